This is an optimization exercise on Yosys and OpenROAD, whose aim is small area, a short achievable clock period and few clock cycles, not a production implementation.
RTL that was checked went through simulation tests only; none was proved equivalent to the original.
Runs are listed by start time; runs that overlapped did not see each other's results, and the first one shown may already differ from the original design.
Some runs may be left out. An edit can pass the tests and still lose a function that they never use.
Function not checked in runs 7, 9, 10, 14, 17, 18 and 23: the RTL went through the layout flow alone.

**flow/config.mk**
```make
export PLATFORM = sky130hd
export DESIGN_NAME = axi4_lite_slave
export DESIGN_NICKNAME = axi4_lite_slave
export VERILOG_FILES = /design/flow/design.v
export SDC_FILE = /design/flow/constraint.sdc
export NUM_CORES = 4
export LEC_CHECK = 0
export CAP_MARGIN = 20
export CORE_MARGIN = 2
export CORE_UTILIZATION = 40
export SLEW_MARGIN = 20
```
**flow/constraint.sdc**
```tcl
create_clock -name core_clock -period 4.0 [get_ports {aclk}]
set_input_delay 0.8000 -clock core_clock [delete_from_list [all_inputs] [get_ports {aclk}]]
set_output_delay 0.8000 -clock core_clock [all_outputs]
set_load 0.01 [all_outputs]
```
**flow/design.v**
```verilog
module axi4_lite_slave #(
    parameter int unsigned ADDR_WIDTH = 32,
    parameter int unsigned DATA_WIDTH = 32
)(
    input  logic                  aclk,
    input  logic                  aresetn,         
    input  logic [ADDR_WIDTH-1:0] awaddr,
    input  logic                  awvalid,
    output logic                  awready,
    input  logic [DATA_WIDTH-1:0] wdata,
    input  logic [3:0]            wstrb,
    input  logic                  wvalid,
    output logic                  wready,
    output logic [1:0]            bresp,
    output logic                  bvalid,
    input  logic                  bready,
    input  logic [ADDR_WIDTH-1:0] araddr,
    input  logic                  arvalid,
    output logic                  arready,
    output logic [DATA_WIDTH-1:0] rdata,
    output logic [1:0]            rresp,
    output logic                  rvalid,
    input  logic                  rready
);
    localparam int unsigned NUM_REGS  = 16;
    localparam int unsigned REG_BYTES = NUM_REGS * 4;    
    localparam logic [1:0] RESP_OKAY   = 2'b00;
    localparam logic [1:0] RESP_SLVERR = 2'b10;
    logic [DATA_WIDTH-1:0] reg_file [0:NUM_REGS-1];
    function automatic logic addr_ok(input logic [ADDR_WIDTH-1:0] a);
        addr_ok = (a[1:0] == 2'b00) &&
                  (a < ADDR_WIDTH'(REG_BYTES));
    endfunction
    function automatic int unsigned ridx(input logic [ADDR_WIDTH-1:0] a);
        ridx = int'(a[5:2]);
    endfunction
    logic                  aw_done;
    logic                  w_done;
    logic [ADDR_WIDTH-1:0] wr_addr;
    logic [DATA_WIDTH-1:0] wr_data;
    logic [3:0]            wr_strb;
    logic [1:0]            wr_resp;
    logic wr_exec;
    assign wr_exec = aw_done & w_done;
    assign awready = !aw_done;
    assign wready  = !w_done;
    always_ff @(posedge aclk) begin
        if (!aresetn) begin
            aw_done <= 1'b0;
            wr_addr <= '0;
            wr_resp <= RESP_OKAY;
        end else if (awvalid && awready) begin
            aw_done <= 1'b1;
            wr_addr <= awaddr;
            wr_resp <= addr_ok(awaddr) ? RESP_OKAY : RESP_SLVERR;
        end else if (bvalid && bready) begin
            aw_done <= 1'b0;
        end
    end
    always_ff @(posedge aclk) begin
        if (!aresetn) begin
            w_done  <= 1'b0;
            wr_data <= '0;
            wr_strb <= '0;
        end else if (wvalid && wready) begin
            w_done  <= 1'b1;
            wr_data <= wdata;
            wr_strb <= wstrb;
        end else if (bvalid && bready) begin
            w_done <= 1'b0;
        end
    end
    always_ff @(posedge aclk) begin
        if (!aresetn) begin
            bvalid <= 1'b0;
            bresp  <= RESP_OKAY;
        end else if (wr_exec && !bvalid) begin
            bvalid <= 1'b1;
            bresp  <= wr_resp;
        end else if (bvalid && bready) begin
            bvalid <= 1'b0;
        end
    end
    always_ff @(posedge aclk) begin
        if (!aresetn) begin
            for (int i = 0; i < NUM_REGS; i++)
                reg_file[i] <= '0;
        end else if (wr_exec && !bvalid && addr_ok(wr_addr)) begin
            if (wr_strb[0]) reg_file[ridx(wr_addr)][ 7: 0] <= wr_data[ 7: 0];
            if (wr_strb[1]) reg_file[ridx(wr_addr)][15: 8] <= wr_data[15: 8];
            if (wr_strb[2]) reg_file[ridx(wr_addr)][23:16] <= wr_data[23:16];
            if (wr_strb[3]) reg_file[ridx(wr_addr)][31:24] <= wr_data[31:24];
        end
    end
    assign arready = !rvalid;
    always_ff @(posedge aclk) begin
        if (!aresetn) begin
            rvalid <= 1'b0;
            rdata  <= '0;
            rresp  <= RESP_OKAY;
        end else if (arvalid && arready) begin
            rvalid <= 1'b1;
            if (addr_ok(araddr)) begin
                rdata <= reg_file[ridx(araddr)];
                rresp <= RESP_OKAY;
            end else begin
                rdata <= '0;
                rresp <= RESP_SLVERR;
            end
        end else if (rvalid && rready) begin
            rvalid <= 1'b0;
        end
    end
endmodule
```
**flow/run.sh**
```bash
#!/bin/bash
# synth_recipe.tcl (not shown) runs the flow's synth.tcl, then flattens the netlist and writes it again
# the make line also repeats each setting of config.mk as NAME=value (left out here)
make -C /OpenROAD-flow-scripts/flow DESIGN_CONFIG=/design/flow/config.mk WORK_HOME=/design/flow/orfs CLKGATE_MAP_FILE= SYNTH_SCRIPT=/design/flow/synth_recipe.tcl finish
```
==> flow_summary_export.csv, run 1 <==
group,metric,value,unit
global_route,antenna_found_initial,0,
synth,synthDistinctLibCells,34,
synth,synth_ff_type,"edfxtp_1",
critical_path,cp.arrival,3.37,ns
timing,finalCritPeriodShare,77.05,%
timing,finalClockSkew,0.02699,ns
critical_path,crit_family,"simple AND/OR/NAND/NOR gates",
critical_path,r2r_start,"wr_addr[27]$_SDFFE_PN0P_",
cts,numCtsBuffers,66,
die,rows,94,
critical_path,cp_num_cells,6,
cells_and_area,synthToLayoutAreaGrowth,18.50,%
timing,hold_viol,0,
critical_path,slowest_stage,"or4_1",
cts,cts_max_level,3,
cells_and_area,seq_area,0.01752,mm²
critical_path,critPathRequiredTime,4.29,ns
cts,post_cts_resized,0,
global_route,track_usage,21.40,%
synth,syn_avg_cell_area,12.48,µm²
timing,fmax,0.3245,GHz
timing,rsz0062_at_grt,"false",
place,place.gp.congestion,0.8150,
timing,fin_crit,3.082,ns
synth,synth_edf_count,512,
critical_path,setup.worst_path.start,"wr_addr[27]$_SDFFE_PN0P_",
cells_and_area,multi_input_area,0.008093,mm²
critical_path,r2r_cells,6,
detailed_routing,drtAntennaViolNets,0,
detailed_routing,drt_iter0_markers,1817,
detailed_routing,via_count,17310,
global_route,grt_start_max_net_pins,69,
synth,synth_top_area_share,58.44,%
timing,relSlewSlack,34.20,%
critical_path,worst-path-buf-inv,2,
cts,postCtsHoldBufs,0,
cells_and_area,num_antenna_cells,0,
status,status,"timing/DRC/antenna clean",
cts,cts_max_path_buffers,3,
cts,cts.sinks,619,
synth,yosys_register_bits,619,
die,die-area,0.06784,mm²
synth,seq_area_frac_synth,66.58,%
critical_path,crit_chain,"or4_1, nor4_4, buf_4, nand3_1, o21ai_0, buf_4",
hold_path,hold_depth,2,
die,die_x,260.5,µm
cells_and_area,nNetsFinal,2361,
synth,synth_most_common_cell,"nor2_1",
cts,clk_pin_slew,0.06,ns
synth,synth_area,0.02631,mm²
synth,yosysWarningCount,1,
cts,cts_tree,"done",
cts,cts_root_buf,"clkbuf_16",
die,die_y,260.5,µm
detailed_routing,via_per_inst,5.462,
timing,finalMaxSlewViolations,0,
critical_path,crit_path_max_fanout,16,
die,core_area,0.06539,mm²
die,start_util,40.23,%
detailed_routing,wl,72.43,mm
detailed_routing,avgRoutedWirePerCell,22.85,µm
cts,clock_latency,0.60,ns
global_route,grt_overflow,0,
place,hpwl,48.17,mm
critical_path,cp-start-kind,"flop",
global_route,grt_pass1_vias,17240,
critical_path,end_kind,"flop",
hold_path,holdCritStartpoint,"wr_addr[22]$_SDFFE_PN0P_",
timing,setup-tns-final,0,ns
detailed_routing,first_pass_iters,5,
synth,synthArstFlopShare,0,%
timing,setup_viol_count_final,0,
hold_path,hold_class,"flop to flop",
critical_path,critical_path.max_stage_delay,0.58,ns
critical_path,cp_common_cell,"buf_4",
synth,ys_top_cells_by_area,"edfxtp_1 58%, dfxtp_1 8.1%, nor2_1 7.6%",
cells_and_area,drive_gt1_share,12.58,%
cells_and_area,fill_cells,5705,
synth,netlist_instances,2108,
die,io_pins,148,
critical_path,path_class,"flop to flop",
timing,worstMarginPinSlew,0.9846,ns
synth,yosysTopAreaCell,"edfxtp_1",
cells_and_area,post-route-util,47.67,%
timing,holdWs,0.4506,ns
place,io_buffers,145,
run,drv_cap,0,
detailed_routing,drc,0,
cts,post_cts_buffers,0,
synth,yosys-top-cells-count,"532 x nor2_1, 512 x edfxtp_1, 200 x nand2_1",
global_route,grt_pass1_wl,107.8,mm
[through the flow]
step | cell area [µm²] | std cells | worst slack (ns)
3_5_place_dp | 29090 | 3050 | 0.9384
3_3_place_gp | 29090 | 3050 | 0.9262
4_1_cts | 31170 | 3170 | 0.9159
5_1_grt | 31170 | 3170 | 0.8178
6_report | 31170 | 3170 | 0.9180
2_1_floorplan | 26310 | 2109 | 1.219
[per-layer routing]
layer  wire length [µm]  track usage (%)  part of all wire, %
met4               1586            6.286                  2.2
met5                  0                0                    0
met2              35420            35.90                   49
met1              30180            28.34                   42
met3               5240            4.060                  7.2
[path summary, 6_finish.rpt]
check | endpoint | slack, ns
worst min register to register | wr_addr[22]$_SDFFE_PN0P_ | 0.45
worst max-delay path | reg_file[8][23]$_SDFFCE_PN0P_ | 0.92
worst min-delay path | wr_addr[22]$_SDFFE_PN0P_ | 0.45
worst max register to register | reg_file[8][23]$_SDFFCE_PN0P_ | 0.92
[flip-flops by register name, summed over array words and instances, names as in the netlist]
name      count
w_done        1
wr_resp       1
bresp         1
bvalid        1
reg_file    512
rresp         1
rdata        32
rvalid        1
aw_done       1
wr_addr      32
wr_data      32
wr_strb       4
[final cells by class]
| type | instances | area share (%) |
|---|---|---|
| flip-flops and latches | 619 | 56.19 |
| inverters | 4 | 0.04816 |
| clock inverters | 18 | 0.3933 |
| well taps | 864 | 3.468 |
| clock buffers | 102 | 6.289 |
| repair buffers | 261 | 7.650 |
| multi-input cells | 1302 | 25.96 |
[cells in the final DEF (no fill, tap or decap), types with 18 or more instances in the layout]
cell type and n:
nand4_1 24, a21oi_1 67, clkdlybuf4s50_1 140, buf_4 111, mux4_2 66, mux2i_1 159, o21ai_0 68, dfxtp_1 107
a22oi_1 62, nor4_1 18, clkbuf_1 22, edfxtp_1 512, a32o_1 31, clkbuf_16 69, nor2_1 530, nand2_1 200
a21o_1 31
[cell families (layout without fill, tap and decap cells)]
logic type / count (synthesis) / after routing / share of synthesized area, %
other: 1 / 2 / 0.01425
AO/OA/AOI/OAI: 263 / 263 / 6.549
flip-flops: 619 / 619 / 66.58
multiplexers: 225 / 225 / 11.70
buffers and inverters: 188 / 385 / 2.782
AND/OR/NAND/NOR: 812 / 812 / 12.37
[worst reg2reg max path: cells and delay by family (launching register included)]
kind,cells,cell delay (ns)
buffers and inverters,2,0.53
AO/OA/AOI/OAI,1,0.34
AND/OR/NAND/NOR,3,1.60
flip-flops,1,0.30
Testbench counts, summed over its fixed seeds: cycles 9,613.
Power of run 1 is not shown: the default activity estimate is doubtful for this run.
==> run 2: changes to the inputs <==
==> flow/design.v (replaced) <==
module axi4_lite_slave #(
    parameter int unsigned ADDR_WIDTH = 32,
    parameter int unsigned DATA_WIDTH = 32
)(
    input  logic                  aclk,
    input  logic                  aresetn,         
    input  logic [ADDR_WIDTH-1:0] awaddr,
    input  logic                  awvalid,
    output logic                  awready,
    input  logic [DATA_WIDTH-1:0] wdata,
    input  logic [3:0]            wstrb,
    input  logic                  wvalid,
    output logic                  wready,
    output logic [1:0]            bresp,
    output logic                  bvalid,
    input  logic                  bready,
    input  logic [ADDR_WIDTH-1:0] araddr,
    input  logic                  arvalid,
    output logic                  arready,
    output logic [DATA_WIDTH-1:0] rdata,
    output logic [1:0]            rresp,
    output logic                  rvalid,
    input  logic                  rready
);
    localparam int unsigned NUM_REGS = 16;
    function automatic logic addr_ok(input logic [ADDR_WIDTH-1:0] a);
        addr_ok = (a[1:0] == 2'b00) && (a[ADDR_WIDTH-1:6] == '0);
    endfunction
    logic [DATA_WIDTH-1:0] reg_file [0:NUM_REGS-1];
    logic                  aw_v, w_v;
    logic [3:0]            aw_idx;
    logic                  aw_ok;
    logic [DATA_WIDTH-1:0] w_data;
    logic [3:0]            w_strb;
    logic                  awready_r, wready_r;
    logic [1:0]            bcnt;           
    logic                  bq0_err, bq1_err;
    logic                  bvalid_r;
    logic aw_hs, w_hs, pair, aw_v_n, w_v_n, push, push_err, pop;
    logic [1:0] brem, bcnt_n;
    assign aw_hs    = awvalid & awready_r;
    assign w_hs     = wvalid & wready_r;
    assign pair     = aw_v & w_v;              
    assign aw_v_n   = aw_hs | (aw_v & ~pair);
    assign w_v_n    = w_hs  | (w_v  & ~pair);
    assign push     = aw_v_n & w_v_n;          
    assign push_err = aw_hs ? ~addr_ok(awaddr) : ~aw_ok;
    assign pop      = bvalid_r & bready;
    assign brem     = bcnt - {1'b0, pop};
    assign bcnt_n   = brem + {1'b0, push};
    assign awready = awready_r;
    assign wready  = wready_r;
    assign bvalid  = bvalid_r;
    assign bresp   = {bq0_err, 1'b0};
    always_ff @(posedge aclk) begin
        if (aw_hs) begin
            aw_idx <= awaddr[5:2];
            aw_ok  <= addr_ok(awaddr);
        end
        if (w_hs) begin
            w_data <= wdata;
            w_strb <= wstrb;
        end
        if (brem == 2'd0)     bq0_err <= push_err;
        else if (pop)         bq0_err <= bq1_err;
        if (brem == 2'd1)     bq1_err <= push_err;
    end
    always_ff @(posedge aclk) begin
        if (!aresetn) begin
            aw_v      <= 1'b0;
            w_v       <= 1'b0;
            bcnt      <= 2'd0;
            bvalid_r  <= 1'b0;
            awready_r <= 1'b1;
            wready_r  <= 1'b1;
        end else begin
            aw_v      <= aw_v_n;
            w_v       <= w_v_n;
            bcnt      <= bcnt_n;
            bvalid_r  <= (bcnt_n != 2'd0);
            awready_r <= ~(aw_v_n & ~w_v_n) & ~bcnt_n[1];
            wready_r  <= ~(w_v_n & ~aw_v_n) & ~bcnt_n[1];
        end
    end
    logic [DATA_WIDTH-1:0] wr_d;
    assign wr_d = w_data & {DATA_WIDTH{aresetn}};
    always_ff @(posedge aclk) begin
        for (int i = 0; i < NUM_REGS; i++)
            for (int b = 0; b < 4; b++)
                if (!aresetn || (pair && aw_ok && aw_idx == 4'(i) && w_strb[b]))
                    reg_file[i][8*b +: 8] <= wr_d[8*b +: 8];
    end
    logic       arready_r;
    logic [1:0] rcnt;                  
    logic [3:0] rq0_idx, rq1_idx;
    logic       rq0_ok, rq1_ok;
    logic       rvalid_r;
    logic [DATA_WIDTH-1:0] rdata_r;
    logic       rerr_r;
    logic ar_hs, adv;
    logic [1:0] rrem, rcnt_n;
    logic [3:0] ar_idx;
    logic       ar_ok;
    assign ar_hs  = arvalid & arready_r;
    assign ar_idx = araddr[5:2];
    assign ar_ok  = addr_ok(araddr);
    assign adv    = (rcnt != 2'd0) & (~rvalid_r | rready);    
    assign rrem   = rcnt - {1'b0, adv};
    assign rcnt_n = rrem + {1'b0, ar_hs};
    assign arready = arready_r;
    assign rvalid  = rvalid_r;
    assign rdata   = rdata_r;
    assign rresp   = {rerr_r, 1'b0};
    always_ff @(posedge aclk) begin
        if (rrem == 2'd0) begin
            rq0_idx <= ar_idx;
            rq0_ok  <= ar_ok;
        end else if (adv) begin
            rq0_idx <= rq1_idx;
            rq0_ok  <= rq1_ok;
        end
        if (rrem == 2'd1) begin
            rq1_idx <= ar_idx;
            rq1_ok  <= ar_ok;
        end
        if (adv) begin
            rdata_r <= rq0_ok ? reg_file[rq0_idx] : '0;
            rerr_r  <= ~rq0_ok;
        end
    end
    always_ff @(posedge aclk) begin
        if (!aresetn) begin
            rcnt      <= 2'd0;
            rvalid_r  <= 1'b0;
            arready_r <= 1'b1;
        end else begin
            rcnt      <= rcnt_n;
            rvalid_r  <= adv | (rvalid_r & ~rready);
            arready_r <= ~rcnt_n[1];
        end
    end
endmodule
==> run 2 against run 1 <==
Still clean on timing, DRC and antenna. Utilization up 0.56 points. Via count down 14%. Die area down 7.6%. Synthesized area down 7.7%. Clock skew down 0.0063 ns. Synthesized cell count down 29%. Worst setup slack better by 0.092 ns. Critical path depth down 1. Clock-buffer cell count down 17. Routed wire length down 0.59%. Sequential share of layout area up 6.5 points. Largest cell class unchanged. Highest routed layer is now met5.
==> flow_summary_export.csv, run 2 <==
group,metric,value,unit
cts,post_cts_buffers,0,
synth,syn_avg_cell_area,16.17,µm²
synth,synthDistinctLibCells,72,
die,io_pins,148,
synth,yosysTopAreaCell,"edfxtp_1",
detailed_routing,wl,72.00,mm
timing,finalCritPeriodShare,74.74,%
timing,fin_crit,2.990,ns
cts,cts.sinks,609,
detailed_routing,avgRoutedWirePerCell,28.37,µm
synth,ys_top_cells_by_area,"edfxtp_1 74%, mux2i_1 2.7%, o21ai_0 2.3%",
cells_and_area,regMostFlops,"reg_file",
timing,hold_viol,0,
global_route,grt_start_max_net_pins,73,
critical_path,path_class,"flop to flop",
global_route,grt_pass1_wl,102.6,mm
global_route,antenna_found_initial,1,
cts,postCtsHoldBufs,0,
hold_path,hold_class,"flop to flop",
critical_path,crit_path_max_fanout,16,
detailed_routing,drt_iter0_markers,2135,
cells_and_area,synthToLayoutAreaGrowth,19.48,%
status,status,"timing/DRC/antenna clean",
synth,netlist_instances,1501,
global_route,track_usage,22.74,%
cells_and_area,final_common_cell,"edfxtp_1",
cells_and_area,largest_register_ffs,512,
detailed_routing,first_pass_iters,6,
global_route,grt_overflow,0,
cts,cts_max_level,3,
cts,cts_root_buf,"clkbuf_16",
detailed_routing,via_per_inst,5.874,
detailed_routing,via_count,14910,
critical_path,critPathRequiredTime,4.31,ns
synth,synthArstFlopShare,0,%
cts,numCtsBuffers,66,
synth,seq_area_frac_synth,74.88,%
die,core_area,0.06013,mm²
timing,relSlewSlack,24.94,%
cells_and_area,drive_gt1_share,14.41,%
critical_path,cp.arrival,3.30,ns
hold_path,holdCritStartpoint,"bq1_err$_DFFE_PN_",
place,io_buffers,145,
synth,yosys-top-cells-count,"598 x edfxtp_1, 111 x o21ai_0, 65 x mux2i_1",
timing,fmax,0.3345,GHz
cells_and_area,nNetsFinal,1820,
timing,finalMaxSlewViolations,0,
die,die_y,250.3,µm
timing,worstMarginPinSlew,1.118,ns
synth,synth_edf_count,598,
timing,setup-tns-final,0,ns
timing,rsz0062_at_grt,"false",
cts,clock_latency,0.61,ns
synth,yosys_register_bits,609,
critical_path,cp-start-kind,"flop",
critical_path,end_kind,"flop",
timing,finalClockSkew,0.02070,ns
cells_and_area,num_antenna_cells,0,
synth,synth_ff_type,"edfxtp_1",
cells_and_area,layout_common_cells,"598 x edfxtp_1, 144 x clkdlybuf4s50_1, 95 x o21ai_0",
place,place.gp.congestion,0.8587,
synth,synth_top_area_share,73.98,%
die,start_util,40.37,%
cts,cts_tree,"done",
die,die-area,0.06267,mm²
timing,setup_viol_count_final,0,
cts,clk_pin_slew,0.06,ns
global_route,grt_pass1_vias,14930,
critical_path,setup.worst_path.start,"rq0_idx[0]$_DFFE_PP_",
place,hpwl,45.61,mm
synth,synth_most_common_cell,"edfxtp_1",
cts,cts_max_path_buffers,3,
die,rows,90,
run,drv_cap,0,
cts,post_cts_resized,0,
synth,synth_area,0.02427,mm²
detailed_routing,drc,0,
detailed_routing,drtAntennaViolNets,0,
synth,yosysWarningCount,2,
die,die_x,250.3,µm
cells_and_area,largest_registers,"reg_file: 512 flops, rdata_r: 32 flops, w_data: 32 flops",
critical_path,r2r_start,"rq0_idx[0]$_DFFE_PP_",
-- run 2: cell families (layout without fill, tap and decap cells) --
| family | after synthesis | in the layout | synth area share [%] |
|---|---|---|---|
| flip-flops | 609 | 609 | 74.88 |
| AO/OA/AOI/OAI | 371 | 371 | 10.31 |
| AND/OR/NAND/NOR | 286 | 286 | 7.072 |
| buffers and inverters | 123 | 377 | 2.557 |
| multiplexers | 103 | 103 | 4.814 |
| adder cells (fa/ha/maj) | 4 | 4 | 0.2062 |
| XOR/XNOR | 4 | 4 | 0.1443 |
| other | 1 | 2 | 0.01545 |
-- run 2: cell type report --
| cell class | count | area (µm²) |
|---|---|---|
| clock inverter | 30 | 212.7 |
| clock buffer | 85 | 1787 |
| timing repair buffer | 242 | 2273 |
| tap | 782 | 978.4 |
| multi-input combinational | 770 | 5499 |
| fill | 5165 | 31130 |
| inverter | 20 | 75.07 |
| sequential | 609 | 18180 |
-- run 2: final timing paths --
kind / end / slack, ns / depth (start not counted)
worst min register to register: bq0_err$_DFFE_PP_ / 0.53 / 2
worst max-delay path: rdata_r[17]$_SDFFCE_PN0P_ / 1.01 / 5
worst max register to register: rdata_r[17]$_SDFFCE_PN0P_ / 1.01 / 5
worst min-delay path: bq0_err$_DFFE_PP_ / 0.53 / 2
-- run 2: per-stage QoR --
stage	utilization, %	instance area, µm²	worst slack (ns)	instances	hold WS [ns]
CTS	48.21	28990	1.100	2537	0.5385
detailed placement	44.88	26990	1.068	2422	0.5210
global route	48.23	29000	1.040	2538	0.5547
global placement	44.82	26950	1.088	2420	0.5089
finish	48.23	29000	1.010	2538	0.5335
floorplan	-	24280	0.1505	1502	0.4748
-- run 2: worst max-delay path, cell delays in order (launching register included) --
cell	delay, ns
edfxtp_1	0.92
buf_4	0.30
and3b_1	0.46
a32o_1	0.34
a2111oi_0	0.51
a31oi_1	0.16
-- run 2: routing by layer --
| layer | routed length (µm) | vias up | GRT usage (%) |
|---|---|---|---|
| met2 | 34100 | 808 | 37.15 |
| met3 | 6599 | 148 | 5.414 |
| met5 | 27 | - | 0 |
| met4 | 2459 | 4 | 8.109 |
| met1 | 28820 | 7520 | 29.73 |
| li1 | - | 6429 | - |
Testbench counts for the RTL of run 2, summed over its fixed seeds: cycles 3,735.
Power of run 2 is not shown: the default activity estimate is doubtful for this run.
==> run 3: changes to the inputs <==
--- a/flow/design.v
+++ b/flow/design.v
@@ -92,8 +92,10 @@
     end
     logic       arready_r;
     logic [1:0] rcnt;                  
-    logic [3:0] rq0_idx, rq1_idx;
-    logic       rq0_ok, rq1_ok;
+    logic [NUM_REGS-1:0] rq0_sel;      
+    logic       rq0_err;
+    logic [3:0] rq1_idx;
+    logic       rq1_ok;
     logic       rvalid_r;
     logic [DATA_WIDTH-1:0] rdata_r;
     logic       rerr_r;
@@ -101,31 +103,42 @@
     logic [1:0] rrem, rcnt_n;
     logic [3:0] ar_idx;
     logic       ar_ok;
+    logic [NUM_REGS-1:0] ar_sel, rq1_sel;
+    logic [DATA_WIDTH-1:0] rd_mux;
     assign ar_hs  = arvalid & arready_r;
     assign ar_idx = araddr[5:2];
     assign ar_ok  = addr_ok(araddr);
     assign adv    = (rcnt != 2'd0) & (~rvalid_r | rready);    
     assign rrem   = rcnt - {1'b0, adv};
     assign rcnt_n = rrem + {1'b0, ar_hs};
+    always_comb begin
+        for (int i = 0; i < NUM_REGS; i++) begin
+            ar_sel[i]  = ar_ok  && (ar_idx  == 4'(i));
+            rq1_sel[i] = rq1_ok && (rq1_idx == 4'(i));
+        end
+        rd_mux = '0;
+        for (int i = 0; i < NUM_REGS; i++)
+            rd_mux = rd_mux | (reg_file[i] & {DATA_WIDTH{rq0_sel[i]}});
+    end
     assign arready = arready_r;
     assign rvalid  = rvalid_r;
     assign rdata   = rdata_r;
     assign rresp   = {rerr_r, 1'b0};
     always_ff @(posedge aclk) begin
         if (rrem == 2'd0) begin
-            rq0_idx <= ar_idx;
-            rq0_ok  <= ar_ok;
+            rq0_sel <= ar_sel;
+            rq0_err <= ~ar_ok;
         end else if (adv) begin
-            rq0_idx <= rq1_idx;
-            rq0_ok  <= rq1_ok;
+            rq0_sel <= rq1_sel;
+            rq0_err <= ~rq1_ok;
         end
         if (rrem == 2'd1) begin
             rq1_idx <= ar_idx;
             rq1_ok  <= ar_ok;
         end
         if (adv) begin
-            rdata_r <= rq0_ok ? reg_file[rq0_idx] : '0;
-            rerr_r  <= ~rq0_ok;
+            rdata_r <= rd_mux;
+            rerr_r  <= rq0_err;
         end
     end
     always_ff @(posedge aclk) begin
==> run 3 against run 2 <==
First-iteration DRC count decreased by 28%. Still clean. Utilization increased by 0.28 points. Via count decreased by 13%. Highest routed layer is now met4. Critical path type unchanged. Global-route usage decreased by 3.0 points. Largest cell class unchanged.
==> flow_summary_export.csv, run 3 <==
group,metric,value,unit
status,status,"timing/DRC/antenna clean",
cells_and_area,largest_register_ffs,512,
synth,yosys_register_bits,621,
cells_and_area,fill_cells,4692,
global_route,grt_pass1_wl,84.66,mm
critical_path,end_kind,"flop",
global_route,grt_pass1_vias,13030,
synth,yosys-top-cells-count,"610 x edfxtp_1, 128 x a221oi_1, 128 x a22o_1",
detailed_routing,via_per_inst,5.724,
cts,cts_tree,"done",
timing,fin_crit,2.581,ns
global_route,grt_overflow,0,
cells_and_area,final_common_cell,"edfxtp_1",
critical_path,crit_path_max_fanout,8,
die,core_area,0.05628,mm²
cts,post_cts_buffers,0,
synth,yosysTopAreaCell,"edfxtp_1",
global_route,antenna_found_initial,0,
timing,setup-tns-final,0,ns
synth,seq_area_frac_synth,81.55,%
synth,synthAdderAreaFrac,0.2202,%
synth,synth_top_area_share,80.58,%
cells_and_area,nNetsFinal,1573,
die,die-area,0.05876,mm²
critical_path,critPathRequiredTime,4.23,ns
cells_and_area,largest_registers,"reg_file: 512 flops, rdata_r: 32 flops, w_data: 32 flops",
die,io_pins,148,
cts,clk_pin_slew,0.06,ns
place,io_buffers,145,
synth,synth-compound-area-share,12.05,%
cells_and_area,drive_gt1_share,12.27,%
synth,synthArstFlopShare,0,%
timing,relSlewSlack,16.73,%
detailed_routing,avgRoutedWirePerCell,26.11,µm
detailed_routing,wl,59.11,mm
die,start_util,40.39,%
synth,synth_ff_type,"edfxtp_1",
cts,cts_max_path_buffers,3,
synth,synth_most_common_cell,"edfxtp_1",
synth,syn_avg_cell_area,18.30,µm²
synth,synth_top_family_by_area,"compound AO/OA/AOI/OAI gates",
cts,cts_root_buf,"clkbuf_16",
synth,synth_edf_count,610,
detailed_routing,via_count,12960,
die,die_y,242.4,µm
cells_and_area,layout_common_cells,"610 x edfxtp_1, 144 x clkdlybuf4s50_1, 128 x a22o_1, 128 x a221oi_1, 82 x buf_4",
detailed_routing,drc,0,
cells_and_area,num_antenna_cells,0,
timing,finalMaxSlewViolations,0,
cts,clock_latency,0.61,ns
timing,hold_viol,0,
cells_and_area,synthToLayoutAreaGrowth,20.11,%
cts,cts_max_level,2,
synth,synth_xor_area_share,0.1541,%
cts,post_cts_resized,0,
cts,cts.sinks,621,
timing,setup_viol_count_final,0,
synth,ys_top_cells_by_area,"edfxtp_1 81%, a221oi_1 4.9%, a22o_1 4.9%",
cts,numCtsBuffers,60,
timing,rsz0062_at_grt,"false",
critical_path,cp-start-kind,"flop",
synth,yosysWarningCount,2,
global_route,grt_start_max_net_pins,74,
synth,synth_area,0.02273,mm²
cts,postCtsHoldBufs,0,
global_route,track_usage,19.75,%
detailed_routing,drt_iter0_markers,1545,
synth,synthDistinctLibCells,33,
place,place.gp.congestion,0.7948,
die,rows,87,
timing,finalCritPeriodShare,64.53,%
timing,finalClockSkew,0.01275,ns
place,hpwl,32.17,mm
critical_path,path_class,"flop to flop",
hold_path,hold_class,"flop to flop",
timing,worstMarginPinSlew,1.249,ns
cells_and_area,regMostFlops,"reg_file",
detailed_routing,drtAntennaViolNets,0,
run,drv_cap,0,
critical_path,cp.arrival,2.81,ns
synth,yosys.area_share.simple,4.370,%
timing,fmax,0.3874,GHz
synth,synthMuxAreaShare,0.08806,%
synth,netlist_instances,1242,
die,die_x,242.4,µm
detailed_routing,first_pass_iters,5,
## run 3: final timing paths
kind                     startpoint                   endpoint  slack [ns]  cells after the start
setup / recovery     w_v$_SDFF_PN0_  reg_file[4][30]$_DFFE_PP_        1.42                      4
hold / removal    rq0_err$_DFFE_PP_           rerr_r$_DFFE_PP_        0.44                      0
setup reg to reg     w_v$_SDFF_PN0_  reg_file[4][30]$_DFFE_PP_        1.42                      4
hold reg to reg   rq0_err$_DFFE_PP_           rerr_r$_DFFE_PP_        0.44                      0
## run 3: logic make-up after synthesis
| family | Yosys count |
|---|---|
| muxes | 2 |
| adders and majority gates | 4 |
| DFF | 621 |
| and+or+nand+nor | 183 |
| AOI/OAI and AO/OA | 343 |
| xor gates and xnor gates | 4 |
| buffers and inverters | 84 |
| other | 1 |
## run 3: metrics by stage
| step | hold slack [ns] | setup WS [ns] | util, % | cells | area [µm²] |
|---|---|---|---|---|---|
| final | 0.4425 | 1.419 | 48.52 | 2264 | 27300 |
| after global routing | 0.4672 | 1.342 | 48.52 | 2264 | 27300 |
| after CTS | 0.4590 | 1.417 | 48.51 | 2264 | 27300 |
| after detailed placement | 0.4415 | 0.8478 | 45.23 | 2156 | 25450 |
| after global placement | 0.4318 | 0.8689 | 45.22 | 2156 | 25450 |
| after floorplan | 0.4003 | 0.5413 | - | 1243 | 22740 |
## run 3: cell type report
class	count	area, µm²	area share (%)
inverters	15	56.30	0.2062
flip-flops and latches	621	18540	67.89
well taps	756	945.9	3.464
multi-input cells	538	3861	14.14
clock buffers	71	1564	5.728
clock inverters	37	281.5	1.031
repair buffers	226	2057	7.534
## run 3: worst max-delay path, cell delays in order, from the launching register on
cell and delay (ns):
dfxtp_1 0.39, nand3_1 0.19, nor3_1 0.45, nand2_1 0.27, o21ai_1 0.91
## run 3: layer usage
layer	part of all wire, %	global-route usage [%]	vias up
met3	8.8	4.099	92
li1	-	-	5649
met1	41	26.89	6590
met2	47	31.84	629
met5	0	0	-
met4	2.7	6.409	0
Testbench counts for the RTL of run 3, summed over its fixed seeds: cycles 3,735.
Power of run 3 is not shown: the default activity estimate is doubtful for this run.
==> run 4: changes to the inputs <==
--- a/flow/config.mk
+++ b/flow/config.mk
@@ -5,7 +5,9 @@
 export SDC_FILE = /design/flow/constraint.sdc
 export NUM_CORES = 4
 export LEC_CHECK = 0
+export ABC_CLOCK_PERIOD_IN_PS = 1500
 export CAP_MARGIN = 20
 export CORE_MARGIN = 2
 export CORE_UTILIZATION = 40
+export SETUP_SLACK_MARGIN = 2.0
 export SLEW_MARGIN = 20
==> run 4 against run 3 <==
Global-route usage about the same. Fmax up 31%. Synthesized area unchanged. Final cell count up 0.66%. Register-to-register slack better by 0.64 ns. Worst setup slack better by 0.62 ns. Critical path depth down 3. Critical path type is now flop to primary output. Critical endpoint is now rdata[7]. Largest cell class unchanged.
==> flow_summary_export.csv, run 4 <==
group,metric,value,unit
status,status,"timing/DRC/antenna clean",
cells_and_area,layout_common_cells,"610 x edfxtp_1, 128 x a22o_1, 128 x a221oi_1",
global_route,busiest_layer,"met2",
detailed_routing,via_per_inst,5.701,
detailed_routing,via_count,12990,
global_route,track_usage,19.74,%
detailed_routing,drtAntennaViolNets,0,
synth,synth_ff_type,"edfxtp_1",
cts,cts_max_path_buffers,3,
global_route,grt_use_met3,3.866,%
critical_path,worst-path-buf-inv,1,
cts,cts_tree,"done",
timing,rsz0062_at_grt,"true",
critical_path,crit_family,"flip-flops",
synth,synth_top_area_share,80.58,%
cells_and_area,drive_gt1_share,18.84,%
timing,finalClockSkew,0.02779,ns
timing,finalMaxSlewViolations,0,
synth,yosys-top-cells-count,"610 x edfxtp_1, 128 x a221oi_1, 128 x a22o_1",
cts,clock_latency,0.63,ns
critical_path,critical_path.max_stage_delay,0.40,ns
timing,hold_viol,0,
synth,synthArstFlopShare,0,%
critical_path,crit_chain,"buf_2",
die,die-area,0.05876,mm²
critical_path,cp.arrival,1.16,ns
cells_and_area,nNetsFinal,1583,
global_route,grt_overflow,0,
global_route,grt_pass1_vias,12880,
synth,seq_area_frac_synth,81.55,%
global_route,grt_start_max_net_pins,77,
detailed_routing,first_pass_iters,5,
synth,synth_most_common_cell,"edfxtp_1",
place,place.gp.congestion,0.7862,
die,core_area,0.05628,mm²
place,io_buffers,145,
synth,ys_top_cells_by_area,"edfxtp_1 81%, a221oi_1 4.9%, a22o_1 4.9%",
die,die_x,242.4,µm
synth,syn_avg_cell_area,18.30,µm²
timing,setup_viol_count_final,0,
critical_path,slowest_stage,"edfxtp_1",
cells_and_area,final_common_cell,"edfxtp_1",
synth,synthDistinctLibCells,33,
cts,numCtsBuffers,60,
synth,yosys_register_bits,621,
detailed_routing,wl,58.89,mm
global_route,grt_pass1_wl,84.70,mm
die,die_y,242.4,µm
critical_path,cp-start-kind,"flop",
timing,finalCritPeriodShare,49.07,%
cells_and_area,largest_registers,"reg_file: 512 flops, rdata_r: 32 flops, w_data: 32 flops",
timing,worstMarginPinSlew,0.8447,ns
cts,cts.sinks,621,
synth,yosysWarningCount,2,
hold_path,hold_class,"flop to flop",
place,placed_cells,2150,
die,rows,87,
timing,holdWs,0.4503,ns
detailed_routing,drc,0,
global_route,antenna_found_initial,1,
critical_path,crit_path_max_fanout,1,
synth,synth_area,0.02273,mm²
cts,cts_max_level,2,
synth,netlist_instances,1242,
run,drv_cap,0,
cts,postCtsHoldBufs,0,
detailed_routing,drt_iter0_markers,1453,
global_route,grt.met2_usage,32.29,%
critical_path,critPathRequiredTime,3.20,ns
die,io_pins,148,
cells_and_area,synthToLayoutAreaGrowth,21.96,%
synth,synth_edf_count,610,
critical_path,end_kind,"primary output",
timing,setup-tns-final,0,ns
detailed_routing,avgRoutedWirePerCell,25.84,µm
cells_and_area,largest_register_ffs,512,
cells_and_area,instances_no_fill,2279,
global_route,gr-usage-met1,27.17,%
timing,relSlewSlack,43.68,%
timing,fmax,0.5094,GHz
timing,fin_crit,1.963,ns
synth,yosysTopAreaCell,"edfxtp_1",
cells_and_area,num_antenna_cells,0,
critical_path,r2r_slack,2.06,ns
cts,clk_pin_slew,0.06,ns
die,start_util,40.39,%
cts,cts_root_buf,"clkbuf_16",
critical_path,path_class,"flop to primary output",
place,hpwl,31.94,mm
cells_and_area,regMostFlops,"reg_file",
## run 4: cell types whose count changed in the layout (fill, tap and decap cells not counted), moves of 5 or more
cell | before | now
dlymetal6s2s_1 | 0 | 13
nand2_1 | 44 | 39
o21ai_2 | 11 | 16
o21ai_4 | 0 | 5
dlygate4sd2_1 | 0 | 9
o21ai_0 | 62 | 55
clkbuf_8 | 0 | 5
nand2_2 | 0 | 5
buf_2 | 0 | 39
clkdlybuf4s50_1 | 144 | 82
## run 4: stage by stage
step | utilization [%] | area, µm² | setup slack, ns
global route | 49.26 | 27720 | 1.975
finish | 49.26 | 27720 | 2.037
floorplan | - | 22820 | 1.175
detailed placement | 45.27 | 25480 | 0.9336
global placement | 45.27 | 25480 | 0.9497
CTS | 48.95 | 27550 | 1.990
## run 4: path summary, 6_finish.rpt
| check | startpoint | cells after the start | to |
|---|---|---|---|
| setup / recovery | rdata_r[7]$_DFFE_PP_ | 1 | rdata[7] |
| hold / removal | rq0_err$_DFFE_PP_ | 0 | rerr_r$_DFFE_PP_ |
| setup reg to reg | rcnt[1]$_SDFF_PN0_ | 8 | rq0_sel[0]$_DFFE_PP_ |
| hold reg to reg | rq0_err$_DFFE_PP_ | 0 | rerr_r$_DFFE_PP_ |
## run 4: cell type report
type	count	area, µm²
clock inverters	39	395.4
well taps	756	945.9
repair buffers	236	2001
clock buffers	74	1647
inverters	15	56.30
fillers	4635	28550
multi-input cells	538	4136
flip-flops and latches	621	18540
## run 4: per-layer routing
metal / vias to the layer above / share of wire [%]
li1: 5666 / -
met1: 6643 / 42
met2: 608 / 48
met3: 76 / 8.3
met4: 0 / 1.9
met5: - / 0
## run 4: cells by family after synthesis
group / share of synthesized area (%)
fa+ha+maj: 0.2202
buf+inv: 1.558
xor+xnor: 0.1541
other cells: 0.01650
mux: 0.08807
flops: 81.55
simple gates: 4.370
compound gates: 12.05
## run 4: repair_timing
item,in CTS,in global routing
gates cloned,0,0
pin swaps,15,24
setup buffers,10,6
endpoints found under the setup margin,192,659
gates resized for setup,201,36
Power of run 4 is not shown: the default activity estimate is doubtful for this run.
==> run 5: changes to the inputs <==
--- a/flow/config.mk
+++ b/flow/config.mk
@@ -5,7 +5,6 @@
 export SDC_FILE = /design/flow/constraint.sdc
 export NUM_CORES = 4
 export LEC_CHECK = 0
-export ABC_CLOCK_PERIOD_IN_PS = 1500
 export CAP_MARGIN = 20
 export CORE_MARGIN = 2
 export CORE_UTILIZATION = 40
==> run 5 against run 4 <==
Non-clock buffer count unchanged. Critical path depth unchanged. Final cell count unchanged. Register-to-register slack about the same. Synthesized area unchanged. Worst hold slack unchanged. Global-route usage unchanged.
==> flow_summary_export.csv, run 5 <==
group,metric,value,unit
die,die-area,0.05876,mm²
cells_and_area,nNetsFinal,1583,
timing,relSlewSlack,43.68,%
critical_path,worst-path-buf-inv,1,
synth,synth_area,0.02273,mm²
critical_path,r2r_end,"rq0_sel[0]$_DFFE_PP_",
die,io_pins,148,
cts,clk_pin_slew,0.06,ns
synth,synthArstFlopShare,0,%
die,rows,87,
critical_path,cp-start-kind,"flop",
timing,finalCritPeriodShare,49.07,%
cells_and_area,largest_register_ffs,512,
timing,setup_viol_count_final,0,
cts,clock_latency,0.63,ns
synth,yosys-top-cells-count,"610 x edfxtp_1, 128 x a221oi_1, 128 x a22o_1",
cts,cts_max_level,2,
global_route,track_usage,19.74,%
die,die_y,242.4,µm
cells_and_area,largest_registers,"reg_file: 512 flops, rdata_r: 32 flops, w_data: 32 flops",
global_route,antenna_found_initial,1,
die,start_util,40.39,%
synth,synth_ff_type,"edfxtp_1",
synth,yosys_register_bits,621,
cells_and_area,fill_cells,4635,
cells_and_area,synthToLayoutAreaGrowth,21.96,%
synth,synth_most_common_cell,"edfxtp_1",
detailed_routing,wl,58.89,mm
cts,cts_max_path_buffers,3,
cts,numCtsBuffers,60,
status,status,"timing/DRC/antenna clean",
timing,worstMarginPinSlew,0.8447,ns
cells_and_area,final_common_cell,"edfxtp_1",
timing,setup-tns-final,0,ns
global_route,grt_overflow,0,
critical_path,critical_path.max_stage_delay,0.40,ns
run,drv_cap,0,
timing,fmax,0.5094,GHz
detailed_routing,drtAntennaViolNets,0,
synth,syn_avg_cell_area,18.30,µm²
cells_and_area,drive_gt1_share,18.84,%
cells_and_area,layout_common_cells,"610 x edfxtp_1, 128 x a22o_1, 128 x a221oi_1",
timing,rsz0062_at_grt,"true",
die,die_x,242.4,µm
die,core_area,0.05628,mm²
detailed_routing,drt_iter0_markers,1453,
synth,yosysTopAreaCell,"edfxtp_1",
timing,fin_crit,1.963,ns
cts,cts_tree,"done",
critical_path,r2r_start,"rcnt[1]$_SDFF_PN0_",
synth,synthDistinctLibCells,33,
cts,postCtsHoldBufs,0,
critical_path,crit_chain,"buf_2",
hold_path,hold_class,"flop to flop",
cts,cts_root_buf,"clkbuf_16",
critical_path,cp.arrival,1.16,ns
critical_path,crit_path_max_fanout,1,
timing,finalClockSkew,0.02779,ns
cts,cts.sinks,621,
synth,seq_area_frac_synth,81.55,%
global_route,grt_pass1_wl,84.70,mm
synth,ys_top_cells_by_area,"edfxtp_1 81%, a221oi_1 4.9%, a22o_1 4.9%",
critical_path,crit_family,"flip-flops",
synth,netlist_instances,1242,
place,place.gp.congestion,0.7862,
critical_path,r2r_cells,8,
timing,finalMaxSlewViolations,0,
detailed_routing,via_count,12990,
cells_and_area,regMostFlops,"reg_file",
synth,synth_top_area_share,80.58,%
synth,yosysWarningCount,2,
detailed_routing,drc,0,
critical_path,r2r_slack,2.06,ns
critical_path,end_kind,"primary output",
global_route,grt_pass1_vias,12880,
critical_path,slowest_stage,"edfxtp_1",
critical_path,critPathRequiredTime,3.20,ns
synth,synth_edf_count,610,
hold_path,hold_depth,0,
critical_path,path_class,"flop to primary output",
place,io_buffers,145,
place,hpwl,31.94,mm
hold_path,holdCritStartpoint,"rq0_err$_DFFE_PP_",
detailed_routing,first_pass_iters,5,
detailed_routing,avgRoutedWirePerCell,25.84,µm
hold_path,min_to,"rerr_r$_DFFE_PP_",
timing,hold_viol,0,
cells_and_area,num_antenna_cells,0,
detailed_routing,via_per_inst,5.701,
global_route,grt_start_max_net_pins,77,
[run 5: cell counts in the layout (fill, tap and decap cells not counted)]
No cell type changed its count.
[run 5: layout make-up]
| class | instances | area [µm²] | share of cell area, % |
|---|---|---|---|
| repair buffers | 236 | 2001 | 7.216 |
| flip-flops and latches | 621 | 18540 | 66.88 |
| multi-input cells | 538 | 4136 | 14.92 |
| well taps | 756 | 945.9 | 3.412 |
| clock inverters | 39 | 395.4 | 1.426 |
| clock buffers | 74 | 1647 | 5.939 |
| inverters | 15 | 56.30 | 0.2031 |
[run 5: cell families after synthesis]
group / after synthesis / synth area share [%]
mux: 2 / 0.08807
flops: 621 / 81.55
buf+inv: 84 / 1.558
simple gates: 183 / 4.370
xor+xnor: 4 / 0.1541
other cells: 1 / 0.01650
fa+ha+maj: 4 / 0.2202
compound gates: 343 / 12.05
[run 5: repair_timing]
action,4_1_cts,5_1_grt
buffers inserted,10,6
resized for setup,201,36
endpoints found under the setup margin,192,659
pin swaps,15,24
[run 5: per-stage QoR]
step / utilization [%] / cell area (µm²) / std cells / setup WS (ns) / hold WS, ns
5_1_grt: 49.26 / 27720 / 2279 / 1.975 / 0.4528
6_report: 49.26 / 27720 / 2279 / 2.037 / 0.4503
3_3_place_gp: 45.27 / 25480 / 2150 / 0.9497 / 0.4237
3_5_place_dp: 45.27 / 25480 / 2150 / 0.9336 / 0.4497
4_1_cts: 48.95 / 27550 / 2273 / 1.990 / 0.4619
2_1_floorplan: - / 22820 / 1243 / 1.175 / 0.4003
[run 5: routing by layer]
| layer | track usage (%) | wire (µm) | vias up |
|---|---|---|---|
| met5 | 0 | 0 | - |
| met4 | 5.084 | 1095 | 0 |
| met3 | 3.866 | 4908 | 76 |
| met2 | 32.29 | 28370 | 608 |
| met1 | 27.17 | 24510 | 6643 |
| li1 | - | - | 5666 |
[run 5: how the worst max path moves through the flow]
stage | slack, ns | endpoint | from | cells past startpoint
2_1_floorplan | 1.17 | rq0_sel[11]$_DFFE_PP_ | rready | 9
3_3_place_gp | 0.95 | rq0_err$_DFFE_PP_ | rready | 8
3_5_place_dp | 0.93 | rq0_err$_DFFE_PP_ | rready | 8
4_1_cts | 1.99 | rdata[7] | rdata_r[7]$_DFFE_PP_ | 1
5_1_grt | 1.97 | rq0_sel[0]$_DFFE_PP_ | rcnt[1]$_SDFF_PN0_ | 8
6_report | 2.04 | rdata[7] | rdata_r[7]$_DFFE_PP_ | 1
Power of run 5 is not shown: the default activity estimate is doubtful for this run.
==> run 6: changes to the inputs <==
==> flow/design.v (replaced) <==
module axi4_lite_slave #(
    parameter int unsigned ADDR_WIDTH = 32,
    parameter int unsigned DATA_WIDTH = 32
)(
    input  logic                  aclk,
    input  logic                  aresetn,         
    input  logic [ADDR_WIDTH-1:0] awaddr,
    input  logic                  awvalid,
    output logic                  awready,
    input  logic [DATA_WIDTH-1:0] wdata,
    input  logic [3:0]            wstrb,
    input  logic                  wvalid,
    output logic                  wready,
    output logic [1:0]            bresp,
    output logic                  bvalid,
    input  logic                  bready,
    input  logic [ADDR_WIDTH-1:0] araddr,
    input  logic                  arvalid,
    output logic                  arready,
    output logic [DATA_WIDTH-1:0] rdata,
    output logic [1:0]            rresp,
    output logic                  rvalid,
    input  logic                  rready
);
    localparam int unsigned NUM_REGS = 16;
    function automatic logic addr_ok(input logic [ADDR_WIDTH-1:0] a);
        addr_ok = (a[1:0] == 2'b00) && (a[ADDR_WIDTH-1:6] == '0);
    endfunction
    logic [DATA_WIDTH-1:0] reg_file [0:NUM_REGS-1];
    logic                  aw_v, w_v;      
    logic                  wr_go;          
    logic [3:0]            aw_idx;
    logic                  aw_ok;
    logic [DATA_WIDTH-1:0] w_data;
    logic [3:0]            w_strb;
    logic                  awready_r, wready_r;
    logic                  b0_v, b1_v;     
    logic                  b0_err, b1_err;
    logic aw_hs, w_hs, pair, aw_v_n, w_v_n, push, push_ok, pop;
    logic b0_v_n, b1_v_n;
    assign aw_hs   = awvalid & awready_r;
    assign w_hs    = wvalid & wready_r;
    assign pair    = aw_v & w_v;               
    assign aw_v_n  = aw_hs | (aw_v & ~pair);
    assign w_v_n   = w_hs  | (w_v  & ~pair);
    assign push    = aw_v_n & w_v_n;           
    assign push_ok = aw_hs ? addr_ok(awaddr) : aw_ok;
    assign pop     = b0_v & bready;
    assign b0_v_n  = b1_v | push | (b0_v & ~pop);
    assign b1_v_n  = ~pop & (b1_v | (b0_v & push));
    assign awready = awready_r;
    assign wready  = wready_r;
    assign bvalid  = b0_v;
    assign bresp   = {b0_err, 1'b0};
    always_ff @(posedge aclk) begin
        if (aw_hs) begin
            aw_idx <= awaddr[5:2];
            aw_ok  <= addr_ok(awaddr);
        end
        if (w_hs) begin
            w_data <= wdata;
            w_strb <= wstrb;
        end
        if (~b0_v | pop) b0_err <= b1_v ? b1_err : ~push_ok;
        if (~b1_v | pop) b1_err <= ~push_ok;
    end
    always_ff @(posedge aclk) begin
        if (!aresetn) begin
            aw_v      <= 1'b0;
            w_v       <= 1'b0;
            wr_go     <= 1'b0;
            b0_v      <= 1'b0;
            b1_v      <= 1'b0;
            awready_r <= 1'b1;
            wready_r  <= 1'b1;
        end else begin
            aw_v      <= aw_v_n;
            w_v       <= w_v_n;
            wr_go     <= push & push_ok;
            b0_v      <= b0_v_n;
            b1_v      <= b1_v_n;
            awready_r <= ~(aw_v_n & ~w_v_n) & ~b1_v_n;
            wready_r  <= ~(w_v_n & ~aw_v_n) & ~b1_v_n;
        end
    end
    logic [DATA_WIDTH-1:0] wr_d;
    assign wr_d = w_data & {DATA_WIDTH{aresetn}};
    always_ff @(posedge aclk) begin
        for (int i = 0; i < NUM_REGS; i++)
            for (int b = 0; b < 4; b++)
                if (!aresetn || (wr_go && aw_idx == 4'(i) && w_strb[b]))
                    reg_file[i][8*b +: 8] <= wr_d[8*b +: 8];
    end
    logic                  arready_r;
    logic                  q0_v, q1_v;      
    logic [NUM_REGS-1:0]   q0_sel;          
    logic                  q0_err;
    logic [3:0]            q1_idx;
    logic                  q1_ok;
    logic                  rvalid_r;
    logic [DATA_WIDTH-1:0] rdata_r;
    logic                  rerr_r;
    logic ar_hs, adv, ar_ok, q1_v_n;
    logic [3:0] ar_idx;
    logic [NUM_REGS-1:0] ar_sel, q1_sel;
    logic [DATA_WIDTH-1:0] rd_mux;
    assign ar_hs  = arvalid & arready_r;
    assign ar_idx = araddr[5:2];
    assign ar_ok  = addr_ok(araddr);
    assign adv    = q0_v & (~rvalid_r | rready);    
    assign q1_v_n = ~adv & (q1_v | (q0_v & ar_hs));
    always_comb begin
        for (int i = 0; i < NUM_REGS; i++) begin
            ar_sel[i] = ar_ok && (ar_idx == 4'(i));
            q1_sel[i] = q1_ok && (q1_idx == 4'(i));
        end
        rd_mux = '0;
        for (int i = 0; i < NUM_REGS; i++)
            rd_mux = rd_mux | (reg_file[i] & {DATA_WIDTH{q0_sel[i]}});
    end
    assign arready = arready_r;
    assign rvalid  = rvalid_r;
    assign rdata   = rdata_r;
    assign rresp   = {rerr_r, 1'b0};
    always_ff @(posedge aclk) begin
        if (~q0_v | adv) begin
            q0_sel <= q1_v ? q1_sel : ar_sel;
            q0_err <= q1_v ? ~q1_ok : ~ar_ok;
        end
        if (~q1_v | adv) begin
            q1_idx <= ar_idx;
            q1_ok  <= ar_ok;
        end
        if (adv) begin
            rdata_r <= rd_mux;
            rerr_r  <= q0_err;
        end
    end
    always_ff @(posedge aclk) begin
        if (!aresetn) begin
            q0_v      <= 1'b0;
            q1_v      <= 1'b0;
            rvalid_r  <= 1'b0;
            arready_r <= 1'b1;
        end else begin
            q0_v      <= q1_v | ar_hs | (q0_v & ~adv);
            q1_v      <= q1_v_n;
            rvalid_r  <= adv | (rvalid_r & ~rready);
            arready_r <= ~q1_v_n;
        end
    end
endmodule
==> run 6 against run 5 <==
Still clean on timing, DRC and antenna. Sequential share of layout area rose by 1.2 points. Synthesized area fell by 0.27%. Clock-buffer cell count rose by 1. First-iteration DRC count rose by 13%. Worst hold slack got worse by 0.025 ns. Critical endpoint is now reg_file[15][4]$_DFFE_PP_. Largest cell class unchanged. Highest routed layer is now met5.
==> flow_summary_export.csv, run 6 <==
group,metric,value,unit
status,status,"timing/DRC/antenna clean",
detailed_routing,top_layer_used,"met5",
synth,yosys_register_bits,621,
cells_and_area,drive_gt1_share,15.87,%
die,die_y,242.1,µm
critical_path,critical_path.max_stage_delay,0.61,ns
synth,synth_top_area_share,80.66,%
timing,hold_viol,0,
synth,ys_top_cells_by_area,"edfxtp_1 81%, a221oi_1 4.9%, a22o_1 4.9%",
detailed_routing,drtAntennaViolNets,0,
die,io_pins,148,
global_route,grt_overflow,0,
cells_and_area,multi_input_area,0.004024,mm²
detailed_routing,via_per_inst,5.777,
cells_and_area,final_common_cell,"edfxtp_1",
timing,finalClockSkew,0.01767,ns
cts,numCtsBuffers,59,
place,dpl_worst_slack,1.244,ns
synth,synthArstFlopShare,0,%
synth,yosys-top-cells-count,"609 x edfxtp_1, 128 x a221oi_1, 128 x a22o_1",
timing,finalCritPeriodShare,52.10,%
timing,setup_ws,1.916,ns
critical_path,path_class,"flop to flop",
cells_and_area,nNetsFinal,1554,
place,place.gp.congestion,0.7916,
synth,yosysWarningCount,2,
detailed_routing,wl_met1,24.72,mm
timing,setup-tns-final,0,ns
detailed_routing,first_pass_iters,5,
synth,synth_ff_type,"edfxtp_1",
timing,finalMaxSlewViolations,0,
timing,fin_crit,2.084,ns
synth,synth_most_common_cell,"edfxtp_1",
detailed_routing,met3_length,5.373,mm
detailed_routing,wl,60.57,mm
cts,clk_pin_slew,0.06,ns
run,drv_cap,0,
cells_and_area,fill_cells,4720,
die,start_util,40.36,%
cells_and_area,num_antenna_cells,0,
critical_path,end_kind,"flop",
detailed_routing,drc,0,
hold_path,hold_class,"flop to flop",
timing,fmax,0.4798,GHz
die,rows,87,
cts,clock_latency,0.61,ns
synth,synthDistinctLibCells,36,
critical_path,cp_common_cell,"nand2_1",
cells_and_area,largest_registers,"reg_file: 512 flops, rdata_r: 32 flops, w_data: 32 flops",
synth,yosysTopAreaCell,"edfxtp_1",
critical_path,slowest_stage,"edfxtp_1",
cts,cts.sinks,621,
global_route,track_usage,20.20,%
global_route,grt_pass1_wl,86.17,mm
cells_and_area,synthToLayoutAreaGrowth,20.12,%
timing,worstMarginPinSlew,0.7365,ns
cts,postCtsHoldBufs,0,
cells_and_area,seq_area,0.01853,mm²
critical_path,crit_path_max_fanout,11,
place,io_buffers,145,
global_route,grt_pass1_vias,12940,
synth,seq_area_frac_synth,81.72,%
global_route,antenna_found_initial,1,
detailed_routing,drt_iter0_markers,1640,
synth,syn_avg_cell_area,18.30,µm²
global_route,grt_start_max_net_pins,70,
cts,cts_root_buf,"clkbuf_16",
timing,relSlewSlack,50.78,%
place,hpwl,32.09,mm
timing,setup_viol_count_final,0,
timing,rsz0062_at_grt,"true",
cells_and_area,largest_register_ffs,512,
cts,cts_max_path_buffers,3,
cts,cts_tree,"done",
die,die_x,242.1,µm
cells_and_area,regMostFlops,"reg_file",
die,die-area,0.05860,mm²
critical_path,cp-start-kind,"flop",
critical_path,cp.arrival,2.33,ns
cells_and_area,layout_common_cells,"609 x edfxtp_1, 128 x a22o_1, 128 x a221oi_1",
detailed_routing,dr_wl_met2,29.37,mm
die,core_area,0.05617,mm²
detailed_routing,via_count,12990,
critical_path,crit_chain,"nand2_1, nor2_1, nand2_1, nand2_1",
critical_path,critPathRequiredTime,4.24,ns
synth,synth_area,0.02267,mm²
cts,cts_max_level,2,
detailed_routing,avgRoutedWirePerCell,26.93,µm
synth,synth_edf_count,609,
synth,netlist_instances,1239,
==> run 6: cell types whose count changed after synthesis, sizes merged, moves of 4 or more <==
cell,before,now
nor2b,12,7
nand3,15,9
nor3b,0,4
and2,41,33
xnor2,4,0
ha,4,0
o31ai,1,14
nand2b,1,8
inv,15,10
o21a,1,5
nand2,44,69
nor2,11,7
o21ai,76,48
==> run 6: cell type report <==
cell class | count | area share, %
Timing Repair Buffer | 218 | 6.832
Inverter | 10 | 0.1516
Tap cell | 756 | 3.473
Multi-Input combinational cell | 537 | 14.78
Clock inverter | 32 | 0.9189
Sequential cell | 621 | 68.05
Clock buffer | 75 | 5.798
==> run 6: timing repair <==
item | in CTS | in global routing
setup buffers | 5 | 4
gates cloned | 0 | 1
gates resized for setup | 175 | 36
endpoints found under the setup margin | 216 | 508
pin swaps | 0 | 6
==> run 6: final timing paths <==
check | startpoint | to | slack [ns] | cells after the start
max reg2reg | aw_idx[3]$_DFFE_PP_ | reg_file[15][4]$_DFFE_PP_ | 1.92 | 4
max | aw_idx[3]$_DFFE_PP_ | reg_file[15][4]$_DFFE_PP_ | 1.92 | 4
min reg2reg | q0_err$_DFFE_PN_ | rerr_r$_DFFE_PP_ | 0.43 | 0
min | q0_err$_DFFE_PN_ | rerr_r$_DFFE_PP_ | 0.43 | 0
==> run 6: per-stage QoR <==
| stage | util, % | std cells | hold slack, ns | instance area (µm²) |
|---|---|---|---|---|
| after floorplan | - | 1240 | 0.4003 | 22680 |
| after global placement | 44.96 | 2132 | 0.4180 | 25250 |
| after detailed placement | 44.96 | 2132 | 0.4177 | 25250 |
| after CTS | 48.17 | 2244 | 0.4252 | 27060 |
| after global routing | 48.48 | 2249 | 0.4378 | 27230 |
| final | 48.48 | 2249 | 0.4253 | 27230 |
==> run 6: logic make-up after synthesis <==
kind of cell | Yosys count | share of synthesized area [%]
flops | 621 | 81.72
compound gates | 334 | 11.94
simple gates | 201 | 4.851
buf+inv | 82 | 1.468
other cells | 1 | 0.01654
==> run 6: metal layers <==
metal | track usage (%) | up-vias
met5 | 0 | -
li1 | - | 5609
met1 | 27.97 | 6652
met3 | 3.301 | 78
met2 | 33.33 | 651
met4 | 5.374 | 2
==> run 6: worst max-delay path, delay by kind of cell, from the launching register on <==
kind             cells  cell delay, ns
DFF                  1            0.61
and+or+nand+nor      4            1.11
Testbench counts for the RTL of run 6, summed over its fixed seeds: cycles 3,735.
Power of run 6 is not shown: the default activity estimate is doubtful for this run.
==> run 7: changes to the inputs <==
--- a/flow/design.v
+++ b/flow/design.v
@@ -61,7 +61,7 @@
             w_data <= wdata;
             w_strb <= wstrb;
         end
-        if (~b0_v | pop) b0_err <= b1_v ? b1_err : ~push_ok;
+        b0_err <= ((~b0_v | pop) & (b1_v ? b1_err : ~push_ok)) | (b0_v & ~pop & b0_err);
         if (~b1_v | pop) b1_err <= ~push_ok;
     end
     always_ff @(posedge aclk) begin
@@ -92,61 +92,96 @@
                     reg_file[i][8*b +: 8] <= wr_d[8*b +: 8];
     end
     logic                  arready_r;
-    logic                  q0_v, q1_v;      
-    logic [NUM_REGS-1:0]   q0_sel;          
-    logic                  q0_err;
-    logic [3:0]            q1_idx;
-    logic                  q1_ok;
-    logic                  rvalid_r;
+    logic                  rvalid_r, v1, v2;
+    logic [3:0]            idx0, idx1, idx2;
+    logic                  ok0, ok1, ok2;
     logic [DATA_WIDTH-1:0] rdata_r;
     logic                  rerr_r;
-    logic ar_hs, adv, ar_ok, q1_v_n;
+    logic ar_hs, take, ar_ok, v2_n, s_ok;
     logic [3:0] ar_idx;
-    logic [NUM_REGS-1:0] ar_sel, q1_sel;
+    logic [NUM_REGS-1:0] s_sel;
     logic [DATA_WIDTH-1:0] rd_mux;
     assign ar_hs  = arvalid & arready_r;
     assign ar_idx = araddr[5:2];
     assign ar_ok  = addr_ok(araddr);
-    assign adv    = q0_v & (~rvalid_r | rready);    
-    assign q1_v_n = ~adv & (q1_v | (q0_v & ar_hs));
+    assign take   = ~rvalid_r | rready;         
+    assign v2_n   = ~take & (v2 | (v1 & ar_hs));
+    assign s_ok   = take ? ok1  : ok0;
+    logic [NUM_REGS*DATA_WIDTH-1:0] rf_flat;
+    logic [NUM_REGS-1:0] sel0, sel1;
     always_comb begin
         for (int i = 0; i < NUM_REGS; i++) begin
-            ar_sel[i] = ar_ok && (ar_idx == 4'(i));
-            q1_sel[i] = q1_ok && (q1_idx == 4'(i));
+            sel0[i] = ok0 && (idx0 == 4'(i));
+            sel1[i] = ok1 && (idx1 == 4'(i));
+            rf_flat[i*DATA_WIDTH +: DATA_WIDTH] = reg_file[i];
         end
-        rd_mux = '0;
-        for (int i = 0; i < NUM_REGS; i++)
-            rd_mux = rd_mux | (reg_file[i] & {DATA_WIDTH{q0_sel[i]}});
     end
+    axi4_lite_slave_selmux #(.N(NUM_REGS)) u_selmux (
+        .s   (take),
+        .a   (sel0),
+        .b   (sel1),
+        .y   (s_sel)
+    );
+    axi4_lite_slave_rdmux #(.N(NUM_REGS), .W(DATA_WIDTH)) u_rdmux (
+        .sel (s_sel),
+        .din (rf_flat),
+        .dout(rd_mux)
+    );
     assign arready = arready_r;
     assign rvalid  = rvalid_r;
     assign rdata   = rdata_r;
     assign rresp   = {rerr_r, 1'b0};
     always_ff @(posedge aclk) begin
-        if (~q0_v | adv) begin
-            q0_sel <= q1_v ? q1_sel : ar_sel;
-            q0_err <= q1_v ? ~q1_ok : ~ar_ok;
+        if (take) begin
+            idx0 <= idx1;
+            ok0  <= ok1;
         end
-        if (~q1_v | adv) begin
-            q1_idx <= ar_idx;
-            q1_ok  <= ar_ok;
+        if (take | ~v1) begin
+            idx1 <= (take & v2) ? idx2 : ar_idx;
+            ok1  <= (take & v2) ? ok2  : ar_ok;
         end
-        if (adv) begin
-            rdata_r <= rd_mux;
-            rerr_r  <= q0_err;
+        if (~v2) begin
+            idx2 <= ar_idx;
+            ok2  <= ar_ok;
         end
+        rdata_r <= rd_mux;
+        rerr_r  <= ~s_ok;
     end
     always_ff @(posedge aclk) begin
         if (!aresetn) begin
-            q0_v      <= 1'b0;
-            q1_v      <= 1'b0;
             rvalid_r  <= 1'b0;
+            v1        <= 1'b0;
+            v2        <= 1'b0;
             arready_r <= 1'b1;
         end else begin
-            q0_v      <= q1_v | ar_hs | (q0_v & ~adv);
-            q1_v      <= q1_v_n;
-            rvalid_r  <= adv | (rvalid_r & ~rready);
-            arready_r <= ~q1_v_n;
+            rvalid_r  <= v1 | ~take;
+            v1        <= (take ? v2 : v1) | ar_hs;
+            v2        <= v2_n;
+            arready_r <= ~v2_n;
         end
     end
 endmodule
+module axi4_lite_slave_rdmux #(
+    parameter int unsigned N = 16,
+    parameter int unsigned W = 32
+)(
+    input  logic [N-1:0] sel,
+    input  logic [N*W-1:0] din,       
+    output logic [W-1:0] dout
+);
+    always_comb begin
+        dout = '0;
+        for (int i = 0; i < N; i++)
+            dout = dout | (din[i*W +: W] & {W{sel[i]}});
+    end
+endmodule
+module axi4_lite_slave_selmux #(
+    parameter int unsigned N = 16
+)(
+    input  logic         s,
+    input  logic [N-1:0] a,
+    input  logic [N-1:0] b,
+    output logic [N-1:0] y
+);
+    assign y = s ? b : a;
+endmodule
==> flow/flow/run.sh (new file) <==
#!/bin/bash
# Standard ORFS layout, with the I/O port buffers made from a small buffer
# cell (buffer_ports -buffer_cell) instead of the one OpenROAD picks itself.
set -euo pipefail
EXTRA=()
[[ -f flow/extra_args ]] && mapfile -t EXTRA < flow/extra_args
bash standard.sh "BUFFER_PORTS_ARGS=-buffer_cell sky130_fd_sc_hd__buf_1" "${EXTRA[@]}" finish > make_finish.log 2>&1
==> flow/standard.sh (new file) <==
#!/bin/bash
# synth_recipe.tcl (not shown) runs the flow's synth.tcl, then flattens the netlist and writes it again
# the make line also repeats each setting of config.mk as NAME=value (left out here)
make -C /OpenROAD-flow-scripts/flow DESIGN_CONFIG=/design/flow/config.mk WORK_HOME=/design/flow/orfs CLKGATE_MAP_FILE= SYNTH_SCRIPT=/design/flow/synth_recipe.tcl "${@:-finish}"
--- a/flow/config.mk
+++ b/flow/config.mk
@@ -8,5 +8,8 @@
 export CAP_MARGIN = 20
 export CORE_MARGIN = 2
 export CORE_UTILIZATION = 40
+export CTS_CLUSTER_DIAMETER = 80
+export CTS_CLUSTER_SIZE = 25
 export SETUP_SLACK_MARGIN = 2.0
 export SLEW_MARGIN = 20
+export SYNTH_HIERARCHICAL = 1
removed: flow/run.sh
==> run 7 against run 6 <==
Still clean on timing, DRC and antenna. First-iteration DRC count up 5.6%. Global-route usage up 1.5 points. Die area down 0.33%. Critical path type unchanged. Largest cell class unchanged.
==> flow_summary_export.csv, run 7 <==
group,metric,value,unit
status,status,"timing/DRC/antenna clean",
global_route,grt_pass1_wl,92.74,mm
cts,postCtsHoldBufs,0,
cells_and_area,nNetsFinal,1612,
die,rows,87,
global_route,track_usage,21.75,%
synth,synth_ff_type,"edfxtp_1",
synth,synthArstFlopShare,0,%
synth,synthAdderAreaFrac,0,%
cts,cts_max_path_buffers,3,
timing,finalMaxSlewViolations,0,
cells_and_area,drive_gt1_share,28.09,%
detailed_routing,via_per_inst,5.955,
critical_path,r2r_start,"aw_idx[0]$_DFFE_PN_",
timing,finalClockSkew,0.02749,ns
synth,yosys.area_share.simple,5.294,%
critical_path,path_class,"flop to flop",
synth,synth_area,0.02260,mm²
detailed_routing,drt_iter0_markers,1732,
synth,yosysTopAreaCell,"edfxtp_1",
cells_and_area,regMostFlops,"reg_file",
run,drv_cap,0,
global_route,antenna_found_initial,0,
critical_path,cp.arrival,2.46,ns
timing,rsz0062_at_grt,"true",
detailed_routing,wl,68.07,mm
detailed_routing,drc,0,
critical_path,critPathRequiredTime,4.26,ns
synth,synthMuxAreaShare,1.257,%
synth,synth_xor_area_share,0,%
critical_path,cp-start-kind,"flop",
synth,yosysWarningCount,9,
cells_and_area,layout_common_cells,"568 x edfxtp_1, 140 x buf_1, 126 x a22o_1",
cts,cts_tree,"done",
cells_and_area,num_antenna_cells,0,
global_route,grt_overflow,0,
die,core_area,0.05617,mm²
timing,fmax,0.4538,GHz
cells_and_area,fin_area,0.02794,mm²
die,die_x,241.7,µm
place,hpwl,32.88,mm
die,die-area,0.05841,mm²
synth,netlist_instances,1254,
cts,numCtsBuffers,30,
timing,relSlewSlack,34.38,%
cells_and_area,largest_registers,"reg_file: 512 flops, rdata_r: 32 flops, w_data: 32 flops",
cells_and_area,largest_register_ffs,512,
synth,synthDistinctLibCells,44,
hold_path,hold_class,"input pin to flop",
synth,yosys-top-cells-count,"568 x edfxtp_1, 126 x a221oi_1, 126 x a22o_1",
timing,fin_crit,2.204,ns
critical_path,end_kind,"flop",
timing,hold_viol,0,
die,io_pins,148,
synth,synth_most_common_cell,"edfxtp_1",
synth,synth_edf_count,568,
place,io_buffers,145,
timing,worstMarginPinSlew,0.9843,ns
cts,clk_pin_slew,0.10,ns
cells_and_area,fill_cells,4507,
critical_path,crit_path_max_fanout,8,
cts,cts.sinks,614,
cts,cts_root_buf,"clkbuf_16",
global_route,grt_start_max_net_pins,103,
timing,setup_viol_count_final,0,
synth,ys_top_cells_by_area,"edfxtp_1 75%, a221oi_1 4.9%, a22o_1 4.9%",
cells_and_area,synthToLayoutAreaGrowth,23.66,%
synth,syn_avg_cell_area,18.02,µm²
die,die_y,241.7,µm
detailed_routing,drtAntennaViolNets,0,
cells_and_area,final_common_cell,"edfxtp_1",
timing,finalCritPeriodShare,55.10,%
synth,synth_top_area_share,75.49,%
place,place.gp.congestion,0.7592,
synth,synth-compound-area-share,11.39,%
detailed_routing,via_count,13600,
synth,seq_area_frac_synth,79.56,%
hold_path,holdCritStartpoint,"wdata[18]",
global_route,grt_pass1_vias,13060,
timing,setup-tns-final,0,ns
synth,yosys_register_bits,614,
timing,holdWs,0.3440,ns
cts,clock_latency,0.62,ns
synth,synth_top_family_by_area,"compound AO/OA/AOI/OAI gates",
die,start_util,40.23,%
cts,cts_max_level,1,
critical_path,setup.worst_path.start,"aw_idx[0]$_DFFE_PN_",
detailed_routing,avgRoutedWirePerCell,29.82,µm
place,place_area,0.02429,mm²
detailed_routing,first_pass_iters,8,
run 7: cell types whose count changed after synthesis, moves of 6 or more:
cell	previous run	this run
mux2_2	0	11
nand2_1	69	57
nor2_1	7	33
nor3_1	2	8
dfxtp_1	12	46
nor2b_1	7	1
edfxtp_1	609	568
clkbuf_1	64	34
buf_6	1	26
o31ai_1	13	2
mux2_4	0	10
run 7: kinds of logic (layout without fill, tap and decap cells):
kind of cell           count (synthesis)  count (layout)
AO/OA/AOI/OAI                        313             313
buffers and inverters                 85             331
flip-flops                           614             614
multiplexers                          22              48
other                                  1               2
AND/OR/NAND/NOR                      219             219
run 7: routing by layer:
layer	up-vias	global-route usage, %	share of wire (%)
met5	-	0	0
met4	0	8.043	4.2
met3	139	4.140	9.6
met2	730	35.11	47
met1	7022	29.43	40
li1	5705	-	-
run 7: cell type report:
type,count,area [µm²],share of cell area [%]
sequential,614,17980,64.36
multi-input combinational,582,5958,21.32
timing repair buffer,262,2026,7.250
tap,756,945.9,3.385
clock buffer,48,859.6,3.076
clock inverter,6,77.57,0.2776
inverter,13,61.31,0.2194
timing repair inverter,2,28.78,0.1030
run 7: final timing paths:
path         cells past startpoint                         to  slack, ns
min reg2reg                      2         rdata_r[9]$_DFF_P_       0.49
max                              4  reg_file[8][17]$_DFFE_PP_       1.80
min                              1       w_data[18]$_DFFE_PP_       0.34
max reg2reg                      4  reg_file[8][17]$_DFFE_PP_       1.80
run 7: worst max-delay path, stage by stage (launching register included):
cell	delay [ns]
edfxtp_1	0.52
nand2b_1	0.22
nor2_1	0.19
nand2_1	0.31
o21ai_2	0.60
run 7: through the flow:
step	std cells	setup slack [ns]	util, %
2_1_floorplan	1255	1.667	-
3_3_place_gp	2098	1.050	43.24
3_5_place_dp	2098	1.037	43.24
4_1_cts	2238	1.746	48.04
5_1_grt	2283	1.723	49.75
6_report	2283	1.796	49.75
run 7: timing repair:
action | 4_1_cts | 5_1_grt
resized for setup | 144 | 60
endpoints found under the setup margin | 397 | 475
pin swaps | 32 | 61
buffers inserted | 63 | 40
cloned | 23 | 5
Power of run 7 is not shown: the default activity estimate is doubtful for this run.
==> run 8: changes to the inputs <==
--- a/flow/design.v
+++ b/flow/design.v
@@ -98,7 +98,7 @@
     logic [DATA_WIDTH-1:0] rdata_r;
     logic                  rerr_r;
     logic ar_hs, take, ar_ok, v2_n, s_ok;
-    logic [3:0] ar_idx;
+    logic [3:0] ar_idx, s_idx;
     logic [NUM_REGS-1:0] s_sel;
     logic [DATA_WIDTH-1:0] rd_mux;
     assign ar_hs  = arvalid & arready_r;
@@ -106,22 +106,15 @@
     assign ar_ok  = addr_ok(araddr);
     assign take   = ~rvalid_r | rready;         
     assign v2_n   = ~take & (v2 | (v1 & ar_hs));
+    assign s_idx  = take ? idx1 : idx0;
     assign s_ok   = take ? ok1  : ok0;
     logic [NUM_REGS*DATA_WIDTH-1:0] rf_flat;
-    logic [NUM_REGS-1:0] sel0, sel1;
     always_comb begin
         for (int i = 0; i < NUM_REGS; i++) begin
-            sel0[i] = ok0 && (idx0 == 4'(i));
-            sel1[i] = ok1 && (idx1 == 4'(i));
+            s_sel[i] = s_ok && (s_idx == 4'(i));
             rf_flat[i*DATA_WIDTH +: DATA_WIDTH] = reg_file[i];
         end
     end
-    axi4_lite_slave_selmux #(.N(NUM_REGS)) u_selmux (
-        .s   (take),
-        .a   (sel0),
-        .b   (sel1),
-        .y   (s_sel)
-    );
     axi4_lite_slave_rdmux #(.N(NUM_REGS), .W(DATA_WIDTH)) u_rdmux (
         .sel (s_sel),
         .din (rf_flat),
@@ -175,13 +168,3 @@
             dout = dout | (din[i*W +: W] & {W{sel[i]}});
     end
 endmodule
-module axi4_lite_slave_selmux #(
-    parameter int unsigned N = 16
-)(
-    input  logic         s,
-    input  logic [N-1:0] a,
-    input  logic [N-1:0] b,
-    output logic [N-1:0] y
-);
-    assign y = s ? b : a;
-endmodule
==> run 8 against run 7 <==
Still clean on timing, DRC and antenna. Register-to-register slack lost 0.14 ns. Via count shrank 4.7%. Cell area shrank 2.2%. Fmax shrank 5.8%. Utilization shrank 0.13 points.
==> flow_summary_export.csv, run 8 <==
group,metric,value,unit
synth,seq_area_frac_synth,80.57,%
cts,clock_latency,0.61,ns
critical_path,r2r_end,"rdata_r[30]$_DFF_P_",
synth,yosysTopAreaCell,"edfxtp_1",
detailed_routing,drc,0,
cts,postCtsHoldBufs,0,
synth,synth_edf_count,564,
cells_and_area,synthToLayoutAreaGrowth,22.79,%
hold_path,hold_class,"input pin to flop",
synth,synth_most_common_cell,"edfxtp_1",
timing,fin_crit,2.340,ns
hold_path,holdCritStartpoint,"wdata[5]",
global_route,grt_pass1_wl,84.65,mm
timing,finalMaxSlewViolations,0,
timing,worstMarginPinSlew,0.6745,ns
cells_and_area,largest_register_ffs,512,
synth,synth_ff_type,"edfxtp_1",
status,status,"timing/DRC/antenna clean",
global_route,grt_overflow,0,
synth,synth_area,0.02226,mm²
die,die-area,0.05756,mm²
cts,clk_pin_slew,0.10,ns
die,start_util,40.41,%
cells_and_area,layout_common_cells,"564 x edfxtp_1, 139 x buf_1, 125 x a22o_1",
cts,cts_max_level,1,
synth,yosys_register_bits,614,
critical_path,critical_path.max_stage_delay,0.34,ns
cts,cts_tree,"done",
die,core_area,0.05509,mm²
synth,synth_top_area_share,76.07,%
critical_path,end_kind,"flop",
synth,yosys-top-cells-count,"564 x edfxtp_1, 126 x a221oi_1, 126 x a22o_1",
global_route,antenna_found_initial,0,
detailed_routing,drtAntennaViolNets,0,
critical_path,crit_chain,"nor2b_4, buf_12, mux2i_4, inv_4, nand2_8, buf_4, nor2_4, buf_12, buf_4, a221oi_2, nand4_1",
detailed_routing,via_per_inst,5.751,
synth,synthArstFlopShare,0,%
die,die_y,239.9,µm
detailed_routing,first_pass_iters,6,
cells_and_area,largest_registers,"reg_file: 512 flops, rdata_r: 32 flops, w_data: 32 flops",
synth,netlist_instances,1228,
timing,holdWs,0.3498,ns
critical_path,r2r_slack,1.66,ns
detailed_routing,wl,59.42,mm
die,io_pins,148,
synth,synthDistinctLibCells,45,
timing,finalClockSkew,0.02610,ns
critical_path,path_class,"flop to flop",
timing,finalCritPeriodShare,58.49,%
critical_path,cp-start-kind,"flop",
hold_path,hold_depth,1,
place,hpwl,33.44,mm
timing,setup_viol_count_final,0,
timing,rsz0062_at_grt,"true",
critical_path,worst-path-buf-inv,5,
cts,numCtsBuffers,29,
detailed_routing,avgRoutedWirePerCell,26.38,µm
detailed_routing,drt_iter0_markers,1793,
place,io_buffers,145,
critical_path,cp.arrival,2.77,ns
timing,setup-tns-final,0,ns
hold_path,min_to,"w_data[5]$_DFFE_PP_",
synth,yosysWarningCount,9,
cells_and_area,num_antenna_cells,0,
cells_and_area,drive_gt1_share,26.06,%
critical_path,r2r_cells,11,
synth,ys_top_cells_by_area,"edfxtp_1 76%, a221oi_1 5.0%, a22o_1 5.0%",
die,die_x,239.9,µm
cells_and_area,final_common_cell,"edfxtp_1",
critical_path,crit_family,"buffers and inverters",
cts,cts_root_buf,"clkbuf_16",
global_route,grt_pass1_vias,12670,
run,drv_cap,0,
timing,relSlewSlack,54.98,%
cts,cts_max_path_buffers,3,
critical_path,r2r_start,"rvalid_r$_SDFF_PN0_",
timing,fmax,0.4274,GHz
detailed_routing,via_count,12950,
cells_and_area,nNetsFinal,1590,
critical_path,slowest_stage,"dfxtp_2",
critical_path,critPathRequiredTime,4.43,ns
global_route,grt_start_max_net_pins,51,
cells_and_area,regMostFlops,"reg_file",
synth,syn_avg_cell_area,18.13,µm²
timing,hold_viol,0,
place,place.gp.congestion,0.7991,
global_route,track_usage,20.13,%
critical_path,crit_path_max_fanout,13,
die,rows,86,
cts,cts.sinks,614,
run 8: cell types whose count changed after synthesis, sizes merged, moves of 7 or more:
cell and change:
nand2 +7, nor3 -8, mux2 -15, nor2 -8
run 8: how the worst max path moves through the flow:
stage	from	end	slack (ns)	cells after the start
after floorplan	rready	rdata_r[10]$_DFF_P_	1.68	10
after global placement	rready	rdata_r[4]$_DFF_P_	0.50	8
after detailed placement	rready	rdata_r[0]$_DFF_P_	0.42	8
after CTS	aw_idx[0]$_DFFE_PN_	reg_file[14][19]$_DFFE_PP_	1.69	3
after global routing	rvalid_r$_SDFF_PN0_	rdata_r[11]$_DFF_P_	1.59	11
final	rvalid_r$_SDFF_PN0_	rdata_r[30]$_DFF_P_	1.66	11
run 8: repair_timing:
| item | in CTS | in global routing |
|---|---|---|
| gates resized for setup | 213 | 69 |
| hold endpoints to repair | 0 | 0 |
| cloned | 18 | 0 |
| setup buffers | 55 | 27 |
| endpoints found under the setup margin | 419 | 620 |
| pin swaps | 51 | 29 |
run 8: cell type report:
class	instances	area (µm²)
Inverter	15	63.81
Clock buffer	45	807.0
Multi-Input combinational cell	531	5026
Timing Repair Buffer	292	2489
Sequential cell	614	17940
Clock inverter	7	75.07
Fill cell	4469	27760
Tap cell	748	935.9
run 8: logic make-up after synthesis:
group / count (synthesis) / synth area share [%]
other: 1 / 0.01684
AOI/OAI and AO/OA: 314 / 11.58
buffers and inverters: 87 / 2.473
DFF: 614 / 80.57
and+or+nand+nor: 201 / 4.799
muxes: 11 / 0.5620
run 8: metrics by stage:
| step | worst slack [ns] | util, % | instance area (µm²) | instances |
|---|---|---|---|---|
| after global routing | 1.595 | 49.62 | 27340 | 2252 |
| after CTS | 1.695 | 48.48 | 26710 | 2225 |
| after global placement | 0.4987 | 43.06 | 23720 | 2100 |
| after floorplan | 1.681 | - | 22330 | 1229 |
| final | 1.660 | 49.62 | 27340 | 2252 |
| after detailed placement | 0.4188 | 43.06 | 23730 | 2100 |
run 8: layer usage:
| metal | wire [µm] | GRT usage, % | up-vias |
|---|---|---|---|
| li1 | - | - | 5601 |
| met1 | 25100 | 28.86 | 6664 |
| met2 | 28530 | 32.71 | 598 |
| met3 | 4293 | 2.457 | 89 |
| met4 | 1491 | 5.327 | 0 |
| met5 | 0 | 0 | - |
Testbench counts for the RTL of run 8, summed over its fixed seeds: cycles 3,735.
Power of run 8 is not shown: the default activity estimate is doubtful for this run.
==> run 9: changes to the inputs <==
--- a/flow/design.v
+++ b/flow/design.v
@@ -29,7 +29,7 @@
     logic [DATA_WIDTH-1:0] reg_file [0:NUM_REGS-1];
     logic                  aw_v, w_v;      
     logic                  wr_go;          
-    logic [3:0]            aw_idx;
+    logic [NUM_REGS-1:0]   aw_sel;         
     logic                  aw_ok;
     logic [DATA_WIDTH-1:0] w_data;
     logic [3:0]            w_strb;
@@ -54,7 +54,8 @@
     assign bresp   = {b0_err, 1'b0};
     always_ff @(posedge aclk) begin
         if (aw_hs) begin
-            aw_idx <= awaddr[5:2];
+            for (int i = 0; i < NUM_REGS; i++)
+                aw_sel[i] <= addr_ok(awaddr) && (awaddr[5:2] == 4'(i));
             aw_ok  <= addr_ok(awaddr);
         end
         if (w_hs) begin
@@ -76,7 +77,7 @@
         end else begin
             aw_v      <= aw_v_n;
             w_v       <= w_v_n;
-            wr_go     <= push & push_ok;
+            wr_go     <= push;
             b0_v      <= b0_v_n;
             b1_v      <= b1_v_n;
             awready_r <= ~(aw_v_n & ~w_v_n) & ~b1_v_n;
@@ -88,7 +89,7 @@
     always_ff @(posedge aclk) begin
         for (int i = 0; i < NUM_REGS; i++)
             for (int b = 0; b < 4; b++)
-                if (!aresetn || (wr_go && aw_idx == 4'(i) && w_strb[b]))
+                if (!aresetn || (wr_go && aw_sel[i] && w_strb[b]))
                     reg_file[i][8*b +: 8] <= wr_d[8*b +: 8];
     end
     logic                  arready_r;
@@ -98,7 +99,7 @@
     logic [DATA_WIDTH-1:0] rdata_r;
     logic                  rerr_r;
     logic ar_hs, take, ar_ok, v2_n, s_ok;
-    logic [3:0] ar_idx, s_idx;
+    logic [3:0] ar_idx;
     logic [NUM_REGS-1:0] s_sel;
     logic [DATA_WIDTH-1:0] rd_mux;
     assign ar_hs  = arvalid & arready_r;
@@ -106,15 +107,22 @@
     assign ar_ok  = addr_ok(araddr);
     assign take   = ~rvalid_r | rready;         
     assign v2_n   = ~take & (v2 | (v1 & ar_hs));
-    assign s_idx  = take ? idx1 : idx0;
     assign s_ok   = take ? ok1  : ok0;
     logic [NUM_REGS*DATA_WIDTH-1:0] rf_flat;
+    logic [NUM_REGS-1:0] sel0, sel1;
     always_comb begin
         for (int i = 0; i < NUM_REGS; i++) begin
-            s_sel[i] = s_ok && (s_idx == 4'(i));
+            sel0[i] = ok0 && (idx0 == 4'(i));
+            sel1[i] = ok1 && (idx1 == 4'(i));
             rf_flat[i*DATA_WIDTH +: DATA_WIDTH] = reg_file[i];
         end
     end
+    axi4_lite_slave_selmux #(.N(NUM_REGS)) u_selmux (
+        .s   (take),
+        .a   (sel0),
+        .b   (sel1),
+        .y   (s_sel)
+    );
     axi4_lite_slave_rdmux #(.N(NUM_REGS), .W(DATA_WIDTH)) u_rdmux (
         .sel (s_sel),
         .din (rf_flat),
@@ -168,3 +176,13 @@
             dout = dout | (din[i*W +: W] & {W{sel[i]}});
     end
 endmodule
+module axi4_lite_slave_selmux #(
+    parameter int unsigned N = 16
+)(
+    input  logic         s,
+    input  logic [N-1:0] a,
+    input  logic [N-1:0] b,
+    output logic [N-1:0] y
+);
+    assign y = s ? b : a;
+endmodule
--- a/flow/config.mk
+++ b/flow/config.mk
@@ -10,6 +10,6 @@
 export CORE_UTILIZATION = 40
 export CTS_CLUSTER_DIAMETER = 80
 export CTS_CLUSTER_SIZE = 25
-export SETUP_SLACK_MARGIN = 2.0
+export SETUP_SLACK_MARGIN = 2.15
 export SLEW_MARGIN = 20
 export SYNTH_HIERARCHICAL = 1
==> run 9 against run 8 <==
Highest routed layer unchanged. Routed wire length is 0.40% higher. Final cell count hardly changed. Non-clock buffer count is 102 lower. Register-to-register slack better by 0.18 ns. Critical path depth is 3 lower. Via count is 0.21% higher. Cell area is 0.45% lower. Critical endpoint is now rdata_r[28]$_DFF_P_. Utilization is 2.2 points lower. Largest cell class unchanged.
==> flow_summary_export.csv, run 9 <==
group,metric,value,unit
die,io_pins,148,
cts,cts_max_path_buffers,3,
place,io_buffers,145,
detailed_routing,drc,0,
critical_path,crit_chain,"nor2b_4, clkinv_8, mux2_4, buf_12, buf_16, a22o_1, a221oi_2, nand4_1",
cells_and_area,instances_no_fill,2251,
global_route,grt_pass1_vias,12600,
synth,yosys-top-cells-count,"580 x edfxtp_1, 126 x a221oi_1, 126 x a22o_1",
global_route,grt_overflow,0,
cells_and_area,layout_common_cells,"580 x edfxtp_1, 126 x a22o_1, 111 x a221oi_2",
cells_and_area,final_common_cell,"edfxtp_1",
global_route,grt_pass1_wl,82.67,mm
die,die_y,244.3,µm
critical_path,slowest_stage,"mux2_4",
cells_and_area,largest_register_ffs,512,
detailed_routing,via_count,12980,
synth,yosysTopAreaCell,"edfxtp_1",
cts,clock_latency,0.62,ns
critical_path,worst-path-buf-inv,3,
synth,synth_edf_count,580,
critical_path,cp.arrival,2.64,ns
cells_and_area,post-route-util,47.44,%
synth,synthArstFlopShare,0,%
timing,setup_viol_count_final,0,
critical_path,crit_path_max_fanout,16,
cts,cts_max_level,1,
die,rows,88,
cells_and_area,synthToLayoutAreaGrowth,17.82,%
critical_path,end_kind,"flop",
die,die-area,0.05969,mm²
detailed_routing,avgRoutedWirePerCell,26.50,µm
critical_path,r2r_slack,1.84,ns
cts,cts_root_buf,"clkbuf_16",
critical_path,cp_num_cells,8,
synth,synthDistinctLibCells,38,
place,place.gp.congestion,0.8079,
hold_path,hold_class,"input pin to flop",
timing,finalClockSkew,0.02663,ns
global_route,grt_start_max_net_pins,65,
status,status,"timing/DRC/antenna clean",
synth,seq_area_frac_synth,79.38,%
run,drv_cap,0,
critical_path,r2r_end,"rdata_r[28]$_DFF_P_",
cells_and_area,nNetsFinal,1571,
synth,yosysWarningCount,9,
critical_path,critPathRequiredTime,4.47,ns
synth,synth_area,0.02310,mm²
die,die_x,244.3,µm
timing,finalMaxSlewViolations,0,
cells_and_area,num_antenna_cells,0,
critical_path,path_class,"flop to flop",
global_route,antenna_found_initial,0,
synth,synth_top_area_share,75.40,%
cts,cts_tree,"done",
synth,yosys_register_bits,626,
place,hpwl,34.28,mm
detailed_routing,drtAntennaViolNets,0,
cells_and_area,regMostFlops,"reg_file",
timing,finalCritPeriodShare,54.10,%
synth,netlist_instances,1310,
detailed_routing,via_per_inst,5.766,
critical_path,cp-start-kind,"flop",
critical_path,endpoint,"rdata_r[28]$_DFF_P_",
critical_path,setup.worst_path.start,"rvalid_r$_SDFF_PN0_",
critical_path,crit_family,"buffers and inverters",
timing,worstMarginPinSlew,0.7741,ns
synth,synth_ff_type,"edfxtp_1",
cells_and_area,drive_gt1_share,24.63,%
place,placed_cells,2144,
critical_path,r2r_start,"rvalid_r$_SDFF_PN0_",
global_route,track_usage,18.61,%
cts,postCtsHoldBufs,0,
timing,rsz0062_at_grt,"true",
cells_and_area,largest_registers,"reg_file: 512 flops, rdata_r: 32 flops, w_data: 32 flops",
detailed_routing,drt_iter0_markers,1400,
timing,setup-tns-final,0,ns
synth,syn_avg_cell_area,17.63,µm²
die,core_area,0.05737,mm²
timing,relSlewSlack,48.39,%
timing,fin_crit,2.164,ns
critical_path,r2r_cells,8,
synth,synth_most_common_cell,"edfxtp_1",
timing,hold_viol,0,
detailed_routing,first_pass_iters,6,
timing,fmax,0.4621,GHz
cts,numCtsBuffers,31,
die,start_util,40.27,%
detailed_routing,wl,59.65,mm
synth,ys_top_cells_by_area,"edfxtp_1 75%, a221oi_1 4.8%, a22o_1 4.8%",
critical_path,critical_path.max_stage_delay,0.39,ns
cts,cts.sinks,626,
cts,clk_pin_slew,0.10,ns
## run 9: logic make-up (layout without fill, tap and decap cells)
group | count (synthesis) | count (layout) | share of synthesized area (%)
AO/OA/AOI/OAI | 269 | 269 | 10.10
buffers and inverters | 90 | 255 | 2.481
flip-flops | 626 | 626 | 79.38
multiplexers | 22 | 31 | 1.230
other | 1 | 2 | 0.01623
AND/OR/NAND/NOR | 302 | 303 | 6.792
## run 9: metal layers
metal | part of all wire (%) | track usage [%] | vias to the layer above
met5 | 0 | 0 | -
met4 | 2.4 | 3.928 | 0
met3 | 7.9 | 2.678 | 88
met2 | 48 | 30.95 | 568
met1 | 42 | 26.17 | 6639
li1 | - | - | 5684
## run 9: metrics by stage
step	cell area [µm²]	worst slack (ns)	hold slack, ns
after CTS	26740	1.843	0.3138
final	27210	1.836	0.3480
after floorplan	23850	1.661	0.4437
after global placement	24800	1.006	0.4575
after global routing	27210	1.769	0.3282
after detailed placement	24800	0.9800	0.4591
## run 9: what timing repair did
item                       CTS  global route
pin swaps                   25            13
gates cloned                 6             7
gates resized for setup    166            44
setup endpoints to repair  668           409
buffers inserted            24            15
## run 9: worst min-delay path by stage
stage	depth (start not counted)	startpoint	end	slack [ns]
floorplan	2	aw_ok$_DFF_P_	aw_ok$_DFF_P_	0.44
global placement	2	reg_file[12][6]$_DFFE_PP_	rdata_r[6]$_DFF_P_	0.46
detailed placement	2	reg_file[12][3]$_DFFE_PP_	rdata_r[3]$_DFF_P_	0.46
CTS	1	wdata[31]	w_data[31]$_DFFE_PP_	0.31
global route	1	wdata[29]	w_data[29]$_DFFE_PP_	0.33
finish	1	wdata[31]	w_data[31]$_DFFE_PP_	0.35
## run 9: area by class of cell
type / count / area (µm²)
clock buffer: 49 / 863.3
multi-input combinational: 605 / 5473
sequential: 626 / 18390
fill: 4793 / 30150
timing repair buffer: 190 / 1393
tap: 765 / 957.2
inverter: 9 / 50.05
timing repair inverter: 1 / 8.758
clock inverter: 6 / 81.33
Power of run 9 is not shown: the default activity estimate is doubtful for this run.
==> run 10: changes to the inputs <==
--- a/flow/config.mk
+++ b/flow/config.mk
@@ -10,6 +10,6 @@
 export CORE_UTILIZATION = 40
 export CTS_CLUSTER_DIAMETER = 80
 export CTS_CLUSTER_SIZE = 25
-export SETUP_SLACK_MARGIN = 2.15
+export SETUP_SLACK_MARGIN = 2.0
 export SLEW_MARGIN = 20
 export SYNTH_HIERARCHICAL = 1
==> run 10 against run 9 <==
Worst setup slack worse by 0.0089 ns. Synthesized cell count stayed put. First-iteration DRC count is 35% higher. Global-route usage is 3.0 points higher. Critical endpoint is now rdata_r[3]$_DFF_P_. Largest cell class unchanged. Still clean on timing, DRC and antenna.
==> flow_summary_export.csv, run 10 <==
group,metric,value,unit
die,start_util,40.27,%
timing,rsz0062_at_grt,"true",
cts,cts_tree,"done",
detailed_routing,via_count,13660,
cts,clock_latency,0.63,ns
critical_path,critPathRequiredTime,4.48,ns
critical_path,crit_chain,"or3b_4, nor3_4, buf_6, mux2_4, buf_12, a22o_1, a221oi_2, nand4_1",
critical_path,setup.worst_path.start,"ok1$_DFFE_PP_",
critical_path,endpoint,"rdata_r[3]$_DFF_P_",
synth,yosysWarningCount,9,
timing,fmax,0.4602,GHz
status,status,"timing/DRC/antenna clean",
timing,relSlewSlack,51.14,%
die,die_x,244.3,µm
cts,cts_max_level,1,
critical_path,cp.arrival,2.66,ns
synth,seq_area_frac_synth,79.38,%
detailed_routing,drtAntennaViolNets,0,
timing,finalCritPeriodShare,54.33,%
timing,setup_viol_count_final,0,
cells_and_area,largest_registers,"reg_file: 512 flops, rdata_r: 32 flops, w_data: 32 flops",
cts,postCtsHoldBufs,0,
place,place.gp.congestion,0.7784,
detailed_routing,avgRoutedWirePerCell,29.56,µm
cells_and_area,drive_gt1_share,22.05,%
synth,yosys_register_bits,626,
critical_path,r2r_start,"ok1$_DFFE_PP_",
timing,worstMarginPinSlew,0.7329,ns
synth,synth_edf_count,580,
critical_path,r2r_end,"rdata_r[3]$_DFF_P_",
cts,cts_max_path_buffers,3,
timing,holdWs,0.3396,ns
synth,synth_top_area_share,75.40,%
die,io_pins,148,
global_route,track_usage,21.64,%
place,hpwl,34.45,mm
critical_path,path_class,"flop to flop",
cts,cts.sinks,626,
synth,synth_area,0.02310,mm²
die,die_y,244.3,µm
critical_path,end_kind,"flop",
detailed_routing,wl,67.66,mm
critical_path,cp-start-kind,"flop",
critical_path,r2r_slack,1.83,ns
place,io_buffers,145,
synth,ys_top_cells_by_area,"edfxtp_1 75%, a221oi_1 4.8%, a22o_1 4.8%",
die,rows,88,
detailed_routing,via_per_inst,5.969,
cells_and_area,regMostFlops,"reg_file",
detailed_routing,drt_iter0_markers,1890,
timing,finalClockSkew,0.02842,ns
die,die-area,0.05969,mm²
detailed_routing,first_pass_iters,6,
synth,syn_avg_cell_area,17.63,µm²
timing,finalMaxSlewViolations,0,
run,drv_cap,0,
cells_and_area,layout_common_cells,"580 x edfxtp_1, 136 x buf_1, 125 x a22o_1",
synth,yosysTopAreaCell,"edfxtp_1",
cells_and_area,final_common_cell,"edfxtp_1",
timing,fin_crit,2.173,ns
synth,synthDistinctLibCells,38,
cells_and_area,num_antenna_cells,0,
global_route,grt_overflow,0,
critical_path,critical_path.max_stage_delay,0.43,ns
cts,numCtsBuffers,30,
timing,hold_viol,0,
global_route,grt_start_max_net_pins,65,
global_route,grt_pass1_vias,13140,
detailed_routing,drc,0,
critical_path,crit_path_max_fanout,5,
synth,synthArstFlopShare,0,%
critical_path,slowest_stage,"edfxtp_1",
global_route,antenna_found_initial,3,
timing,setup-tns-final,0,ns
die,core_area,0.05737,mm²
cells_and_area,synthToLayoutAreaGrowth,19.74,%
synth,netlist_instances,1310,
cells_and_area,largest_register_ffs,512,
global_route,grt_pass1_wl,93.34,mm
synth,synth_most_common_cell,"edfxtp_1",
cts,clk_pin_slew,0.10,ns
critical_path,r2r_cells,8,
cells_and_area,nNetsFinal,1608,
synth,synth_ff_type,"edfxtp_1",
cts,cts_root_buf,"clkbuf_16",
hold_path,hold_class,"input pin to flop",
synth,yosys-top-cells-count,"580 x edfxtp_1, 126 x a221oi_1, 126 x a22o_1",
[run 10: cells by family (layout without fill, tap and decap cells)]
family / count (synthesis) / count (layout) / share of synthesized area [%]
flip-flops: 626 / 626 / 79.38
AND/OR/NAND/NOR: 302 / 302 / 6.792
AO/OA/AOI/OAI: 269 / 269 / 10.10
buffers and inverters: 90 / 281 / 2.481
multiplexers: 22 / 44 / 1.230
other: 1 / 2 / 0.01623
[run 10: how the worst min path moves through the flow]
stage,from,end,slack (ns),cells after the start
after floorplan,aw_ok$_DFF_P_,aw_ok$_DFF_P_,0.44,2
after global placement,reg_file[12][6]$_DFFE_PP_,rdata_r[6]$_DFF_P_,0.46,2
after detailed placement,reg_file[12][3]$_DFFE_PP_,rdata_r[3]$_DFF_P_,0.46,2
after CTS,wdata[6],w_data[6]$_DFFE_PP_,0.32,1
after global routing,wdata[1],w_data[1]$_DFFE_PP_,0.33,1
final,wdata[6],w_data[6]$_DFFE_PP_,0.34,1
[run 10: repair_timing]
action | CTS | global route
pin swaps | 8 | 25
cloned | 20 | 5
resized for setup | 93 | 45
setup endpoints to repair | 274 | 47
setup buffers | 52 | 13
[run 10: per-stage QoR]
| step | instances | cell area, µm² | setup slack (ns) | util (%) |
|---|---|---|---|---|
| finish | 2289 | 27660 | 1.827 | 48.22 |
| global route | 2289 | 27660 | 1.787 | 48.22 |
| CTS | 2271 | 27160 | 1.862 | 47.35 |
| detailed placement | 2144 | 24710 | 1.019 | 43.07 |
| global placement | 2144 | 24710 | 1.044 | 43.07 |
| floorplan | 1311 | 23750 | 1.661 | - |
[run 10: layout make-up]
cell class,instances,area (µm²)
timing repair buffer,215,1545
clock buffer,48,849.6
sequential,626,18350
inverter,9,53.80
fill,4731,29700
multi-input combinational,617,5763
tap,765,957.2
timing repair inverter,2,31.28
clock inverter,7,112.6
[run 10: worst max-delay path: cells and delay by family (launching register included)]
kind / cells / cell delay, ns
muxes: 1 / 0.31
DFF: 1 / 0.43
buffers and inverters: 2 / 0.29
and+or+nand+nor: 3 / 0.51
AOI/OAI and AO/OA: 2 / 0.49
[run 10: per-layer routing]
metal	global-route usage, %	share of wire, %
met5	0	0.035
met4	6.725	3.2
met3	4.181	9.0
met2	34.94	47
met1	29.72	41
Power of run 10 is not shown: the default activity estimate is doubtful for this run.
==> run 11: changes to the inputs <==
==> flow/design.v: back to that of run 6 <==
--- a/flow/config.mk
+++ b/flow/config.mk
@@ -8,8 +8,5 @@
 export CAP_MARGIN = 20
 export CORE_MARGIN = 2
 export CORE_UTILIZATION = 40
-export CTS_CLUSTER_DIAMETER = 80
-export CTS_CLUSTER_SIZE = 25
 export SETUP_SLACK_MARGIN = 2.0
 export SLEW_MARGIN = 20
-export SYNTH_HIERARCHICAL = 1
==> run 11 against run 10 <==
Highest routed layer is now met4. Still clean on timing, DRC and antenna. Global-route usage shrank 1.6 points. Non-clock buffer count grew 4. Via count shrank 4.0%. Die area shrank 1.8%.
==> flow_summary_export.csv, run 11 <==
group,metric,value,unit
place,io_buffers,145,
place,place.gp.congestion,0.8005,
critical_path,slowest_stage,"edfxtp_1",
cts,cts_max_path_buffers,3,
critical_path,r2r_end,"reg_file[9][26]$_DFFE_PP_",
synth,synth_edf_count,609,
cells_and_area,layout_common_cells,"609 x edfxtp_1, 140 x buf_1, 128 x a22o_1, 128 x a221oi_1, 72 x buf_4",
die,die_x,242.1,µm
synth,yosys.area_share.simple,4.851,%
critical_path,r2r_cells,5,
critical_path,crit_family,"flip-flops",
critical_path,worst-path-buf-inv,1,
cells_and_area,final_common_cell,"edfxtp_1",
cts,cts.sinks,621,
cells_and_area,regMostFlops,"reg_file",
synth,syn_avg_cell_area,18.30,µm²
timing,finalClockSkew,0.02511,ns
synth,ys_top_cells_by_area,"edfxtp_1 81%, a221oi_1 4.9%, a22o_1 4.9%",
critical_path,endpoint,"rdata[14]",
synth,synth_ff_type,"edfxtp_1",
status,status,"timing/DRC/antenna clean",
critical_path,cp_num_cells,1,
detailed_routing,drt_iter0_markers,1541,
synth,synth_most_common_cell,"edfxtp_1",
synth,synth_top_area_share,80.66,%
die,core_area,0.05617,mm²
global_route,grt_use_met3,4.619,%
cells_and_area,nNetsFinal,1556,
cts,cts_tree,"done",
synth,synth_area,0.02267,mm²
hold_path,hold_class,"input pin to flop",
critical_path,crit_chain,"buf_1",
cells_and_area,largest_registers,"reg_file: 512 flops, rdata_r: 32 flops, w_data: 32 flops",
timing,fin_crit,2.032,ns
timing,setup_viol_count_final,0,
cells_and_area,fill_cells,4840,
timing,worstMarginPinSlew,0.7757,ns
critical_path,cp-start-kind,"flop",
critical_path,crit_path_max_fanout,1,
synth,seq_area_frac_synth,81.72,%
global_route,grt_pass1_vias,12950,
synth,synthDistinctLibCells,36,
cells_and_area,synthToLayoutAreaGrowth,16.22,%
cts,clock_latency,0.63,ns
detailed_routing,drc,0,
cells_and_area,num_antenna_cells,0,
cells_and_area,largest_register_ffs,512,
synth,yosysWarningCount,2,
critical_path,r2r_start,"aw_idx[1]$_DFFE_PP_",
timing,finalCritPeriodShare,50.81,%
global_route,busiest_layer,"met2",
die,start_util,40.36,%
timing,finalMaxSlewViolations,0,
global_route,grt_start_max_net_pins,40,
die,die_y,242.1,µm
cts,cts_max_level,2,
synth,netlist_instances,1239,
die,die-area,0.05860,mm²
global_route,grt_pass1_wl,85.41,mm
detailed_routing,via_per_inst,5.826,
synth,yosysTopAreaCell,"edfxtp_1",
cts,postCtsHoldBufs,0,
die,io_pins,148,
timing,relSlewSlack,48.16,%
synth,synthArstFlopShare,0,%
detailed_routing,drtAntennaViolNets,0,
global_route,grt.met2_usage,31.58,%
detailed_routing,avgRoutedWirePerCell,26.54,µm
timing,rsz0062_at_grt,"true",
cts,cts_root_buf,"clkbuf_16",
detailed_routing,wl,59.77,mm
die,rows,87,
critical_path,cp.arrival,1.23,ns
global_route,gr-usage-met1,27.83,%
cells_and_area,drive_gt1_share,12.43,%
synth,synthAdderAreaFrac,0,%
synth,synth_top_family_by_area,"compound AO/OA/AOI/OAI gates",
timing,fmax,0.4921,GHz
critical_path,r2r_slack,2.05,ns
timing,hold_viol,0,
synth,yosys_register_bits,621,
critical_path,critical_path.max_stage_delay,0.44,ns
critical_path,end_kind,"primary output",
synth,synthMuxAreaShare,0,%
detailed_routing,via_count,13120,
global_route,grt_overflow,0,
global_route,track_usage,20.04,%
detailed_routing,first_pass_iters,6,
critical_path,setup.worst_path.start,"rdata_r[14]$_DFFE_PP_",
cts,clk_pin_slew,0.06,ns
place,hpwl,32.02,mm
cts,numCtsBuffers,60,
critical_path,path_class,"flop to primary output",
synth,yosys-top-cells-count,"609 x edfxtp_1, 128 x a221oi_1, 128 x a22o_1",
synth,synth-compound-area-share,11.94,%
run,drv_cap,0,
critical_path,critPathRequiredTime,3.20,ns
synth,synth_xor_area_share,0,%
cells_and_area,seq_area,0.01853,mm²
timing,setup-tns-final,0,ns
cells_and_area,multi_input_area,0.003910,mm²
global_route,antenna_found_initial,0,
hold_path,hold_depth,1,
[run 11: layout make-up]
cell class | count | share of cell area [%]
Clock buffer | 75 | 5.993
Clock inverter | 34 | 0.8690
Inverter | 10 | 0.1567
Multi-Input combinational cell | 537 | 14.84
Sequential cell | 621 | 70.32
Tap cell | 756 | 3.590
Timing Repair Buffer | 219 | 4.236
[run 11: logic make-up (layout without fill, tap and decap cells)]
| family | count (synthesis) | count (layout) |
|---|---|---|
| DFF | 621 | 621 |
| AOI/OAI and AO/OA | 334 | 334 |
| and+or+nand+nor | 201 | 201 |
| buffers and inverters | 82 | 338 |
| other | 1 | 2 |
[run 11: per-stage QoR]
| step | hold slack [ns] | worst slack (ns) | instance area (µm²) | std cells | utilization [%] |
|---|---|---|---|---|---|
| 5_1_grt | 0.3198 | 1.907 | 26350 | 2252 | 46.91 |
| 4_1_cts | 0.3067 | 1.941 | 26260 | 2247 | 46.75 |
| 3_5_place_dp | 0.4148 | 1.376 | 24380 | 2135 | 43.41 |
| 3_3_place_gp | 0.4145 | 1.450 | 24380 | 2135 | 43.41 |
| 2_1_floorplan | 0.4003 | 2.000 | 22680 | 1240 | - |
| 6_report | 0.3385 | 1.968 | 26350 | 2252 | 46.91 |
[run 11: worst min path at each step]
stage | start | endpoint | slack, ns
3_5_place_dp | q0_err$_DFFE_PN_ | rerr_r$_DFFE_PP_ | 0.41
5_1_grt | wdata[17] | w_data[17]$_DFFE_PP_ | 0.32
3_3_place_gp | q0_err$_DFFE_PN_ | rerr_r$_DFFE_PP_ | 0.41
2_1_floorplan | q0_err$_DFFE_PN_ | rerr_r$_DFFE_PP_ | 0.40
6_report | wdata[17] | w_data[17]$_DFFE_PP_ | 0.34
4_1_cts | wdata[17] | w_data[17]$_DFFE_PP_ | 0.31
[run 11: metal layers]
layer	share of wire (%)	vias up
met5	0	-
met4	2.6	0
met3	9.0	127
met2	47	701
met1	42	6668
li1	-	5624
[run 11: timing repair]
item	4_1_cts	5_1_grt
resized for setup	13	24
pin swaps	0	1
buffers inserted	3	5
endpoints found under the setup margin	132	533
Testbench counts for the RTL of run 11, summed over its fixed seeds: cycles 3,735.
Power of run 11 is not shown: the default activity estimate is doubtful for this run.
==> run 12: changes to the inputs <==
--- a/flow/config.mk
+++ b/flow/config.mk
@@ -5,8 +5,10 @@
 export SDC_FILE = /design/flow/constraint.sdc
 export NUM_CORES = 4
 export LEC_CHECK = 0
-export CAP_MARGIN = 20
+export CAP_MARGIN = 0
 export CORE_MARGIN = 2
 export CORE_UTILIZATION = 40
+export CTS_CLUSTER_DIAMETER = 80
+export CTS_CLUSTER_SIZE = 25
 export SETUP_SLACK_MARGIN = 2.0
-export SLEW_MARGIN = 20
+export SLEW_MARGIN = 0
==> run 12 against run 11 <==
Still clean on timing, DRC and antenna. Non-clock buffer count down 2. Clock-buffer cell count is 36 lower. Routed wire length is 1.7% lower. Clock skew shrank 0.012 ns. Critical path depth stayed put. Cell area decreased by 3.6%. Final cell count is 2.8% lower. Synthesized cell count unchanged. Largest cell class unchanged.
==> flow_summary_export.csv, run 12 <==
group,metric,value,unit
global_route,grt_overflow,0,
cts,clk_pin_slew,0.09,ns
synth,synth_most_common_cell,"edfxtp_1",
timing,hold_viol,0,
global_route,grt_start_max_net_pins,40,
synth,synth_top_family_by_area,"compound AO/OA/AOI/OAI gates",
cells_and_area,largest_registers,"reg_file: 512 flops, rdata_r: 32 flops, w_data: 32 flops",
timing,finalClockSkew,0.01287,ns
run,drv_cap,0,
synth,synth_top_area_share,80.66,%
detailed_routing,first_pass_iters,5,
synth,syn_avg_cell_area,18.30,µm²
hold_path,hold_class,"input pin to flop",
timing,finalMaxSlewViolations,0,
cells_and_area,drive_gt1_share,10.19,%
cts,cts.sinks,621,
critical_path,worst-path-buf-inv,1,
cts,cts_root_buf,"clkbuf_16",
synth,ys_top_cells_by_area,"edfxtp_1 81%, a221oi_1 4.9%, a22o_1 4.9%",
place,dpl_worst_slack,1.376,ns
detailed_routing,drt_iter0_markers,1672,
place,place.gp.congestion,0.8005,
timing,rsz0062_at_grt,"true",
detailed_routing,drtAntennaViolNets,0,
die,die_y,242.1,µm
synth,yosysTopAreaCell,"edfxtp_1",
timing,fmax,0.4965,GHz
die,die_x,242.1,µm
critical_path,crit_path_max_fanout,1,
critical_path,end_kind,"primary output",
synth,synth_ff_type,"edfxtp_1",
detailed_routing,avgRoutedWirePerCell,26.83,µm
die,io_pins,148,
cts,cts_max_level,1,
global_route,grt_pass1_vias,12630,
timing,setup_viol_count_final,0,
timing,relSlewSlack,48.47,%
cells_and_area,largest_register_ffs,512,
critical_path,crit_chain,"buf_1",
synth,synth_xor_area_share,0,%
cells_and_area,layout_common_cells,"609 x edfxtp_1, 140 x buf_1, 128 x a22o_1, 128 x a221oi_1, 71 x buf_4",
critical_path,crit_family,"flip-flops",
detailed_routing,wl,58.73,mm
cells_and_area,final_common_cell,"edfxtp_1",
synth,yosys.area_share.simple,4.851,%
place,hpwl,32.02,mm
global_route,antenna_found_initial,0,
critical_path,critPathRequiredTime,3.20,ns
status,status,"timing/DRC/antenna clean",
synth,synth-compound-area-share,11.94,%
critical_path,path_class,"flop to primary output",
cts,numCtsBuffers,30,
place,io_buffers,145,
timing,fin_crit,2.014,ns
global_route,track_usage,19.52,%
cts,cts_tree,"done",
synth,yosysWarningCount,2,
synth,netlist_instances,1239,
die,rows,87,
timing,finalCritPeriodShare,50.35,%
cells_and_area,regMostFlops,"reg_file",
critical_path,cp-start-kind,"flop",
die,start_util,40.36,%
cells_and_area,nNetsFinal,1524,
detailed_routing,drc,0,
cells_and_area,num_antenna_cells,0,
critical_path,slowest_stage,"edfxtp_1",
die,core_area,0.05617,mm²
cts,clock_latency,0.61,ns
die,die-area,0.05860,mm²
synth,yosys_register_bits,621,
critical_path,cp.arrival,1.21,ns
timing,worstMarginPinSlew,0.7711,ns
timing,setup-tns-final,0,ns
cells_and_area,synthToLayoutAreaGrowth,12.04,%
critical_path,critical_path.max_stage_delay,0.45,ns
cts,cts_max_path_buffers,3,
synth,seq_area_frac_synth,81.72,%
synth,synth_edf_count,609,
synth,synthArstFlopShare,0,%
global_route,grt_pass1_wl,84.06,mm
synth,synthMuxAreaShare,0,%
cts,postCtsHoldBufs,0,
synth,yosys-top-cells-count,"609 x edfxtp_1, 128 x a221oi_1, 128 x a22o_1",
detailed_routing,via_per_inst,5.915,
synth,synthAdderAreaFrac,0,%
timing,setup_ws,1.986,ns
synth,synth_area,0.02267,mm²
detailed_routing,via_count,12950,
synth,synthDistinctLibCells,36,
## run 12: changes by cell type in the layout (fill, tap and decap cells not counted), moves of 4 or more
cell / previous run / this run
o21ai_0: 42 / 46
clkinv_2: 7 / 2
clkinv_1: 21 / 1
clkbuf_16: 61 / 31
o21ai_1: 6 / 2
clkbuf_1: 14 / 7
## run 12: kinds of logic after synthesis
kind of cell,after synthesis
AOI/OAI and AO/OA,334
buffers and inverters,82
DFF,621
other,1
and+or+nand+nor,201
## run 12: path summary, 6_finish.rpt
path                            depth (start not counted)             startpoint                        to  slack [ns]
worst max-delay path                                    1  rdata_r[14]$_DFFE_PP_                 rdata[14]        1.99
worst min register to register                          0       q0_err$_DFFE_PN_          rerr_r$_DFFE_PP_        0.45
worst max register to register                          4    aw_idx[0]$_DFFE_PP_  reg_file[1][4]$_DFFE_PP_        2.04
worst min-delay path                                    1              wdata[17]      w_data[17]$_DFFE_PP_        0.35
## run 12: layout make-up
type / count / area [µm²]
fillers: 4912 / 30770
inverters: 10 / 41.29
flip-flops and latches: 621 / 18530
repair buffers: 217 / 1097
well taps: 756 / 945.9
multi-input cells: 537 / 3899
clock buffers: 39 / 815.8
clock inverters: 9 / 75.07
## run 12: worst reg2reg max path: stages, from the launching register on
cell	delay, ns
edfxtp_1	0.50
nand2_1	0.25
nor4_4	0.42
nand2_1	0.10
nand2_1	0.35
## run 12: per-layer routing
layer / global-route usage, % / up-vias / part of all wire (%)
met5: 0 / - / 0
met4: 4.611 / 0 / 2.0
met3: 2.958 / 86 / 8.2
met2: 31.52 / 671 / 47
met1: 28.04 / 6659 / 43
li1: - / 5531 / -
## run 12: stage by stage
step | cell area (µm²) | instances | util [%] | hold WS (ns)
floorplan | 22680 | 1240 | - | 0.4003
global placement | 24380 | 2135 | 43.41 | 0.4145
detailed placement | 24380 | 2135 | 43.41 | 0.4148
CTS | 25300 | 2184 | 45.04 | 0.3209
global route | 25400 | 2189 | 45.22 | 0.3310
finish | 25400 | 2189 | 45.22 | 0.3488
## run 12: timing repair
action | in CTS | in global routing
setup buffers | 1 | 5
resized for setup | 7 | 21
setup endpoints to repair | 130 | 444
Power of run 12 is not shown: the default activity estimate is doubtful for this run.
==> run 13: changes to the inputs <==
--- a/flow/config.mk
+++ b/flow/config.mk
@@ -5,10 +5,10 @@
 export SDC_FILE = /design/flow/constraint.sdc
 export NUM_CORES = 4
 export LEC_CHECK = 0
-export CAP_MARGIN = 0
+export CAP_MARGIN = 20
 export CORE_MARGIN = 2
 export CORE_UTILIZATION = 40
 export CTS_CLUSTER_DIAMETER = 80
 export CTS_CLUSTER_SIZE = 25
 export SETUP_SLACK_MARGIN = 2.0
-export SLEW_MARGIN = 0
+export SLEW_MARGIN = 20
==> run 13 against run 12 <==
Worst setup slack did not move. Via count did not move. Fmax did not move. Register-to-register slack barely moved. Global-route usage did not move. Final cell count did not move. Die area did not move. Clock-buffer cell count did not move. Synthesized area did not move. Sequential cell count did not move. Cell area did not move. Critical endpoint unchanged. Largest cell class unchanged.
==> flow_summary_export.csv, run 13 <==
group,metric,value,unit
cts,cts_max_path_buffers,3,
synth,synthArstFlopShare,0,%
cells_and_area,num_antenna_cells,0,
detailed_routing,via_count,12950,
detailed_routing,wl,58.73,mm
cells_and_area,fill_cells,4912,
timing,worstMarginPinSlew,0.7711,ns
synth,synth_ff_type,"edfxtp_1",
cts,cts_root_buf,"clkbuf_16",
timing,fin_crit,2.014,ns
detailed_routing,via_per_inst,5.915,
timing,rsz0062_at_grt,"true",
synth,synth_area,0.02267,mm²
detailed_routing,first_pass_iters,5,
cts,cts_tree,"done",
critical_path,r2r_slack,2.04,ns
cts,clock_latency,0.61,ns
status,status,"timing/DRC/antenna clean",
place,place.gp.congestion,0.8005,
synth,seq_area_frac_synth,81.72,%
cells_and_area,instances_no_fill,2189,
timing,holdWs,0.3488,ns
critical_path,critical_path.max_stage_delay,0.45,ns
global_route,grt_pass1_wl,84.06,mm
detailed_routing,drc,0,
synth,syn_avg_cell_area,18.30,µm²
critical_path,crit_path_max_fanout,1,
synth,yosysWarningCount,2,
cells_and_area,drive_gt1_share,10.19,%
synth,netlist_instances,1239,
cts,clk_pin_slew,0.09,ns
cells_and_area,layout_common_cells,"609 x edfxtp_1, 140 x buf_1, 128 x a22o_1, 128 x a221oi_1, 71 x buf_4",
timing,fmax,0.4965,GHz
synth,ys_top_cells_by_area,"edfxtp_1 81%, a221oi_1 4.9%, a22o_1 4.9%",
synth,synthDistinctLibCells,36,
die,start_util,40.36,%
synth,synth_edf_count,609,
detailed_routing,avgRoutedWirePerCell,26.83,µm
timing,finalMaxSlewViolations,0,
detailed_routing,drtAntennaViolNets,0,
cells_and_area,largest_registers,"reg_file: 512 flops, rdata_r: 32 flops, w_data: 32 flops",
die,die_y,242.1,µm
die,die_x,242.1,µm
synth,synth_top_area_share,80.66,%
critical_path,crit_family,"flip-flops",
die,io_pins,148,
timing,relSlewSlack,48.47,%
cts,cts_max_level,1,
die,rows,87,
cells_and_area,final_common_cell,"edfxtp_1",
global_route,grt_start_max_net_pins,40,
critical_path,end_kind,"primary output",
cts,cts.sinks,621,
cells_and_area,nNetsFinal,1524,
global_route,antenna_found_initial,0,
place,io_buffers,145,
timing,setup-tns-final,0,ns
critical_path,path_class,"flop to primary output",
timing,setup_viol_count_final,0,
run,drv_cap,0,
place,placed_cells,2135,
global_route,grt_overflow,0,
cells_and_area,largest_register_ffs,512,
critical_path,slowest_stage,"edfxtp_1",
critical_path,cp.arrival,1.21,ns
critical_path,worst-path-buf-inv,1,
synth,yosys-top-cells-count,"609 x edfxtp_1, 128 x a221oi_1, 128 x a22o_1",
synth,yosys_register_bits,621,
global_route,grt_pass1_vias,12630,
synth,yosysTopAreaCell,"edfxtp_1",
cells_and_area,synthToLayoutAreaGrowth,12.04,%
detailed_routing,drt_iter0_markers,1672,
timing,finalClockSkew,0.01287,ns
place,hpwl,32.02,mm
cells_and_area,seq_area,0.01853,mm²
cells_and_area,regMostFlops,"reg_file",
timing,finalCritPeriodShare,50.35,%
critical_path,cp-start-kind,"flop",
die,die-area,0.05860,mm²
critical_path,critPathRequiredTime,3.20,ns
cells_and_area,multi_input_area,0.003899,mm²
hold_path,hold_class,"input pin to flop",
synth,synth_most_common_cell,"edfxtp_1",
critical_path,crit_chain,"buf_1",
die,core_area,0.05617,mm²
global_route,track_usage,19.52,%
cts,numCtsBuffers,30,
timing,hold_viol,0,
[run 13: cell families after synthesis]
kind of cell | synth area share, %
buffers and inverters | 1.468
flip-flops | 81.72
AND/OR/NAND/NOR | 4.851
AO/OA/AOI/OAI | 11.94
other | 0.01654
[run 13: what timing repair did]
action / in CTS / in global routing
resized for setup: 7 / 21
hold buffers: 0 / 0
buffers inserted: 1 / 5
endpoints found under the setup margin: 130 / 444
[run 13: cell type report]
| type | count | share of cell area [%] |
|---|---|---|
| multi-input combinational | 537 | 15.35 |
| tap | 756 | 3.724 |
| inverter | 10 | 0.1625 |
| sequential | 621 | 72.94 |
| clock buffer | 39 | 3.211 |
| clock inverter | 9 | 0.2955 |
| timing repair buffer | 217 | 4.320 |
[run 13: worst paths after layout]
path	startpoint	end	cells past startpoint
setup reg to reg	aw_idx[0]$_DFFE_PP_	reg_file[1][4]$_DFFE_PP_	4
setup / recovery	rdata_r[14]$_DFFE_PP_	rdata[14]	1
hold / removal	wdata[17]	w_data[17]$_DFFE_PP_	1
hold reg to reg	q0_err$_DFFE_PN_	rerr_r$_DFFE_PP_	0
[run 13: per-stage QoR]
step                      utilization [%]  worst slack (ns)  cell area, µm²
final                               45.22             1.986           25400
after global routing                45.22             1.921           25400
after CTS                           45.04             1.843           25300
after detailed placement            43.41             1.376           24380
after global placement              43.41             1.450           24380
after floorplan                         -             2.000           22680
[run 13: per-layer routing]
metal | wire (µm) | vias up | global-route usage (%) | part of all wire, %
met3 | 4814 | 86 | 2.958 | 8.2
li1 | - | 5531 | - | -
met4 | 1173 | 0 | 4.611 | 2.0
met1 | 25130 | 6659 | 28.04 | 43
met2 | 27620 | 671 | 31.52 | 47
met5 | 0 | - | 0 | 0
Power of run 13 is not shown: the default activity estimate is doubtful for this run.
==> run 14: changes to the inputs <==
--- a/flow/design.v
+++ b/flow/design.v
@@ -93,16 +93,15 @@
     end
     logic                  arready_r;
     logic                  q0_v, q1_v;      
-    logic [NUM_REGS-1:0]   q0_sel;          
-    logic                  q0_err;
-    logic [3:0]            q1_idx;
-    logic                  q1_ok;
+    logic [3:0]            q0_idx, q1_idx;
+    logic                  q0_ok, q1_ok;
     logic                  rvalid_r;
     logic [DATA_WIDTH-1:0] rdata_r;
     logic                  rerr_r;
     logic ar_hs, adv, ar_ok, q1_v_n;
     logic [3:0] ar_idx;
-    logic [NUM_REGS-1:0] ar_sel, q1_sel;
+    logic [NUM_REGS-1:0] q0_sel;
+    logic [NUM_REGS*DATA_WIDTH-1:0] rf_flat;
     logic [DATA_WIDTH-1:0] rd_mux;
     assign ar_hs  = arvalid & arready_r;
     assign ar_idx = araddr[5:2];
@@ -111,21 +110,23 @@
     assign q1_v_n = ~adv & (q1_v | (q0_v & ar_hs));
     always_comb begin
         for (int i = 0; i < NUM_REGS; i++) begin
-            ar_sel[i] = ar_ok && (ar_idx == 4'(i));
-            q1_sel[i] = q1_ok && (q1_idx == 4'(i));
+            q0_sel[i] = q0_ok && (q0_idx == 4'(i));
+            rf_flat[i*DATA_WIDTH +: DATA_WIDTH] = reg_file[i];
         end
-        rd_mux = '0;
-        for (int i = 0; i < NUM_REGS; i++)
-            rd_mux = rd_mux | (reg_file[i] & {DATA_WIDTH{q0_sel[i]}});
     end
+    axi4_lite_slave_rdmux #(.N(NUM_REGS), .W(DATA_WIDTH)) u_rdmux (
+        .sel (q0_sel),
+        .din (rf_flat),
+        .dout(rd_mux)
+    );
     assign arready = arready_r;
     assign rvalid  = rvalid_r;
     assign rdata   = rdata_r;
     assign rresp   = {rerr_r, 1'b0};
     always_ff @(posedge aclk) begin
         if (~q0_v | adv) begin
-            q0_sel <= q1_v ? q1_sel : ar_sel;
-            q0_err <= q1_v ? ~q1_ok : ~ar_ok;
+            q0_idx <= q1_v ? q1_idx : ar_idx;
+            q0_ok  <= q1_v ? q1_ok  : ar_ok;
         end
         if (~q1_v | adv) begin
             q1_idx <= ar_idx;
@@ -133,7 +134,7 @@
         end
         if (adv) begin
             rdata_r <= rd_mux;
-            rerr_r  <= q0_err;
+            rerr_r  <= ~q0_ok;
         end
     end
     always_ff @(posedge aclk) begin
@@ -150,3 +151,17 @@
         end
     end
 endmodule
+module axi4_lite_slave_rdmux #(
+    parameter int unsigned N = 16,
+    parameter int unsigned W = 32
+)(
+    input  logic [N-1:0]   sel,
+    input  logic [N*W-1:0] din,       
+    output logic [W-1:0]   dout
+);
+    always_comb begin
+        dout = '0;
+        for (int i = 0; i < N; i++)
+            dout = dout | (din[i*W +: W] & {W{sel[i]}});
+    end
+endmodule
--- a/flow/config.mk
+++ b/flow/config.mk
@@ -12,3 +12,4 @@
 export CTS_CLUSTER_SIZE = 25
 export SETUP_SLACK_MARGIN = 2.0
 export SLEW_MARGIN = 20
+export SYNTH_HIERARCHICAL = 1
==> run 14 against run 13 <==
Fmax shrank 3.4%. Worst setup slack worse by 0.070 ns. First-iteration DRC count fell by 23%. Still clean on timing, DRC and antenna. Via count decreased by 2.1%. Routed wire length hardly changed. Cell area up 4.9%. Worst hold slack improved by 0.016 ns. Synthesized cell count decreased by 2.7%. Critical path type is now flop to flop. Final cell count rose by 0.32%.
==> flow_summary_export.csv, run 14 <==
group,metric,value,unit
timing,fmax,0.4798,GHz
cts,numCtsBuffers,28,
global_route,grt_start_max_net_pins,73,
critical_path,path_class,"flop to flop",
detailed_routing,wl,58.75,mm
hold_path,hold_class,"input pin to flop",
critical_path,end_kind,"flop",
global_route,antenna_found_initial,5,
synth,yosys_register_bits,609,
cts,clk_pin_slew,0.10,ns
cells_and_area,multi_input_area,0.004817,mm²
cells_and_area,regMostFlops,"reg_file",
synth,netlist_instances,1205,
synth,synth_edf_count,598,
global_route,grt_overflow,0,
critical_path,critPathRequiredTime,4.24,ns
global_route,grt_pass1_vias,12520,
cts,cts_max_path_buffers,3,
critical_path,cp-start-kind,"flop",
status,status,"timing/DRC/antenna clean",
cells_and_area,largest_register_ffs,512,
detailed_routing,avgRoutedWirePerCell,26.75,µm
die,rows,86,
place,place.gp.congestion,0.8029,
timing,setup-tns-final,0,ns
detailed_routing,drtAntennaViolNets,0,
die,die_y,240.5,µm
die,io_pins,148,
cells_and_area,nNetsFinal,1533,
die,start_util,40.53,%
detailed_routing,drc,0,
cells_and_area,synthToLayoutAreaGrowth,19.09,%
cts,cts_root_buf,"clkbuf_16",
timing,finalCritPeriodShare,52.11,%
cells_and_area,largest_registers,"reg_file: 512 flops, rdata_r: 32 flops, w_data: 32 flops",
die,die-area,0.05784,mm²
synth,yosys-top-cells-count,"598 x edfxtp_1, 126 x a221oi_1, 126 x a22o_1",
timing,rsz0062_at_grt,"true",
cells_and_area,fill_cells,4504,
synth,ys_top_cells_by_area,"edfxtp_1 80%, a221oi_1 4.9%, a22o_1 4.9%",
synth,seq_area_frac_synth,81.25,%
cells_and_area,seq_area,0.01818,mm²
die,die_x,240.5,µm
cts,cts_max_level,1,
place,io_buffers,145,
critical_path,cp.arrival,2.32,ns
timing,setup_viol_count_final,0,
global_route,track_usage,19.81,%
timing,fin_crit,2.084,ns
detailed_routing,drt_iter0_markers,1281,
timing,holdWs,0.3649,ns
synth,synthArstFlopShare,0,%
critical_path,crit_path_max_fanout,8,
synth,yosysWarningCount,9,
detailed_routing,via_per_inst,5.770,
cells_and_area,drive_gt1_share,22.38,%
timing,worstMarginPinSlew,0.6704,ns
synth,synth_most_common_cell,"edfxtp_1",
cts,cts.sinks,609,
synth,synth_area,0.02237,mm²
synth,synth_ff_type,"edfxtp_1",
synth,yosysTopAreaCell,"edfxtp_1",
place,hpwl,34.24,mm
timing,hold_viol,0,
timing,finalClockSkew,0.01293,ns
cts,clock_latency,0.59,ns
timing,finalMaxSlewViolations,0,
cells_and_area,num_antenna_cells,0,
detailed_routing,via_count,12670,
global_route,grt_pass1_wl,83.90,mm
cts,cts_tree,"done",
cells_and_area,final_common_cell,"edfxtp_1",
synth,synth_top_area_share,80.27,%
timing,relSlewSlack,55.26,%
synth,syn_avg_cell_area,18.57,µm²
die,core_area,0.05520,mm²
synth,synthDistinctLibCells,37,
detailed_routing,first_pass_iters,5,
cells_and_area,layout_common_cells,"598 x edfxtp_1, 137 x buf_1, 124 x a22o_1",
run,drv_cap,0,
run 14: kinds of logic after synthesis:
logic type             after synthesis  synth area share [%]
buffers and inverters               83                 2.310
AND/OR/NAND/NOR                    190                 4.513
other                                1               0.01676
flip-flops                         609                 81.25
multiplexers                         4                0.2013
AO/OA/AOI/OAI                      318                 11.71
run 14: repair_timing:
item	CTS	global route
pin swaps	27	21
cloned	5	3
setup endpoints to repair	330	414
hold buffers	0	0
buffers inserted	39	16
gates resized for setup	135	95
run 14: path summary, 6_finish.rpt:
kind	start	to	slack, ns	cells after the start
worst max register to register	aw_idx[0]$_DFFE_PN_	reg_file[6][22]$_DFFE_PP_	1.92	3
worst max-delay path	aw_idx[0]$_DFFE_PN_	reg_file[6][22]$_DFFE_PP_	1.92	3
worst min-delay path	wdata[27]	w_data[27]$_DFFE_PP_	0.36	1
worst min register to register	b1_err$_DFFE_PP_	b0_err$_DFFE_PN_	0.54	2
run 14: layout make-up:
| class | count | area share (%) |
|---|---|---|
| clock buffers | 50 | 3.057 |
| well taps | 748 | 3.513 |
| flip-flops and latches | 609 | 68.23 |
| inverters | 11 | 0.1691 |
| repair buffers | 261 | 6.885 |
| multi-input cells | 515 | 18.08 |
| clock inverters | 2 | 0.06575 |
run 14: per-layer routing:
metal	share of wire [%]	wire, µm	track usage (%)	up-vias
li1	-	-	-	5467
met1	42	24800	27.64	6584
met2	49	28520	33.16	537
met3	7.3	4293	2.928	76
met4	1.8	1083	4.028	8
met5	0.087	51	0	-
run 14: per-stage QoR:
step	cell area (µm²)	util (%)	setup WS, ns	cells
after global routing	26640	48.26	1.852	2196
after global placement	23860	43.23	1.402	2079
final	26640	48.26	1.916	2196
after CTS	25910	46.94	1.901	2176
after floorplan	22400	-	1.861	1206
after detailed placement	23890	43.28	1.382	2080
run 14: worst max-delay path: stages, from the launching register on:
cell and delay, ns:
edfxtp_1 0.52, nor2b_4 0.22, nand4b_1 0.41, o21ai_2 0.58
Power of run 14 is not shown: the default activity estimate is doubtful for this run.
==> run 15: changes to the inputs <==
==> flow/design.v: back to that of run 6 <==
--- a/flow/config.mk
+++ b/flow/config.mk
@@ -7,9 +7,8 @@
 export LEC_CHECK = 0
 export CAP_MARGIN = 20
 export CORE_MARGIN = 2
-export CORE_UTILIZATION = 40
+export CORE_UTILIZATION = 55
 export CTS_CLUSTER_DIAMETER = 80
 export CTS_CLUSTER_SIZE = 25
 export SETUP_SLACK_MARGIN = 2.0
 export SLEW_MARGIN = 20
-export SYNTH_HIERARCHICAL = 1
==> run 15 against run 14 <==
Clock-buffer cell count shrank 9. Register-to-register slack gained 0.12 ns. Still clean on timing, DRC and antenna. Sequential share of layout area up 5.0 points. Routed wire length decreased by 3.2%. Worst hold slack got worse by 0.016 ns. Synthesized cell count rose by 2.8%. Clock skew increased by 0.011 ns. Via count increased by 0.48%. Fmax rose by 6.0%. Largest cell class unchanged. Highest routed layer is now met4.
==> flow_summary_export.csv, run 15 <==
group,metric,value,unit
timing,finalCritPeriodShare,49.18,%
cells_and_area,layout_common_cells,"609 x edfxtp_1, 144 x buf_1, 128 x a22o_1",
detailed_routing,avgRoutedWirePerCell,28.76,µm
synth,yosys_register_bits,621,
critical_path,setup.worst_path.start,"aw_idx[0]$_DFFE_PP_",
timing,setup_viol_count_final,0,
die,die-area,0.04286,mm²
critical_path,crit_chain,"nand2b_1, nor2_1, nand3_1, o21ai_0, buf_4",
detailed_routing,drc,0,
hold_path,hold_class,"input pin to flop",
timing,hold_viol,0,
critical_path,critical_path.max_stage_delay,0.53,ns
run,drv_cap,0,
cells_and_area,regMostFlops,"reg_file",
cells_and_area,multi_input_area,0.003916,mm²
synth,synthDistinctLibCells,36,
critical_path,worst-path-buf-inv,1,
synth,synth_area,0.02267,mm²
cells_and_area,num_antenna_cells,0,
critical_path,r2r_start,"aw_idx[0]$_DFFE_PP_",
cts,cts_tree,"done",
global_route,antenna_found_initial,0,
synth,synth_ff_type,"edfxtp_1",
detailed_routing,drtAntennaViolNets,0,
critical_path,end_kind,"flop",
detailed_routing,first_pass_iters,5,
synth,synth_most_common_cell,"edfxtp_1",
cells_and_area,instances_no_fill,1978,
place,io_buffers,145,
status,status,"timing/DRC/antenna clean",
cts,clock_latency,0.61,ns
synth,synth_edf_count,609,
timing,worstMarginPinSlew,0.7464,ns
synth,yosysWarningCount,2,
detailed_routing,via_count,12730,
timing,rsz0062_at_grt,"true",
detailed_routing,wl,56.89,mm
global_route,track_usage,26.15,%
place,hpwl,31.26,mm
critical_path,critPathRequiredTime,4.31,ns
timing,fmax,0.5084,GHz
synth,seq_area_frac_synth,81.72,%
timing,setup-tns-final,0,ns
place,place.gp.congestion,0.8323,
cts,postCtsHoldBufs,0,
cells_and_area,fill_cells,2978,
detailed_routing,via_per_inst,6.437,
cells_and_area,largest_register_ffs,512,
synth,synthArstFlopShare,0,%
critical_path,cp-start-kind,"flop",
synth,synth_top_area_share,80.66,%
global_route,grt_pass1_wl,82.08,mm
die,die_x,207.0,µm
synth,yosys-top-cells-count,"609 x edfxtp_1, 128 x a221oi_1, 128 x a22o_1",
hold_path,holdCritStartpoint,"wdata[22]",
cells_and_area,final_common_cell,"edfxtp_1",
critical_path,slowest_stage,"edfxtp_1",
synth,syn_avg_cell_area,18.30,µm²
cts,clk_pin_slew,0.10,ns
timing,finalClockSkew,0.02435,ns
detailed_routing,drt_iter0_markers,1639,
cts,cts.sinks,621,
cts,cts_max_path_buffers,3,
critical_path,crit_family,"simple AND/OR/NAND/NOR gates",
place,placed_cells,1909,
cts,numCtsBuffers,30,
critical_path,path_class,"flop to flop",
cells_and_area,synthToLayoutAreaGrowth,11.61,%
cells_and_area,drive_gt1_share,10.93,%
cts,cts_root_buf,"clkbuf_16",
global_route,grt_overflow,0,
global_route,grt_pass1_vias,12440,
die,core_area,0.04074,mm²
synth,netlist_instances,1239,
synth,ys_top_cells_by_area,"edfxtp_1 81%, a221oi_1 4.9%, a22o_1 4.9%",
cells_and_area,seq_area,0.01853,mm²
die,rows,74,
timing,relSlewSlack,50.12,%
cells_and_area,nNetsFinal,1536,
die,io_pins,148,
timing,finalMaxSlewViolations,0,
cells_and_area,largest_registers,"reg_file: 512 flops, rdata_r: 32 flops, w_data: 32 flops",
die,die_y,207.0,µm
die,start_util,55.65,%
critical_path,crit_path_max_fanout,8,
synth,yosysTopAreaCell,"edfxtp_1",
global_route,grt_start_max_net_pins,78,
timing,fin_crit,1.967,ns
critical_path,cp.arrival,2.27,ns
cts,cts_max_level,1,
[run 15: cell types whose count changed after synthesis, moves of 4 or more]
cell	delta
clkbuf_1	+24
buf_6	-23
nand2_1	+14
edfxtp_1	+11
o31ai_1	+10
nor2_1	-8
nor3_1	-5
mux2_2	-4
[run 15: layout make-up]
type                            instances  area share (%)
Timing Repair inverter                  1         0.02967
Tap cell                              532           2.631
Inverter                               10          0.1632
Multi-Input combinational cell        537           15.48
Timing Repair Buffer                  228           4.816
Clock buffer                           41           3.298
Sequential cell                       621           73.22
Clock inverter                          8          0.3610
[run 15: final timing paths]
check	endpoint	slack, ns	cells after the start
setup / recovery	reg_file[10][30]$_DFFE_PP_	2.03	5
hold reg to reg	rerr_r$_DFFE_PP_	0.44	0
hold / removal	w_data[22]$_DFFE_PP_	0.35	1
setup reg to reg	reg_file[10][30]$_DFFE_PP_	2.03	5
[run 15: worst reg2reg max path, cell delays in order (launching register included)]
cell and delay [ns]:
edfxtp_1 0.53, nand2b_1 0.21, nor2_1 0.15, nand3_1 0.27, o21ai_0 0.25, buf_4 0.26
[run 15: through the flow]
stage / util [%] / cell area, µm² / worst slack (ns) / hold WS (ns)
after floorplan: - / 22680 / 2.000 / 0.4003
after global placement: 59.12 / 24090 / 1.273 / 0.4096
after detailed placement: 59.12 / 24090 / 1.238 / 0.4460
after CTS: 61.77 / 25160 / 1.930 / 0.3240
after global routing: 62.11 / 25300 / 1.959 / 0.3281
final: 62.11 / 25300 / 2.033 / 0.3487
[run 15: cells by family after synthesis]
group                  after synthesis  synth area share [%]
DFF                                621                 81.72
AOI/OAI and AO/OA                  334                 11.94
and+or+nand+nor                    201                 4.851
buffers and inverters               82                 1.468
other                                1               0.01654
[run 15: layer usage]
metal	share of wire, %	wire length [µm]	vias up	track usage, %
met4	1.7	957	0	5.369
met2	48	27480	590	42.47
met5	0	0	-	0
met1	42	23680	6528	38.26
li1	-	-	5549	-
met3	8.4	4769	66	3.942
[run 15: timing repair]
action / 4_1_cts / 5_1_grt
gates resized for setup: 13 / 20
buffers inserted: 8 / 11
setup endpoints to repair: 211 / 338
pin swaps: 0 / 1
cloned: 1 / 0
Testbench counts for the RTL of run 15, summed over its fixed seeds: cycles 3,735.
Power of run 15 is not shown: the default activity estimate is doubtful for this run.
==> run 16: changes to the inputs <==
--- a/flow/config.mk
+++ b/flow/config.mk
@@ -7,8 +7,8 @@
 export LEC_CHECK = 0
 export CAP_MARGIN = 20
 export CORE_MARGIN = 2
-export CORE_UTILIZATION = 55
+export CORE_UTILIZATION = 40
 export CTS_CLUSTER_DIAMETER = 80
 export CTS_CLUSTER_SIZE = 25
-export SETUP_SLACK_MARGIN = 2.0
+export SETUP_SLACK_MARGIN = 1.9
 export SLEW_MARGIN = 20
==> run 16 against run 15 <==
Sequential cell count is the same. Utilization shrank 17 points. Critical path type unchanged. Worst hold slack worse by 0.0081 ns. Still clean on timing, DRC and antenna. Highest routed layer unchanged. First-iteration DRC count down 0.92%. Non-clock buffer count fell by 11. Largest cell class unchanged.
==> flow_summary_export.csv, run 16 <==
group,metric,value,unit
global_route,grt_start_max_net_pins,67,
synth,yosys_register_bits,621,
synth,synth_edf_count,609,
cts,cts_max_level,1,
synth,synth_most_common_cell,"edfxtp_1",
critical_path,worst-path-buf-inv,1,
global_route,grt_pass1_vias,12620,
cells_and_area,nNetsFinal,1523,
timing,finalMaxSlewViolations,0,
cells_and_area,fill_cells,4852,
cells_and_area,synthToLayoutAreaGrowth,11.71,%
run,drv_cap,0,
timing,setup_viol_count_final,0,
cells_and_area,final_common_cell,"edfxtp_1",
hold_path,hold_class,"input pin to flop",
synth,synthDistinctLibCells,36,
timing,finalClockSkew,0.02522,ns
synth,yosysWarningCount,2,
timing,fin_crit,2.126,ns
cts,clock_latency,0.62,ns
cts,clk_pin_slew,0.10,ns
synth,ys_top_cells_by_area,"edfxtp_1 81%, a221oi_1 4.9%, a22o_1 4.9%",
die,die_y,242.1,µm
place,io_buffers,145,
critical_path,slowest_stage,"edfxtp_1",
detailed_routing,drc,0,
cells_and_area,fin_area,0.02533,mm²
global_route,track_usage,19.72,%
place,place_area,0.02438,mm²
die,core_area,0.05617,mm²
synth,yosys-top-cells-count,"609 x edfxtp_1, 128 x a221oi_1, 128 x a22o_1",
synth,netlist_instances,1239,
detailed_routing,drtAntennaViolNets,0,
critical_path,end_kind,"flop",
timing,hold_viol,0,
cells_and_area,largest_registers,"reg_file: 512 flops, rdata_r: 32 flops, w_data: 32 flops",
hold_path,hold_depth,1,
global_route,grt_overflow,0,
cells_and_area,layout_common_cells,"609 x edfxtp_1, 144 x buf_1, 128 x a22o_1, 128 x a221oi_1, 71 x buf_4",
cells_and_area,instances_no_fill,2195,
detailed_routing,via_count,12770,
critical_path,crit_family,"simple AND/OR/NAND/NOR gates",
place,placed_cells,2135,
cts,cts.sinks,621,
timing,fmax,0.4703,GHz
synth,synth_top_area_share,80.66,%
cts,cts_tree,"done",
die,start_util,40.36,%
synth,yosysTopAreaCell,"edfxtp_1",
timing,setup-tns-final,0,ns
cts,numCtsBuffers,29,
critical_path,critPathRequiredTime,4.29,ns
critical_path,critical_path.max_stage_delay,0.51,ns
timing,rsz0062_at_grt,"true",
synth,synthArstFlopShare,0,%
synth,synth_ff_type,"edfxtp_1",
synth,syn_avg_cell_area,18.30,µm²
cts,cts_root_buf,"clkbuf_16",
detailed_routing,first_pass_iters,7,
synth,seq_area_frac_synth,81.72,%
global_route,antenna_found_initial,0,
detailed_routing,wl,58.92,mm
place,dpl_worst_slack,1.364,ns
die,io_pins,148,
global_route,grt_pass1_wl,85.39,mm
critical_path,r2r_cells,5,
die,rows,87,
cells_and_area,drive_gt1_share,9.173,%
die,die-area,0.05860,mm²
critical_path,path_class,"flop to flop",
die,die_x,242.1,µm
timing,setup_ws,1.874,ns
cts,cts_max_path_buffers,3,
detailed_routing,avgRoutedWirePerCell,26.84,µm
synth,synth_area,0.02267,mm²
status,status,"timing/DRC/antenna clean",
cts,postCtsHoldBufs,0,
critical_path,cp_num_cells,5,
critical_path,crit_chain,"nor2b_1, nor3b_1, buf_4, nand2_1, nand2_2",
critical_path,crit_path_max_fanout,8,
detailed_routing,drt_iter0_markers,1624,
cells_and_area,largest_register_ffs,512,
timing,worstMarginPinSlew,1.019,ns
cells_and_area,regMostFlops,"reg_file",
cells_and_area,num_antenna_cells,0,
timing,finalCritPeriodShare,53.15,%
critical_path,cp-start-kind,"flop",
timing,relSlewSlack,32.05,%
critical_path,cp.arrival,2.42,ns
place,hpwl,33.33,mm
place,place.gp.congestion,0.7962,
detailed_routing,via_per_inst,5.820,
## run 16: cell counts after synthesis
Identical to the previous run, type by type.
## run 16: per-layer routing
metal  share of wire [%]  routed length, µm  track usage [%]  vias up
met5                   0                  0                0        -
met4                 1.6                939            3.885        0
met3                 8.9               5255            3.013       74
met2                  47              27750            32.16      664
met1                  42              24980            28.32     6514
li1                    -                  -                -     5522
## run 16: area by class of cell
| cell class | instances | area (µm²) | area share, % |
|---|---|---|---|
| Clock buffer | 49 | 810.8 | 3.201 |
| Clock inverter | 5 | 43.79 | 0.1729 |
| Inverter | 10 | 37.54 | 0.1482 |
| Multi-Input combinational cell | 537 | 3865 | 15.26 |
| Sequential cell | 621 | 18530 | 73.15 |
| Tap cell | 756 | 945.9 | 3.735 |
| Timing Repair Buffer | 217 | 1096 | 4.328 |
## run 16: path summary, 6_finish.rpt
path | startpoint | slack, ns | endpoint
worst max register to register | aw_idx[2]$_DFFE_PP_ | 1.87 | reg_file[5][9]$_DFFE_PP_
worst max-delay path | aw_idx[2]$_DFFE_PP_ | 1.87 | reg_file[5][9]$_DFFE_PP_
worst min-delay path | wdata[14] | 0.34 | w_data[14]$_DFFE_PP_
worst min register to register | q0_err$_DFFE_PN_ | 0.43 | rerr_r$_DFFE_PP_
## run 16: repair_timing
item | 4_1_cts | 5_1_grt
pin swaps | 0 | 2
setup buffers | 1 | 5
gates cloned | 0 | 0
setup endpoints to repair | 62 | 196
resized for setup | 7 | 8
## run 16: logic make-up after synthesis
group	count (synthesis)	synth area share [%]
other cells	1	0.01654
simple gates	201	4.851
buf+inv	82	1.468
compound gates	334	11.94
flops	621	81.72
## run 16: per-stage QoR
stage	utilization, %	hold slack, ns
2_1_floorplan	-	0.4003
3_3_place_gp	43.39	0.4110
5_1_grt	45.09	0.3248
3_5_place_dp	43.41	0.4153
4_1_cts	44.98	0.3278
6_report	45.09	0.3406
## run 16: worst reg2reg max path: cells and delay by family (launching register included)
kind	cells	cell delay, ns
AND/OR/NAND/NOR	4	1.08
buffers and inverters	1	0.19
flip-flops	1	0.51
Power of run 16 is not shown: the default activity estimate is doubtful for this run.
==> run 17: changes to the inputs <==
--- a/flow/design.v
+++ b/flow/design.v
@@ -92,32 +92,46 @@
                     reg_file[i][8*b +: 8] <= wr_d[8*b +: 8];
     end
     logic                  arready_r;
-    logic                  q0_v, q1_v;      
+    logic                  q0_v, q1_v;
     logic [NUM_REGS-1:0]   q0_sel;          
     logic                  q0_err;
     logic [3:0]            q1_idx;
     logic                  q1_ok;
     logic                  rvalid_r;
+    logic [NUM_REGS-1:0]   p_sel;
+    logic                  p_err;
     logic [DATA_WIDTH-1:0] rdata_r;
     logic                  rerr_r;
-    logic ar_hs, adv, ar_ok, q1_v_n;
+    logic ar_hs, take, adv, ar_ok, q1_v_n;
     logic [3:0] ar_idx;
-    logic [NUM_REGS-1:0] ar_sel, q1_sel;
+    logic [NUM_REGS-1:0] ar_sel, q1_sel, s_sel;
+    logic [NUM_REGS*DATA_WIDTH-1:0] rf_flat;
     logic [DATA_WIDTH-1:0] rd_mux;
     assign ar_hs  = arvalid & arready_r;
     assign ar_idx = araddr[5:2];
     assign ar_ok  = addr_ok(araddr);
-    assign adv    = q0_v & (~rvalid_r | rready);    
+    assign take   = ~rvalid_r | rready;         
+    assign adv    = q0_v & take;                
     assign q1_v_n = ~adv & (q1_v | (q0_v & ar_hs));
     always_comb begin
         for (int i = 0; i < NUM_REGS; i++) begin
-            ar_sel[i] = ar_ok && (ar_idx == 4'(i));
+            ar_sel[i] = ar_ok  && (ar_idx == 4'(i));
             q1_sel[i] = q1_ok && (q1_idx == 4'(i));
+            rf_flat[i*DATA_WIDTH +: DATA_WIDTH] = reg_file[i];
         end
-        rd_mux = '0;
-        for (int i = 0; i < NUM_REGS; i++)
-            rd_mux = rd_mux | (reg_file[i] & {DATA_WIDTH{q0_sel[i]}});
     end
+    axi4_lite_slave_nextsel #(.N(NUM_REGS)) u_nextsel (
+        .rready (rready),
+        .rvalid (rvalid_r),
+        .q0_sel (q0_sel),
+        .p_sel  (p_sel),
+        .s_sel  (s_sel)
+    );
+    axi4_lite_slave_rdmux #(.N(NUM_REGS), .W(DATA_WIDTH)) u_rdmux (
+        .sel (s_sel),
+        .din (rf_flat),
+        .dout(rd_mux)
+    );
     assign arready = arready_r;
     assign rvalid  = rvalid_r;
     assign rdata   = rdata_r;
@@ -131,10 +145,12 @@
             q1_idx <= ar_idx;
             q1_ok  <= ar_ok;
         end
-        if (adv) begin
-            rdata_r <= rd_mux;
-            rerr_r  <= q0_err;
+        if (take) begin
+            p_sel <= q0_sel;
+            p_err <= q0_err;
         end
+        rdata_r <= rd_mux;
+        rerr_r  <= rready ? q0_err : (rvalid_r ? p_err : q0_err);
     end
     always_ff @(posedge aclk) begin
         if (!aresetn) begin
@@ -150,3 +166,30 @@
         end
     end
 endmodule
+module axi4_lite_slave_nextsel #(
+    parameter int unsigned N = 16
+)(
+    input  logic         rready,
+    input  logic         rvalid,
+    input  logic [N-1:0] q0_sel,
+    input  logic [N-1:0] p_sel,
+    output logic [N-1:0] s_sel
+);
+    logic [N-1:0] hold_sel;
+    assign hold_sel = rvalid ? p_sel : q0_sel;
+    assign s_sel    = rready ? q0_sel : hold_sel;
+endmodule
+module axi4_lite_slave_rdmux #(
+    parameter int unsigned N = 16,
+    parameter int unsigned W = 32
+)(
+    input  logic [N-1:0]   sel,
+    input  logic [N*W-1:0] din,       
+    output logic [W-1:0]   dout
+);
+    always_comb begin
+        dout = '0;
+        for (int i = 0; i < N; i++)
+            dout = dout | (din[i*W +: W] & {W{sel[i]}});
+    end
+endmodule
--- a/flow/config.mk
+++ b/flow/config.mk
@@ -10,5 +10,6 @@
 export CORE_UTILIZATION = 40
 export CTS_CLUSTER_DIAMETER = 80
 export CTS_CLUSTER_SIZE = 25
-export SETUP_SLACK_MARGIN = 1.9
+export SETUP_SLACK_MARGIN = 2.1
 export SLEW_MARGIN = 20
+export SYNTH_HIERARCHICAL = 1
==> run 17 against run 16 <==
Worst hold slack got worse by 0.0022 ns. Worst setup slack got worse by 0.063 ns. Global-route usage grew 3.2 points. Utilization is 6.0 points higher. Via count increased by 9.7%. Largest cell class unchanged.
==> flow_summary_export.csv, run 17 <==
group,metric,value,unit
cells_and_area,final_common_cell,"edfxtp_1",
die,die-area,0.06013,mm²
detailed_routing,drc,0,
cts,cts_tree,"done",
cts,numCtsBuffers,31,
detailed_routing,drt_iter0_markers,1636,
synth,yosysTopAreaCell,"edfxtp_1",
cts,cts_max_path_buffers,3,
cells_and_area,layout_common_cells,"594 x edfxtp_1, 125 x a22o_1, 105 x buf_1",
cells_and_area,drive_gt1_share,31.67,%
synth,synthArstFlopShare,0,%
cells_and_area,nNetsFinal,1626,
timing,hold_viol,0,
timing,fmax,0.4568,GHz
timing,relSlewSlack,51.75,%
global_route,grt_pass1_vias,13530,
cts,cts_root_buf,"clkbuf_16",
timing,worstMarginPinSlew,0.7220,ns
critical_path,cp.arrival,2.66,ns
critical_path,critPathRequiredTime,4.47,ns
detailed_routing,first_pass_iters,5,
cts,clock_latency,0.64,ns
cells_and_area,largest_registers,"reg_file: 512 flops, rdata_r: 32 flops, w_data: 32 flops",
timing,rsz0062_at_grt,"true",
synth,yosys-top-cells-count,"594 x edfxtp_1, 126 x a221oi_1, 126 x a22o_1",
detailed_routing,via_count,14010,
place,hpwl,34.35,mm
synth,syn_avg_cell_area,18.51,µm²
cts,postCtsHoldBufs,0,
timing,fin_crit,2.189,ns
global_route,grt_pass1_wl,97.68,mm
place,dpl_worst_slack,0.9173,ns
synth,synth_area,0.02327,mm²
cells_and_area,largest_register_ffs,512,
synth,yosys_register_bits,638,
timing,setup_ws,1.811,ns
global_route,track_usage,22.90,%
detailed_routing,via_per_inst,6.076,
synth,synth_edf_count,594,
synth,synth_ff_type,"edfxtp_1",
synth,synthDistinctLibCells,45,
critical_path,path_class,"flop to flop",
cells_and_area,fin_area,0.02943,mm²
cells_and_area,fill_cells,4517,
timing,finalClockSkew,0.03034,ns
timing,finalCritPeriodShare,54.73,%
cells_and_area,multi_input_area,0.006120,mm²
synth,seq_area_frac_synth,80.43,%
critical_path,cp-start-kind,"flop",
status,status,"timing/DRC/antenna clean",
cells_and_area,num_antenna_cells,0,
die,start_util,40.41,%
timing,finalMaxSlewViolations,0,
die,core_area,0.05759,mm²
cts,clk_pin_slew,0.10,ns
synth,netlist_instances,1257,
detailed_routing,drtAntennaViolNets,0,
cells_and_area,regMostFlops,"reg_file",
cells_and_area,instances_no_fill,2306,
global_route,grt_start_max_net_pins,77,
detailed_routing,wl,72.33,mm
cells_and_area,synthToLayoutAreaGrowth,26.48,%
die,rows,88,
place,place_area,0.02491,mm²
global_route,antenna_found_initial,0,
detailed_routing,avgRoutedWirePerCell,31.36,µm
timing,setup_viol_count_final,0,
critical_path,crit_path_max_fanout,16,
place,placed_cells,2117,
synth,yosysWarningCount,9,
timing,setup-tns-final,0,ns
cts,cts_max_level,1,
run,drv_cap,0,
cells_and_area,seq_area,0.01877,mm²
die,io_pins,148,
global_route,grt_overflow,0,
synth,synth_most_common_cell,"edfxtp_1",
place,io_buffers,145,
die,die_x,245.2,µm
place,place.gp.congestion,0.7913,
synth,synth_top_area_share,76.65,%
critical_path,end_kind,"flop",
die,die_y,245.2,µm
hold_path,hold_class,"input pin to flop",
synth,ys_top_cells_by_area,"edfxtp_1 77%, a221oi_1 4.7%, a22o_1 4.7%",
cts,cts.sinks,638,
==> run 17: path summary, 6_finish.rpt <==
kind / startpoint / end / slack [ns] / depth (start not counted)
setup / recovery: rvalid_r$_SDFF_PN0_ / rdata_r[5]$_DFF_P_ / 1.81 / 7
setup reg to reg: rvalid_r$_SDFF_PN0_ / rdata_r[5]$_DFF_P_ / 1.81 / 7
hold reg to reg: q0_err$_DFFE_PN_ / p_err$_DFFE_PN_ / 0.47 / 0
hold / removal: wdata[26] / w_data[26]$_DFFE_PP_ / 0.34 / 1
==> run 17: layer usage <==
layer | wire length [µm] | vias up | track usage [%]
met5 | 0 | - | 0
met4 | 2993 | 0 | 8.124
met3 | 7085 | 176 | 4.166
met2 | 34740 | 847 | 37.63
met1 | 27500 | 7191 | 30.61
li1 | - | 5798 | -
==> run 17: worst max-delay path: stages, from the launching register on <==
cell	delay, ns
dfxtp_2	0.34
nor2b_4	0.20
buf_12	0.13
buf_16	0.12
buf_16	0.15
mux2_4	0.47
a221oi_1	0.42
nand4_1	0.20
==> run 17: logic make-up after synthesis <==
| group | after synthesis | share of synthesized area (%) |
|---|---|---|
| muxes | 16 | 0.9354 |
| DFF | 638 | 80.43 |
| and+or+nand+nor | 170 | 4.156 |
| buffers and inverters | 82 | 2.333 |
| AOI/OAI and AO/OA | 350 | 12.13 |
| other | 1 | 0.01611 |
==> run 17: through the flow <==
step | hold WS (ns) | utilization (%)
floorplan | 0.4081 | -
global placement | 0.4325 | 43.21
detailed placement | 0.4263 | 43.26
CTS | 0.3180 | 49.04
global route | 0.3226 | 51.11
finish | 0.3384 | 51.11
==> run 17: cell type report <==
| cell class | instances | area share [%] |
|---|---|---|
| flip-flops and latches | 638 | 63.78 |
| multi-input cells | 568 | 20.79 |
| clock inverters | 6 | 0.3316 |
| clock buffers | 49 | 2.865 |
| inverters | 11 | 0.2168 |
| repair buffers | 269 | 8.761 |
| well taps | 765 | 3.252 |
==> run 17: what timing repair did <==
action                                  4_1_cts  5_1_grt
endpoints found under the setup margin      810      554
endpoints found under the hold margin         0        0
cloned                                       35        0
gates resized for setup                     280       72
setup buffers                                38       61
pin swaps                                    48       55
Power of run 17 is not shown: the default activity estimate is doubtful for this run.
==> run 18: changes to the inputs <==
==> flow/design.v (replaced) <==
module axi4_lite_slave #(
    parameter int unsigned ADDR_WIDTH = 32,
    parameter int unsigned DATA_WIDTH = 32
)(
    input  logic                  aclk,
    input  logic                  aresetn,         
    input  logic [ADDR_WIDTH-1:0] awaddr,
    input  logic                  awvalid,
    output logic                  awready,
    input  logic [DATA_WIDTH-1:0] wdata,
    input  logic [3:0]            wstrb,
    input  logic                  wvalid,
    output logic                  wready,
    output logic [1:0]            bresp,
    output logic                  bvalid,
    input  logic                  bready,
    input  logic [ADDR_WIDTH-1:0] araddr,
    input  logic                  arvalid,
    output logic                  arready,
    output logic [DATA_WIDTH-1:0] rdata,
    output logic [1:0]            rresp,
    output logic                  rvalid,
    input  logic                  rready
);
    localparam int unsigned NUM_REGS = 16;
    function automatic logic addr_ok(input logic [ADDR_WIDTH-1:0] a);
        addr_ok = (a[1:0] == 2'b00) && (a[ADDR_WIDTH-1:6] == '0);
    endfunction
    logic [DATA_WIDTH-1:0] reg_file [0:NUM_REGS-1];
    logic       aw_v;                  
    logic [3:0] aw_idx;
    logic       aw_ok;
    logic       bvalid_r, berr_r;
    logic bspace, aw_hs, w_hs, wr_ok;
    logic [3:0] wr_idx;
    assign bspace  = ~bvalid_r | bready;       
    assign awready = ~aw_v | (wvalid & bspace);
    assign wready  = bspace & (aw_v | awvalid);
    assign aw_hs   = awvalid & awready;
    assign w_hs    = wvalid & wready;          
    assign wr_idx  = aw_v ? aw_idx : awaddr[5:2];
    assign wr_ok   = aw_v ? aw_ok  : addr_ok(awaddr);
    assign bvalid  = bvalid_r;
    assign bresp   = {berr_r, 1'b0};
    always_ff @(posedge aclk) begin
        if (aw_hs & (aw_v | ~w_hs)) begin
            aw_idx <= awaddr[5:2];
            aw_ok  <= addr_ok(awaddr);
        end
        if (w_hs) berr_r <= ~wr_ok;
    end
    always_ff @(posedge aclk) begin
        if (!aresetn) begin
            aw_v     <= 1'b0;
            bvalid_r <= 1'b0;
        end else begin
            aw_v     <= aw_hs ? (aw_v | ~w_hs) : (aw_v & ~w_hs);
            bvalid_r <= w_hs | (bvalid_r & ~bready);
        end
    end
    logic [DATA_WIDTH-1:0] wr_d;
    assign wr_d = wdata & {DATA_WIDTH{aresetn}};
    logic [NUM_REGS-1:0] wr_sel;            
    axi4_lite_slave_dec #(.N(NUM_REGS)) u_wrdec (
        .en  (w_hs & wr_ok),
        .idx (wr_idx),
        .sel (wr_sel)
    );
    always_ff @(posedge aclk) begin
        for (int i = 0; i < NUM_REGS; i++)
            for (int b = 0; b < 4; b++)
                if (!aresetn || (wr_sel[i] && wstrb[b]))
                    reg_file[i][8*b +: 8] <= wr_d[8*b +: 8];
    end
    logic                  q0_v;
    logic [NUM_REGS-1:0]   q0_sel;          
    logic                  q0_err;
    logic                  rvalid_r;
    logic [DATA_WIDTH-1:0] rdata_r;
    logic                  rerr_r;
    logic ar_hs, take, adv, ar_ok;
    logic [3:0] ar_idx;
    logic [NUM_REGS-1:0] ar_sel;
    logic [DATA_WIDTH-1:0] rd_mux;
    assign take    = ~rvalid_r | rready;       
    assign adv     = q0_v & take;              
    assign arready = ~q0_v | take;
    assign ar_hs   = arvalid & arready;
    assign ar_idx  = araddr[5:2];
    assign ar_ok   = addr_ok(araddr);
    always_comb begin
        for (int i = 0; i < NUM_REGS; i++)
            ar_sel[i] = ar_ok && (ar_idx == 4'(i));
        rd_mux = '0;
        for (int i = 0; i < NUM_REGS; i++)
            rd_mux = rd_mux | (reg_file[i] & {DATA_WIDTH{q0_sel[i]}});
    end
    assign rvalid  = rvalid_r;
    assign rdata   = rdata_r;
    assign rresp   = {rerr_r, 1'b0};
    always_ff @(posedge aclk) begin
        if (~q0_v | adv) begin
            q0_sel <= ar_sel;
            q0_err <= ~ar_ok;
        end
        if (adv) begin
            rdata_r <= rd_mux;
            rerr_r  <= q0_err;
        end
    end
    always_ff @(posedge aclk) begin
        if (!aresetn) begin
            q0_v     <= 1'b0;
            rvalid_r <= 1'b0;
        end else begin
            q0_v     <= ar_hs | (q0_v & ~adv);
            rvalid_r <= adv | (rvalid_r & ~rready);
        end
    end
endmodule
module axi4_lite_slave_dec #(
    parameter int unsigned N = 16
)(
    input  logic         en,
    input  logic [3:0]   idx,
    output logic [N-1:0] sel
);
    always_comb begin
        for (int i = 0; i < N; i++)
            sel[i] = en && (idx == 4'(i));
    end
endmodule
--- a/flow/config.mk
+++ b/flow/config.mk
@@ -10,6 +10,6 @@
 export CORE_UTILIZATION = 40
 export CTS_CLUSTER_DIAMETER = 80
 export CTS_CLUSTER_SIZE = 25
-export SETUP_SLACK_MARGIN = 2.1
+export SETUP_SLACK_MARGIN = 2.0
 export SLEW_MARGIN = 20
 export SYNTH_HIERARCHICAL = 1
==> run 18 against run 17 <==
Cell area is 18% lower. Final cell count decreased by 11%. Synthesized cell count down 5.8%. Global-route usage is 2.8 points lower. Largest cell class unchanged. Via count is 15% lower. Sequential share of layout area up 7.0 points. Worst setup slack got worse by 0.63 ns. Clock skew shrank 0.017 ns. Sequential cell count shrank 66. Worst hold slack improved by 0.089 ns. Non-clock buffer count fell by 73. Highest routed layer is now met5. Register-to-register slack worse by 0.22 ns.
==> flow_summary_export.csv, run 18 <==
group,metric,value,unit
cells_and_area,nNetsFinal,1445,
cells_and_area,layout_common_cells,"568 x edfxtp_1, 140 x buf_1, 128 x a22o_1",
cts,clk_pin_slew,0.09,ns
cells_and_area,multi_input_area,0.004355,mm²
detailed_routing,drc,0,
timing,rsz0062_at_grt,"true",
critical_path,crit_chain,"buf_1, or4_4, o41a_1, nor2_4, or3b_4, nor3_4, buf_6, nand2_4, nand2_8",
die,die_x,233.9,µm
status,status,"timing/DRC/antenna clean",
synth,yosysWarningCount,9,
critical_path,critical_path.max_stage_delay,0.53,ns
global_route,track_usage,20.13,%
place,io_buffers,145,
global_route,antenna_found_initial,2,
die,rows,84,
run,drv_cap,0,
critical_path,slowest_stage,"or4_4",
detailed_routing,met3_length,4.199,mm
die,io_pins,148,
cells_and_area,drive_gt1_share,16.35,%
cts,cts_max_level,1,
timing,worstMarginPinSlew,1.139,ns
synth,ys_top_cells_by_area,"edfxtp_1 81%, a221oi_1 5.3%, a22o_1 5.3%",
place,place.gp.congestion,0.7971,
critical_path,path_class,"input pin to flop",
synth,synth_area,0.02114,mm²
cells_and_area,largest_registers,"reg_file: 512 flops, rdata_r: 32 flops, q0_sel: 16 flops",
timing,finalClockSkew,0.01306,ns
timing,finalCritPeriodShare,70.53,%
critical_path,critPathRequiredTime,4.29,ns
cells_and_area,fill_cells,4389,
detailed_routing,via_per_inst,5.789,
critical_path,crit_family,"simple AND/OR/NAND/NOR gates",
timing,setup_viol_count_final,0,
detailed_routing,wl,55.55,mm
die,core_area,0.05245,mm²
cts,cts_root_buf,"clkbuf_16",
detailed_routing,drtAntennaViolNets,0,
timing,hold_viol,0,
global_route,grt_start_max_net_pins,69,
synth,syn_avg_cell_area,17.86,µm²
timing,relSlewSlack,23.70,%
critical_path,end_kind,"flop",
timing,fin_crit,2.821,ns
cts,clock_latency,0.59,ns
synth,yosysTopAreaCell,"edfxtp_1",
critical_path,cp.arrival,3.11,ns
critical_path,crit_path_max_fanout,8,
timing,finalMaxSlewViolations,0,
synth,synth_ff_type,"edfxtp_1",
timing,setup-tns-final,0,ns
cts,cts.sinks,572,
synth,synth_edf_count,568,
cells_and_area,largest_register_ffs,512,
timing,fmax,0.3545,GHz
cells_and_area,synthToLayoutAreaGrowth,14.60,%
global_route,grt_overflow,0,
detailed_routing,top_layer_used,"met5",
cts,cts_tree,"done",
cells_and_area,seq_area,0.01714,mm²
die,start_util,40.31,%
synth,yosys_register_bits,572,
cells_and_area,regMostFlops,"reg_file",
detailed_routing,via_count,11850,
detailed_routing,wl_met1,23.23,mm
synth,synth_top_area_share,80.68,%
synth,synthDistinctLibCells,37,
hold_path,hold_class,"input pin to flop",
synth,synthArstFlopShare,0,%
cts,cts_max_path_buffers,3,
cells_and_area,final_common_cell,"edfxtp_1",
global_route,grt_pass1_wl,79.67,mm
synth,yosys-top-cells-count,"568 x edfxtp_1, 136 x nand2_1, 128 x a221oi_1, 128 x a22o_1, 67 x clkbuf_1",
detailed_routing,drt_iter0_markers,1168,
global_route,grt_pass1_vias,12040,
synth,seq_area_frac_synth,81.06,%
critical_path,cp-start-kind,"input pin",
place,hpwl,31.95,mm
synth,netlist_instances,1184,
critical_path,worst-path-buf-inv,2,
die,die_y,233.9,µm
detailed_routing,avgRoutedWirePerCell,27.14,µm
detailed_routing,first_pass_iters,6,
detailed_routing,dr_wl_met2,26.83,mm
die,die-area,0.05471,mm²
synth,synth_most_common_cell,"edfxtp_1",
cts,numCtsBuffers,27,
[run 18: cell types whose count changed after synthesis, sizes merged, moves of 7 or more]
cell / change
nand2: +88
o21ai: -61
dfxtp: -40
clkbuf: +30
buf: -28
edfxtp: -26
o31ai: -14
mux2: -12
nor3: +12
nor2: +11
inv: -10
nand3: -7
[run 18: per-stage QoR]
stage	instances	util [%]	area [µm²]	hold WS (ns)	setup slack, ns
after floorplan	1185	-	21360	0.4003	1.021
after global placement	1964	43.14	22620	0.4090	0.5234
final	2047	46.20	24230	0.4273	1.179
after CTS	2039	45.59	23910	0.4121	1.276
after global routing	2047	46.20	24230	0.4367	1.119
after detailed placement	1964	43.14	22620	0.4257	0.4900
[run 18: final timing paths]
| kind | from | slack [ns] | cells after the start | end |
|---|---|---|---|---|
| worst max-delay path | awaddr[23] | 1.18 | 9 | reg_file[0][6]$_DFFE_PP_ |
| worst min-delay path | arvalid | 0.43 | 3 | q0_v$_SDFF_PN0_ |
| worst max register to register | aw_v$_SDFF_PN0_ | 1.59 | 6 | reg_file[5][11]$_DFFE_PP_ |
| worst min register to register | q0_err$_DFFE_PN_ | 0.44 | 0 | rerr_r$_DFFE_PP_ |
[run 18: layout make-up]
| type | count | area share [%] |
|---|---|---|
| Inverter | 1 | 0.01549 |
| Timing Repair Buffer | 196 | 4.266 |
| Tap cell | 688 | 3.553 |
| Sequential cell | 572 | 70.76 |
| Antenna cell | 1 | 0.01033 |
| Multi-Input combinational cell | 540 | 17.98 |
| Clock buffer | 46 | 3.207 |
| Clock inverter | 3 | 0.2169 |
[run 18: kinds of logic after synthesis]
logic type	count (synthesis)	share of synthesized area, %
AOI/OAI and AO/OA	264	10.88
buffers and inverters	74	1.426
DFF	572	81.06
muxes	4	0.2130
other	1	0.01774
and+or+nand+nor	269	6.404
[run 18: timing repair]
action                     4_1_cts  5_1_grt
hold buffers                     0        0
setup endpoints to repair      533      596
pin swaps                       12       14
setup buffers                   26        6
resized for setup               62       62
gates cloned                     0        1
[run 18: per-layer routing]
layer | global-route usage (%) | vias up
met4 | 5.044 | 2
met3 | 3.222 | 74
met2 | 33.45 | 538
met5 | 0 | -
li1 | - | 5199
met1 | 27.82 | 6037
[run 18: worst register-to-register path, stage by stage (launching register included)]
cell and delay, ns:
dfxtp_4 0.39, buf_12 0.11, mux2_2 0.46, nand2b_1 0.37, nor2_2 0.32, nand2_1 0.10, nand2_2 0.33
Power of run 18 is not shown: the default activity estimate is doubtful for this run.
==> run 19: changes to the inputs <==
==> flow/design.v: back to that of run 6 <==
--- a/flow/config.mk
+++ b/flow/config.mk
@@ -10,6 +10,5 @@
 export CORE_UTILIZATION = 40
 export CTS_CLUSTER_DIAMETER = 80
 export CTS_CLUSTER_SIZE = 25
-export SETUP_SLACK_MARGIN = 2.0
+export SETUP_SLACK_MARGIN = 2.05
 export SLEW_MARGIN = 20
-export SYNTH_HIERARCHICAL = 1
==> run 19 against run 18 <==
Global-route usage shrank 0.42 points. Via count grew 9.1%. First-iteration DRC count grew 44%. Fmax grew 41%. Critical path type is now flop to primary output. Worst setup slack gained 0.82 ns. Utilization shrank 0.76 points. Register-to-register slack gained 0.46 ns. Clock skew grew 0.021 ns. Highest routed layer is now met4. Die area grew 7.1%. Critical endpoint is now rdata[14]. Non-clock buffer count grew 28. Routed wire length grew 6.7%. Synthesized cell count grew 4.6%.
==> flow_summary_export.csv, run 19 <==
group,metric,value,unit
cells_and_area,post-route-util,45.44,%
place,place_area,0.02442,mm²
cells_and_area,largest_registers,"reg_file: 512 flops, rdata_r: 32 flops, w_data: 32 flops",
die,die_x,242.1,µm
place,hpwl,32.15,mm
cts,cts_tree,"done",
synth,netlist_instances,1239,
synth,yosysWarningCount,2,
hold_path,hold_class,"input pin to flop",
critical_path,crit_family,"flip-flops",
detailed_routing,via_count,12930,
place,io_buffers,145,
timing,setup_viol_count_final,0,
global_route,grt_overflow,0,
synth,synthArstFlopShare,0,%
cts,cts_root_buf,"clkbuf_16",
cells_and_area,instances_no_fill,2194,
synth,seq_area_frac_synth,81.72,%
place,placed_cells,2137,
global_route,track_usage,19.71,%
synth,synth_ff_type,"edfxtp_1",
critical_path,worst-path-buf-inv,1,
synth,ys_top_cells_by_area,"edfxtp_1 81%, a221oi_1 4.9%, a22o_1 4.9%",
cells_and_area,num_antenna_cells,0,
critical_path,cp.arrival,1.20,ns
synth,synth_edf_count,609,
run,drv_cap,0,
critical_path,critPathRequiredTime,3.20,ns
critical_path,cp_num_cells,1,
synth,yosys-top-cells-count,"609 x edfxtp_1, 128 x a221oi_1, 128 x a22o_1",
detailed_routing,avgRoutedWirePerCell,27.03,µm
detailed_routing,drc,0,
cells_and_area,nNetsFinal,1531,
cells_and_area,fill_cells,4919,
synth,synth_most_common_cell,"edfxtp_1",
cells_and_area,final_common_cell,"edfxtp_1",
timing,hold_viol,0,
timing,finalClockSkew,0.03428,ns
die,io_pins,148,
detailed_routing,drtAntennaViolNets,0,
die,die_y,242.1,µm
global_route,grt_pass1_wl,84.66,mm
cells_and_area,largest_register_ffs,512,
critical_path,crit_path_max_fanout,1,
status,status,"timing/DRC/antenna clean",
cells_and_area,synthToLayoutAreaGrowth,12.58,%
synth,synthDistinctLibCells,36,
critical_path,critical_path.max_stage_delay,0.44,ns
synth,yosysTopAreaCell,"edfxtp_1",
detailed_routing,drt_iter0_markers,1679,
cts,cts.sinks,621,
synth,synth_top_area_share,80.66,%
hold_path,hold_depth,1,
cts,cts_max_level,1,
timing,setup-tns-final,0,ns
timing,relSlewSlack,50.48,%
cts,numCtsBuffers,29,
die,start_util,40.36,%
cells_and_area,drive_gt1_share,12.87,%
cells_and_area,regMostFlops,"reg_file",
detailed_routing,wl,59.30,mm
timing,finalCritPeriodShare,50.08,%
synth,synth_area,0.02267,mm²
critical_path,path_class,"flop to primary output",
synth,yosys_register_bits,621,
detailed_routing,first_pass_iters,5,
cts,clock_latency,0.61,ns
timing,rsz0062_at_grt,"true",
die,die-area,0.05860,mm²
timing,fmax,0.4992,GHz
global_route,gr-usage-met1,28.83,%
global_route,grt_pass1_vias,12390,
critical_path,r2r_cells,5,
die,rows,87,
synth,syn_avg_cell_area,18.30,µm²
critical_path,slowest_stage,"edfxtp_1",
place,place.gp.congestion,0.8070,
timing,fin_crit,2.003,ns
global_route,grt_start_max_net_pins,67,
cts,postCtsHoldBufs,0,
detailed_routing,via_per_inst,5.892,
cts,cts_max_path_buffers,3,
critical_path,cp-start-kind,"flop",
global_route,busiest_layer,"met2",
critical_path,crit_chain,"clkbuf_2",
global_route,grt.met2_usage,31.89,%
cts,clk_pin_slew,0.10,ns
die,core_area,0.05617,mm²
timing,worstMarginPinSlew,0.7409,ns
critical_path,end_kind,"primary output",
cells_and_area,fin_area,0.02552,mm²
timing,finalMaxSlewViolations,0,
global_route,grt_use_met3,2.891,%
cells_and_area,layout_common_cells,"609 x edfxtp_1, 128 x a22o_1, 128 x a221oi_1",
global_route,antenna_found_initial,0,
## run 19: changes by cell type after synthesis, sizes merged, moves of 9 or more
cell / before / now
o31ai: 0 / 14
edfxtp: 568 / 609
inv: 1 / 10
o21ai: 1 / 48
nor3: 14 / 2
nand2: 137 / 69
## run 19: kinds of logic after synthesis
family	after synthesis	synth area share [%]
buf+inv	82	1.468
flops	621	81.72
other cells	1	0.01654
compound gates	334	11.94
simple gates	201	4.851
## run 19: final cells by class
type / count / area, µm² / area share [%]
flip-flops and latches: 621 / 18530 / 72.61
multi-input cells: 537 / 3941 / 15.44
repair buffers: 224 / 1196 / 4.687
well taps: 756 / 945.9 / 3.706
clock buffers: 42 / 807.0 / 3.162
clock inverters: 3 / 52.55 / 0.2059
inverters: 10 / 41.29 / 0.1618
repair inverters: 1 / 7.507 / 0.02941
## run 19: through the flow
step           setup slack (ns)  hold slack [ns]
2_1_floorplan             2.016           0.4003
3_3_place_gp              1.411           0.4065
3_5_place_dp              1.370           0.4180
4_1_cts                   1.947           0.3287
5_1_grt                   1.959           0.3333
6_report                  1.997           0.3509
## run 19: worst paths after layout
path	startpoint	to	slack, ns
worst max-delay path	rdata_r[14]$_DFFE_PP_	rdata[14]	2.00
worst min-delay path	wdata[15]	w_data[15]$_DFFE_PP_	0.35
worst max register to register	aw_idx[0]$_DFFE_PP_	reg_file[0][10]$_DFFE_PP_	2.05
worst min register to register	q0_err$_DFFE_PN_	rerr_r$_DFFE_PP_	0.44
## run 19: metal layers
metal | part of all wire, % | routed length [µm]
met5 | 0 | 0
met4 | 1.7 | 1013
met3 | 8.1 | 4826
met2 | 47 | 28110
met1 | 43 | 25350
## run 19: timing repair
action | 4_1_cts | 5_1_grt
endpoints found under the hold margin | 0 | 0
endpoints found under the setup margin | 167 | 465
cloned | 1 | 0
gates resized for setup | 27 | 46
pin swaps | 0 | 3
buffers inserted | 7 | 4
Testbench counts for the RTL of run 19, summed over its fixed seeds: cycles 3,735.
Power of run 19 is not shown: the default activity estimate is doubtful for this run.
==> run 20: changes to the inputs <==
==> flow/flow/extra_args (new file) <==
CTS_ARGS=-sink_clustering_enable -repair_clock_nets -sink_clustering_size 25 -sink_clustering_max_diameter 80 -dont_use_dummy_load
--- a/flow/config.mk
+++ b/flow/config.mk
@@ -10,5 +10,5 @@
 export CORE_UTILIZATION = 40
 export CTS_CLUSTER_DIAMETER = 80
 export CTS_CLUSTER_SIZE = 25
-export SETUP_SLACK_MARGIN = 2.05
+export SETUP_SLACK_MARGIN = 2.0
 export SLEW_MARGIN = 20
==> run 20 against run 19 <==
Synthesized cell count did not move. Final cell count fell by 1.0%. Clock-buffer cell count fell by 12. Non-clock buffer count fell by 7. First-iteration DRC count fell by 3.4%. Worst hold slack improved by 0.0040 ns. Utilization fell by 0.47 points. Critical path depth did not move. Largest cell class unchanged. Highest routed layer unchanged.
==> flow_summary_export.csv, run 20 <==
group,metric,value,unit
synth,synth_area,0.02267,mm²
timing,setup-tns-final,0,ns
synth,netlist_instances,1239,
detailed_routing,dr_wl_met2,27.40,mm
die,rows,87,
cells_and_area,layout_common_cells,"609 x edfxtp_1, 141 x buf_1, 128 x a22o_1, 128 x a221oi_1, 71 x buf_4",
hold_path,hold_class,"input pin to flop",
timing,holdWs,0.3549,ns
timing,worstMarginPinSlew,0.7649,ns
global_route,antenna_found_initial,0,
die,die-area,0.05860,mm²
critical_path,setup.worst_path.start,"rdata_r[14]$_DFFE_PP_",
synth,yosys_register_bits,621,
critical_path,crit_family,"flip-flops",
global_route,track_usage,19.48,%
synth,synth_top_area_share,80.66,%
detailed_routing,wl,58.47,mm
place,io_buffers,145,
detailed_routing,drc,0,
critical_path,worst-path-buf-inv,1,
global_route,grt_pass1_wl,83.79,mm
timing,rsz0062_at_grt,"true",
synth,synth_ff_type,"edfxtp_1",
run,drv_cap,0,
place,hpwl,32.02,mm
critical_path,slowest_stage,"edfxtp_1",
cells_and_area,num_antenna_cells,0,
detailed_routing,drtAntennaViolNets,0,
global_route,grt_pass1_vias,12570,
die,io_pins,148,
critical_path,cp-start-kind,"flop",
timing,fmax,0.4977,GHz
cells_and_area,multi_input_area,0.003899,mm²
global_route,grt_start_max_net_pins,40,
synth,ys_top_cells_by_area,"edfxtp_1 81%, a221oi_1 4.9%, a22o_1 4.9%",
timing,hold_viol,0,
cts,cts_max_level,1,
detailed_routing,via_per_inst,5.893,
detailed_routing,met3_length,5.019,mm
critical_path,end_kind,"primary output",
critical_path,cp.arrival,1.21,ns
critical_path,crit_chain,"buf_1",
detailed_routing,drt_iter0_markers,1622,
cells_and_area,nNetsFinal,1524,
die,die_x,242.1,µm
synth,yosysTopAreaCell,"edfxtp_1",
critical_path,r2r_cells,5,
global_route,grt_overflow,0,
cts,cts_tree,"done",
cts,postCtsHoldBufs,0,
cts,cts.sinks,621,
synth,synthDistinctLibCells,36,
timing,finalCritPeriodShare,50.23,%
die,die_y,242.1,µm
cells_and_area,fill_cells,4913,
synth,synth_most_common_cell,"edfxtp_1",
critical_path,crit_path_max_fanout,1,
cells_and_area,drive_gt1_share,9.541,%
detailed_routing,via_count,12790,
die,core_area,0.05617,mm²
cells_and_area,final_common_cell,"edfxtp_1",
critical_path,r2r_start,"aw_idx[2]$_DFFE_PP_",
status,status,"timing/DRC/antenna clean",
detailed_routing,first_pass_iters,5,
cells_and_area,regMostFlops,"reg_file",
critical_path,critPathRequiredTime,3.20,ns
timing,relSlewSlack,48.88,%
synth,seq_area_frac_synth,81.72,%
timing,setup_viol_count_final,0,
timing,finalClockSkew,0.02712,ns
critical_path,critical_path.max_stage_delay,0.45,ns
die,start_util,40.36,%
critical_path,endpoint,"rdata[14]",
critical_path,r2r_slack,2.03,ns
detailed_routing,top_layer_used,"met4",
cts,cts_max_path_buffers,3,
cells_and_area,synthToLayoutAreaGrowth,11.42,%
critical_path,cp_num_cells,1,
cts,cts_root_buf,"clkbuf_16",
cts,numCtsBuffers,30,
timing,finalMaxSlewViolations,0,
synth,yosys-top-cells-count,"609 x edfxtp_1, 128 x a221oi_1, 128 x a22o_1",
place,place.gp.congestion,0.8005,
critical_path,r2r_end,"reg_file[9][6]$_DFFE_PP_",
synth,syn_avg_cell_area,18.30,µm²
synth,synthArstFlopShare,0,%
synth,yosysWarningCount,2,
cells_and_area,largest_register_ffs,512,
cells_and_area,largest_registers,"reg_file: 512 flops, rdata_r: 32 flops, w_data: 32 flops",
detailed_routing,avgRoutedWirePerCell,26.93,µm
cts,clk_pin_slew,0.10,ns
timing,fin_crit,2.009,ns
detailed_routing,wl_met1,24.90,mm
cts,clock_latency,0.61,ns
synth,synth_edf_count,609,
cells_and_area,seq_area,0.01853,mm²
critical_path,path_class,"flop to primary output",
run 20: cell counts after synthesis:
No cell type changed its count.
run 20: kinds of logic after synthesis:
family | synth area share, %
compound gates | 11.94
buf+inv | 1.468
flops | 81.72
other cells | 0.01654
simple gates | 4.851
run 20: how the worst min path moves through the flow:
stage                     start              endpoint  slack, ns  cells past startpoint
2_1_floorplan  q0_err$_DFFE_PN_      rerr_r$_DFFE_PP_       0.40                      0
3_3_place_gp   q0_err$_DFFE_PN_      rerr_r$_DFFE_PP_       0.41                      0
3_5_place_dp   q0_err$_DFFE_PN_      rerr_r$_DFFE_PP_       0.41                      0
4_1_cts                wdata[8]   w_data[8]$_DFFE_PP_       0.34                      1
5_1_grt                wdata[9]   w_data[9]$_DFFE_PP_       0.34                      1
6_report              wdata[22]  w_data[22]$_DFFE_PP_       0.35                      1
run 20: metrics by stage:
stage          util, %  instance area, µm²  worst slack (ns)  cells
4_1_cts          44.79               25160             1.840   2166
5_1_grt          44.97               25260             1.903   2171
2_1_floorplan        -               22680             2.000   1240
3_3_place_gp     43.41               24380             1.450   2135
3_5_place_dp     43.41               24380             1.376   2135
6_report         44.97               25260             1.991   2171
run 20: final cells by class:
type,count,area share (%)
Inverter,10,0.1635
Timing Repair Buffer,217,4.339
Tap cell,756,3.745
Sequential cell,621,73.35
Multi-Input combinational cell,537,15.43
Clock buffer,30,2.972
run 20: per-layer routing:
| layer | vias to the layer above | GRT usage, % |
|---|---|---|
| met4 | 0 | 4.448 |
| met3 | 85 | 2.969 |
| met1 | 6525 | 27.91 |
| met5 | - | 0 |
| met2 | 681 | 31.57 |
| li1 | 5503 | - |
run 20: timing repair:
item | CTS | global route
setup buffers | 1 | 5
pin swaps | 0 | 0
endpoints found under the setup margin | 130 | 459
resized for setup | 7 | 20
hold endpoints to repair | 0 | 0
Power of run 20 is not shown: the default activity estimate is doubtful for this run.
==> run 21: changes to the inputs <==
--- a/flow/config.mk
+++ b/flow/config.mk
@@ -10,5 +10,6 @@
 export CORE_UTILIZATION = 40
 export CTS_CLUSTER_DIAMETER = 80
 export CTS_CLUSTER_SIZE = 25
+export GPL_TIMING_DRIVEN = 0
 export SETUP_SLACK_MARGIN = 2.0
 export SLEW_MARGIN = 20
removed: flow/flow/extra_args
==> run 21 against run 20 <==
Via count is 6.6% higher. Non-clock buffer count grew 69. Worst hold slack lost 0.014 ns. Sequential cell count unchanged. Global-route usage grew 3.1 points. Critical path depth is 1 higher. First-iteration DRC count increased by 31%. Worst setup slack worse by 0.076 ns. Critical path type unchanged.
==> flow_summary_export.csv, run 21 <==
group,metric,value,unit
synth,synth_top_area_share,80.66,%
place,place_area,0.02443,mm²
synth,syn_avg_cell_area,18.30,µm²
detailed_routing,first_pass_iters,5,
cells_and_area,synthToLayoutAreaGrowth,17.95,%
synth,synth_most_common_cell,"edfxtp_1",
global_route,track_usage,22.53,%
die,die-area,0.05860,mm²
synth,synth_ff_type,"edfxtp_1",
synth,synth_edf_count,609,
cells_and_area,final_common_cell,"edfxtp_1",
die,io_pins,148,
synth,yosys-top-cells-count,"609 x edfxtp_1, 128 x a221oi_1, 128 x a22o_1",
place,place.gp.congestion,0.9210,
cells_and_area,nNetsFinal,1594,
timing,worstMarginPinSlew,1.210,ns
cts,cts_max_path_buffers,3,
synth,yosysWarningCount,2,
global_route,grt_pass1_vias,12960,
detailed_routing,drt_iter0_markers,2132,
timing,hold_viol,0,
timing,finalMaxSlewViolations,0,
cts,cts.sinks,621,
timing,fmax,0.4794,GHz
die,die_y,242.1,µm
critical_path,worst-path-buf-inv,2,
cts,postCtsHoldBufs,0,
timing,setup-tns-final,0,ns
cells_and_area,layout_common_cells,"609 x edfxtp_1, 140 x buf_1, 128 x a22o_1",
die,core_area,0.05617,mm²
cells_and_area,largest_register_ffs,512,
cells_and_area,fin_area,0.02674,mm²
place,placed_cells,2161,
cells_and_area,largest_registers,"reg_file: 512 flops, rdata_r: 32 flops, w_data: 32 flops",
detailed_routing,wl,68.75,mm
timing,finalClockSkew,0.02448,ns
run,drv_cap,0,
critical_path,critical_path.max_stage_delay,0.42,ns
synth,netlist_instances,1239,
cts,cts_root_buf,"clkbuf_16",
place,hpwl,42.20,mm
cells_and_area,regMostFlops,"reg_file",
cts,cts_tree,"done",
synth,synthArstFlopShare,0,%
critical_path,crit_family,"flip-flops",
critical_path,crit_chain,"buf_6, buf_6",
detailed_routing,via_per_inst,6.039,
global_route,grt_pass1_wl,93.83,mm
die,die_x,242.1,µm
timing,rsz0062_at_grt,"true",
die,start_util,40.36,%
critical_path,slowest_stage,"edfxtp_1",
critical_path,crit_path_max_fanout,1,
detailed_routing,avgRoutedWirePerCell,30.44,µm
synth,ys_top_cells_by_area,"edfxtp_1 81%, a221oi_1 4.9%, a22o_1 4.9%",
hold_path,hold_class,"input pin to flop",
critical_path,r2r_slack,1.96,ns
critical_path,cp.arrival,1.29,ns
global_route,grt_overflow,0,
status,status,"timing/DRC/antenna clean",
detailed_routing,drc,0,
cells_and_area,drive_gt1_share,18.43,%
cts,cts_max_level,1,
timing,finalCritPeriodShare,52.14,%
cells_and_area,num_antenna_cells,0,
critical_path,cp-start-kind,"flop",
timing,setup_viol_count_final,0,
detailed_routing,via_count,13640,
cts,clock_latency,0.62,ns
cts,numCtsBuffers,30,
place,io_buffers,144,
global_route,antenna_found_initial,0,
timing,fin_crit,2.086,ns
critical_path,path_class,"flop to primary output",
synth,yosysTopAreaCell,"edfxtp_1",
cts,clk_pin_slew,0.10,ns
die,rows,87,
cells_and_area,instances_no_fill,2259,
synth,seq_area_frac_synth,81.72,%
synth,synthDistinctLibCells,36,
detailed_routing,drtAntennaViolNets,0,
critical_path,cp_common_cell,"buf_6",
timing,relSlewSlack,19.35,%
critical_path,critPathRequiredTime,3.20,ns
global_route,grt_start_max_net_pins,42,
synth,yosys_register_bits,621,
critical_path,end_kind,"primary output",
synth,synth_area,0.02267,mm²
-- run 21: cell counts after synthesis --
Identical to the previous run, type by type.
-- run 21: worst reg2reg max path, stage by stage, from the launching register on --
cell,delay [ns]
edfxtp_1,0.53
nor2b_2,0.32
nand3_2,0.32
o21ai_4,0.34
buf_4,0.24
-- run 21: area by class of cell --
cell class / count / area (µm²)
Timing Repair Buffer: 214 / 1320
Sequential cell: 621 / 18530
Fill cell: 4731 / 29430
Multi-Input combinational cell: 537 / 4543
Tap cell: 756 / 945.9
Clock buffer: 42 / 817.0
Timing Repair inverter: 1 / 7.507
Clock inverter: 6 / 95.09
Buffer: 72 / 440.4
Inverter: 10 / 41.29
-- run 21: metrics by stage --
step / utilization [%] / setup slack (ns) / hold slack, ns
floorplan: - / 2.000 / 0.4003
global placement: 43.03 / 0.7435 / 0.4374
detailed placement: 43.49 / 1.102 / 0.4184
CTS: 46.40 / 1.817 / 0.3296
global route: 47.61 / 1.887 / 0.3358
finish: 47.61 / 1.914 / 0.3406
-- run 21: cells by family (layout without fill, tap and decap cells) --
| group | Yosys count | in the layout | share of synthesized area (%) |
|---|---|---|---|
| and+or+nand+nor | 201 | 201 | 4.851 |
| other | 1 | 2 | 0.01654 |
| DFF | 621 | 621 | 81.72 |
| AOI/OAI and AO/OA | 334 | 334 | 11.94 |
| buffers and inverters | 82 | 345 | 1.468 |
-- run 21: final timing paths --
path                       start                       end  depth (start not counted)
max             b0_err$_DFFE_PN_                  bresp[1]                          2
min                    wdata[11]      w_data[11]$_DFFE_PP_                          1
max reg2reg  aw_idx[0]$_DFFE_PP_  reg_file[6][3]$_DFFE_PP_                          4
min reg2reg     q0_err$_DFFE_PN_          rerr_r$_DFFE_PP_                          0
-- run 21: layer usage --
layer | global-route usage [%] | wire length [µm]
met5 | 0.3268 | 0
met4 | 8.134 | 2407
met3 | 4.265 | 7139
met2 | 36.20 | 32050
met1 | 30.74 | 27160
-- run 21: timing repair --
action	CTS	global route
resized for setup	151	95
cloned	1	0
endpoints found under the setup margin	559	386
pin swaps	7	21
setup buffers	18	31
hold endpoints to repair	0	0
Power of run 21 is not shown: the default activity estimate is doubtful for this run.
==> run 22: changes to the inputs <==
==> flow/flow/extra_args (new file) <==
MATCH_CELL_FOOTPRINT=0
--- a/flow/config.mk
+++ b/flow/config.mk
@@ -10,6 +10,5 @@
 export CORE_UTILIZATION = 40
 export CTS_CLUSTER_DIAMETER = 80
 export CTS_CLUSTER_SIZE = 25
-export GPL_TIMING_DRIVEN = 0
 export SETUP_SLACK_MARGIN = 2.0
 export SLEW_MARGIN = 20
==> run 22 against run 21 <==
Clock skew down 0.012 ns. Fmax increased by 3.6%. Synthesized area unchanged. Critical path type unchanged. Critical endpoint is now rdata[14].
==> flow_summary_export.csv, run 22 <==
group,metric,value,unit
critical_path,crit_path_max_fanout,1,
cells_and_area,nNetsFinal,1524,
cts,clk_pin_slew,0.09,ns
run,drv_cap,0,
critical_path,r2r_start,"aw_idx[0]$_DFFE_PP_",
cells_and_area,layout_common_cells,"609 x edfxtp_1, 140 x buf_1, 128 x a22o_1, 128 x a221oi_1, 71 x buf_4",
place,io_buffers,145,
timing,relSlewSlack,48.47,%
cts,cts_root_buf,"clkbuf_16",
timing,hold_viol,0,
die,die_y,242.1,µm
synth,yosysTopAreaCell,"edfxtp_1",
global_route,grt_overflow,0,
timing,finalClockSkew,0.01287,ns
synth,seq_area_frac_synth,81.72,%
cts,cts_max_level,1,
global_route,antenna_found_initial,0,
place,dpl_worst_slack,1.376,ns
place,hpwl,32.02,mm
synth,synth_top_area_share,80.66,%
timing,worstMarginPinSlew,0.7711,ns
status,status,"timing/DRC/antenna clean",
cts,cts_tree,"done",
hold_path,holdCritStartpoint,"wdata[17]",
global_route,track_usage,19.52,%
synth,synth_ff_type,"edfxtp_1",
cells_and_area,fill_cells,4912,
critical_path,r2r_slack,2.04,ns
detailed_routing,avgRoutedWirePerCell,26.83,µm
synth,synth_area,0.02267,mm²
global_route,grt_start_max_net_pins,40,
synth,yosys-top-cells-count,"609 x edfxtp_1, 128 x a221oi_1, 128 x a22o_1",
critical_path,critical_path.max_stage_delay,0.45,ns
die,core_area,0.05617,mm²
detailed_routing,via_count,12950,
critical_path,slowest_stage,"edfxtp_1",
synth,yosys_register_bits,621,
hold_path,hold_class,"input pin to flop",
cells_and_area,multi_input_area,0.003899,mm²
critical_path,crit_family,"flip-flops",
detailed_routing,wl,58.73,mm
synth,synthArstFlopShare,0,%
cells_and_area,synthToLayoutAreaGrowth,12.04,%
synth,netlist_instances,1239,
detailed_routing,drt_iter0_markers,1672,
global_route,grt_pass1_vias,12630,
timing,setup_ws,1.986,ns
place,place.gp.congestion,0.8005,
timing,rsz0062_at_grt,"true",
detailed_routing,first_pass_iters,5,
cts,clock_latency,0.61,ns
critical_path,crit_chain,"buf_1",
cells_and_area,regMostFlops,"reg_file",
global_route,grt_pass1_wl,84.06,mm
cells_and_area,final_common_cell,"edfxtp_1",
die,die-area,0.05860,mm²
cells_and_area,largest_registers,"reg_file: 512 flops, rdata_r: 32 flops, w_data: 32 flops",
timing,setup_viol_count_final,0,
timing,finalCritPeriodShare,50.35,%
cells_and_area,drive_gt1_share,10.19,%
hold_path,min_to,"w_data[17]$_DFFE_PP_",
cts,numCtsBuffers,30,
die,die_x,242.1,µm
detailed_routing,via_per_inst,5.915,
critical_path,path_class,"flop to primary output",
cells_and_area,num_antenna_cells,0,
die,rows,87,
synth,synth_most_common_cell,"edfxtp_1",
detailed_routing,drc,0,
detailed_routing,drtAntennaViolNets,0,
critical_path,cp.arrival,1.21,ns
synth,yosysWarningCount,2,
cts,cts.sinks,621,
critical_path,r2r_end,"reg_file[1][4]$_DFFE_PP_",
synth,syn_avg_cell_area,18.30,µm²
timing,finalMaxSlewViolations,0,
timing,setup-tns-final,0,ns
cells_and_area,largest_register_ffs,512,
cells_and_area,seq_area,0.01853,mm²
synth,synth_edf_count,609,
synth,ys_top_cells_by_area,"edfxtp_1 81%, a221oi_1 4.9%, a22o_1 4.9%",
timing,fmax,0.4965,GHz
critical_path,critPathRequiredTime,3.20,ns
critical_path,end_kind,"primary output",
timing,fin_crit,2.014,ns
critical_path,worst-path-buf-inv,1,
synth,synthDistinctLibCells,36,
die,io_pins,148,
die,start_util,40.36,%
critical_path,cp-start-kind,"flop",
critical_path,r2r_cells,4,
hold_path,hold_depth,1,
cts,cts_max_path_buffers,3,
## run 22: cell counts after synthesis
No cell type changed its count.
## run 22: repair_timing
item	in CTS	in global routing
hold buffers	0	0
endpoints found under the setup margin	130	444
gates resized for setup	7	21
gates cloned	0	0
setup buffers	1	5
## run 22: layout make-up
cell class                 instances  area share, %
sequential                       621          72.94
inverter                          10         0.1625
tap                              756          3.724
timing repair buffer             217          4.320
clock inverter                     9         0.2955
clock buffer                      39          3.211
multi-input combinational        537          15.35
## run 22: cell families after synthesis
family	count (synthesis)	share of synthesized area, %
other	1	0.01654
AND/OR/NAND/NOR	201	4.851
AO/OA/AOI/OAI	334	11.94
buffers and inverters	82	1.468
flip-flops	621	81.72
## run 22: layer usage
metal	share of wire (%)	global-route usage [%]
met3	8.2	2.958
met1	43	28.04
met5	0	0
met4	2.0	4.611
met2	47	31.52
## run 22: how the worst max path moves through the flow
stage               cells after the start  slack [ns]                    endpoint                  start
finish                                  1        1.99                   rdata[14]  rdata_r[14]$_DFFE_PP_
global route                            1        1.92                   rdata[14]  rdata_r[14]$_DFFE_PP_
CTS                                     5        1.84    reg_file[5][8]$_DFFE_PP_    aw_idx[2]$_DFFE_PP_
detailed placement                      3        1.38  reg_file[12][12]$_DFFE_PP_                aresetn
global placement                        3        1.45   reg_file[5][12]$_DFFE_PP_                aresetn
floorplan                               3        2.00        rdata_r[0]$_DFFE_PP_                 rready
## run 22: per-stage QoR
step | util [%] | hold WS (ns) | cells | area, µm²
floorplan | - | 0.4003 | 1240 | 22680
global placement | 43.41 | 0.4145 | 2135 | 24380
detailed placement | 43.41 | 0.4148 | 2135 | 24380
CTS | 45.04 | 0.3209 | 2184 | 25300
global route | 45.22 | 0.3310 | 2189 | 25400
finish | 45.22 | 0.3488 | 2189 | 25400
Power of run 22 is not shown: the default activity estimate is doubtful for this run.
==> run 23: changes to the inputs <==
==> flow/design.v (replaced) <==
module axi4_lite_slave #(
    parameter int unsigned ADDR_WIDTH = 32,
    parameter int unsigned DATA_WIDTH = 32
)(
    input  logic                  aclk,
    input  logic                  aresetn,         
    input  logic [ADDR_WIDTH-1:0] awaddr,
    input  logic                  awvalid,
    output logic                  awready,
    input  logic [DATA_WIDTH-1:0] wdata,
    input  logic [3:0]            wstrb,
    input  logic                  wvalid,
    output logic                  wready,
    output logic [1:0]            bresp,
    output logic                  bvalid,
    input  logic                  bready,
    input  logic [ADDR_WIDTH-1:0] araddr,
    input  logic                  arvalid,
    output logic                  arready,
    output logic [DATA_WIDTH-1:0] rdata,
    output logic [1:0]            rresp,
    output logic                  rvalid,
    input  logic                  rready
);
    localparam int unsigned NUM_REGS = 16;
    logic [DATA_WIDTH-1:0] reg_file [0:NUM_REGS-1];
    logic       aw_v;                  
    logic [3:0] aw_idx;
    logic       aw_ok;
    logic       bvalid_r, berr_r;
    logic bspace, aw_hs, w_hs, wr_ok;
    logic [3:0] wr_idx;
    assign bspace  = ~bvalid_r | bready;       
    assign awready = ~aw_v | (wvalid & bspace);
    assign wready  = bspace & (aw_v | awvalid);
    assign aw_hs   = awvalid & awready;
    assign w_hs    = wvalid & wready;          
    logic awaddr_ok;
    axi4_lite_slave_aok #(.AW(ADDR_WIDTH)) u_awok (.a(awaddr), .ok(awaddr_ok));
    assign wr_idx  = aw_v ? aw_idx : awaddr[5:2];
    assign wr_ok   = aw_v ? aw_ok  : awaddr_ok;
    assign bvalid  = bvalid_r;
    assign bresp   = {berr_r, 1'b0};
    always_ff @(posedge aclk) begin
        if (aw_hs & (aw_v | ~w_hs)) begin
            aw_idx <= awaddr[5:2];
            aw_ok  <= awaddr_ok;
        end
        if (w_hs) berr_r <= ~wr_ok;
    end
    always_ff @(posedge aclk) begin
        if (!aresetn) begin
            aw_v     <= 1'b0;
            bvalid_r <= 1'b0;
        end else begin
            aw_v     <= aw_hs ? (aw_v | ~w_hs) : (aw_v & ~w_hs);
            bvalid_r <= w_hs | (bvalid_r & ~bready);
        end
    end
    logic [DATA_WIDTH-1:0] wr_d;
    assign wr_d = wdata & {DATA_WIDTH{aresetn}};
    logic [NUM_REGS-1:0] wr_dec;            
    logic                wr_en;             
    axi4_lite_slave_dec #(.N(NUM_REGS)) u_wrdec (.idx(wr_idx), .sel(wr_dec));
    assign wr_en = w_hs & wr_ok;
    always_ff @(posedge aclk) begin
        for (int i = 0; i < NUM_REGS; i++)
            for (int b = 0; b < 4; b++)
                if (!aresetn || (wr_en && wr_dec[i] && wstrb[b]))
                    reg_file[i][8*b +: 8] <= wr_d[8*b +: 8];
    end
    logic                  q0_v;
    logic [NUM_REGS-1:0]   q0_sel;          
    logic                  q0_err;
    logic                  rvalid_r;
    logic [DATA_WIDTH-1:0] rdata_r;
    logic                  rerr_r;
    logic ar_hs, take, adv, ar_ok;
    logic [3:0] ar_idx;
    logic [NUM_REGS-1:0] ar_sel;
    logic [DATA_WIDTH-1:0] rd_mux;
    assign take    = ~rvalid_r | rready;       
    assign adv     = q0_v & take;              
    assign arready = ~q0_v | take;
    assign ar_hs   = arvalid & arready;
    assign ar_idx  = araddr[5:2];
    axi4_lite_slave_aok #(.AW(ADDR_WIDTH)) u_arok (.a(araddr), .ok(ar_ok));
    always_comb begin
        for (int i = 0; i < NUM_REGS; i++)
            ar_sel[i] = ar_ok && (ar_idx == 4'(i));
        rd_mux = '0;
        for (int i = 0; i < NUM_REGS; i++)
            rd_mux = rd_mux | (reg_file[i] & {DATA_WIDTH{q0_sel[i]}});
    end
    assign rvalid  = rvalid_r;
    assign rdata   = rdata_r;
    assign rresp   = {rerr_r, 1'b0};
    always_ff @(posedge aclk) begin
        if (~q0_v | adv) begin
            q0_sel <= ar_sel;
            q0_err <= ~ar_ok;
        end
        if (adv) begin
            rdata_r <= rd_mux;
            rerr_r  <= q0_err;
        end
    end
    always_ff @(posedge aclk) begin
        if (!aresetn) begin
            q0_v     <= 1'b0;
            rvalid_r <= 1'b0;
        end else begin
            q0_v     <= ar_hs | (q0_v & ~adv);
            rvalid_r <= adv | (rvalid_r & ~rready);
        end
    end
endmodule
module axi4_lite_slave_dec #(
    parameter int unsigned N = 16
)(
    input  logic [3:0]   idx,
    output logic [N-1:0] sel
);
    always_comb begin
        for (int i = 0; i < N; i++)
            sel[i] = (idx == 4'(i));
    end
endmodule
module axi4_lite_slave_aok #(
    parameter int unsigned AW = 32
)(
    input  logic [AW-1:0] a,
    output logic          ok
);
    assign ok = (a[1:0] == 2'b00) && (a[AW-1:6] == '0);
endmodule
--- a/flow/config.mk
+++ b/flow/config.mk
@@ -12,3 +12,4 @@
 export CTS_CLUSTER_SIZE = 25
 export SETUP_SLACK_MARGIN = 2.0
 export SLEW_MARGIN = 20
+export SYNTH_HIERARCHICAL = 1
removed: flow/flow/extra_args
==> run 23 against run 22 <==
Synthesized cell count decreased by 3.5%. Die area decreased by 5.0%. First-iteration DRC count up 16%. Fmax is 13% lower. Register-to-register slack worse by 0.35 ns. Sequential share of layout area down 10 points. Worst setup slack got worse by 0.30 ns. Worst hold slack gained 0.084 ns. Global-route usage rose by 2.5 points. Utilization increased by 5.9 points. Non-clock buffer count up 108. Critical path type is now flop to flop.
==> flow_summary_export.csv, run 23 <==
group,metric,value,unit
status,status,"timing/DRC/antenna clean",
timing,fmax,0.4323,GHz
cells_and_area,largest_registers,"reg_file: 512 flops, rdata_r: 32 flops, q0_sel: 16 flops",
critical_path,cp.arrival,2.63,ns
place,place.gp.congestion,0.7573,
die,io_pins,148,
die,die_x,236.0,µm
critical_path,critPathRequiredTime,4.32,ns
hold_path,hold_class,"input pin to flop",
critical_path,path_class,"flop to flop",
global_route,grt_pass1_vias,13120,
critical_path,crit_chain,"buf_6, mux2_4, nor4b_4, buf_4, nand3_4, o21ai_4, buf_12",
cells_and_area,largest_register_ffs,512,
cells_and_area,final_common_cell,"edfxtp_1",
detailed_routing,avgRoutedWirePerCell,29.40,µm
timing,rsz0062_at_grt,"true",
timing,finalClockSkew,0.01237,ns
synth,ys_top_cells_by_area,"edfxtp_1 79%, a221oi_1 5.2%, a22o_1 5.2%",
critical_path,end_kind,"flop",
cts,postCtsHoldBufs,0,
synth,synth_edf_count,568,
critical_path,crit_family,"buffers and inverters",
cts,clk_pin_slew,0.10,ns
run,drv_cap,0,
cells_and_area,num_antenna_cells,0,
cts,cts_root_buf,"clkbuf_16",
critical_path,worst-path-buf-inv,3,
timing,setup-tns-final,0,ns
die,rows,85,
cts,numCtsBuffers,27,
cts,cts_max_path_buffers,3,
cells_and_area,regMostFlops,"reg_file",
synth,synth_most_common_cell,"edfxtp_1",
synth,yosys_register_bits,572,
synth,synth_area,0.02153,mm²
synth,yosysWarningCount,9,
synth,synthArstFlopShare,0,%
critical_path,cp_num_cells,7,
detailed_routing,drc,0,
critical_path,endpoint,"reg_file[2][20]$_DFFE_PP_",
global_route,grt_overflow,0,
cells_and_area,nNetsFinal,1580,
cells_and_area,post-route-util,51.10,%
die,die-area,0.05570,mm²
global_route,grt_start_max_net_pins,42,
cts,cts.sinks,572,
critical_path,setup.worst_path.start,"aw_v$_SDFF_PN0_",
synth,synth_ff_type,"edfxtp_1",
timing,finalCritPeriodShare,57.83,%
detailed_routing,drt_iter0_markers,1942,
detailed_routing,wl,64.09,mm
critical_path,critical_path.max_stage_delay,0.42,ns
detailed_routing,via_per_inst,6.096,
synth,seq_area_frac_synth,79.59,%
synth,yosys-top-cells-count,"568 x edfxtp_1, 128 x a221oi_1, 128 x a22o_1",
timing,relSlewSlack,15.67,%
detailed_routing,drtAntennaViolNets,0,
place,hpwl,31.88,mm
detailed_routing,first_pass_iters,7,
global_route,track_usage,21.98,%
critical_path,slowest_stage,"dfxtp_4",
critical_path,crit_path_max_fanout,8,
synth,netlist_instances,1196,
die,start_util,40.25,%
cts,cts_max_level,1,
synth,synth_top_area_share,79.22,%
global_route,antenna_found_initial,0,
timing,finalMaxSlewViolations,0,
timing,hold_viol,0,
synth,yosysTopAreaCell,"edfxtp_1",
timing,fin_crit,2.313,ns
cts,clock_latency,0.60,ns
critical_path,r2r_slack,1.69,ns
cells_and_area,layout_common_cells,"568 x edfxtp_1, 136 x buf_1, 128 x a22o_1",
critical_path,cp-start-kind,"flop",
global_route,grt_pass1_wl,90.08,mm
die,die_y,236.0,µm
synth,syn_avg_cell_area,18.00,µm²
timing,worstMarginPinSlew,1.265,ns
cells_and_area,drive_gt1_share,26.55,%
cts,cts_tree,"done",
critical_path,r2r_cells,7,
die,core_area,0.05350,mm²
place,io_buffers,145,
critical_path,r2r_start,"aw_v$_SDFF_PN0_",
critical_path,r2r_end,"reg_file[2][20]$_DFFE_PP_",
cells_and_area,synthToLayoutAreaGrowth,26.96,%
detailed_routing,via_count,13290,
timing,setup_viol_count_final,0,
synth,synthDistinctLibCells,39,
-- run 23: cell types whose count changed after synthesis, sizes merged, moves of 6 or more --
cell	previous run	this run
nand2	69	5
nand3	9	67
edfxtp	609	568
buf	8	28
o21ai	48	64
o31ai	14	0
dfxtp	12	4
inv	10	3
nor2	7	14
and4bb	0	6
-- run 23: worst min-delay path by stage --
stage                           startpoint          endpoint  slack, ns  depth (start not counted)
after floorplan           q0_err$_DFFE_PN_  rerr_r$_DFFE_PP_       0.40                          0
after global placement    q0_err$_DFFE_PN_  rerr_r$_DFFE_PP_       0.41                          0
after detailed placement  q0_err$_DFFE_PN_  rerr_r$_DFFE_PP_       0.41                          0
after CTS                          arvalid   q0_v$_SDFF_PN0_       0.43                          3
after global routing               arvalid   q0_v$_SDFF_PN0_       0.43                          3
final                              arvalid   q0_v$_SDFF_PN0_       0.43                          3
-- run 23: cells by family after synthesis --
group	synth area share, %
muxes	0.2789
other	0.01742
buffers and inverters	2.139
AOI/OAI and AO/OA	12.22
and+or+nand+nor	5.753
DFF	79.59
-- run 23: cell type report --
| type | count | area [µm²] |
|---|---|---|
| flip-flops and latches | 572 | 17140 |
| repair buffers | 325 | 2985 |
| inverters | 3 | 11.26 |
| clock buffers | 34 | 701.9 |
| well taps | 696 | 870.8 |
| fillers | 4138 | 26160 |
| multi-input cells | 544 | 5583 |
| clock inverters | 6 | 41.29 |
-- run 23: repair_timing --
action	in CTS	in global routing
gates cloned	12	0
pin swaps	80	73
gates resized for setup	107	68
endpoints found under the setup margin	532	534
buffers inserted	116	40
-- run 23: worst register-to-register path: cells and delay by family (launching register included) --
family	cells	cell delay [ns]
buffers and inverters	3	0.52
AND/OR/NAND/NOR	2	0.47
flip-flops	1	0.42
multiplexers	1	0.37
AO/OA/AOI/OAI	1	0.25
-- run 23: metal layers --
| metal | global-route usage (%) | wire [µm] |
|---|---|---|
| met5 | 0 | 0 |
| met4 | 6.234 | 1930 |
| met3 | 2.914 | 5198 |
| met2 | 36.18 | 30980 |
| met1 | 30.76 | 25980 |
-- run 23: through the flow --
step	hold WS [ns]	setup WS, ns	instance area (µm²)	cells
2_1_floorplan	0.4003	1.636	22370	1197
3_3_place_gp	0.4054	0.7397	23560	1971
3_5_place_dp	0.4116	0.6987	23580	1972
4_1_cts	0.4346	1.803	26620	2140
5_1_grt	0.4328	1.636	27340	2180
6_report	0.4332	1.687	27340	2180
Power of run 23 is not shown: the default activity estimate is doubtful for this run.
==> run 24: changes to the inputs <==
==> flow/design.v: back to that of run 6 <==
==> flow/flow/extra_args (new file) <==
CTS_ARGS=-sink_clustering_enable -repair_clock_nets -sink_clustering_size 30 -sink_clustering_max_diameter 90 -dont_use_dummy_load
--- a/flow/config.mk
+++ b/flow/config.mk
@@ -8,8 +8,7 @@
 export CAP_MARGIN = 20
 export CORE_MARGIN = 2
 export CORE_UTILIZATION = 40
-export CTS_CLUSTER_DIAMETER = 80
-export CTS_CLUSTER_SIZE = 25
+export CTS_CLUSTER_DIAMETER = 90
+export CTS_CLUSTER_SIZE = 30
 export SETUP_SLACK_MARGIN = 2.0
 export SLEW_MARGIN = 20
-export SYNTH_HIERARCHICAL = 1
==> run 24 against run 23 <==
Non-clock buffer count fell by 105. Global-route usage fell by 2.6 points. Fmax rose by 15%. Still clean on timing, DRC and antenna. Via count fell by 4.3%. Register-to-register slack improved by 0.30 ns. Synthesized cell count rose by 3.6%. Clock skew rose by 0.028 ns.
==> flow_summary_export.csv, run 24 <==
group,metric,value,unit
cells_and_area,nNetsFinal,1522,
synth,yosys-top-cells-count,"609 x edfxtp_1, 128 x a221oi_1, 128 x a22o_1",
cts,numCtsBuffers,25,
synth,syn_avg_cell_area,18.30,µm²
cells_and_area,final_common_cell,"edfxtp_1",
detailed_routing,wl,58.30,mm
global_route,grt_overflow,0,
detailed_routing,via_count,12710,
synth,yosysTopAreaCell,"edfxtp_1",
synth,synth_xor_area_share,0,%
global_route,grt_start_max_net_pins,40,
synth,yosysWarningCount,2,
cts,cts_root_buf,"clkbuf_16",
global_route,grt_pass1_vias,12480,
synth,yosys_register_bits,621,
timing,holdWs,0.3788,ns
cells_and_area,regMostFlops,"reg_file",
synth,synth_top_family_by_area,"compound AO/OA/AOI/OAI gates",
detailed_routing,avgRoutedWirePerCell,26.88,µm
synth,synth_area,0.02267,mm²
cts,cts_max_level,1,
timing,rsz0062_at_grt,"true",
die,die_x,242.1,µm
critical_path,crit_path_max_fanout,1,
synth,seq_area_frac_synth,81.72,%
detailed_routing,drc,0,
die,die-area,0.05860,mm²
timing,fin_crit,2.013,ns
synth,synthDistinctLibCells,36,
cells_and_area,num_antenna_cells,0,
synth,synth-compound-area-share,11.94,%
cells_and_area,fill_cells,4916,
synth,netlist_instances,1239,
die,io_pins,148,
global_route,track_usage,19.39,%
die,core_area,0.05617,mm²
critical_path,cp.arrival,1.21,ns
synth,synth_most_common_cell,"edfxtp_1",
hold_path,hold_class,"input pin to flop",
place,io_buffers,145,
synth,ys_top_cells_by_area,"edfxtp_1 81%, a221oi_1 4.9%, a22o_1 4.9%",
synth,synth_ff_type,"edfxtp_1",
timing,worstMarginPinSlew,0.7781,ns
critical_path,crit_family,"flip-flops",
timing,setup_viol_count_final,0,
detailed_routing,drt_iter0_markers,1572,
place,hpwl,32.02,mm
critical_path,slowest_stage,"edfxtp_1",
critical_path,critical_path.max_stage_delay,0.47,ns
place,place.gp.congestion,0.8005,
timing,hold_viol,0,
detailed_routing,drtAntennaViolNets,0,
cells_and_area,largest_registers,"reg_file: 512 flops, rdata_r: 32 flops, w_data: 32 flops",
timing,finalMaxSlewViolations,0,
timing,relSlewSlack,48.00,%
cells_and_area,drive_gt1_share,9.200,%
synth,synthMuxAreaShare,0,%
synth,yosys.area_share.simple,4.851,%
die,die_y,242.1,µm
synth,synthArstFlopShare,0,%
die,start_util,40.36,%
detailed_routing,via_per_inst,5.861,
cts,clock_latency,0.59,ns
critical_path,critPathRequiredTime,3.20,ns
critical_path,cp-start-kind,"flop",
cells_and_area,largest_register_ffs,512,
global_route,grt_pass1_wl,83.44,mm
status,status,"timing/DRC/antenna clean",
cells_and_area,layout_common_cells,"609 x edfxtp_1, 144 x buf_1, 128 x a22o_1, 128 x a221oi_1, 74 x buf_4",
cells_and_area,synthToLayoutAreaGrowth,10.93,%
die,rows,87,
cts,cts_max_path_buffers,3,
timing,fmax,0.4969,GHz
cts,cts_tree,"done",
critical_path,path_class,"flop to primary output",
synth,synthAdderAreaFrac,0,%
timing,setup-tns-final,0,ns
global_route,antenna_found_initial,0,
critical_path,crit_chain,"buf_1",
critical_path,worst-path-buf-inv,1,
synth,synth_edf_count,609,
critical_path,end_kind,"primary output",
cts,cts.sinks,621,
cts,clk_pin_slew,0.11,ns
timing,finalCritPeriodShare,50.32,%
detailed_routing,first_pass_iters,5,
synth,synth_top_area_share,80.66,%
run,drv_cap,0,
timing,finalClockSkew,0.04039,ns
## run 24: changes by cell type after synthesis, moves of 6 or more
cell,delta
o21ai_0,+31
buf_2,-12
dfxtp_1,+8
nand2_1,+64
buf_6,-9
nor2_1,-7
o21ai_1,-47
inv_1,+7
o31ai_1,+13
nand3_1,-58
nand2b_1,+6
edfxtp_1,+41
## run 24: logic make-up after synthesis
kind of cell,Yosys count
DFF,621
AOI/OAI and AO/OA,334
and+or+nand+nor,201
buffers and inverters,82
other,1
## run 24: final cells by class
type	instances	area, µm²	area share, %
sequential	621	18530	73.67
clock buffer	25	625.6	2.488
tap	756	945.9	3.761
timing repair buffer	220	1115	4.433
inverter	10	41.29	0.1642
multi-input combinational	537	3894	15.48
## run 24: final timing paths
| check | startpoint | end | slack, ns | cells after the start |
|---|---|---|---|---|
| max | rdata_r[14]$_DFFE_PP_ | rdata[14] | 1.99 | 1 |
| min reg2reg | q0_err$_DFFE_PN_ | rerr_r$_DFFE_PP_ | 0.44 | 0 |
| max reg2reg | aw_idx[0]$_DFFE_PP_ | reg_file[1][25]$_DFFE_PP_ | 1.99 | 4 |
| min | wdata[11] | w_data[11]$_DFFE_PP_ | 0.38 | 1 |
## run 24: metrics by stage
stage          util, %  cell area, µm²  cells  setup slack (ns)
2_1_floorplan        -           22680   1240             2.000
3_3_place_gp     43.41           24380   2135             1.450
3_5_place_dp     43.41           24380   2135             1.376
4_1_cts          44.57           25030   2161             1.836
5_1_grt          44.77           25150   2169             1.941
6_report         44.77           25150   2169             1.987
## run 24: what timing repair did
item | 4_1_cts | 5_1_grt
gates cloned | 0 | 0
setup endpoints to repair | 130 | 510
gates resized for setup | 7 | 16
hold buffers | 0 | 0
setup buffers | 1 | 8
## run 24: metal layers
metal	wire (µm)	vias to the layer above	part of all wire [%]	GRT usage, %
met5	0	-	0	0
met3	4930	61	8.5	2.913
met1	24800	6500	43	27.87
met2	27680	654	47	31.59
met4	889	0	1.5	3.940
li1	-	5497	-	-
Testbench counts for the RTL of run 24, summed over its fixed seeds: cycles 3,735.
Power of run 24 is not shown: the default activity estimate is doubtful for this run.
==> run 25: changes to the inputs <==
--- a/flow/config.mk
+++ b/flow/config.mk
@@ -8,7 +8,8 @@
 export CAP_MARGIN = 20
 export CORE_MARGIN = 2
 export CORE_UTILIZATION = 40
-export CTS_CLUSTER_DIAMETER = 90
-export CTS_CLUSTER_SIZE = 30
+export CTS_CLUSTER_DIAMETER = 80
+export CTS_CLUSTER_SIZE = 25
+export PLACE_DENSITY = 0.75
 export SETUP_SLACK_MARGIN = 2.0
 export SLEW_MARGIN = 20
removed: flow/flow/extra_args
==> run 25 against run 24 <==
Fmax is 2.4% lower. Worst setup slack worse by 0.049 ns. Register-to-register slack worse by 0.05 ns. Die area stayed put. Synthesized cell count stayed put. Sequential cell count stayed put. Utilization is 0.65 points higher. Clock-buffer cell count is 13 higher. Highest routed layer unchanged.
==> flow_summary_export.csv, run 25 <==
group,metric,value,unit
synth,synthDistinctLibCells,36,
synth,yosys-top-cells-count,"609 x edfxtp_1, 128 x a221oi_1, 128 x a22o_1",
die,io_pins,148,
synth,ys_top_cells_by_area,"edfxtp_1 81%, a221oi_1 4.9%, a22o_1 4.9%",
global_route,grt_pass1_wl,84.09,mm
critical_path,r2r_slack,1.94,ns
hold_path,min_to,"w_data[7]$_DFFE_PP_",
cts,postCtsHoldBufs,0,
critical_path,worst-path-buf-inv,1,
detailed_routing,via_count,13220,
run,drv_cap,0,
place,io_buffers,145,
place,place.gp.congestion,0.8452,
synth,synth_edf_count,609,
cells_and_area,largest_register_ffs,512,
cells_and_area,final_common_cell,"edfxtp_1",
synth,synth_ff_type,"edfxtp_1",
synth,synthArstFlopShare,0,%
place,dpl_worst_slack,1.145,ns
critical_path,cp-start-kind,"flop",
critical_path,end_kind,"flop",
critical_path,slowest_stage,"edfxtp_1",
critical_path,cp_common_cell,"nand2_1",
synth,synthMuxAreaShare,0,%
timing,relSlewSlack,47.02,%
global_route,grt_overflow,0,
global_route,grt_start_max_net_pins,107,
synth,synth_top_family_by_area,"compound AO/OA/AOI/OAI gates",
cells_and_area,fill_cells,4766,
synth,synth_xor_area_share,0,%
critical_path,crit_family,"simple AND/OR/NAND/NOR gates",
synth,syn_avg_cell_area,18.30,µm²
timing,finalMaxSlewViolations,0,
die,die_y,242.1,µm
cells_and_area,drive_gt1_share,11.06,%
timing,worstMarginPinSlew,0.7948,ns
timing,finalCritPeriodShare,51.54,%
synth,seq_area_frac_synth,81.72,%
global_route,antenna_found_initial,0,
cells_and_area,synthToLayoutAreaGrowth,12.53,%
hold_path,hold_depth,1,
die,start_util,40.36,%
global_route,grt_pass1_vias,12970,
synth,netlist_instances,1239,
detailed_routing,drtAntennaViolNets,0,
synth,yosys.area_share.simple,4.851,%
timing,setup_viol_count_final,0,
critical_path,path_class,"flop to flop",
detailed_routing,first_pass_iters,6,
cts,cts_root_buf,"clkbuf_16",
critical_path,r2r_end,"reg_file[5][20]$_DFFE_PP_",
die,rows,87,
die,die_x,242.1,µm
critical_path,cp.arrival,2.34,ns
cts,numCtsBuffers,29,
hold_path,hold_class,"input pin to flop",
detailed_routing,drc,0,
critical_path,crit_chain,"nand2_1, nor3b_4, buf_4, nand2_1, nand2_2",
timing,hold_viol,0,
synth,yosysTopAreaCell,"edfxtp_1",
critical_path,cp_num_cells,5,
cells_and_area,layout_common_cells,"609 x edfxtp_1, 136 x buf_1, 128 x a22o_1, 128 x a221oi_1, 78 x buf_4",
timing,rsz0062_at_grt,"true",
critical_path,critPathRequiredTime,4.28,ns
timing,fmax,0.4850,GHz
synth,synth_most_common_cell,"edfxtp_1",
global_route,track_usage,19.28,%
timing,setup-tns-final,0,ns
synth,synth_area,0.02267,mm²
cts,clk_pin_slew,0.10,ns
critical_path,crit_path_max_fanout,8,
cts,cts.sinks,621,
timing,finalClockSkew,0.02441,ns
critical_path,critical_path.max_stage_delay,0.52,ns
cts,clock_latency,0.62,ns
timing,fin_crit,2.062,ns
status,status,"timing/DRC/antenna clean",
cts,cts_max_path_buffers,3,
cts,cts_tree,"done",
detailed_routing,avgRoutedWirePerCell,26.73,µm
critical_path,r2r_cells,5,
detailed_routing,via_per_inst,6.023,
timing,setup_ws,1.938,ns
detailed_routing,drt_iter0_markers,2203,
die,die-area,0.05860,mm²
synth,yosysWarningCount,2,
critical_path,r2r_start,"aw_idx[0]$_DFFE_PP_",
synth,synth_top_area_share,80.66,%
synth,synth-compound-area-share,11.94,%
cells_and_area,nNetsFinal,1531,
cts,cts_max_level,1,
cells_and_area,largest_registers,"reg_file: 512 flops, rdata_r: 32 flops, w_data: 32 flops",
synth,yosys_register_bits,621,
cells_and_area,regMostFlops,"reg_file",
hold_path,holdCritStartpoint,"wdata[7]",
synth,synthAdderAreaFrac,0,%
die,core_area,0.05617,mm²
detailed_routing,wl,58.67,mm
place,hpwl,32.24,mm
run 25: kinds of logic (layout without fill, tap and decap cells):
group | after synthesis | after routing
AND/OR/NAND/NOR | 201 | 201
flip-flops | 621 | 621
AO/OA/AOI/OAI | 334 | 334
other | 1 | 3
buffers and inverters | 82 | 280
run 25: through the flow:
step / instance area, µm² / hold slack, ns / utilization (%) / std cells
3_5_place_dp: 24320 / 0.4189 / 43.30 / 2127
5_1_grt: 25510 / 0.3387 / 45.42 / 2194
2_1_floorplan: 22680 / 0.4003 / - / 1240
3_3_place_gp: 24310 / 0.4194 / 43.29 / 2127
6_report: 25510 / 0.3472 / 45.42 / 2195
4_1_cts: 25380 / 0.3328 / 45.19 / 2184
run 25: routing by layer:
layer / share of wire, % / up-vias / track usage, %
met5: 0 / - / 0
met3: 12 / 117 / 3.611
met2: 48 / 996 / 31.68
li1: - / 5529 / -
met1: 37 / 6578 / 26.62
met4: 2.5 / 0 / 4.847
run 25: timing repair:
| action | 4_1_cts | 5_1_grt |
|---|---|---|
| resized for setup | 17 | 23 |
| setup buffers | 11 | 10 |
| pin swaps | 1 | 1 |
| gates cloned | 1 | 0 |
| endpoints found under the setup margin | 222 | 360 |
run 25: how the worst max path moves through the flow:
| stage | startpoint | end | slack, ns |
|---|---|---|---|
| floorplan | rready | rdata_r[0]$_DFFE_PP_ | 2.00 |
| global placement | rready | rdata_r[27]$_DFFE_PP_ | 1.21 |
| detailed placement | aresetn | reg_file[12][11]$_DFFE_PP_ | 1.14 |
| CTS | aw_idx[2]$_DFFE_PP_ | reg_file[5][24]$_DFFE_PP_ | 1.93 |
| global route | aw_idx[0]$_DFFE_PP_ | reg_file[11][0]$_DFFE_PP_ | 1.88 |
| finish | aw_idx[0]$_DFFE_PP_ | reg_file[5][20]$_DFFE_PP_ | 1.94 |
run 25: area by class of cell:
cell class	count	area, µm²	share of cell area [%]
multi-input combinational	537	3936	15.43
timing repair inverter	1	7.507	0.02943
sequential	621	18530	72.62
antenna	1	2.502	0.009809
tap	756	945.9	3.708
clock inverter	7	121.4	0.4757
clock buffer	38	759.5	2.977
inverter	10	41.29	0.1618
timing repair buffer	224	1170	4.586
run 25: worst reg2reg max path, delay by kind of cell (launching register included):
| family | cells | cell delay, ns |
|---|---|---|
| flops | 1 | 0.52 |
| simple gates | 4 | 1.02 |
| buf+inv | 1 | 0.20 |
Power of run 25 is not shown: the default activity estimate is doubtful for this run.

[separate check: timing with driven ports]
In the flow no input, the clock included, has a driving cell. The finished layouts below were timed again as built, in two steps. Step 1 (the two cells are an assumption about what drives the block):
set clk [get_ports {aclk}]
set_driving_cell -lib_cell sky130_fd_sc_hd__clkbuf_16 $clk
set_driving_cell -lib_cell sky130_fd_sc_hd__buf_2 [delete_from_list [all_inputs] $clk]
Step 2 also shifts input and output timing later by t, the mid clock arrival at the registers, as if the neighbouring blocks saw the same clock. a / b / c = no drivers / after step 1 / after step 2; a / b = the first two.
run | t (ns) | slack for setup (ns) | hold slack, ns | slew at the worst register clock pin (ns) | cell pins on the clock port's net
run 1 | 0.643 | 0.918 / 0.918 / 0.891 | 0.451 / 0.451 / 0.451 | 0.06 / 0.06 | 1
run 2 | 0.663 | 1.010 / 1.010 / 1.010 | 0.534 / 0.534 / 0.534 | 0.06 / 0.06 | 1
run 3 | 0.659 | 1.419 / 1.419 / 0.853 | 0.443 / 0.443 / 0.443 | 0.06 / 0.06 | 1
run 4 | 0.674 | 2.037 / 1.977 / 1.419 | 0.450 / 0.450 / 0.450 | 0.07 / 0.07 | 1
run 5 | 0.674 | 2.037 / 1.977 / 1.419 | 0.450 / 0.450 / 0.450 | 0.07 / 0.07 | 1
run 6 | 0.662 | 1.916 / 1.916 / 1.418 | 0.425 / 0.425 / 0.425 | 0.07 / 0.07 | 1
run 7 | 0.665 | 1.796 / 1.796 / 1.338 | 0.344 / 0.305 / 0.490 | 0.11 / 0.11 | 1
run 8 | 0.655 | 1.660 / 1.660 / 1.081 | 0.350 / 0.315 / 0.487 | 0.10 / 0.10 | 1
run 9 | 0.659 | 1.836 / 1.836 / 1.268 | 0.348 / 0.317 / 0.483 | 0.10 / 0.10 | 1
run 10 | 0.673 | 1.827 / 1.827 / 1.360 | 0.340 / 0.304 / 0.490 | 0.11 / 0.11 | 1
run 11 | 0.671 | 1.968 / 1.913 / 1.469 | 0.338 / 0.311 / 0.433 | 0.06 / 0.06 | 1
run 12 | 0.668 | 1.986 / 1.927 / 1.464 | 0.349 / 0.317 / 0.449 | 0.10 / 0.10 | 1
run 13 | 0.668 | 1.986 / 1.927 / 1.464 | 0.349 / 0.317 / 0.449 | 0.10 / 0.10 | 1
run 14 | 0.645 | 1.916 / 1.895 / 1.440 | 0.365 / 0.334 / 0.536 | 0.10 / 0.10 | 1
run 15 | 0.656 | 2.033 / 1.987 / 1.589 | 0.349 / 0.314 / 0.444 | 0.10 / 0.10 | 1
run 16 | 0.664 | 1.874 / 1.874 / 1.315 | 0.341 / 0.314 / 0.432 | 0.10 / 0.10 | 1
run 17 | 0.681 | 1.811 / 1.811 / 1.208 | 0.338 / 0.299 / 0.466 | 0.12 / 0.12 | 1
run 18 | 0.643 | 1.179 / 1.212 / 0.570 | 0.427 / 0.395 / 0.442 | 0.10 / 0.10 | 1
run 19 | 0.651 | 1.997 / 1.940 / 1.454 | 0.351 / 0.324 / 0.438 | 0.10 / 0.10 | 1
run 20 | 0.659 | 1.991 / 1.931 / 1.485 | 0.355 / 0.322 / 0.459 | 0.10 / 0.10 | 1
run 21 | 0.671 | 1.914 / 1.856 / 1.333 | 0.341 / 0.308 / 0.448 | 0.10 / 0.10 | 1
run 22 | 0.668 | 1.986 / 1.927 / 1.464 | 0.349 / 0.317 / 0.449 | 0.10 / 0.10 | 1
run 23 | 0.653 | 1.687 / 1.687 / 1.138 | 0.433 / 0.401 / 0.435 | 0.10 / 0.10 | 1
run 24 | 0.625 | 1.987 / 1.931 / 1.478 | 0.379 / 0.347 / 0.443 | 0.11 / 0.11 | 1
run 25 | 0.659 | 1.938 / 1.938 / 1.613 | 0.347 / 0.328 / 0.437 | 0.10 / 0.10 | 1
After both steps every run listed still meets setup and hold.
